What follows belongs to an exercise in optimizing a design on an open flow for small area; a production flow would make more cautious choices.
Where RTL was checked, it was by simulation tests only, not by an equivalence proof against the original.
Runs are listed by start time; runs that overlapped did not see each other's results, and the first one shown may already differ from the original design.
Not every run is shown, and edits may drop behaviour that the tests do not exercise.
Only the layout flow was run in run 1; the RTL was not checked for function there.

File: flow/constraint.sdc
create_clock -name core_clock -period 5.0 [get_ports {clk}]
set_input_delay 1.0000 -clock core_clock [delete_from_list [all_inputs] [get_ports {clk}]]
set_output_delay 1.0000 -clock core_clock [all_outputs]
set_load 0.01 [all_outputs]
File: flow/run.sh
#!/bin/bash
# synth_recipe.tcl (not shown) runs the flow's synth.tcl, then flattens the netlist and writes it again
# the make line also repeats each setting of config.mk as NAME=value (left out here)
make -C /OpenROAD-flow-scripts/flow DESIGN_CONFIG=/design/flow/config.mk WORK_HOME=/design/flow/orfs CLKGATE_MAP_FILE= SYNTH_SCRIPT=/design/flow/synth_recipe.tcl finish
File: flow/config.mk
export PLATFORM = sky130hd
export DESIGN_NAME = top_module
export DESIGN_NICKNAME = top_module
export VERILOG_FILES = /design/flow/design.v
export SDC_FILE = /design/flow/constraint.sdc
export NUM_CORES = 4
export LEC_CHECK = 0
export CAP_MARGIN = 20
export CORE_MARGIN = 2
export CORE_UTILIZATION = 40
export SLEW_MARGIN = 20
File: flow/design.v
`timescale 1ns / 1ps
module fifo (
    input              clk,         
    input              rstn,        
    input              we,          
    input              re,          
    input              soft_rst,    
    input              lfd_state,   
    input      [7:0]   din,         
    output reg [7:0]   dout,        
    output             full,        
    output             empty        
);
    reg [4:0] wr_pt, rd_pt;         
    reg [6:0] fifo_counter;         
    reg       lfd_state_s;          
    reg [8:0] mem[15:0];
    integer i;
    always @(posedge clk) begin
        if (!rstn || soft_rst) begin
            wr_pt <= 5'd0;
            rd_pt <= 5'd0;
        end
        else begin
            if (re && !empty)
                rd_pt <= rd_pt + 5'd1;
            if (we && !full)
                wr_pt <= wr_pt + 5'd1;
        end
    end
    always @(posedge clk) begin
        if (!rstn)
            lfd_state_s <= 1'b0;
        else
            lfd_state_s <= lfd_state;
    end
    always @(posedge clk) begin
        if (!rstn || soft_rst) begin
            for (i = 0; i < 16; i = i + 1)
                mem[i] <= 9'd0;
        end
        else if (we && !full) begin
            mem[wr_pt[3:0]] <= {lfd_state_s, din};   
        end
    end
    always @(posedge clk) begin
        if (!rstn)
            dout <= 8'd0;
        else if (soft_rst)
            dout <= 8'd0;   
        else if (re && !empty)
            dout <= mem[rd_pt[3:0]][7:0];   
    end
    always @(posedge clk) begin
        if (!rstn || soft_rst) begin
            fifo_counter <= 7'd0;
        end
        else if (re && !empty) begin
            if (mem[rd_pt[3:0]][8] == 1)   
                fifo_counter <= mem[rd_pt[3:0]][7:2] + 7'd1;   
            else if (fifo_counter != 7'd0)
                fifo_counter <= fifo_counter - 7'd1;
        end
    end
    assign full  = ((wr_pt[4] != rd_pt[4]) && (wr_pt[3:0] == rd_pt[3:0])) ? 1'b1 : 1'b0;
    assign empty = (wr_pt == rd_pt) ? 1'b1 : 1'b0;
endmodule
`timescale 1ns / 1ps
module fsm (
    input        clk, rstn, pkt_vd,
    input        fifo_full,
    input        fifo_empty0, fifo_empty1, fifo_empty2,
    input        sft_rst0, sft_rst1, sft_rst2,
    input        parity_done, low_pkt_vd,
    input  [1:0] din,
    output       detect_add, ld_state, laf_state, full_state,
    output       lfd_state, write_enb_reg, rst_in_reg, busy
);
    parameter decode_address     = 3'b000,
              load_first_data    = 3'b001,
              load_data          = 3'b010,
              wait_till_empty    = 3'b011,
              load_parity        = 3'b100,
              check_parity_error = 3'b101,
              fifo_full_state    = 3'b110,
              load_after_full    = 3'b111;
    reg [2:0] pst, nst;  
    always @(posedge clk) begin
        if (!rstn || sft_rst0 || sft_rst1 || sft_rst2)
            pst <= decode_address;
        else
            pst <= nst;
    end
    always @(*) begin
        nst = decode_address;   
        case (pst)
            decode_address: begin
                if ((pkt_vd && din == 2'd0 && fifo_empty0) ||
                    (pkt_vd && din == 2'd1 && fifo_empty1) ||
                    (pkt_vd && din == 2'd2 && fifo_empty2))
                    nst = load_first_data;
                else if ((pkt_vd && din == 2'd0 && !fifo_empty0) ||
                         (pkt_vd && din == 2'd1 && !fifo_empty1) ||
                         (pkt_vd && din == 2'd2 && !fifo_empty2))
                    nst = wait_till_empty;
                else
                    nst = decode_address;
            end
            load_first_data:
                nst = load_data;
            load_data: begin
                if (!fifo_full && !pkt_vd)
                    nst = load_parity;
                else if (fifo_full)
                    nst = fifo_full_state;
                else
                    nst = load_data;
            end
            wait_till_empty: begin
                if (fifo_empty0 || fifo_empty1 || fifo_empty2)
                    nst = load_first_data;
                else
                    nst = wait_till_empty;
            end
            load_parity:
                nst = check_parity_error;
            check_parity_error: begin
                if (fifo_full)
                    nst = fifo_full_state;
                else
                    nst = decode_address;
            end
            fifo_full_state: begin
                if (!fifo_full)
                    nst = load_after_full;
                else
                    nst = fifo_full_state;
            end
            load_after_full: begin
                if (!parity_done && !low_pkt_vd)
                    nst = load_data;
                else if (!parity_done && low_pkt_vd)
                    nst = load_parity;
                else if (parity_done)
                    nst = decode_address;
            end
        endcase
    end
    assign detect_add     = (pst == decode_address);
    assign lfd_state      = (pst == load_first_data);
    assign ld_state       = (pst == load_data);
    assign laf_state      = (pst == load_after_full);
    assign full_state     = (pst == fifo_full_state);
    assign write_enb_reg  = (pst == load_data || pst == load_parity || pst == load_after_full);
    assign rst_in_reg     = (pst == check_parity_error);
    assign busy           = (pst == load_data || pst == decode_address) ? 1'b0 : 1'b1;
endmodule
`timescale 1ns / 1ps
module register (
    input        clk, rstn, pkt_vd, fifo_full, rst_in_reg,
    input        detect_addr, ld_state, laf_state, full_state, lfd_state,
    input  [7:0] din,
    output reg   parity_done, low_pkt_vd, error,
    output reg [7:0] dout
);
    reg [7:0] hold_header_reg;      
    reg [7:0] fifo_full_reg;        
    reg [7:0] pkt_parity_reg;       
    reg [7:0] itrnl_parity_reg;     
    always @(posedge clk) begin
        if (!rstn) begin
            dout <= 8'b0;
            fifo_full_reg <= 8'b0;                         
        end
        else begin
            if (detect_addr && pkt_vd)
                hold_header_reg <= din;                    
            else if (lfd_state)
                dout <= hold_header_reg;                   
            else if (ld_state && !fifo_full)
                dout <= din;                               
            else if (ld_state && fifo_full)
                fifo_full_reg <= din;                      
            else if (laf_state)
                dout <= fifo_full_reg;                     
        end
    end
    always @(posedge clk) begin
        if (!rstn)
            pkt_parity_reg <= 8'b0;
        else if (!pkt_vd && ld_state)
            pkt_parity_reg <= din;  
    end
    always @(posedge clk) begin
        if (!rstn)
            itrnl_parity_reg <= 8'b0;
        else if (detect_addr)
            itrnl_parity_reg <= 8'b0;  
        else if (lfd_state)
            itrnl_parity_reg <= itrnl_parity_reg ^ hold_header_reg;  
        else if (ld_state && pkt_vd && !full_state)
            itrnl_parity_reg <= itrnl_parity_reg ^ din;  
    end
    always @(posedge clk) begin
        if (!rstn)
            error <= 1'b0;
        else if (parity_done) begin
            error <= (itrnl_parity_reg != pkt_parity_reg);  
        end
    end
    always @(posedge clk) begin
        if (!rstn)
            parity_done <= 1'b0;
        else if ((ld_state && !fifo_full && !pkt_vd) || (laf_state && !pkt_vd))
            parity_done <= 1'b1;  
        else
            parity_done <= 1'b0;
    end
    always @(posedge clk) begin
        if (!rstn)
            low_pkt_vd <= 1'b0;
        else if (rst_in_reg)
            low_pkt_vd <= 1'b0;  
        else if (ld_state && !pkt_vd)
            low_pkt_vd <= 1'b1;  
    end
endmodule
`timescale 1ns / 1ps
module synchronizer_block (
    input        clk, rstn,
    input        detect_addr, write_enb_reg,
    input        re0, re1, re2,     
    input        e0, e1, e2,        
    input        f0, f1, f2,        
    input  [1:0] din,               
    output reg   fifo_full,         
    output       vo0, vo1, vo2,     
    output reg   sr0, sr1, sr2,     
    output reg [2:0] we             
);
    reg [1:0] address;              
    reg [4:0] count_0, count_1, count_2;   
    always @(posedge clk) begin
        if (!rstn)
            address <= 2'b00;
        else if (detect_addr)
            address <= din;
    end
    always @(*) begin
        if (write_enb_reg) begin
            case (address)
                2'b00: we = 3'b001;   
                2'b01: we = 3'b010;   
                2'b10: we = 3'b100;   
                default: we = 3'b000;
            endcase
        end else begin
            we = 3'b000;
        end
    end
    always @(*) begin
        case (address)
            2'b00: fifo_full = f0;
            2'b01: fifo_full = f1;
            2'b10: fifo_full = f2;
            default: fifo_full = 1'b0;
        endcase
    end
    assign vo0 = ~e0;
    assign vo1 = ~e1;
    assign vo2 = ~e2;
    always @(posedge clk) begin
        if (!rstn) begin
            sr0     <= 1'b0;
            count_0 <= 5'd0;
        end else if (!vo0 || re0) begin
            sr0     <= 1'b0;
            count_0 <= 5'd0;
        end else if (count_0 <= 5'd29) begin
            sr0     <= 1'b0;
            count_0 <= count_0 + 1;
        end else begin
            sr0     <= 1'b1;
            count_0 <= 5'd0;
        end
    end
    always @(posedge clk) begin
        if (!rstn) begin
            sr1     <= 1'b0;
            count_1 <= 5'd0;
        end else if (!vo1 || re1) begin
            sr1     <= 1'b0;
            count_1 <= 5'd0;
        end else if (count_1 <= 5'd29) begin
            sr1     <= 1'b0;
            count_1 <= count_1 + 1;
        end else begin
            sr1     <= 1'b1;
            count_1 <= 5'd0;
        end
    end
    always @(posedge clk) begin
        if (!rstn) begin
            sr2     <= 1'b0;
            count_2 <= 5'd0;
        end else if (!vo2 || re2) begin
            sr2     <= 1'b0;
            count_2 <= 5'd0;
        end else if (count_2 <= 5'd29) begin
            sr2     <= 1'b0;
            count_2 <= count_2 + 1;
        end else begin
            sr2     <= 1'b1;
            count_2 <= 5'd0;
        end
    end
endmodule
`timescale 1ns / 1ps
module top_module (
    input         clk, rstn,           
    input         pkt_vd,             
    input         re0, re1, re2,      
    input  [7:0]  din,                
    output        vo0, vo1, vo2,      
    output        busy, error,        
    output [7:0]  dout0, dout1, dout2  
);
    wire sr0, sr1, sr2;              
    wire parity_done;                
    wire fifo_full;                  
    wire low_pkt_vd;                 
    wire fe0, fe1, fe2;              
    wire full0, full1, full2;        
    wire detect_addr;                
    wire ld_state, laf_state;        
    wire full_state, write_enb_reg;  
    wire lfd_state, rst_int_reg;     
    wire [2:0] we;                   
    wire [7:0] data_out;             
    fifo f1 (
        .clk(clk), .rstn(rstn),
        .we(we[0]), .re(re0), .soft_rst(sr0),
        .lfd_state(lfd_state),
        .empty(fe0), .full(full0),
        .din(data_out), .dout(dout0)
    );
    fifo f2 (
        .clk(clk), .rstn(rstn),
        .we(we[1]), .re(re1), .soft_rst(sr1),
        .lfd_state(lfd_state),
        .empty(fe1), .full(full1),
        .din(data_out), .dout(dout1)
    );
    fifo f3 (
        .clk(clk), .rstn(rstn),
        .we(we[2]), .re(re2), .soft_rst(sr2),
        .lfd_state(lfd_state),
        .empty(fe2), .full(full2),
        .din(data_out), .dout(dout2)
    );
    fsm fb (
        .clk(clk), .rstn(rstn),
        .pkt_vd(pkt_vd),
        .din(din[1:0]),
        .fifo_full(fifo_full),
        .fifo_empty0(fe0),
        .fifo_empty1(fe1),
        .fifo_empty2(fe2),
        .sft_rst0(sr0),
        .sft_rst1(sr1),
        .sft_rst2(sr2),
        .parity_done(parity_done),
        .low_pkt_vd(low_pkt_vd),
        .detect_add(detect_addr),
        .ld_state(ld_state),
        .laf_state(laf_state),
        .full_state(full_state),
        .lfd_state(lfd_state),
        .write_enb_reg(write_enb_reg),
        .rst_in_reg(rst_int_reg),
        .busy(busy)
    );
    register r1 (
        .clk(clk), .rstn(rstn),
        .pkt_vd(pkt_vd),
        .fifo_full(fifo_full),
        .rst_in_reg(rst_int_reg),
        .detect_addr(detect_addr),
        .ld_state(ld_state),
        .laf_state(laf_state),
        .full_state(full_state),
        .lfd_state(lfd_state),
        .din(din),
        .parity_done(parity_done),
        .low_pkt_vd(low_pkt_vd),
        .error(error),
        .dout(data_out)
    );
    synchronizer_block s1 (
        .clk(clk), .rstn(rstn),
        .detect_addr(detect_addr),
        .write_enb_reg(write_enb_reg),
        .re0(re0), .re1(re1), .re2(re2),
        .e0(fe0), .e1(fe1), .e2(fe2),
        .f0(full0), .f1(full1), .f2(full2),
        .din(din[1:0]),
        .vo0(vo0), .vo1(vo1), .vo2(vo2),
        .sr0(sr0), .sr1(sr1), .sr2(sr2),
        .fifo_full(fifo_full),
        .we(we)
    );
endmodule
==> flow_summary.ini, run 1 <==
[synthesis]
ys_warn_count = 4
syn_inst = 1739
yosys.area.top_type = edfxtp_1
yosysUniqueCellTypes = 70
yosys.area_share.simple = 0.178
synth-xor-area-share = 0.0207
synth_top_family_by_area = simple AND/OR/NAND/NOR gates
syn-mean-instance-area_sq_um = 13.6
synth_compound_area_frac = 0.0395
ys_ff_latch = 504
syn_nets = 1774
async_reset_ff_frac = 0
synthTopCellsByArea = edfxtp_1, mux4_2, and2_1
synth.mux.area_fraction = 0.127
synth_adder_area_share = 0.0111
synth_top_area_frac = 0.498
ys.flop_type = edfxtp_1
syn_area_sq_um = 23600
synth-edff-count = 392
yosysSeqAreaShare = 0.593

[detailed_routing]
drc_errors = 0
drt_iter0_markers = 1176
via_per_inst = 5.36
avgRoutedWirePerCell_um = 21.9
via_count = 13700
wl_um = 55900
ant_nets = 0
drtPass1Iterations = 5

[floorplanning]
coreArea_sq_um = 58700
die_w_um = 247
die-area_sq_um = 61000
rows = 89
start_util = 0.403
die_h_um = 247
ioPinCount = 43

[clocking]
post_cts_buffers = 0
cts_resized = 0
clock_sinks = 504
root_buffer = clkbuf_16
cts_hold_buf = 0
clock_path_buffers = 3
worstSkewPairLatency_ns = 0.60
htree_levels = 2
cts_buffers = 55
cts_tree = built
clk_pin_slew_ns = 0.05

[layout]
antenna_cells = 0
fillers = 5165
post_route_cells_drive_above_1_share = 0.156
largest_registers = f1.mem x128, f2.mem x128, f3.mem x128
seq_area_sq_um = 14000
syn2layout_area_growth_pct = 11.6
multi_input_area_sq_um = 8920
layout_commonest_cell = edfxtp_1
fin_nets = 1774
final_cell_mix = edfxtp_1, and2_1, mux4_2

[worst_setup_path]
slowest_delay_ns = 0.72
cp_top_family = simple AND/OR/NAND/NOR gates
endpoint_kind = primary output
arrival_ns = 2.99
critPathKind = reg2out
cp-start-kind = flop
crit_path_top_delay_cell = dfxtp_1
critPathBufInv = 2
required_ns = 4.00
cp_cell_sequence = xnor2_1, nand4_1, nor2_1, inv_1, clkdlybuf4s50_1
crit_fanout = 10

[timing]
timing.setup.tns_ns = 0
setup_viol = 0
slew_headroom = 0.214
period_needed_ns = 3.99
rsz0062_at_grt = no
hold_violations = 0
drv_slew = 0
fin_crit_sh = 0.798
finClkSkew_ns = 0.0205
max_freq_mhz = 251
tightest_slew_ns = 1.17

[grt]
gr-total-overflow = 0
grt_pass1_wl_um = 85600
first_global_vias = 13800
antenna_found_initial = 0
grt_max_degree = 50
grt_usage = 0.188

[placement]
routabilityCongestion = 0.805
hpwl_um = 36100
io_buffers = 42

[flow_run]
maxCapViolations = 0

[run_status]
outcome = no timing/DRC/antenna violations

[worst_hold_path]
hold_class = reg2reg
==> metal layers <==
| layer | vias to the layer above | GRT usage | share of wire |
|---|---|---|---|
| li1 | 6270 | - | - |
| met3 | 80 | 0.0303 | 0.059 |
| met4 | 0 | 0.0498 | 0.022 |
| met2 | 435 | 0.303 | 0.47 |
| met5 | - | 0 | 0 |
| met1 | 6903 | 0.264 | 0.45 |
==> final cells by class <==
class	count	area share
clock buffers	79	0.0571
clock inverters	20	0.00844
inverters	30	0.00427
multi-input cells	1077	0.338
flip-flops and latches	504	0.532
well taps	773	0.0367
repair buffers	71	0.0240
==> metrics by stage <==
stage	utilization	hold WS (ns)	cells	worst slack (ns)	instance area [sq um]
2_1_floorplan	-	0.434	1739	2.35	23600
3_3_place_gp	0.420	0.442	2455	1.43	24700
3_5_place_dp	0.420	0.455	2455	1.33	24700
4_1_cts	0.450	0.466	2554	1.01	26400
5_1_grt	0.450	0.491	2554	0.871	26400
6_report	0.450	0.463	2554	1.01	26400
==> worst paths after layout <==
kind / cells after the start / startpoint / to / slack, ns
max reg2reg: 5 / f1.rd_pt[2]$_SDFFE_PP0P_ / f1.mem[5][0]$_SDFFCE_PN0P_ / 1.61
min reg2reg: 2 / f1.dout[1]$_SDFFE_PP0P_ / f1.dout[1]$_SDFFE_PP0P_ / 0.46
max: 5 / f1.rd_pt[2]$_SDFFE_PP0P_ / vo0 / 1.01
min: 2 / f1.dout[1]$_SDFFE_PP0P_ / f1.dout[1]$_SDFFE_PP0P_ / 0.46
==> worst register-to-register path, stage by stage (launching register included) <==
cell,delay (ns)
dfxtp_1,0.72
xnor2_1,0.23
nand4_1,0.49
o2111ai_2,0.94
nor3_1,0.30
nand2b_1,0.40
==> kinds of logic after synthesis <==
family                   after synthesis
buffers and inverters                158
AO/OA/AOI/OAI                        133
AND/OR/NAND/NOR                      717
XOR/XNOR                              55
adder cells (fa/ha/maj)               21
multiplexers                         151
flip-flops                           504
==> cells in the mapped netlist, drive strengths merged (4+ instances only) <==
library cell and n:
or3 6, nand3 14, and3 23, edfxtp 392
buf 49, nor2b 8, clkbuf 79, a22oi 7
o21ai 28, o2bb2ai 8, or4 5, a21oi 37
ha 21, mux2i 31, o31ai 6, and2 386
xnor2 28, nand4 4, a21boi 16, xor2 27
nor3b 6, mux4 120, nor3 33, a21o 7
nand2b 50, inv 30, and4 7, nand2 109
nor2 55, dfxtp 112, o211ai 4
Power of run 1 is not shown: the default activity estimate is doubtful for this run.
==> inputs of run 2 (changes only) <==
==> flow/design.v (replaced) <==
module fifo (
    input            clk,
    input            rstn,
    input            we,
    input            re,
    input            soft_rst,
    input      [7:0] din,
    output reg [7:0] dout,
    output           full,
    output           empty
);
    reg [3:0] wr_pt, rd_pt;
    reg       wrap;                  
    reg [7:0] mem [15:0];
    wire same = (wr_pt == rd_pt);
    assign empty = same & ~wrap;
    assign full  = same &  wrap;
    wire do_wr = we & ~full;
    wire do_rd = re & ~empty;
    always @(posedge clk) begin
        if (!rstn || soft_rst) begin
            wr_pt <= 4'd0;
            rd_pt <= 4'd0;
            wrap  <= 1'b0;
        end else begin
            if (do_rd) rd_pt <= rd_pt + 4'd1;
            if (do_wr) wr_pt <= wr_pt + 4'd1;
            wrap <= wrap ^ (do_wr & (&wr_pt)) ^ (do_rd & (&rd_pt));
        end
    end
    always @(posedge clk)
        if (do_wr) mem[wr_pt] <= din;
    always @(posedge clk) begin
        if (!rstn || soft_rst)
            dout <= 8'd0;
        else if (do_rd)
            dout <= mem[rd_pt];
    end
endmodule
module fsm (
    input        clk, rstn, pkt_vd,
    input        fifo_full,
    input        fifo_empty0, fifo_empty1, fifo_empty2,
    input        sft_rst,
    input        parity_done, low_pkt_vd,
    input  [1:0] din,
    output       detect_add, ld_state, laf_state,
    output       lfd_state, write_enb_reg, rst_in_reg, busy
);
    localparam decode_address     = 3'b000,
               load_first_data    = 3'b001,
               load_data          = 3'b010,
               wait_till_empty    = 3'b011,
               load_parity        = 3'b100,
               check_parity_error = 3'b101,
               fifo_full_state    = 3'b110,
               load_after_full    = 3'b111;
    reg [2:0] pst, nst;
    always @(posedge clk) begin
        if (!rstn || sft_rst)
            pst <= decode_address;
        else
            pst <= nst;
    end
    reg sel_empty;
    always @(*) begin
        case (din)
            2'd0: sel_empty = fifo_empty0;
            2'd1: sel_empty = fifo_empty1;
            default: sel_empty = fifo_empty2;
        endcase
    end
    always @(*) begin
        nst = decode_address;
        case (pst)
            decode_address:
                if (pkt_vd && din != 2'd3)
                    nst = sel_empty ? load_first_data : wait_till_empty;
            load_first_data:
                nst = load_data;
            load_data:
                nst = fifo_full ? fifo_full_state : (pkt_vd ? load_data : load_parity);
            wait_till_empty:
                nst = (fifo_empty0 || fifo_empty1 || fifo_empty2) ? load_first_data : wait_till_empty;
            load_parity:
                nst = check_parity_error;
            check_parity_error:
                nst = fifo_full ? fifo_full_state : decode_address;
            fifo_full_state:
                nst = fifo_full ? fifo_full_state : load_after_full;
            load_after_full:
                nst = parity_done ? decode_address : (low_pkt_vd ? load_parity : load_data);
        endcase
    end
    assign detect_add    = (pst == decode_address);
    assign lfd_state     = (pst == load_first_data);
    assign ld_state      = (pst == load_data);
    assign laf_state     = (pst == load_after_full);
    assign write_enb_reg = (pst == load_data || pst == load_parity || pst == load_after_full);
    assign rst_in_reg    = (pst == check_parity_error);
    assign busy          = !(pst == load_data || pst == decode_address);
endmodule
module register (
    input        clk, rstn, pkt_vd, fifo_full, rst_in_reg,
    input        detect_addr, ld_state, laf_state,
    input  [7:0] din,
    output reg   parity_done, low_pkt_vd, error,
    output reg [7:0] dout
);
    reg [7:0] fifo_full_reg;
    reg [7:0] pkt_parity_reg;
    reg [7:0] itrnl_parity_reg;
    always @(posedge clk) begin
        if (detect_addr || (ld_state && !fifo_full))
            dout <= din;
        else if (laf_state)
            dout <= fifo_full_reg;
    end
    always @(posedge clk) begin
        if (!rstn)
            fifo_full_reg <= 8'b0;
        else if (ld_state && fifo_full)
            fifo_full_reg <= din;
    end
    always @(posedge clk) begin
        if (!rstn)
            pkt_parity_reg <= 8'b0;
        else if (!pkt_vd && ld_state)
            pkt_parity_reg <= din;
    end
    always @(posedge clk) begin
        if (detect_addr)
            itrnl_parity_reg <= din;
        else if (ld_state && pkt_vd)
            itrnl_parity_reg <= itrnl_parity_reg ^ din;
    end
    always @(posedge clk) begin
        if (!rstn)
            error <= 1'b0;
        else if (parity_done)
            error <= (itrnl_parity_reg != pkt_parity_reg);
    end
    always @(posedge clk) begin
        if (!rstn)
            parity_done <= 1'b0;
        else
            parity_done <= !pkt_vd && ((ld_state && !fifo_full) || laf_state);
    end
    always @(posedge clk) begin
        if (!rstn)
            low_pkt_vd <= 1'b0;
        else if (rst_in_reg)
            low_pkt_vd <= 1'b0;
        else if (ld_state && !pkt_vd)
            low_pkt_vd <= 1'b1;
    end
endmodule
module synchronizer_block (
    input        clk, rstn,
    input        detect_addr, write_enb_reg,
    input        re0, re1, re2,
    input        e0, e1, e2,
    input        f0, f1, f2,
    input  [1:0] din,
    output reg   fifo_full,
    output       vo0, vo1, vo2,
    output       sr0, sr1, sr2,
    output reg [2:0] we
);
    reg [1:0] address;
    reg [4:0] count_0, count_1, count_2;
    always @(posedge clk) begin
        if (!rstn)
            address <= 2'b00;
        else if (detect_addr)
            address <= din;
    end
    always @(*) begin
        we = 3'b000;
        if (write_enb_reg)
            case (address)
                2'b00: we = 3'b001;
                2'b01: we = 3'b010;
                2'b10: we = 3'b100;
                default: we = 3'b000;
            endcase
    end
    always @(*) begin
        case (address)
            2'b00: fifo_full = f0;
            2'b01: fifo_full = f1;
            2'b10: fifo_full = f2;
            default: fifo_full = 1'b0;
        endcase
    end
    assign vo0 = ~e0;
    assign vo1 = ~e1;
    assign vo2 = ~e2;
    assign sr0 = &count_0;
    assign sr1 = &count_1;
    assign sr2 = &count_2;
    always @(posedge clk) begin
        if (!rstn || e0 || re0) count_0 <= 5'd0;
        else                    count_0 <= (count_0 + 5'd1) | {4'd0, sr0};
    end
    always @(posedge clk) begin
        if (!rstn || e1 || re1) count_1 <= 5'd0;
        else                    count_1 <= (count_1 + 5'd1) | {4'd0, sr1};
    end
    always @(posedge clk) begin
        if (!rstn || e2 || re2) count_2 <= 5'd0;
        else                    count_2 <= (count_2 + 5'd1) | {4'd0, sr2};
    end
endmodule
module top_module (
    input         clk, rstn,
    input         pkt_vd,
    input         re0, re1, re2,
    input  [7:0]  din,
    output        vo0, vo1, vo2,
    output        busy, error,
    output [7:0]  dout0, dout1, dout2
);
    wire sr0, sr1, sr2;
    wire parity_done, fifo_full, low_pkt_vd;
    wire fe0, fe1, fe2;
    wire full0, full1, full2;
    wire detect_addr, ld_state, laf_state, write_enb_reg;
    wire lfd_state, rst_int_reg;
    wire [2:0] we;
    wire [7:0] data_out;
    fifo f1 (.clk(clk), .rstn(rstn), .we(we[0]), .re(re0), .soft_rst(sr0),
             .din(data_out), .dout(dout0), .full(full0), .empty(fe0));
    fifo f2 (.clk(clk), .rstn(rstn), .we(we[1]), .re(re1), .soft_rst(sr1),
             .din(data_out), .dout(dout1), .full(full1), .empty(fe1));
    fifo f3 (.clk(clk), .rstn(rstn), .we(we[2]), .re(re2), .soft_rst(sr2),
             .din(data_out), .dout(dout2), .full(full2), .empty(fe2));
    fsm fb (
        .clk(clk), .rstn(rstn), .pkt_vd(pkt_vd), .din(din[1:0]),
        .fifo_full(fifo_full),
        .fifo_empty0(fe0), .fifo_empty1(fe1), .fifo_empty2(fe2),
        .sft_rst(sr0 | sr1 | sr2),
        .parity_done(parity_done), .low_pkt_vd(low_pkt_vd),
        .detect_add(detect_addr), .ld_state(ld_state), .laf_state(laf_state),
        .lfd_state(lfd_state), .write_enb_reg(write_enb_reg),
        .rst_in_reg(rst_int_reg), .busy(busy)
    );
    register r1 (
        .clk(clk), .rstn(rstn), .pkt_vd(pkt_vd), .fifo_full(fifo_full),
        .rst_in_reg(rst_int_reg),
        .detect_addr(detect_addr), .ld_state(ld_state), .laf_state(laf_state),
        .din(din),
        .parity_done(parity_done), .low_pkt_vd(low_pkt_vd), .error(error),
        .dout(data_out)
    );
    synchronizer_block s1 (
        .clk(clk), .rstn(rstn),
        .detect_addr(detect_addr), .write_enb_reg(write_enb_reg),
        .re0(re0), .re1(re1), .re2(re2),
        .e0(fe0), .e1(fe1), .e2(fe2),
        .f0(full0), .f1(full1), .f2(full2),
        .din(din[1:0]),
        .vo0(vo0), .vo1(vo1), .vo2(vo2),
        .sr0(sr0), .sr1(sr1), .sr2(sr2),
        .fifo_full(fifo_full), .we(we)
    );
endmodule
==> run 2 against run 1 <==
Effect of this change:
- cell area shrank 14%
- sequential cell count shrank 14
- global-route usage shrank 2.6 points
- sequential share of layout area grew 7.5 points
- still clean
- core utilization grew 0.70 points
==> flow_summary.ini, run 2 <==
[synthesis]
synth-edff-count = 400
synth_top_area_frac = 0.599
ys_ff_latch = 490
ys_warn_count = 4
synth_commonest_cells = edfxtp_1, mux4_2, nor2_1, dfxtp_1, nand2_1
async_reset_ff_frac = 0
syn-mean-instance-area_sq_um = 17.1
syn_nets = 1207
yosysUniqueCellTypes = 63
yosys.area.top_type = edfxtp_1
yosysMostFrequentCell = edfxtp_1
syn_area_sq_um = 20100
ys.flop_type = edfxtp_1
syn_inst = 1172
synthTopCellsByArea = edfxtp_1, mux4_2, dfxtp_1
yosysSeqAreaShare = 0.688

[worst_setup_path]
r2r_cells = 4
cp_cell_sequence = xnor2_2, and4_1, nand2_1, clkdlybuf4s50_1
critPathKind = reg2out
regToRegSetupSlack_ns = 1.48
crit_fanout = 11
r2r-end = f1.mem[3][6]$_DFFE_PP_
worstReg2RegStart = fb.pst[1]$_SDFF_PP0_
endpoint_kind = primary output
critPathBufInv = 1
arrival_ns = 2.72
slowest_delay_ns = 0.79
cp_top_family = flip-flops
worst-path-stages = 4
cp-start-kind = flop
crit_path_top_delay_cell = dfxtp_1
required_ns = 4.00

[clocking]
clock_sinks = 490
htree_levels = 2
clk_pin_slew_ns = 0.06
cts_hold_buf = 0
worstSkewPairLatency_ns = 0.59
cts_buffers = 48
root_buffer = clkbuf_16
cts_resized = 0
clock_path_buffers = 3
cts_tree = built
post_cts_buffers = 0

[detailed_routing]
drtPass1Iterations = 5
via_per_inst = 5.27
via_count = 10200
ant_nets = 0
wl_um = 41500
drc_errors = 0
avgRoutedWirePerCell_um = 21.5
drt_iter0_markers = 866

[layout]
antenna_cells = 0
final_cell_area_sq_um = 22800
post_route_cells_drive_above_1_share = 0.198
fin_nets = 1255
fillers = 4305
syn2layout_area_growth_pct = 13.5
layout_commonest_cell = edfxtp_1
largest_registers = f1.mem x128, f2.mem x128, f3.mem x128
final_cell_mix = edfxtp_1, mux4_2, nor2_1

[floorplanning]
die_h_um = 228
die_w_um = 228
ioPinCount = 43
rows = 82
die-area_sq_um = 52000
coreArea_sq_um = 49900
start_util = 0.402

[timing]
hold_violations = 0
rsz0062_at_grt = no
fin_crit_sh = 0.744
drv_slew = 0
max_freq_mhz = 269
slew_headroom = 0.309
timing.setup.tns_ns = 0
setup_viol = 0
finClkSkew_ns = 0.0284
period_needed_ns = 3.72
tightest_slew_ns = 1.03

[placement]
hpwl_um = 26400
routabilityCongestion = 0.773
place_area_sq_um = 21200
io_buffers = 42

[worst_hold_path]
hold_class = reg2reg
hold_end = s1.count_1[0]$_SDFF_PP0_
min-delay-start = s1.count_1[0]$_SDFF_PP0_
hold_path_depth = 1

[grt]
grt_max_degree = 49
grt_pass1_wl_um = 64400
first_global_vias = 10500
grt_usage = 0.162
gr-total-overflow = 0
antenna_found_initial = 1

[flow_run]
maxCapViolations = 0

[run_status]
outcome = no timing/DRC/antenna violations
run 2: changes by cell type after synthesis, sizes merged, moves of 13 or more:
cell    change
and2      -384
clkbuf     -47
nor2       +45
nand2b     -40
nand2      -34
a21oi      -22
dfxtp      -22
and3       -17
o21ai      -17
buf        -16
nor3       -16
nand3      +13
run 2: how the worst max path moves through the flow:
stage	end	slack, ns	startpoint
final	vo2	1.28	f3.rd_pt[3]$_SDFFE_PP0P_
after global routing	vo2	1.09	f3.rd_pt[3]$_SDFFE_PP0P_
after CTS	vo2	1.19	f3.rd_pt[3]$_SDFFE_PP0P_
after detailed placement	f1.mem[0][2]$_DFFE_PP_	1.45	fb.pst[1]$_SDFF_PP0_
after global placement	f1.mem[1][2]$_DFFE_PP_	1.61	fb.pst[1]$_SDFF_PP0_
after floorplan	f3.mem[2][0]$_DFFE_PP_	2.56	f3.rd_pt[0]$_SDFFE_PP0P_
run 2: worst reg2reg max path, stage by stage, from the launching register on:
cell and delay (ns):
dfxtp_1 0.89, xnor2_1 0.19, o21ai_0 0.68, o2111ai_1 0.50, nor3_1 0.90
run 2: stage by stage:
step	instances	setup WS (ns)	hold WS (ns)	util
after floorplan	1172	2.56	0.437	-
after global placement	1842	1.61	0.455	0.425
after detailed placement	1842	1.45	0.461	0.425
after CTS	1932	1.19	0.472	0.456
after global routing	1932	1.09	0.502	0.457
final	1932	1.28	0.469	0.457
run 2: layout make-up:
class / count / area (sq um) / area share
Clock inverter: 22 / 180 / 0.00791
Sequential cell: 490 / 13800 / 0.607
Multi-Input combinational cell: 594 / 5900 / 0.259
Inverter: 23 / 86.3 / 0.00379
Tap cell: 672 / 841 / 0.0369
Timing Repair Buffer: 63 / 578 / 0.0254
Clock buffer: 68 / 1370 / 0.0601
run 2: logic make-up (layout without fill, tap and decap cells):
group | after synthesis | in the layout | share of synthesized area
AOI/OAI and AO/OA | 84 | 84 | 0.0331
xor gates and xnor gates | 54 | 54 | 0.0262
adders and majority gates | 21 | 21 | 0.0131
buffers and inverters | 88 | 176 | 0.0200
DFF | 490 | 490 | 0.688
muxes | 158 | 158 | 0.154
and+or+nand+nor | 277 | 277 | 0.0656
run 2: routing by layer:
metal,track usage,wire length (um),vias up
li1,-,-,4684
met3,0.0230,1940,42
met4,0.0498,817,0
met5,0,0,-
met2,0.265,20200,240
met1,0.226,18600,5209
Power of run 2 is not shown: the default activity estimate is doubtful for this run.
==> inputs of run 3 (changes only) <==
--- a/flow/config.mk
+++ b/flow/config.mk
@@ -8,4 +8,6 @@
 export CAP_MARGIN = 20
 export CORE_MARGIN = 2
-export CORE_UTILIZATION = 40
+export CORE_UTILIZATION = 60
+export CTS_BUF_LIST = sky130_fd_sc_hd__clkbuf_2 sky130_fd_sc_hd__clkbuf_4
+export CTS_CLUSTER_SIZE = 20
 export SLEW_MARGIN = 20
==> run 3 against run 2 <==
Effect of this change:
- still clean on timing, DRC and antenna
- count of clock-buffer cells in the layout rose by 122
- sequential share of layout area increased by 0.69 points
- via count grew 6.1%
- register-to-register slack improved by 0.05 ns
- critical path depth down 1
- first-iteration DRC count grew 22%
- die area decreased by 33%
- cell area down 1.1%
- core utilization increased by 23 points
- worst setup slack got worse by 0.48 ns
- largest cell class unchanged
==> flow_summary.ini, run 3 <==
[detailed_routing]
drc_errors = 0
avgRoutedWirePerCell_um = 22.6
drt_iter0_markers = 1055
via_per_inst = 5.89
drtPass1Iterations = 7
ant_nets = 0
wl_um = 41500
via_count = 10800

[layout]
layout_commonest_cell = edfxtp_1
post_route_cells_drive_above_1_share = 0.267
syn2layout_area_growth_pct = 12.2
largest_registers = f1.mem x128, f2.mem x128, f3.mem x128
fin_nets = 1329
final_cell_mix = edfxtp_1, clkbuf_4, mux4_2

[worst_setup_path]
cp_cell_sequence = nor2_1, clkinv_1, clkdlybuf4s50_1
crit_path_top_delay_cell = nor2_1
cp-start-kind = flop
slowest_delay_ns = 0.68
critPathKind = reg2out
crit_fanout = 18
endpoint_kind = primary output
required_ns = 4.00
arrival_ns = 3.20

[timing]
slew_headroom = 0.264
timing.setup.tns_ns = 0
hold_violations = 0
tightest_slew_ns = 1.10
setup_viol = 0
finClkSkew_ns = 0.0429
period_needed_ns = 4.20
fin_crit_sh = 0.839
drv_slew = 0
finalWorstSetupSlack_ns = 0.805
max_freq_mhz = 238
rsz0062_at_grt = no

[synthesis]
ys_warn_count = 4
synthTopCellsByArea = edfxtp_1, mux4_2, dfxtp_1
ys_ff_latch = 490
yosys.area.top_type = edfxtp_1
synth-edff-count = 400
syn_area_sq_um = 20100
yosysSeqAreaShare = 0.688
yosysMostFrequentCell = edfxtp_1
yosysUniqueCellTypes = 63
syn-mean-instance-area_sq_um = 17.1
ys.flop_type = edfxtp_1
syn_nets = 1207
syn_inst = 1172
synth_top_area_frac = 0.599
async_reset_ff_frac = 0
synth_commonest_cells = edfxtp_1, mux4_2, nor2_1, dfxtp_1, nand2_1

[placement]
hpwl_um = 25300
io_buffers = 42
routabilityCongestion = 0.790
dp_slack_ns = 1.46

[floorplanning]
die-area_sq_um = 34900
die_h_um = 187
coreArea_sq_um = 32700
die_w_um = 187
rows = 66
start_util = 0.614
ioPinCount = 43

[clocking]
clock_sinks = 490
cts_hold_buf = 0
root_buffer = clkbuf_4
cts_resized = 0
clock_path_buffers = 3
cts_tree = built
clk_pin_slew_ns = 0.06
cts_buffers = 119
worstSkewPairLatency_ns = 0.79
post_cts_buffers = 0
htree_levels = 3

[grt]
gr-total-overflow = 0
grt_max_degree = 49
first_global_vias = 10900
antenna_found_initial = 1
grt_pass1_wl_um = 63900
grt_usage = 0.244

[flow_run]
maxCapViolations = 0

[run_status]
outcome = no timing/DRC/antenna violations

[worst_hold_path]
hold_class = reg2reg
-- run 3: cell counts after synthesis --
No cell type changed its count.
-- run 3: final timing paths --
check                                 from                       end  slack, ns  cells past startpoint
setup / recovery      fb.pst[0]$_SDFF_PP0_                      busy       0.80                      3
hold / removal    s1.count_2[0]$_SDFF_PP0_  s1.count_2[0]$_SDFF_PP0_       0.48                      1
setup reg to reg      fb.pst[1]$_SDFF_PP0_    f1.mem[1][0]$_DFFE_PP_       1.53                      5
hold reg to reg   s1.count_2[0]$_SDFF_PP0_  s1.count_2[0]$_SDFF_PP0_       0.48                      1
-- run 3: critical path, delay by kind of cell, from the launching register on --
family / cells / cell delay, ns
buffers and inverters: 2 / 1.30
AND/OR/NAND/NOR: 1 / 0.68
flip-flops: 1 / 0.44
-- run 3: area by class of cell --
class / instances / area (sq um)
Sequential cell: 490 / 13800
Antenna cell: 1 / 2.50
Multi-Input combinational cell: 594 / 5890
Timing Repair Buffer: 66 / 601
Tap cell: 442 / 553
Inverter: 23 / 86.3
Clock inverter: 27 / 131
Fill cell: 2294 / 10200
Clock buffer: 190 / 1430
-- run 3: logic make-up after synthesis --
group / Yosys count / share of synthesized area
buffers and inverters: 88 / 0.0200
adders and majority gates: 21 / 0.0131
DFF: 490 / 0.688
xor gates and xnor gates: 54 / 0.0262
muxes: 158 / 0.154
AOI/OAI and AO/OA: 84 / 0.0331
and+or+nand+nor: 277 / 0.0656
-- run 3: metrics by stage --
| step | utilization | cell area, sq um | cells | hold WS [ns] |
|---|---|---|---|---|
| CTS | 0.687 | 22500 | 1832 | 0.477 |
| global placement | 0.640 | 20900 | 1615 | 0.456 |
| global route | 0.688 | 22500 | 1833 | 0.486 |
| finish | 0.688 | 22500 | 1833 | 0.475 |
| detailed placement | 0.640 | 20900 | 1615 | 0.460 |
| floorplan | - | 20100 | 1172 | 0.437 |
-- run 3: layer usage --
layer / vias up / global-route usage / wire length, um
met5: - / 0 / 0
met3: 56 / 0.0542 / 2800
li1: 4931 / - / -
met1: 5440 / 0.359 / 18100
met2: 365 / 0.374 / 19800
met4: 0 / 0.0675 / 679
Power of run 3 is not shown: the default activity estimate is doubtful for this run.
==> inputs of run 4 (changes only) <==
--- a/flow/config.mk
+++ b/flow/config.mk
@@ -8,6 +8,5 @@
 export CAP_MARGIN = 20
 export CORE_MARGIN = 2
-export CORE_UTILIZATION = 60
-export CTS_BUF_LIST = sky130_fd_sc_hd__clkbuf_2 sky130_fd_sc_hd__clkbuf_4
-export CTS_CLUSTER_SIZE = 20
+export CORE_UTILIZATION = 40
+export CTS_BUF_LIST = sky130_fd_sc_hd__clkbuf_4
 export SLEW_MARGIN = 20
==> run 4 against run 3 <==
Effect of this change:
- critical path type unchanged
- critical path depth is 1 higher
- non-clock buffer count shrank 3
- register-to-register slack got worse by 0.07 ns
- final cell count rose by 13%
- first-iteration DRC count down 16%
- largest cell class unchanged
- count of clock-buffer cells in the layout fell by 2
- area after synthesis unchanged
- hold slack got worse by 0.0019 ns
- critical endpoint is now vo1
- cell area up 1.4%
- via count is 1.5% lower
- still clean
- sequential share of layout area is 0.83 points lower
==> flow_summary.ini, run 4 <==
[run_status]
outcome = no timing/DRC/antenna violations

[synthesis]
yosysUniqueCellTypes = 63
yosysSeqAreaShare = 0.688
async_reset_ff_frac = 0
yosysMostFrequentCell = edfxtp_1
ys_warn_count = 4
syn_inst = 1172
synth-edff-count = 400
yosys.area.top_type = edfxtp_1
synthTopCellsByArea = edfxtp_1, mux4_2, dfxtp_1
ys_ff_latch = 490
syn-mean-instance-area_sq_um = 17.1
syn_area_sq_um = 20100
ys.flop_type = edfxtp_1
synth_top_area_frac = 0.599
synth_commonest_cells = edfxtp_1, mux4_2, nor2_1, dfxtp_1, nand2_1
syn_nets = 1207

[worst_setup_path]
worstReg2RegStart = fb.pst[1]$_SDFF_PP0_
required_ns = 4.00
r2r_cells = 4
cp-start-kind = flop
r2r-end = f1.mem[3][5]$_DFFE_PP_
critPathKind = reg2out
arrival_ns = 2.97
endpoint_kind = primary output
regToRegSetupSlack_ns = 1.46
startpoint = f2.rd_pt[3]$_SDFFE_PP0P_
crit_fanout = 11

[timing]
hold_ws_ns = 0.474
rsz0062_at_grt = no
hold_violations = 0
fin_crit_sh = 0.794
timing.setup.tns_ns = 0
slew_headroom = 0.310
max_freq_mhz = 252
setup_viol = 0
drv_slew = 0
finClkSkew_ns = 0.0658
tightest_slew_ns = 1.03
period_needed_ns = 3.97

[detailed_routing]
drc_errors = 0
drt_iter0_markers = 891
drtPass1Iterations = 5
wl_um = 42000
via_per_inst = 5.15
avgRoutedWirePerCell_um = 20.3
via_count = 10600
ant_nets = 0

[clocking]
cts_buffers = 120
worstSkewPairLatency_ns = 0.85
root_buffer = clkbuf_4
cts_resized = 0
clock_path_buffers = 3
htree_levels = 3
post_cts_buffers = 0
clk_pin_slew_ns = 0.07
cts_hold_buf = 0
cts_tree = built
clock_sinks = 490

[grt]
first_global_vias = 11100
grt_pass1_wl_um = 65800
grt_max_degree = 49
gr-total-overflow = 0
antenna_found_initial = 2
grt_usage = 0.165

[layout]
final_cell_mix = edfxtp_1, clkbuf_4, mux4_2
post_route_cells_drive_above_1_share = 0.269
layout_commonest_cell = edfxtp_1
syn2layout_area_growth_pct = 13.7
fin_nets = 1327
largest_registers = f1.mem x128, f2.mem x128, f3.mem x128

[floorplanning]
rows = 82
die-area_sq_um = 52000
die_h_um = 228
ioPinCount = 43
coreArea_sq_um = 49900
start_util = 0.402
die_w_um = 228

[worst_hold_path]
hold_class = reg2reg
hold_end = s1.count_1[0]$_SDFF_PP0_
hold_path_depth = 1
min-delay-start = s1.count_1[0]$_SDFF_PP0_

[placement]
routabilityCongestion = 0.773
io_buffers = 42
hpwl_um = 26400

[flow_run]
maxCapViolations = 0
==> run 4: cell counts after synthesis <==
No cell type changed its count.
==> run 4: metrics by stage <==
stage | setup slack (ns) | area [sq um] | cells | utilization
finish | 1.03 | 22800 | 2064 | 0.458
global route | 0.803 | 22800 | 2064 | 0.458
CTS | 0.890 | 22800 | 2063 | 0.457
detailed placement | 1.45 | 21200 | 1842 | 0.425
global placement | 1.61 | 21200 | 1842 | 0.425
floorplan | 2.56 | 20100 | 1172 | -
==> run 4: cells by family after synthesis <==
group           count (synthesis)  share of synthesized area
xor+xnor                       54                     0.0262
buf+inv                        88                     0.0200
mux                           158                      0.154
flops                         490                      0.688
compound gates                 84                     0.0331
simple gates                  277                     0.0656
fa+ha+maj                      21                     0.0131
==> run 4: critical path: stages, from the launching register on <==
cell and delay, ns:
dfxtp_1 0.79, xnor2_1 0.23, and4_4 0.28, nand2_1 0.23
clkdlybuf4s50_1 0.59
==> run 4: worst max-delay path by stage <==
stage / to / slack [ns] / depth (start not counted)
floorplan: f3.mem[2][0]$_DFFE_PP_ / 2.56 / 7
global placement: f1.mem[1][2]$_DFFE_PP_ / 1.61 / 5
detailed placement: f1.mem[0][2]$_DFFE_PP_ / 1.45 / 5
CTS: vo2 / 0.89 / 4
global route: vo1 / 0.80 / 4
finish: vo1 / 1.03 / 4
==> run 4: layout make-up <==
class	count	area [sq um]
well taps	672	841
inverters	23	86.3
multi-input cells	594	5900
diodes	1	2.50
fillers	4415	27000
flip-flops and latches	490	13800
clock buffers	188	1410
clock inverters	33	189
repair buffers	63	578
==> run 4: layer usage <==
layer | vias up | global-route usage | routed length, um
met5 | - | 0 | 0
met1 | 5377 | 0.223 | 18500
met2 | 296 | 0.268 | 20700
met4 | 0 | 0.0613 | 725
met3 | 38 | 0.0330 | 2100
li1 | 4920 | - | -
Power of run 4 is not shown: the default activity estimate is doubtful for this run.
==> inputs of run 5 (changes only) <==
==> flow/flow/run.sh (new file) <==
#!/bin/bash
export CTS_ARGS="-sink_clustering_enable -repair_clock_nets -buf_list sky130_fd_sc_hd__clkbuf_8 -dont_use_dummy_load -sink_clustering_size 20 -sink_clustering_max_diameter 40"
bash standard.sh > standard.log 2>&1
==> flow/standard.sh (new file) <==
#!/bin/bash
# synth_recipe.tcl (not shown) runs the flow's synth.tcl, then flattens the netlist and writes it again
# the make line also repeats each setting of config.mk as NAME=value (left out here)
make -C /OpenROAD-flow-scripts/flow DESIGN_CONFIG=/design/flow/config.mk WORK_HOME=/design/flow/orfs CLKGATE_MAP_FILE= SYNTH_SCRIPT=/design/flow/synth_recipe.tcl "${@:-finish}"
--- a/flow/config.mk
+++ b/flow/config.mk
@@ -6,7 +6,7 @@
 export NUM_CORES = 4
 export LEC_CHECK = 0
+export ABC_AREA = 1
 export CAP_MARGIN = 20
 export CORE_MARGIN = 2
-export CORE_UTILIZATION = 40
-export CTS_BUF_LIST = sky130_fd_sc_hd__clkbuf_4
+export CORE_UTILIZATION = 55
 export SLEW_MARGIN = 20
removed: flow/run.sh
==> run 5 against run 4 <==
Effect of this change:
- via count is 23% higher
- area after synthesis is 1.1% lower
- non-clock buffer count is 1 higher
- clock skew is 0.030 ns lower
- global-route usage is 8.5 points higher
- first-iteration DRC count is 41% higher
- final cell count is 7.9% higher
- register-to-register slack better by 0.80 ns
- routed wire length is 11% higher
- critical path depth is 2 higher
==> flow_summary.ini, run 5 <==
[run_status]
outcome = no timing/DRC/antenna violations

[synthesis]
syn_inst = 1733
syn_nets = 1768
ys_warn_count = 4
synth_top_area_frac = 0.605
synth_commonest_cells = edfxtp_1, nor2_1, o21ai_0, nand2_1, dfxtp_1
yosysUniqueCellTypes = 38
ys.flop_type = edfxtp_1
yosysSeqAreaShare = 0.696
yosysMostFrequentCell = edfxtp_1
synth-edff-count = 400
synthTopCellsByArea = edfxtp_1, dfxtp_1, nor2_1
ys_ff_latch = 490
syn_area_sq_um = 19900
yosys.area.top_type = edfxtp_1
syn-mean-instance-area_sq_um = 11.5
async_reset_ff_frac = 0

[detailed_routing]
drc_errors = 0
drt_iter0_markers = 1252
drtPass1Iterations = 5
ant_nets = 0
via_per_inst = 5.85
via_count = 13000
avgRoutedWirePerCell_um = 21.0
wl_um = 46700

[timing]
drv_slew = 0
tightest_slew_ns = 1.11
fin_crit_sh = 0.752
rsz0062_at_grt = no
timing.setup.tns_ns = 0
slew_headroom = 0.261
period_needed_ns = 3.76
max_freq_mhz = 266
finClkSkew_ns = 0.0355
finalWorstSetupSlack_ns = 1.24
hold_violations = 0
setup_viol = 0

[clocking]
cts_resized = 0
clock_sinks = 490
cts_buffers = 55
htree_levels = 2
root_buffer = clkbuf_8
cts_hold_buf = 0
worstSkewPairLatency_ns = 0.65
clock_path_buffers = 3
clk_pin_slew_ns = 0.07
post_cts_buffers = 0
cts_tree = built

[layout]
largest_registers = f1.mem x128, f2.mem x128, f3.mem x128
fillers = 2932
final_cell_mix = edfxtp_1, nor2_1, o21ai_0
fin_util = 0.601
final_cells = 2227
post_route_cells_drive_above_1_share = 0.0651
fin_nets = 1803
syn2layout_area_growth_pct = 7.75
multi_input_area_sq_um = 5280
layout_commonest_cell = edfxtp_1
antenna_cells = 0
seq_area_sq_um = 13800

[placement]
dp_slack_ns = 1.84
routabilityCongestion = 0.883
hpwl_um = 28200
place_inst = 2172
io_buffers = 42

[worst_setup_path]
endpoint_kind = primary output
cp-start-kind = flop
crit_fanout = 21
arrival_ns = 2.76
critPathKind = reg2out
required_ns = 4.00

[grt]
first_global_vias = 12500
grt_usage = 0.250
antenna_found_initial = 0
grt_pass1_wl_um = 72600
gr-total-overflow = 0
grt_max_degree = 68

[floorplanning]
ioPinCount = 43
rows = 69
die-area_sq_um = 37600
start_util = 0.558
die_w_um = 194
coreArea_sq_um = 35600
die_h_um = 194

[flow_run]
maxCapViolations = 0

[worst_hold_path]
hold_class = reg2reg
-- run 5: logic make-up (layout without fill, tap and decap cells) --
logic type,count (synthesis),after routing,synth area share
AO/OA/AOI/OAI,435,435,0.124
XOR/XNOR,17,17,0.00750
adder cells (fa/ha/maj),21,21,0.0132
buffers and inverters,184,217,0.0381
flip-flops,490,490,0.696
AND/OR/NAND/NOR,586,586,0.121
-- run 5: per-stage QoR --
stage                     hold WS, ns  instance area [sq um]
after floorplan                 0.437                  19900
after global placement          0.452                  20600
after detailed placement        0.464                  20600
after CTS                       0.474                  21400
after global routing            0.500                  21400
final                           0.471                  21400
-- run 5: routing by layer --
layer,GRT usage,up-vias,routed length [um]
li1,-,6205,-
met2,0.394,397,21900
met4,0.0645,0,826
met3,0.0412,73,2750
met1,0.366,6355,21200
met5,0,-,0
-- run 5: layout make-up --
type / count / share of cell area
clock buffer: 55 / 0.0354
inverter: 98 / 0.0173
multi-input combinational: 1059 / 0.247
sequential: 490 / 0.646
tap: 461 / 0.0270
timing repair buffer: 64 / 0.0274
-- run 5: path summary, 6_finish.rpt --
kind	from	endpoint	slack (ns)	cells after the start
max	f2.rd_pt[1]$_SDFFE_PP0P_	vo1	1.24	6
min	s1.count_1[0]$_SDFF_PP0_	s1.count_1[0]$_SDFF_PP0_	0.47	1
max reg2reg	f1.rd_pt[0]$_SDFFE_PP0P_	f1.mem[11][6]$_DFFE_PP_	2.26	9
min reg2reg	s1.count_1[0]$_SDFF_PP0_	s1.count_1[0]$_SDFF_PP0_	0.47	1
-- run 5: critical path, stage by stage (launching register included) --
cell and delay, ns:
dfxtp_1 0.83, inv_1 0.15, nand2_1 0.09, nand2_1 0.05, nor2_1 0.21, nand3_2 0.23, clkdlybuf4s50_1 0.55
Power of run 5 is not shown: the default activity estimate is doubtful for this run.
==> inputs of run 6 (changes only) <==
==> flow/flow/run.sh (replaced) <==
#!/bin/bash
export CTS_ARGS="-sink_clustering_enable -repair_clock_nets -buf_list sky130_fd_sc_hd__clkbuf_8 -dont_use_dummy_load -sink_clustering_size 16 -sink_clustering_max_diameter 50"
bash standard.sh > standard.log 2>&1
--- a/flow/config.mk
+++ b/flow/config.mk
@@ -6,7 +6,6 @@
 export NUM_CORES = 4
 export LEC_CHECK = 0
-export ABC_AREA = 1
 export CAP_MARGIN = 20
 export CORE_MARGIN = 2
-export CORE_UTILIZATION = 55
+export CORE_UTILIZATION = 40
 export SLEW_MARGIN = 20
==> run 6 against run 5 <==
Effect of this change:
- via count shrank 23%
- core utilization is 16 points lower
- area after synthesis is 1.1% higher
- first-iteration DRC count shrank 30%
- global-route usage fell by 8.9 points
- clock skew is 0.0088 ns higher
- critical path type unchanged
- largest cell class unchanged
==> flow_summary.ini, run 6 <==
[timing]
max_freq_mhz = 265
fin_crit_sh = 0.754
slew_headroom = 0.291
finalWorstSetupSlack_ns = 1.23
drv_slew = 0
hold_violations = 0
finClkSkew_ns = 0.0443
tightest_slew_ns = 1.06
rsz0062_at_grt = no
period_needed_ns = 3.77
timing.setup.tns_ns = 0
setup_viol = 0

[clocking]
cts_resized = 0
clock_path_buffers = 3
clock_sinks = 490
htree_levels = 2
cts_tree = built
clk_pin_slew_ns = 0.07
worstSkewPairLatency_ns = 0.63
cts_hold_buf = 0
cts_buffers = 43
root_buffer = clkbuf_8
post_cts_buffers = 0

[synthesis]
syn_inst = 1172
yosys.area.top_type = edfxtp_1
synth_commonest_cells = edfxtp_1, mux4_2, nor2_1, dfxtp_1, nand2_1
yosysSeqAreaShare = 0.688
ys.flop_type = edfxtp_1
synth-edff-count = 400
yosysUniqueCellTypes = 63
syn_nets = 1207
synthTopCellsByArea = edfxtp_1, mux4_2, dfxtp_1
async_reset_ff_frac = 0
yosysMostFrequentCell = edfxtp_1
ys_warn_count = 4
ys_ff_latch = 490
syn_area_sq_um = 20100
syn-mean-instance-area_sq_um = 17.1
synth_top_area_frac = 0.599

[detailed_routing]
drt_iter0_markers = 882
drc_errors = 0
via_count = 10100
wl_met1_um = 18700
ant_nets = 0
via_per_inst = 5.35
routed.top_layer = met4
avgRoutedWirePerCell_um = 21.9
wl_met3_um = 1640
drtPass1Iterations = 5
wl_met2_um = 19900
wl_um = 41300

[floorplanning]
ioPinCount = 43
die-area_sq_um = 52000
die_h_um = 228
rows = 82
die_w_um = 228
start_util = 0.402
coreArea_sq_um = 49900

[grt]
antenna_found_initial = 1
gr-total-overflow = 0
first_global_vias = 10300
grt_pass1_wl_um = 63800
grt_max_degree = 49
grt_usage = 0.161

[layout]
largest_registers = f1.mem x128, f2.mem x128, f3.mem x128
final_cell_area_sq_um = 21800
final_cell_mix = edfxtp_1, mux4_2, nor2_1
layout_commonest_cell = edfxtp_1
antenna_cells = 0
fin_nets = 1250
post_route_cells_drive_above_1_share = 0.180
syn2layout_area_growth_pct = 8.70

[placement]
routabilityCongestion = 0.773
dp_slack_ns = 1.45
hpwl_um = 26400
io_buffers = 42
place_area_sq_um = 21200

[flow_run]
maxCapViolations = 0

[run_status]
outcome = no timing/DRC/antenna violations

[worst_setup_path]
endpoint_kind = primary output
critPathKind = reg2out
crit_fanout = 11
cp-start-kind = flop
arrival_ns = 2.77
required_ns = 4.00

[worst_hold_path]
hold_class = reg2reg
run 6: cells by family (layout without fill, tap and decap cells):
family	after synthesis	after routing	synth area share
flops	490	490	0.688
fa+ha+maj	21	21	0.0131
simple gates	277	277	0.0656
mux	158	158	0.154
buf+inv	88	129	0.0200
compound gates	84	84	0.0331
xor+xnor	54	54	0.0262
run 6: worst max-delay path, cell delays in order (launching register included):
cell             delay (ns)
dfxtp_1                0.81
xnor2_2                0.20
and4_1                 0.46
nand2_1                0.19
clkdlybuf4s50_1        0.51
run 6: path summary, 6_finish.rpt:
| check | cells after the start | from | end | slack, ns |
|---|---|---|---|---|
| setup / recovery | 4 | f3.rd_pt[3]$_SDFFE_PP0P_ | vo2 | 1.23 |
| hold / removal | 1 | s1.count_1[0]$_SDFF_PP0_ | s1.count_1[0]$_SDFF_PP0_ | 0.47 |
| setup reg to reg | 4 | fb.pst[1]$_SDFF_PP0_ | f1.mem[3][3]$_DFFE_PP_ | 1.52 |
| hold reg to reg | 1 | s1.count_1[0]$_SDFF_PP0_ | s1.count_1[0]$_SDFF_PP0_ | 0.47 |
run 6: cell type report:
class | count | area, sq um
tap | 672 | 841
inverter | 23 | 86.3
sequential | 490 | 13800
timing repair buffer | 63 | 578
clock buffer | 43 | 592
multi-input combinational | 594 | 5900
fill | 4372 | 28100
run 6: stage by stage:
stage	instances	utilization	hold WS, ns
after floorplan	1172	-	0.437
after global placement	1842	0.425	0.455
after detailed placement	1842	0.425	0.461
after CTS	1885	0.437	0.473
after global routing	1885	0.437	0.511
final	1885	0.437	0.470
run 6: routing by layer:
layer,GRT usage,vias up
met3,0.0220,60
met4,0.0515,0
met1,0.225,5184
met5,0,-
li1,-,4618
met2,0.263,216
Power of run 6 is not shown: the default activity estimate is doubtful for this run.
==> inputs of run 7 (changes only) <==
==> flow/flow/run.sh (replaced) <==
#!/bin/bash
# The standard layout (standard.sh) with three changes:
#  - synthesis maps logic with an area-oriented ABC script (flow/area.abc);
#    the rest of the synthesis script, and so every register, is the standard flow's own;
#  - clock tree: no dummy loads, clkbuf_8 sink clusters;
#  - port buffers use the smallest buffer cell.
set -euo pipefail
HERE=$(pwd)
cat flow/abc_override.tcl synth_recipe.tcl > my_synth.tcl
sed "s#SYNTH_SCRIPT=[^ ]*#SYNTH_SCRIPT=$HERE/my_synth.tcl#" standard.sh > my_standard.sh
export MY_ABC_SCRIPT=$HERE/flow/area.abc
export CTS_ARGS="-sink_clustering_enable -repair_clock_nets -buf_list sky130_fd_sc_hd__clkbuf_8 -dont_use_dummy_load -sink_clustering_size 16 -sink_clustering_max_diameter 50"
export BUFFER_PORTS_ARGS="-buffer_cell sky130_fd_sc_hd__buf_1"
bash my_standard.sh > standard.log 2>&1
==> flow/flow/abc_override.tcl (new file) <==
# Map the combinational logic with an area-oriented ABC script (flow/area.abc)
# instead of ORFS's delay-driven one. Everything else in synthesis is unchanged.
proc abc {args} {
  set i [lsearch -exact $args -script]
  if { $i >= 0 } { set args [lreplace $args $i [expr {$i + 1}] -script $::env(MY_ABC_SCRIPT)] }
  set i [lsearch -exact $args -D]
  if { $i >= 0 } { set args [lreplace $args $i [expr {$i + 1}]] }
  yosys abc {*}$args
}
==> flow/flow/area.abc (new file) <==
strash
dch
map -a
mfs2
strash
dch
map -a
topo
==> run 7 against run 6 <==
Effect of this change:
- largest cell class unchanged
- core utilization up 0.67 points
- non-clock buffer count up 2
- sequential share of layout area increased by 3.2 points
- still clean on timing, DRC and antenna
- final cell count rose by 19%
- area after synthesis decreased by 5.0%
- critical path type unchanged
- routed wire length rose by 7.5%
==> flow_summary.ini, run 7 <==
[run_status]
outcome = no timing/DRC/antenna violations

[clocking]
post_cts_buffers = 0
clock_sinks = 490
cts_hold_buf = 0
root_buffer = clkbuf_8
cts_buffers = 44
htree_levels = 2
cts_tree = built
clk_pin_slew_ns = 0.07
worstSkewPairLatency_ns = 0.62
cts_resized = 0
clock_path_buffers = 3

[grt]
grt_max_degree = 71
antenna_found_initial = 0
grt_usage = 0.180
gr-total-overflow = 0
first_global_vias = 11900
grt_pass1_wl_um = 69600

[layout]
post_route_cells_drive_above_1_share = 0.0445
fin_util = 0.444
syn2layout_area_growth_pct = 8.94
fillers = 4304
largest_registers = f1.mem x128, f2.mem x128, f3.mem x128
seq_area_sq_um = 13800
antenna_cells = 0
final_cell_mix = edfxtp_1, nor2_1, o21ai_0
multi_input_area_sq_um = 4930
fin_nets = 1676
layout_commonest_cell = edfxtp_1

[detailed_routing]
ant_nets = 0
avgRoutedWirePerCell_um = 19.8
drt_iter0_markers = 1045
wl_um = 44400
via_count = 12500
via_per_inst = 5.56
drc_errors = 0
drtPass1Iterations = 5

[floorplanning]
ioPinCount = 43
coreArea_sq_um = 46800
rows = 79
die-area_sq_um = 49400
start_util = 0.408
die_w_um = 222
die_h_um = 222

[synthesis]
syn_nets = 1565
syn_area_sq_um = 19100
ys.flop_type = edfxtp_1
ys_warn_count = 4
syn-mean-instance-area_sq_um = 12.5
async_reset_ff_frac = 0
yosysMostFrequentCell = edfxtp_1
synthTopCellsByArea = edfxtp_1, dfxtp_1, o21ai_0
synth_commonest_cells = edfxtp_1, nor2_1, o21ai_0, dfxtp_1, clkinv_1
synth-edff-count = 400
yosysUniqueCellTypes = 24
ys_ff_latch = 490
synth_top_area_frac = 0.630
yosysSeqAreaShare = 0.725
yosys.area.top_type = edfxtp_1
syn_inst = 1530

[timing]
fin_crit_sh = 0.818
timing.setup.tns_ns = 0
period_needed_ns = 4.09
finalWorstSetupSlack_ns = 0.910
drv_slew = 0
rsz0062_at_grt = no
max_freq_mhz = 245
hold_violations = 0
finClkSkew_ns = 0.0369
slew_headroom = 0.293
setup_viol = 0
tightest_slew_ns = 1.06
hold_ws_ns = 0.468

[worst_hold_path]
hold_class = reg2reg
min-delay-start = s1.count_1[3]$_SDFF_PP0_

[worst_setup_path]
arrival_ns = 3.09
required_ns = 4.00
crit_fanout = 17
critPathKind = reg2out
endpoint_kind = primary output
worstReg2RegStart = f1.rd_pt[1]$_SDFFE_PP0P_
cp-start-kind = flop
startpoint = f2.rd_pt[2]$_SDFFE_PP0P_

[flow_run]
maxCapViolations = 0

[placement]
hpwl_um = 26200
io_buffers = 42
routabilityCongestion = 0.858
dp_slack_ns = 1.56
## run 7: changes by cell type in the layout (fill, tap and decap cells not counted), moves of 24 or more
cell,change
a31oi_1,+24
buf_1,+42
nor2_1,+194
a21oi_1,+38
mux2i_1,-38
o21ai_0,+265
o221ai_1,+28
o22ai_1,+69
clkinv_1,+85
clkdlybuf4s50_1,-42
mux4_2,-120
## run 7: cell families (layout without fill, tap and decap cells)
family,after synthesis,in the layout,share of synthesized area
fa+ha+maj,21,21,0.0138
buf+inv,86,195,0.0169
xor+xnor,16,16,0.00735
simple gates,412,412,0.0846
flops,490,490,0.725
compound gates,505,505,0.152
## run 7: stage by stage
| stage | std cells | cell area, sq um |
|---|---|---|
| finish | 2246 | 20800 |
| global route | 2246 | 20800 |
| CTS | 2246 | 20800 |
| detailed placement | 2202 | 20200 |
| global placement | 2202 | 20200 |
| floorplan | 1530 | 19100 |
## run 7: per-layer routing
layer / track usage / wire length [um]
met1: 0.255 / 19800
met2: 0.284 / 20500
met3: 0.0364 / 3080
met4: 0.0506 / 1030
met5: 0 / 0
## run 7: worst paths after layout
| path | to | slack [ns] | cells after the start |
|---|---|---|---|
| worst max-delay path | vo1 | 0.91 | 8 |
| worst min register to register | s1.count_1[3]$_SDFF_PP0_ | 0.47 | 2 |
| worst max register to register | f1.wrap$_SDFF_PP0_ | 1.60 | 13 |
| worst min-delay path | s1.count_1[3]$_SDFF_PP0_ | 0.47 | 2 |
## run 7: critical path, cell delays in order (launching register included)
cell      delay, ns
dfxtp_1        0.47
clkinv_1       0.50
nand2_1        0.18
nand4_1        0.16
a221oi_1       0.26
o21ai_0        0.20
nor2_1         0.40
clkinv_1       0.17
buf_1          0.16
## run 7: cell type report
class | count | share of cell area
timing repair buffer | 65 | 0.0159
multi-input combinational | 954 | 0.237
sequential | 490 | 0.666
inverter | 86 | 0.0155
clock buffer | 44 | 0.0292
tap | 607 | 0.0366
Power of run 7 is not shown: the default activity estimate is doubtful for this run.
==> inputs of run 8 (changes only) <==
--- a/flow/config.mk
+++ b/flow/config.mk
@@ -8,4 +8,4 @@
 export CAP_MARGIN = 20
 export CORE_MARGIN = 2
-export CORE_UTILIZATION = 40
+export CORE_UTILIZATION = 65
 export SLEW_MARGIN = 20
==> run 8 against run 7 <==
Effect of this change:
- die area shrank 38%
- count of clock-buffer cells in the layout shrank 3
- cell area fell by 1.4%
- maximum frequency rose by 5.9%
- via count rose by 1.2%
- first-iteration DRC count increased by 48%
- register-to-register slack improved by 0.12 ns
- critical path depth unchanged
- hold slack better by 0.00056 ns
- clock skew grew 0.0097 ns
- worst setup slack better by 0.23 ns
==> flow_summary.ini, run 8 <==
[synthesis]
synth-edff-count = 400
ys_warn_count = 4
yosys.area.top_type = edfxtp_1
yosysSeqAreaShare = 0.725
yosysMostFrequentCell = edfxtp_1
ys.flop_type = edfxtp_1
yosysUniqueCellTypes = 24
async_reset_ff_frac = 0
syn_nets = 1565
synth_commonest_cells = edfxtp_1, nor2_1, o21ai_0, dfxtp_1, clkinv_1
ys_ff_latch = 490
syn_inst = 1530
synth_top_area_frac = 0.630
synthTopCellsByArea = edfxtp_1, dfxtp_1, o21ai_0
syn-mean-instance-area_sq_um = 12.5
syn_area_sq_um = 19100

[floorplanning]
ioPinCount = 43
rows = 62
coreArea_sq_um = 28800
die_w_um = 175
start_util = 0.662
die_h_um = 175
die-area_sq_um = 30700

[layout]
layout_commonest_cell = edfxtp_1
final_cell_mix = edfxtp_1, nor2_1, o21ai_0
antenna_cells = 0
post_route_cells_drive_above_1_share = 0.0451
fin_nets = 1677
largest_registers = f1.mem x128, f2.mem x128, f3.mem x128
syn2layout_area_growth_pct = 7.41

[worst_setup_path]
crit_fanout = 16
worstReg2RegStart = f1.rd_pt[0]$_SDFFE_PP0P_
startpoint = f3.rd_pt[2]$_SDFFE_PP0P_
required_ns = 4.00
endpoint_kind = primary output
critPathKind = reg2out
cp-start-kind = flop
arrival_ns = 2.86

[worst_hold_path]
hold_class = reg2reg
min-delay-start = s1.count_0[3]$_SDFF_PP0_

[timing]
rsz0062_at_grt = no
setup_viol = 0
fin_crit_sh = 0.772
max_freq_mhz = 259
timing.setup.tns_ns = 0
finClkSkew_ns = 0.0466
drv_slew = 0
tightest_slew_ns = 1.01
slew_headroom = 0.324
hold_violations = 0
period_needed_ns = 3.86

[detailed_routing]
drtPass1Iterations = 5
routed.top_layer = met4
wl_um = 43100
drc_errors = 0
wl_met3_um = 3610
via_per_inst = 6.25
wl_met2_um = 19800
avgRoutedWirePerCell_um = 21.3
drt_iter0_markers = 1543
via_count = 12600
wl_met1_um = 18700
ant_nets = 0

[clocking]
clock_path_buffers = 3
htree_levels = 2
post_cts_buffers = 0
cts_resized = 0
clock_sinks = 490
worstSkewPairLatency_ns = 0.59
clk_pin_slew_ns = 0.10
cts_tree = built
cts_buffers = 41
cts_hold_buf = 0
root_buffer = clkbuf_8

[grt]
grt_usage = 0.285
grt_pass1_wl_um = 67300
gr-total-overflow = 0
antenna_found_initial = 0
first_global_vias = 12100
grt_max_degree = 62

[run_status]
outcome = no timing/DRC/antenna violations

[placement]
routabilityCongestion = 0.845
hpwl_um = 25900
io_buffers = 42

[flow_run]
maxCapViolations = 0
run 8: cell counts after synthesis:
No cell type changed its count.
run 8: layout make-up:
type                    count  area [sq um]
repair buffers             69           360
multi-input cells         954          4920
clock buffers              41           564
fillers                  2055          8310
well taps                 384           480
inverters                  86           323
flip-flops and latches    490         13800
run 8: final timing paths:
check                                   to  slack (ns)  cells past startpoint
setup / recovery                       vo2        1.14                      8
hold / removal    s1.count_0[3]$_SDFF_PP0_        0.47                      2
setup reg to reg        f1.wrap$_SDFF_PP0_        1.72                     12
hold reg to reg   s1.count_0[3]$_SDFF_PP0_        0.47                      2
run 8: worst max-delay path, cell delays in order (launching register included):
cell	delay [ns]
dfxtp_1	0.47
clkinv_1	0.44
nand2_1	0.16
nand4_1	0.12
a221oi_1	0.24
o21ai_0	0.17
nor2_1	0.30
clkinv_1	0.21
buf_1	0.17
run 8: cell families (layout without fill, tap and decap cells):
| family | after synthesis | in the layout | share of synthesized area |
|---|---|---|---|
| buffers and inverters | 86 | 196 | 0.0169 |
| flip-flops | 490 | 490 | 0.725 |
| adder cells (fa/ha/maj) | 21 | 21 | 0.0138 |
| AO/OA/AOI/OAI | 505 | 505 | 0.152 |
| XOR/XNOR | 16 | 16 | 0.00735 |
| AND/OR/NAND/NOR | 412 | 412 | 0.0846 |
run 8: per-stage QoR:
step                 util  instance area [sq um]  setup WS, ns  hold slack [ns]  cells
finish              0.711                  20500          1.14            0.469   2024
global route        0.711                  20500         0.899            0.491   2024
CTS                 0.711                  20500          1.12            0.473   2024
detailed placement  0.692                  19900          1.61            0.462   1983
global placement    0.692                  19900          1.78            0.457   1983
floorplan               -                  19100          1.72            0.448   1530
run 8: metal layers:
metal  vias up  GRT usage
met4         0     0.0764
met3        73     0.0374
met5         -          0
met1      6072      0.431
met2       550      0.442
li1       5948          -
Power of run 8 is not shown: the default activity estimate is doubtful for this run.
==> inputs of run 9 (changes only) <==
--- a/flow/design.v
+++ b/flow/design.v
@@ -10,30 +10,30 @@
     output           empty
 );
-    reg [3:0] wr_pt, rd_pt;
-    reg       wrap;                  
+    reg [4:0] last;
     reg [7:0] mem [15:0];
-    wire same = (wr_pt == rd_pt);
-    assign empty = same & ~wrap;
-    assign full  = same &  wrap;
+    integer i;
+    assign empty = last[4];
+    assign full  = (last == 5'd15);
     wire do_wr = we & ~full;
     wire do_rd = re & ~empty;
     always @(posedge clk) begin
-        if (!rstn || soft_rst) begin
-            wr_pt <= 4'd0;
-            rd_pt <= 4'd0;
-            wrap  <= 1'b0;
-        end else begin
-            if (do_rd) rd_pt <= rd_pt + 4'd1;
-            if (do_wr) wr_pt <= wr_pt + 4'd1;
-            wrap <= wrap ^ (do_wr & (&wr_pt)) ^ (do_rd & (&rd_pt));
+        if (!rstn || soft_rst)
+            last <= 5'b11111;
+        else if (do_wr && !do_rd)
+            last <= last + 5'd1;
+        else if (do_rd && !do_wr)
+            last <= last - 5'd1;
+    end
+    always @(posedge clk)
+        if (do_wr) begin
+            mem[0] <= din;
+            for (i = 1; i < 16; i = i + 1)
+                mem[i] <= mem[i-1];
         end
-    end
-    always @(posedge clk)
-        if (do_wr) mem[wr_pt] <= din;
     always @(posedge clk) begin
         if (!rstn || soft_rst)
             dout <= 8'd0;
         else if (do_rd)
-            dout <= mem[rd_pt];
+            dout <= mem[last[3:0]];
     end
 endmodule
--- a/flow/config.mk
+++ b/flow/config.mk
@@ -8,4 +8,4 @@
 export CAP_MARGIN = 20
 export CORE_MARGIN = 2
-export CORE_UTILIZATION = 65
+export CORE_UTILIZATION = 40
 export SLEW_MARGIN = 20
==> run 9 against run 8 <==
Effect of this change:
- still clean on timing, DRC and antenna
- sequential cell count decreased by 12
- via count decreased by 17%
- core utilization decreased by 27 points
- critical path depth increased by 9
- die area increased by 51%
- synthesized cell count decreased by 19%
- routed wire length decreased by 13%
- sequential share of layout area increased by 1.9 points
- maximum frequency increased by 5.3%
- final cell count decreased by 4.6%
- clock skew increased by 0.056 ns
- non-clock buffer count decreased by 16
==> flow_summary.ini, run 9 <==
[clocking]
clock_sinks = 478
cts_resized = 0
cts_buffers = 43
post_cts_buffers = 0
htree_levels = 2
cts_tree = built
cts_hold_buf = 0
clock_path_buffers = 3
root_buffer = clkbuf_8
clk_pin_slew_ns = 0.09
worstSkewPairLatency_ns = 0.64

[floorplanning]
start_util = 0.404
coreArea_sq_um = 44100
die-area_sq_um = 46300
die_w_um = 215
rows = 77
die_h_um = 215
ioPinCount = 43

[timing]
drv_slew = 0
hold_violations = 0
finClkSkew_ns = 0.103
timing.setup.tns_ns = 0
tightest_slew_ns = 1.10
max_freq_mhz = 273
fin_crit_sh = 0.734
setup_viol = 0
rsz0062_at_grt = no
period_needed_ns = 3.67
slew_headroom = 0.267

[layout]
multi_input_area_sq_um = 4000
layout_commonest_cell = edfxtp_1
final_cell_mix = edfxtp_1, a22oi_1, nor2_1
largest_registers = f1.mem x128, f2.mem x128, f3.mem x128
seq_area_sq_um = 13600
fillers = 4054
post_route_cells_drive_above_1_share = 0.0605
final_cells = 1931
fin_nets = 1375
syn2layout_area_growth_pct = 9.60
fin_util = 0.443

[detailed_routing]
wl_met1_um = 17500
drc_errors = 0
avgRoutedWirePerCell_um = 19.5
via_per_inst = 5.47
wl_met3_um = 2300
routed.top_layer = met4
ant_nets = 0
drt_iter0_markers = 1283
wl_met2_um = 17000
drtPass1Iterations = 5
wl_um = 37700
via_count = 10600

[synthesis]
yosys.area.top_type = edfxtp_1
yosysUniqueCellTypes = 29
synthTopCellsByArea = edfxtp_1, dfxtp_1, a22oi_1
yosysMostFrequentCell = edfxtp_1
synth_commonest_cells = edfxtp_1, nor2_1, a22oi_1, clkinv_1, nand2_1
syn-mean-instance-area_sq_um = 14.4
syn_inst = 1242
syn_nets = 1277
ys_ff_latch = 478
syn_area_sq_um = 17800
synth_top_area_frac = 0.673
async_reset_ff_frac = 0
yosysSeqAreaShare = 0.761
ys_warn_count = 5
synth-edff-count = 400
ys.flop_type = edfxtp_1

[worst_setup_path]
crit_fanout = 8
cp-start-kind = flop
r2r_cells = 17
endpoint_kind = flop
required_ns = 5.47
arrival_ns = 4.14
critPathKind = reg2reg

[grt]
gr-total-overflow = 0
grt_pass1_wl_um = 59600
first_global_vias = 10400
antenna_found_initial = 1
grt_max_degree = 78
grt_usage = 0.163

[placement]
place_inst = 1887
hpwl_um = 24900
routabilityCongestion = 0.829
io_buffers = 42

[worst_hold_path]
hold_path_depth = 0
hold_class = reg2reg

[flow_run]
maxCapViolations = 0

[run_status]
outcome = no timing/DRC/antenna violations
run 9: changes by cell type in the layout (fill, tap and decap cells not counted), moves of 15 or more:
cell / previous run / this run
nand3_1: 22 / 37
o211ai_1: 18 / 3
o21ai_0: 272 / 57
a221oi_1: 4 / 24
o22ai_1: 70 / 2
buf_4: 27 / 11
nand2_1: 72 / 94
a22oi_1: 24 / 124
nor2_1: 295 / 121
o221ai_1: 29 / 1
run 9: path summary, 6_finish.rpt:
path                                start                 endpoint  slack [ns]
hold reg to reg    f2.mem[8][3]$_DFFE_PP_   f2.mem[9][3]$_DFFE_PP_        0.40
hold / removal     f2.mem[8][3]$_DFFE_PP_   f2.mem[9][3]$_DFFE_PP_        0.40
setup / recovery  f3.last[0]$_SDFFE_PP1P_  f3.last[4]$_SDFFE_PP1P_        1.33
setup reg to reg  f3.last[0]$_SDFFE_PP1P_  f3.last[4]$_SDFFE_PP1P_        1.33
run 9: metal layers:
metal | track usage | up-vias
met1 | 0.235 | 5193
li1 | - | 4968
met2 | 0.248 | 325
met3 | 0.0317 | 69
met4 | 0.0582 | 0
met5 | 0 | -
run 9: logic make-up after synthesis:
kind of cell             count (synthesis)  share of synthesized area
adder cells (fa/ha/maj)                 21                     0.0160
XOR/XNOR                                14                    0.00687
AND/OR/NAND/NOR                        285                     0.0658
AO/OA/AOI/OAI                          340                      0.129
buffers and inverters                  104                     0.0219
flip-flops                             478                      0.761
run 9: final cells by class:
type                       count  area share
sequential                   478       0.694
clock buffer                  43      0.0303
tap                          592      0.0379
timing repair buffer          53      0.0123
multi-input combinational    660       0.204
inverter                     104      0.0209
antenna                        1    0.000128
run 9: critical path, cell delays in order, from the launching register on:
cell and delay [ns]:
dfxtp_1 0.41, clkinv_1 0.15, nor2_1 0.31, clkinv_1 0.19
nor2_1 0.62, clkinv_1 0.15, nor2_1 0.25, nor4_4 0.06
ha_1 0.27, fa_1 0.47, nor2_4 0.12, o21ai_2 0.07
nand2_1 0.06, nand2_1 0.04, nand2_1 0.05, a31oi_1 0.05
a21oi_1 0.15, o21ai_1 0.07
run 9: stage by stage:
stage / hold WS [ns] / setup slack, ns / area, sq um
finish: 0.401 / 1.33 / 19600
global placement: 0.428 / 1.51 / 19000
global route: 0.403 / 0.977 / 19600
CTS: 0.402 / 1.33 / 19600
floorplan: 0.422 / -1.87 / 18000
detailed placement: 0.432 / 1.40 / 19000
Power of run 9 is not shown: the default activity estimate is doubtful for this run.
==> inputs of run 10 (changes only) <==
==> flow/flow/area.abc (replaced) <==
strash
&get -n
&st
&dch
&nf -a -R 1000
&put
mfs2 -a
strash
&get -n
&st
&dch
&nf -a -R 1000
&put
==> run 10 against run 9 <==
Effect of this change:
- count of clock-buffer cells in the layout unchanged
- core utilization increased by 0.61 points
- non-clock buffer count increased by 14
- register-to-register slack improved by 0.41 ns
- area after synthesis decreased by 1.5%
- highest routed layer unchanged
==> flow_summary.ini, run 10 <==
[clocking]
htree_levels = 2
cts_buffers = 43
post_cts_buffers = 0
cts_tree = built
clock_path_buffers = 3
cts_resized = 0
worstSkewPairLatency_ns = 0.61
cts_hold_buf = 0
root_buffer = clkbuf_8
clock_sinks = 478
clk_pin_slew_ns = 0.10

[floorplanning]
coreArea_sq_um = 43300
die_h_um = 214
die_w_um = 214
die-area_sq_um = 45600
ioPinCount = 43
start_util = 0.406
rows = 76

[detailed_routing]
via_per_inst = 5.65
drc_errors = 0
drtPass1Iterations = 6
drt_iter0_markers = 1132
avgRoutedWirePerCell_um = 20.8
ant_nets = 0
via_count = 10200
wl_um = 37600

[worst_hold_path]
hold_path_depth = 0
hold_class = reg2reg

[grt]
antenna_found_initial = 0
grt_pass1_wl_um = 58300
grt_max_degree = 92
first_global_vias = 9986
gr-total-overflow = 0
grt_usage = 0.167

[timing]
timing.setup.tns_ns = 0
slew_headroom = 0.276
finalWorstSetupSlack_ns = 1.74
finClkSkew_ns = 0.0534
period_needed_ns = 3.26
max_freq_mhz = 307
tightest_slew_ns = 1.08
drv_slew = 0
setup_viol = 0
rsz0062_at_grt = no
fin_crit_sh = 0.652
hold_violations = 0

[placement]
dp_slack_ns = 1.24
routabilityCongestion = 0.799
hpwl_um = 24300
io_buffers = 42

[synthesis]
yosys.area.top_type = edfxtp_1
syn-mean-instance-area_sq_um = 15.8
yosys.area_share.simple = 0.0695
synth.mux.area_fraction = 0.00569
yosysSeqAreaShare = 0.772
synth-xor-area-share = 0.0149
synth-edff-count = 400
synth_top_area_frac = 0.683
syn_area_sq_um = 17600
yosysMostFrequentCell = edfxtp_1
ys_warn_count = 5
ys.flop_type = edfxtp_1
yosysUniqueCellTypes = 36
synth_compound_area_frac = 0.117
synth_adder_area_share = 0.0162
ys_ff_latch = 478
async_reset_ff_frac = 0
synth_top_family_by_area = compound AO/OA/AOI/OAI gates
synthTopCellsByArea = edfxtp_1, dfxtp_1, a222oi_1
synth_commonest_cells = edfxtp_1, nor2_1, dfxtp_1, o21ai_0, nand2_1
syn_inst = 1116
syn_nets = 1151

[worst_setup_path]
regToRegSetupSlack_ns = 1.74
cp-start-kind = flop
critPathKind = reg2reg
arrival_ns = 3.82
required_ns = 5.56
r2r_cells = 12
crit_fanout = 48
endpoint_kind = flop

[layout]
post_route_cells_drive_above_1_share = 0.0840
syn2layout_area_growth_pct = 10.6
fin_nets = 1263
largest_registers = f1.mem x128, f2.mem x128, f3.mem x128
fin_util = 0.449
layout_commonest_cell = edfxtp_1
antenna_cells = 0
final_cell_mix = edfxtp_1, nor2_1, dfxtp_1

[run_status]
outcome = no timing/DRC/antenna violations

[flow_run]
maxCapViolations = 0
## run 10: changes by cell type after synthesis, moves of 16 or more
| cell | change |
|---|---|
| nor3_1 | +16 |
| a222oi_1 | +57 |
| a21oi_1 | -16 |
| xnor2_1 | +16 |
| nand2_1 | -31 |
| clkinv_1 | -84 |
| a22oi_1 | -72 |
| nor2_1 | -35 |
## run 10: critical path, cell delays in order, from the launching register on
cell and delay [ns]:
dfxtp_1 0.58, nand2_1 0.23, nor3_1 0.54, nor3_4 0.04, buf_4 0.33, ha_1 0.33
clkinv_2 0.09, ha_1 0.26, a21o_1 0.20, a21oi_2 0.14, xnor2_1 0.08, or3_1 0.31
nand3_1 0.08
## run 10: area by class of cell
type | instances | area [sq um]
Clock buffer | 43 | 592
Sequential cell | 478 | 13600
Tap cell | 585 | 732
Inverter | 20 | 80.1
Timing Repair Buffer | 67 | 347
Fill cell | 3825 | 23800
Multi-Input combinational cell | 618 | 4100
## run 10: worst paths after layout
kind	from	end
worst max-delay path	f2.last[0]$_SDFFE_PP1P_	f2.last[4]$_SDFFE_PP1P_
worst min-delay path	f1.mem[2][7]$_DFFE_PP_	f1.mem[3][7]$_DFFE_PP_
worst max register to register	f2.last[0]$_SDFFE_PP1P_	f2.last[4]$_SDFFE_PP1P_
worst min register to register	f1.mem[2][7]$_DFFE_PP_	f1.mem[3][7]$_DFFE_PP_
## run 10: cell families after synthesis
kind of cell,after synthesis
and+or+nand+nor,267
DFF,478
buffers and inverters,20
adders and majority gates,21
xor gates and xnor gates,30
muxes,9
AOI/OAI and AO/OA,291
## run 10: stage by stage
stage                     cells  hold slack, ns  area, sq um
after floorplan            1116           0.421        17800
after global routing       1811           0.419        19400
after global placement     1767           0.428        18800
final                      1811           0.418        19400
after CTS                  1811           0.419        19400
after detailed placement   1768           0.432        18800
## run 10: per-layer routing
layer / global-route usage / routed length [um] / share of wire / up-vias
met3: 0.0330 / 2360 / 0.063 / 76
met1: 0.240 / 17100 / 0.45 / 5071
met4: 0.0697 / 1290 / 0.034 / 0
met2: 0.250 / 16900 / 0.45 / 351
li1: - / - / - / 4740
met5: 0 / 0 / 0 / -
Power of run 10 is not shown: the default activity estimate is doubtful for this run.
==> inputs of run 11 (changes only) <==
--- a/flow/flow/run.sh
+++ b/flow/flow/run.sh
@@ -10,5 +10,5 @@
 sed "s#SYNTH_SCRIPT=[^ ]*#SYNTH_SCRIPT=$HERE/my_synth.tcl#" standard.sh > my_standard.sh
 export MY_ABC_SCRIPT=$HERE/flow/area.abc
-export CTS_ARGS="-sink_clustering_enable -repair_clock_nets -buf_list sky130_fd_sc_hd__clkbuf_8 -dont_use_dummy_load -sink_clustering_size 16 -sink_clustering_max_diameter 50"
+export CTS_ARGS="-sink_clustering_enable -repair_clock_nets -buf_list sky130_fd_sc_hd__clkbuf_16 -dont_use_dummy_load -sink_clustering_size 30 -sink_clustering_max_diameter 70"
 export BUFFER_PORTS_ARGS="-buffer_cell sky130_fd_sc_hd__buf_1"
 bash my_standard.sh > standard.log 2>&1
==> run 11 against run 10 <==
Effect of this change:
- final cell count is 0.77% lower
- register-to-register slack better by 0.03 ns
- die area is the same
- still clean on timing, DRC and antenna
- via count is essentially flat
- global-route usage down 0.34 points
- critical path depth unchanged
- cell area is 0.69% higher
- routed wire length is 1.1% lower
- synthesized cell count unchanged
- maximum frequency increased by 1.1%
- worst setup slack gained 0.034 ns
- sequential cell count did not move
- critical endpoint unchanged
==> flow_summary.ini, run 11 <==
[clocking]
worstSkewPairLatency_ns = 0.59
clk_pin_slew_ns = 0.10
clock_sinks = 478
cts_tree = built
cts_resized = 0
cts_hold_buf = 0
post_cts_buffers = 0
htree_levels = 1
cts_buffers = 29
clock_path_buffers = 3
root_buffer = clkbuf_16

[layout]
layout_commonest_cell = edfxtp_1
post_route_cells_drive_above_1_share = 0.0734
antenna_cells = 0
largest_registers = f1.mem x128, f2.mem x128, f3.mem x128
syn2layout_area_growth_pct = 11.3
final_cells = 1797
final_cell_mix = edfxtp_1, nor2_1, dfxtp_1
fin_nets = 1249

[grt]
first_global_vias = 9884
grt_max_degree = 92
gr-total-overflow = 0
antenna_found_initial = 0
grt_usage = 0.164
grt_pass1_wl_um = 58100

[synthesis]
synth_commonest_cells = edfxtp_1, nor2_1, dfxtp_1, o21ai_0, nand2_1
ys_ff_latch = 478
yosysMostFrequentCell = edfxtp_1
syn_area_sq_um = 17600
syn_nets = 1151
yosysUniqueCellTypes = 36
ys_warn_count = 5
syn_inst = 1116
yosys.area.top_type = edfxtp_1
syn-mean-instance-area_sq_um = 15.8
yosysSeqAreaShare = 0.772
ys.flop_type = edfxtp_1
synth-edff-count = 400
synth_top_area_frac = 0.683
async_reset_ff_frac = 0
synthTopCellsByArea = edfxtp_1, dfxtp_1, a222oi_1

[floorplanning]
ioPinCount = 43
start_util = 0.406
coreArea_sq_um = 43300
die-area_sq_um = 45600
die_h_um = 214
rows = 76
die_w_um = 214

[timing]
finClkSkew_ns = 0.0566
period_needed_ns = 3.22
max_freq_mhz = 310
hold_violations = 0
drv_slew = 0
hold_ws_ns = 0.414
fin_crit_sh = 0.645
timing.setup.tns_ns = 0
setup_viol = 0
slew_headroom = 0.299
rsz0062_at_grt = no
tightest_slew_ns = 1.05

[placement]
hpwl_um = 24300
place_inst = 1768
io_buffers = 42
routabilityCongestion = 0.799

[detailed_routing]
drtPass1Iterations = 7
wl_um = 37200
drc_errors = 0
via_count = 10200
ant_nets = 0
avgRoutedWirePerCell_um = 20.7
via_per_inst = 5.70
drt_iter0_markers = 1055

[flow_run]
maxCapViolations = 0

[worst_setup_path]
required_ns = 5.51
critPathKind = reg2reg
arrival_ns = 3.73
endpoint_kind = flop
crit_fanout = 48
cp-start-kind = flop

[worst_hold_path]
hold_class = reg2reg

[run_status]
outcome = no timing/DRC/antenna violations
run 11: cell counts after synthesis:
No cell type changed its count.
run 11: path summary, 6_finish.rpt:
| kind | from | endpoint | slack (ns) | cells after the start |
|---|---|---|---|---|
| worst min-delay path | f3.mem[6][7]$_DFFE_PP_ | f3.mem[7][7]$_DFFE_PP_ | 0.41 | 0 |
| worst max register to register | f2.last[0]$_SDFFE_PP1P_ | f2.last[4]$_SDFFE_PP1P_ | 1.78 | 12 |
| worst max-delay path | f2.last[0]$_SDFFE_PP1P_ | f2.last[4]$_SDFFE_PP1P_ | 1.78 | 12 |
| worst min register to register | f3.mem[6][7]$_DFFE_PP_ | f3.mem[7][7]$_DFFE_PP_ | 0.41 | 0 |
run 11: layout make-up:
| type | count | area, sq um |
|---|---|---|
| clock buffer | 29 | 726 |
| fill | 3798 | 23700 |
| inverter | 20 | 80.1 |
| multi-input combinational | 618 | 4100 |
| sequential | 478 | 13600 |
| tap | 585 | 732 |
| timing repair buffer | 67 | 347 |
run 11: through the flow:
step / instance area, sq um / utilization / setup slack (ns)
6_report: 19600 / 0.452 / 1.78
3_3_place_gp: 18800 / 0.435 / 1.28
5_1_grt: 19600 / 0.452 / 1.51
2_1_floorplan: 17800 / - / -0.596
3_5_place_dp: 18800 / 0.435 / 1.24
4_1_cts: 19600 / 0.452 / 1.76
run 11: kinds of logic (layout without fill, tap and decap cells):
kind of cell	Yosys count	count (layout)	share of synthesized area
muxes	9	9	0.00569
buffers and inverters	20	116	0.00427
adders and majority gates	21	21	0.0162
and+or+nand+nor	267	267	0.0695
AOI/OAI and AO/OA	291	291	0.117
xor gates and xnor gates	30	30	0.0149
DFF	478	478	0.772
run 11: layer usage:
metal | global-route usage | up-vias | share of wire
li1 | - | 4717 | -
met1 | 0.241 | 5093 | 0.45
met2 | 0.253 | 367 | 0.45
met3 | 0.0264 | 57 | 0.068
met4 | 0.0462 | 0 | 0.027
met5 | 0 | - | 0
run 11: worst max-delay path: stages, from the launching register on:
cell and delay, ns:
dfxtp_1 0.57, nand2_1 0.23, nor3_1 0.54, nor3_4 0.04
buf_4 0.32, ha_1 0.33, clkinv_2 0.09, ha_1 0.26
a21o_1 0.20, a21oi_2 0.14, xnor2_1 0.08, or3_1 0.31
nand3_1 0.08
Power of run 11 is not shown: the default activity estimate is doubtful for this run.
==> inputs of run 12 (changes only) <==
--- a/flow/design.v
+++ b/flow/design.v
@@ -197,18 +197,18 @@
     assign vo1 = ~e1;
     assign vo2 = ~e2;
-    assign sr0 = &count_0;
-    assign sr1 = &count_1;
-    assign sr2 = &count_2;
+    assign sr0 = (count_0 == 5'b10000);
+    assign sr1 = (count_1 == 5'b10000);
+    assign sr2 = (count_2 == 5'b10000);
     always @(posedge clk) begin
         if (!rstn || e0 || re0) count_0 <= 5'd0;
-        else                    count_0 <= (count_0 + 5'd1) | {4'd0, sr0};
+        else count_0 <= {count_0[3:0], count_0[4] ^ count_0[1] ^ ~|count_0};
     end
     always @(posedge clk) begin
         if (!rstn || e1 || re1) count_1 <= 5'd0;
-        else                    count_1 <= (count_1 + 5'd1) | {4'd0, sr1};
+        else count_1 <= {count_1[3:0], count_1[4] ^ count_1[1] ^ ~|count_1};
     end
     always @(posedge clk) begin
         if (!rstn || e2 || re2) count_2 <= 5'd0;
-        else                    count_2 <= (count_2 + 5'd1) | {4'd0, sr2};
+        else count_2 <= {count_2[3:0], count_2[4] ^ count_2[1] ^ ~|count_2};
     end
 endmodule
--- a/flow/flow/run.sh
+++ b/flow/flow/run.sh
@@ -10,5 +10,5 @@
 sed "s#SYNTH_SCRIPT=[^ ]*#SYNTH_SCRIPT=$HERE/my_synth.tcl#" standard.sh > my_standard.sh
 export MY_ABC_SCRIPT=$HERE/flow/area.abc
-export CTS_ARGS="-sink_clustering_enable -repair_clock_nets -buf_list sky130_fd_sc_hd__clkbuf_16 -dont_use_dummy_load -sink_clustering_size 30 -sink_clustering_max_diameter 70"
+export CTS_ARGS="-sink_clustering_enable -repair_clock_nets -buf_list sky130_fd_sc_hd__clkbuf_4 -dont_use_dummy_load -sink_clustering_size 10 -sink_clustering_max_diameter 40"
 export BUFFER_PORTS_ARGS="-buffer_cell sky130_fd_sc_hd__buf_1"
 bash my_standard.sh > standard.log 2>&1
--- a/flow/config.mk
+++ b/flow/config.mk
@@ -6,6 +6,6 @@
 export NUM_CORES = 4
 export LEC_CHECK = 0
-export CAP_MARGIN = 20
+export CAP_MARGIN = 0
 export CORE_MARGIN = 2
 export CORE_UTILIZATION = 40
-export SLEW_MARGIN = 20
+export SLEW_MARGIN = 0
==> run 12 against run 11 <==
Effect of this change:
- still clean
- sequential cell count unchanged
- count of clock-buffer cells in the layout increased by 39
- clock skew increased by 0.0049 ns
- hold slack got worse by 0.0015 ns
- synthesized cell count decreased by 2.2%
- first-iteration DRC count increased by 23%
- cell area decreased by 1.5%
- area after synthesis decreased by 0.57%
- final cell count increased by 1.0%
- critical path type unchanged
- largest cell class unchanged
==> flow_summary.ini, run 12 <==
[run_status]
outcome = no timing/DRC/antenna violations

[flow_run]
maxCapViolations = 0

[clocking]
worstSkewPairLatency_ns = 0.74
post_cts_buffers = 0
cts_tree = built
clk_pin_slew_ns = 0.09
cts_hold_buf = 0
clock_path_buffers = 3
cts_buffers = 68
htree_levels = 3
cts_resized = 0
root_buffer = clkbuf_4
clock_sinks = 478

[placement]
hpwl_um = 24500
io_buffers = 42
routabilityCongestion = 0.806

[worst_setup_path]
slowest_delay_ns = 0.76
crit_fanout = 64
cp-start-kind = flop
arrival_ns = 3.40
crit_path_top_delay_cell = buf_4
required_ns = 5.32
critPathBufInv = 2
endpoint_kind = flop
cp_cell_sequence = nand2_1, o31ai_1, nor3_4, buf_4, buf_4
cp_top_family = buffers and inverters
critPathKind = reg2reg
crit_top_cell = buf_4

[timing]
period_needed_ns = 3.08
setup_viol = 0
finClkSkew_ns = 0.0616
hold_violations = 0
fin_crit_sh = 0.617
max_freq_mhz = 324
hold_ws_ns = 0.413
rsz0062_at_grt = no
slew_headroom = 0.200
drv_slew = 0
tightest_slew_ns = 1.19

[grt]
first_global_vias = 10200
gr-total-overflow = 0
grt_usage = 0.178
grt_pass1_wl_um = 60900
grt_max_degree = 87
antenna_found_initial = 2

[floorplanning]
start_util = 0.406
die-area_sq_um = 45400
rows = 76
die_w_um = 213
die_h_um = 213
ioPinCount = 43
coreArea_sq_um = 43100

[layout]
fillers = 3807
seq_area_sq_um = 13600
largest_registers = f1.mem x128, f2.mem x128, f3.mem x128
multi_input_area_sq_um = 4020
post_route_cells_drive_above_1_share = 0.107
layout_commonest_cell = edfxtp_1
fin_nets = 1259
syn2layout_area_growth_pct = 10.3
final_cell_mix = edfxtp_1, nor2_1, dfxtp_1

[worst_hold_path]
hold_class = reg2reg

[synthesis]
synth_top_area_frac = 0.687
syn_inst = 1091
synthTopCellsByArea = edfxtp_1, dfxtp_1, a222oi_1
ys.flop_type = edfxtp_1
ys_warn_count = 5
syn_nets = 1120
yosysSeqAreaShare = 0.776
async_reset_ff_frac = 0
synth-edff-count = 400
yosys.area.top_type = edfxtp_1
syn-mean-instance-area_sq_um = 16.0
ys_ff_latch = 478
yosysMostFrequentCell = edfxtp_1
synth_commonest_cells = edfxtp_1, nor2_1, dfxtp_1, nand2_1, a222oi_1
syn_area_sq_um = 17500
yosysUniqueCellTypes = 38

[detailed_routing]
drt_iter0_markers = 1297
drc_errors = 0
drtPass1Iterations = 6
via_count = 10400
via_per_inst = 5.73
ant_nets = 0
avgRoutedWirePerCell_um = 21.8
wl_um = 39500
[run 12: cell type report]
type                            count  area share
Multi-Input combinational cell    599       0.209
Tap cell                          585      0.0380
Sequential cell                   478       0.705
Antenna cell                        2    0.000260
Clock buffer                       68      0.0265
Timing Repair Buffer               69      0.0187
Inverter                           14     0.00299
[run 12: path summary, 6_finish.rpt]
check	end	cells past startpoint	slack, ns	start
max	f3.mem[14][3]$_DFFE_PP_	5	1.92	f3.last[0]$_SDFFE_PP1P_
min	f1.mem[9][2]$_DFFE_PP_	0	0.41	f1.mem[8][2]$_DFFE_PP_
max reg2reg	f3.mem[14][3]$_DFFE_PP_	5	1.92	f3.last[0]$_SDFFE_PP1P_
min reg2reg	f1.mem[9][2]$_DFFE_PP_	0	0.41	f1.mem[8][2]$_DFFE_PP_
[run 12: per-stage QoR]
step	worst slack, ns	cell area (sq um)	cells	util	TNS, ns
floorplan	-0.636	17600	1091	-	-4.16
global placement	1.38	18800	1745	0.436	0
detailed placement	1.29	18800	1745	0.436	0
CTS	1.91	19300	1813	0.447	0
global route	1.63	19300	1814	0.447	0
finish	1.92	19300	1815	0.448	0
[run 12: layer usage]
metal / up-vias / part of all wire / track usage
met5: - / 0 / 0
met4: 0 / 0.030 / 0.0719
met3: 84 / 0.081 / 0.0387
met2: 446 / 0.45 / 0.265
met1: 5136 / 0.44 / 0.254
li1: 4729 / - / -
[run 12: cells by family after synthesis]
| group | count (synthesis) | synth area share |
|---|---|---|
| DFF | 478 | 0.776 |
| and+or+nand+nor | 270 | 0.0716 |
| AOI/OAI and AO/OA | 266 | 0.111 |
| xor gates and xnor gates | 34 | 0.0170 |
| adders and majority gates | 15 | 0.0120 |
| buffers and inverters | 14 | 0.00301 |
| muxes | 14 | 0.00866 |
Power of run 12 is not shown: the default activity estimate is doubtful for this run.
==> inputs of run 13 (changes only) <==
--- a/flow/flow/run.sh
+++ b/flow/flow/run.sh
@@ -10,5 +10,5 @@
 sed "s#SYNTH_SCRIPT=[^ ]*#SYNTH_SCRIPT=$HERE/my_synth.tcl#" standard.sh > my_standard.sh
 export MY_ABC_SCRIPT=$HERE/flow/area.abc
-export CTS_ARGS="-sink_clustering_enable -repair_clock_nets -buf_list sky130_fd_sc_hd__clkbuf_4 -dont_use_dummy_load -sink_clustering_size 10 -sink_clustering_max_diameter 40"
+export CTS_ARGS="-sink_clustering_enable -repair_clock_nets -buf_list sky130_fd_sc_hd__clkbuf_8 -dont_use_dummy_load -sink_clustering_size 16 -sink_clustering_max_diameter 50"
 export BUFFER_PORTS_ARGS="-buffer_cell sky130_fd_sc_hd__buf_1"
 bash my_standard.sh > standard.log 2>&1
==> run 13 against run 12 <==
Effect of this change:
- still clean on timing, DRC and antenna
- final cell count shrank 1.5%
- largest cell class unchanged
- clock skew is 0.020 ns lower
- die area unchanged
- via count decreased by 1.8%
- sequential share of layout area fell by 0.28 points
- critical endpoint is now f3.last[4]$_SDFFE_PP1P_
- worst setup slack lost 0.018 ns
- maximum frequency decreased by 0.57%
- global-route usage fell by 0.29 points
- area after synthesis unchanged
==> flow_summary.ini, run 13 <==
[synthesis]
yosysSeqAreaShare = 0.776
synth_commonest_cells = edfxtp_1, nor2_1, dfxtp_1, nand2_1, a222oi_1
syn_nets = 1120
ys_warn_count = 5
ys_ff_latch = 478
yosysMostFrequentCell = edfxtp_1
ys.flop_type = edfxtp_1
yosys.area.top_type = edfxtp_1
syn-mean-instance-area_sq_um = 16.0
async_reset_ff_frac = 0
syn_area_sq_um = 17500
yosysUniqueCellTypes = 38
synth_top_area_frac = 0.687
synthTopCellsByArea = edfxtp_1, dfxtp_1, a222oi_1
synth-edff-count = 400
syn_inst = 1091

[layout]
seq_area_sq_um = 13600
fin_util = 0.449
multi_input_area_sq_um = 4020
post_route_cells_drive_above_1_share = 0.0889
fin_nets = 1234
antenna_cells = 0
layout_commonest_cell = edfxtp_1
syn2layout_area_growth_pct = 10.7
fillers = 3791
largest_registers = f1.mem x128, f2.mem x128, f3.mem x128
final_cell_mix = edfxtp_1, nor2_1, dfxtp_1

[floorplanning]
start_util = 0.406
die_h_um = 213
rows = 76
die-area_sq_um = 45400
ioPinCount = 43
die_w_um = 213
coreArea_sq_um = 43100

[timing]
period_needed_ns = 3.10
drv_slew = 0
tightest_slew_ns = 1.20
slew_headroom = 0.191
setup_viol = 0
rsz0062_at_grt = no
fin_crit_sh = 0.620
hold_violations = 0
max_freq_mhz = 323
finClkSkew_ns = 0.0413

[clocking]
cts_resized = 0
cts_buffers = 43
clock_sinks = 478
cts_hold_buf = 0
post_cts_buffers = 0
clock_path_buffers = 3
cts_tree = built
root_buffer = clkbuf_8
worstSkewPairLatency_ns = 0.62
clk_pin_slew_ns = 0.09
htree_levels = 2

[worst_setup_path]
required_ns = 5.47
arrival_ns = 3.58
crit_fanout = 14
slowest_delay_ns = 0.65
r2r_cells = 5
cp-start-kind = input pin
critPathKind = in2reg
endpoint_kind = flop
crit_path_top_delay_cell = nor2b_1
cp_cell_sequence = buf_1, nor2b_1, clkinv_1, ha_1, clkinv_2, ha_1, a21o_1, a21oi_2, xnor2_1, nor2_1, xnor2_1, nand2_1

[detailed_routing]
wl_um = 39000
via_per_inst = 5.71
ant_nets = 0
drt_iter0_markers = 1144
drtPass1Iterations = 8
via_count = 10200
avgRoutedWirePerCell_um = 21.8
drc_errors = 0

[grt]
gr-total-overflow = 0
first_global_vias = 9981
antenna_found_initial = 1
grt_usage = 0.175
grt_max_degree = 87
grt_pass1_wl_um = 60100

[placement]
routabilityCongestion = 0.806
io_buffers = 42
hpwl_um = 24500

[worst_hold_path]
hold_class = reg2reg
hold_path_depth = 0

[run_status]
outcome = no timing/DRC/antenna violations

[flow_run]
maxCapViolations = 0
==> run 13: metal layers <==
| layer | GRT usage | vias up | wire length (um) |
|---|---|---|---|
| met1 | 0.251 | 5102 | 17300 |
| met3 | 0.0346 | 64 | 2920 |
| met5 | 0 | - | 16 |
| li1 | - | 4644 | - |
| met4 | 0.0649 | 2 | 1120 |
| met2 | 0.264 | 396 | 17700 |
==> run 13: worst max-delay path, delay by kind of cell <==
family          cells  cell delay, ns
compound gates      2            0.35
fa+ha+maj           2            0.60
buf+inv             3            0.58
simple gates        3            0.78
xor+xnor            2            0.27
==> run 13: final timing paths <==
path / start / to / slack [ns]
worst max-delay path: re2 / f3.last[4]$_SDFFE_PP1P_ / 1.90
worst min-delay path: f3.mem[12][6]$_DFFE_PP_ / f3.mem[13][6]$_DFFE_PP_ / 0.43
worst max register to register: fb.pst[1]$_SDFF_PP0_ / f3.mem[5][6]$_DFFE_PP_ / 1.91
worst min register to register: f3.mem[12][6]$_DFFE_PP_ / f3.mem[13][6]$_DFFE_PP_ / 0.43
==> run 13: cell type report <==
type / instances / area share
inverters: 14 / 0.00297
multi-input cells: 599 / 0.208
well taps: 585 / 0.0378
clock buffers: 43 / 0.0306
flip-flops and latches: 478 / 0.702
repair buffers: 69 / 0.0186
==> run 13: stage by stage <==
step           TNS (ns)  instance area (sq um)  instances  hold slack [ns]  setup slack [ns]
2_1_floorplan     -4.16                  17600       1091            0.425            -0.636
4_1_cts               0                  19400       1788            0.430              1.90
3_5_place_dp          0                  18800       1745            0.433              1.29
3_3_place_gp          0                  18800       1745            0.428              1.38
5_1_grt               0                  19400       1788            0.436              1.61
6_report              0                  19400       1788            0.426              1.90
==> run 13: logic make-up (layout without fill, tap and decap cells) <==
logic type	count (synthesis)	in the layout	synth area share
AOI/OAI and AO/OA	266	266	0.111
xor gates and xnor gates	34	34	0.0170
adders and majority gates	15	15	0.0120
buffers and inverters	14	126	0.00301
DFF	478	478	0.776
muxes	14	14	0.00866
and+or+nand+nor	270	270	0.0716
Power of run 13 is not shown: the default activity estimate is doubtful for this run.
==> inputs of run 14 (changes only) <==
--- a/flow/flow/run.sh
+++ b/flow/flow/run.sh
@@ -10,5 +10,5 @@
 sed "s#SYNTH_SCRIPT=[^ ]*#SYNTH_SCRIPT=$HERE/my_synth.tcl#" standard.sh > my_standard.sh
 export MY_ABC_SCRIPT=$HERE/flow/area.abc
-export CTS_ARGS="-sink_clustering_enable -repair_clock_nets -buf_list sky130_fd_sc_hd__clkbuf_8 -dont_use_dummy_load -sink_clustering_size 16 -sink_clustering_max_diameter 50"
+export CTS_ARGS="-sink_clustering_enable -repair_clock_nets -buf_list sky130_fd_sc_hd__clkbuf_4 -dont_use_dummy_load -sink_clustering_size 10 -sink_clustering_max_diameter 40"
 export BUFFER_PORTS_ARGS="-buffer_cell sky130_fd_sc_hd__buf_1"
 bash my_standard.sh > standard.log 2>&1
==> flow/flow/area.abc (replaced) <==
strash
&get -n
&st
&dch
&nf -a -R 1000 -Q 100 -C 32
&put
mfs2 -a
strash
&get -n
&st
&dch
&nf -a -R 1000 -Q 100 -C 32
&put
--- a/flow/config.mk
+++ b/flow/config.mk
@@ -6,6 +6,6 @@
 export NUM_CORES = 4
 export LEC_CHECK = 0
-export CAP_MARGIN = 0
+export CAP_MARGIN = 20
 export CORE_MARGIN = 2
 export CORE_UTILIZATION = 40
-export SLEW_MARGIN = 0
+export SLEW_MARGIN = 20
==> run 14 against run 13 <==
Effect of this change:
- register-to-register slack got worse by 0.29 ns
- clock skew rose by 0.085 ns
- critical path type is now reg2reg
- count of clock-buffer cells in the layout rose by 15
- cell area fell by 1.2%
- synthesized cell count fell by 4.3%
- routed wire length rose by 0.30%
- area after synthesis fell by 0.49%
- sequential share of layout area rose by 0.85 points
- sequential cell count did not move
- maximum frequency fell by 8.2%
==> flow_summary.ini, run 14 <==
[run_status]
outcome = no timing/DRC/antenna violations

[placement]
routabilityCongestion = 0.798
hpwl_um = 24400
io_buffers = 42

[detailed_routing]
ant_nets = 0
avgRoutedWirePerCell_um = 22.3
via_per_inst = 5.80
wl_um = 39200
drc_errors = 0
via_count = 10200
drtPass1Iterations = 7
drt_iter0_markers = 1165

[grt]
antenna_found_initial = 2
first_global_vias = 9937
grt_usage = 0.176
grt_pass1_wl_um = 60400
gr-total-overflow = 0
grt_max_degree = 91

[synthesis]
ys.flop_type = edfxtp_1
syn_area_sq_um = 17400
synth_commonest_cells = edfxtp_1, a222oi_1, dfxtp_1, nor2_1, nand2_1
syn_nets = 1073
yosysUniqueCellTypes = 41
synth_adder_area_share = 0.0121
ys_ff_latch = 478
synth.mux.area_fraction = 0.00870
synth-edff-count = 400
syn_inst = 1044
yosysMostFrequentCell = edfxtp_1
yosys.area_share.simple = 0.0660
synth_compound_area_frac = 0.112
syn-mean-instance-area_sq_um = 16.7
synth-xor-area-share = 0.0166
synth_top_family_by_area = compound AO/OA/AOI/OAI gates
synth_top_area_frac = 0.690
async_reset_ff_frac = 0
ys_warn_count = 5
synthTopCellsByArea = edfxtp_1, dfxtp_1, a222oi_1
yosys.area.top_type = edfxtp_1
yosysSeqAreaShare = 0.780

[timing]
period_needed_ns = 3.38
timing.setup.tns_ns = 0
drv_slew = 0
finClkSkew_ns = 0.126
tightest_slew_ns = 1.03
slew_headroom = 0.308
rsz0062_at_grt = no
hold_violations = 0
max_freq_mhz = 296
setup_viol = 0
fin_crit_sh = 0.676

[floorplanning]
start_util = 0.405
ioPinCount = 43
coreArea_sq_um = 43000
die_w_um = 213
rows = 76
die_h_um = 213
die-area_sq_um = 45200

[worst_setup_path]
cp_cell_sequence = nand2_2, nor2_2, a2111oi_4, buf_4, ha_1, fa_1, clkinv_1, a21o_1, a21oi_2, a21oi_1, o21ai_1, xnor2_1, nand2_1
worstReg2RegStart = f2.last[1]$_SDFFE_PP1P_
endpoint_kind = flop
startpoint = f2.last[1]$_SDFFE_PP1P_
arrival_ns = 4.07
critPathKind = reg2reg
cp-start-kind = flop
required_ns = 5.70
crit_path_top_delay_cell = dfxtp_1
slowest_delay_ns = 0.60
crit_fanout = 40

[clocking]
cts_tree = built
worstSkewPairLatency_ns = 0.83
root_buffer = clkbuf_4
clock_path_buffers = 3
cts_hold_buf = 0
clk_pin_slew_ns = 0.11
clock_sinks = 478
cts_buffers = 58
cts_resized = 0
htree_levels = 2
post_cts_buffers = 0

[flow_run]
maxCapViolations = 0

[layout]
layout_commonest_cell = edfxtp_1
largest_registers = f1.mem x128, f2.mem x128, f3.mem x128
final_cell_mix = edfxtp_1, a222oi_1, dfxtp_1
syn2layout_area_growth_pct = 9.89
post_route_cells_drive_above_1_share = 0.105
fin_nets = 1198

[worst_hold_path]
hold_class = reg2reg
min-delay-start = f1.mem[5][2]$_DFFE_PP_
## run 14: changes by cell type after synthesis, sizes merged, moves of 7 or more
cell / before / now
nor2: 91 / 72
a21oi: 43 / 22
o221a: 0 / 9
a22oi: 46 / 34
a31oi: 5 / 12
o21ai: 48 / 40
nand2: 67 / 58
a22o: 12 / 1
a222oi: 62 / 85
o22ai: 15 / 5
nand4: 26 / 17
and4: 0 / 8
## run 14: layout make-up
class                           instances  area [sq um]
Fill cell                            3841         23900
Sequential cell                       478         13600
Multi-Input combinational cell        548          3960
Tap cell                              585           732
Clock buffer                           58           435
Timing Repair Buffer                   65           332
Inverter                               18          72.6
Antenna cell                            2          5.00
## run 14: worst paths after layout
kind	to	slack [ns]	cells past startpoint
worst max-delay path	f2.last[4]$_SDFFE_PP1P_	1.62	13
worst min-delay path	f1.mem[6][2]$_DFFE_PP_	0.37	0
worst max register to register	f2.last[4]$_SDFFE_PP1P_	1.62	13
worst min register to register	f1.mem[6][2]$_DFFE_PP_	0.37	0
## run 14: logic make-up (layout without fill, tap and decap cells)
kind of cell	after synthesis	after routing
AO/OA/AOI/OAI	247	247
other	0	2
flip-flops	478	478
multiplexers	14	14
buffers and inverters	18	141
XOR/XNOR	33	33
AND/OR/NAND/NOR	239	239
adder cells (fa/ha/maj)	15	15
## run 14: metal layers
metal,vias up,wire (um),GRT usage
li1,4603,-,-
met1,5107,17600,0.253
met2,402,17700,0.266
met3,58,3080,0.0431
met4,0,739,0.0516
met5,-,0,0
## run 14: critical path: cells and delay by family (launching register included)
kind | cells | cell delay [ns]
AOI/OAI and AO/OA | 5 | 0.56
xor gates and xnor gates | 1 | 0.15
adders and majority gates | 2 | 0.77
buffers and inverters | 2 | 0.39
DFF | 1 | 0.60
and+or+nand+nor | 3 | 0.79
## run 14: per-stage QoR
stage,setup WS [ns],hold WS (ns),instance area (sq um),utilization,cells
floorplan,-1.92,0.421,17600,-,1044
global placement,1.18,0.428,18700,0.434,1693
detailed placement,1.13,0.429,18700,0.434,1693
CTS,1.62,0.376,19100,0.444,1751
global route,1.34,0.408,19100,0.445,1754
finish,1.62,0.366,19100,0.445,1754
Power of run 14 is not shown: the default activity estimate is doubtful for this run.
==> inputs of run 15 (changes only) <==
--- a/flow/config.mk
+++ b/flow/config.mk
@@ -8,4 +8,4 @@
 export CAP_MARGIN = 20
 export CORE_MARGIN = 2
-export CORE_UTILIZATION = 40
+export CORE_UTILIZATION = 60
 export SLEW_MARGIN = 20
==> run 15 against run 14 <==
Effect of this change:
- still clean on timing, DRC and antenna
- sequential share of layout area grew 0.77 points
- cell area shrank 1.1%
- non-clock buffer count grew 9
- die area shrank 33%
- register-to-register slack is essentially flat
- synthesized cell count is the same
- final cell count shrank 11%
- largest cell class unchanged
==> flow_summary.ini, run 15 <==
[run_status]
outcome = no timing/DRC/antenna violations

[synthesis]
syn-mean-instance-area_sq_um = 16.7
ys.flop_type = edfxtp_1
synthTopCellsByArea = edfxtp_1, dfxtp_1, a222oi_1
yosysMostFrequentCell = edfxtp_1
ys_ff_latch = 478
yosys.area.top_type = edfxtp_1
synth_commonest_cells = edfxtp_1, a222oi_1, dfxtp_1, nor2_1, nand2_1
async_reset_ff_frac = 0
yosysSeqAreaShare = 0.780
ys_warn_count = 5
syn_area_sq_um = 17400
synth-edff-count = 400
yosysUniqueCellTypes = 41
syn_inst = 1044
syn_nets = 1073
synth_top_area_frac = 0.690

[timing]
rsz0062_at_grt = no
hold_ws_ns = 0.428
drv_slew = 0
finClkSkew_ns = 0.0347
slew_headroom = 0.204
setup_viol = 0
hold_violations = 0
max_freq_mhz = 297
period_needed_ns = 3.36
tightest_slew_ns = 1.19
fin_crit_sh = 0.673

[placement]
io_buffers = 42
hpwl_um = 23800
routabilityCongestion = 0.793

[clocking]
post_cts_buffers = 0
htree_levels = 2
clk_pin_slew_ns = 0.10
cts_tree = built
root_buffer = clkbuf_4
cts_resized = 0
worstSkewPairLatency_ns = 0.73
clock_sinks = 478
cts_hold_buf = 0
clock_path_buffers = 3
cts_buffers = 58

[floorplanning]
ioPinCount = 43
coreArea_sq_um = 28600
start_util = 0.608
die_w_um = 174
die-area_sq_um = 30400
die_h_um = 174
rows = 62

[worst_setup_path]
critPathKind = reg2reg
required_ns = 5.56
endpoint_kind = flop
slowest_delay_ns = 0.60
crit_path_top_delay_cell = dfxtp_1
regToRegSetupSlack_ns = 1.64
arrival_ns = 3.92
cp-start-kind = flop
cp_cell_sequence = nand2_2, nor2_2, a2111oi_4, buf_4, ha_1, clkinv_2, ha_1, a21o_1, a21oi_2, xnor2_1, nor2_1, xnor2_1, nand2_1
crit_fanout = 42

[layout]
fin_util = 0.661
syn2layout_area_growth_pct = 8.71
fillers = 2059
largest_registers = f1.mem x128, f2.mem x128, f3.mem x128
layout_commonest_cell = edfxtp_1
fin_nets = 1207
final_cell_mix = edfxtp_1, a222oi_1, dfxtp_1
post_route_cells_drive_above_1_share = 0.108

[grt]
grt_usage = 0.256
gr-total-overflow = 0
first_global_vias = 9988
antenna_found_initial = 1
grt_max_degree = 89
grt_pass1_wl_um = 58900

[detailed_routing]
via_count = 10300
drtPass1Iterations = 9
drc_errors = 0
ant_nets = 0
via_per_inst = 6.57
wl_um = 38700
avgRoutedWirePerCell_um = 24.8
drt_iter0_markers = 1612

[worst_hold_path]
hold_class = reg2reg

[flow_run]
maxCapViolations = 0
-- run 15: cell counts after synthesis --
No cell type changed its count.
-- run 15: layout make-up --
| cell class | instances | area, sq um | area share |
|---|---|---|---|
| flip-flops and latches | 478 | 13600 | 0.718 |
| multi-input cells | 548 | 3940 | 0.208 |
| well taps | 384 | 480 | 0.0254 |
| clock buffers | 58 | 435 | 0.0230 |
| repair buffers | 74 | 398 | 0.0210 |
| inverters | 18 | 72.6 | 0.00384 |
| diodes | 2 | 5.00 | 0.000265 |
-- run 15: per-stage QoR --
step,cells,TNS (ns),setup slack (ns),instance area [sq um]
global placement,1502,0,1.51,18500
global route,1562,0,1.39,18900
detailed placement,1502,0,1.47,18500
CTS,1560,0,1.65,18900
floorplan,1044,-176.36,-1.92,17600
finish,1562,0,1.64,18900
-- run 15: critical path, delay by kind of cell, from the launching register on --
| kind | cells | cell delay, ns |
|---|---|---|
| XOR/XNOR | 2 | 0.29 |
| AND/OR/NAND/NOR | 4 | 0.86 |
| AO/OA/AOI/OAI | 3 | 0.48 |
| adder cells (fa/ha/maj) | 2 | 0.58 |
| buffers and inverters | 2 | 0.41 |
| flip-flops | 1 | 0.60 |
-- run 15: path summary, 6_finish.rpt --
kind / startpoint / end / depth (start not counted)
max: f1.last[0]$_SDFFE_PP1P_ / f1.last[4]$_SDFFE_PP1P_ / 13
min reg2reg: f2.mem[6][3]$_DFFE_PP_ / f2.mem[7][3]$_DFFE_PP_ / 0
max reg2reg: f1.last[0]$_SDFFE_PP1P_ / f1.last[4]$_SDFFE_PP1P_ / 13
min: f2.mem[6][3]$_DFFE_PP_ / f2.mem[7][3]$_DFFE_PP_ / 0
-- run 15: logic make-up after synthesis --
family	count (synthesis)	share of synthesized area
fa+ha+maj	15	0.0121
xor+xnor	33	0.0166
simple gates	239	0.0660
compound gates	247	0.112
flops	478	0.780
buf+inv	18	0.00388
mux	14	0.00870
-- run 15: layer usage --
layer	vias up	GRT usage	part of all wire	wire, um
li1	4604	-	-	-
met1	5034	0.374	0.43	16500
met2	541	0.392	0.45	17600
met3	89	0.0507	0.092	3570
met4	0	0.0826	0.028	1090
met5	-	0	0	0
Power of run 15 is not shown: the default activity estimate is doubtful for this run.
==> inputs of run 16 (changes only) <==
--- a/flow/flow/run.sh
+++ b/flow/flow/run.sh
@@ -4,5 +4,7 @@
 #    the rest of the synthesis script, and so every register, is the standard flow's own;
 #  - clock tree: no dummy loads, clkbuf_8 sink clusters;
-#  - port buffers use the smallest buffer cell.
+#  - port buffers use the smallest buffer cell;
+#  - no pre-placement timing repair at floorplan (REMOVE_ABC_BUFFERS=1): it
+#    upsizes cells against unplaced, unbuffered wire loads.
 set -euo pipefail
 HERE=$(pwd)
@@ -11,4 +13,5 @@
 export MY_ABC_SCRIPT=$HERE/flow/area.abc
 export CTS_ARGS="-sink_clustering_enable -repair_clock_nets -buf_list sky130_fd_sc_hd__clkbuf_4 -dont_use_dummy_load -sink_clustering_size 10 -sink_clustering_max_diameter 40"
+export REMOVE_ABC_BUFFERS=1
 export BUFFER_PORTS_ARGS="-buffer_cell sky130_fd_sc_hd__buf_1"
 bash my_standard.sh > standard.log 2>&1
==> run 16 against run 15 <==
Effect of this change:
- still clean on timing, DRC and antenna
- critical path depth fell by 7
- count of clock-buffer cells in the layout did not move
- via count rose by 0.90%
- maximum frequency fell by 1.0%
- sequential share of layout area rose by 0.24 points
- area after synthesis did not move
- final cell count rose by 0.45%
- routed wire length rose by 0.20%
- critical path type unchanged
- highest routed layer unchanged
==> flow_summary.ini, run 16 <==
[grt]
grt_usage = 0.257
gr-total-overflow = 0
grt_pass1_wl_um = 59100
grt_use_met2 = 0.393
grtUsageMet3 = 0.0466
grt_max_degree = 77
first_global_vias = 10100
busiest_layer = met2
antenna_found_initial = 1
met1_usage = 0.384

[timing]
hold_violations = 0
setup_viol = 0
drv_slew = 0
max_freq_mhz = 294
slew_headroom = 0.243
hold_ws_ns = 0.410
period_needed_ns = 3.40
fin_crit_sh = 0.680
tightest_slew_ns = 1.13
finalWorstSetupSlack_ns = 1.60
finClkSkew_ns = 0.0625
rsz0062_at_grt = no

[synthesis]
synth_top_area_frac = 0.690
yosys.area.top_type = edfxtp_1
synth-edff-count = 400
syn_area_sq_um = 17400
synthTopCellsByArea = edfxtp_1, dfxtp_1, a222oi_1
async_reset_ff_frac = 0
yosysSeqAreaShare = 0.780
synth_commonest_cells = edfxtp_1, a222oi_1, dfxtp_1, nor2_1, nand2_1
syn-mean-instance-area_sq_um = 16.7
yosysMostFrequentCell = edfxtp_1
yosysUniqueCellTypes = 41
ys.flop_type = edfxtp_1
syn_inst = 1044
ys_ff_latch = 478
ys_warn_count = 5

[detailed_routing]
drc_errors = 0
drt_iter0_markers = 1605
via_per_inst = 6.60
avgRoutedWirePerCell_um = 24.7
ant_nets = 0
drtPass1Iterations = 8
via_count = 10400
wl_um = 38800

[placement]
io_buffers = 42
dp_slack_ns = 1.51
routabilityCongestion = 0.795
hpwl_um = 23800

[floorplanning]
start_util = 0.608
die_h_um = 174
coreArea_sq_um = 28600
rows = 62
ioPinCount = 43
die_w_um = 174
die-area_sq_um = 30400

[worst_setup_path]
arrival_ns = 3.74
endpoint_kind = flop
crit_top_cell = buf_4
crit_path_top_delay_cell = buf_4
critPathKind = reg2reg
crit_fanout = 76
slowest_delay_ns = 0.84
required_ns = 5.34
cp-start-kind = flop
cp_cell_sequence = nand3_1, nand2_1, a21oi_1, nor4b_2, buf_4, buf_4

[layout]
post_route_cells_drive_above_1_share = 0.0904
largest_registers = f1.mem x128, f2.mem x128, f3.mem x128
final_cell_mix = edfxtp_1, a222oi_1, dfxtp_1
syn2layout_area_growth_pct = 8.26
layout_commonest_cell = edfxtp_1
fin_nets = 1215

[clocking]
clk_pin_slew_ns = 0.11
post_cts_buffers = 0
cts_resized = 0
worstSkewPairLatency_ns = 0.74
cts_buffers = 58
cts_hold_buf = 0
clock_path_buffers = 3
clock_sinks = 478
root_buffer = clkbuf_4
cts_tree = built
htree_levels = 2

[run_status]
outcome = no timing/DRC/antenna violations

[worst_hold_path]
hold_class = reg2reg

[flow_run]
maxCapViolations = 0
==> run 16: changes by cell type in the layout (fill, tap and decap cells not counted), moves of 3 or more <==
cell,change
nand2_2,-5
buf_4,+8
nor2_1,+4
dfxtp_1,+5
ha_4,-3
a21oi_2,-5
ha_1,+3
clkinv_2,-4
nor2_2,-3
clkinv_1,+4
dfxtp_2,-3
a21oi_1,+6
nand2_1,+5
==> run 16: cell families after synthesis <==
group	after synthesis	share of synthesized area
adder cells (fa/ha/maj)	15	0.0121
AND/OR/NAND/NOR	239	0.0660
AO/OA/AOI/OAI	247	0.112
flip-flops	478	0.780
multiplexers	14	0.00870
buffers and inverters	18	0.00388
XOR/XNOR	33	0.0166
==> run 16: path summary, 6_finish.rpt <==
check / startpoint / to / slack [ns] / depth (start not counted)
setup / recovery: fb.pst[1]$_SDFF_PP0_ / f3.mem[10][2]$_DFFE_PP_ / 1.60 / 6
hold / removal: f1.mem[11][4]$_DFFE_PP_ / f1.mem[12][4]$_DFFE_PP_ / 0.41 / 0
hold reg to reg: f1.mem[11][4]$_DFFE_PP_ / f1.mem[12][4]$_DFFE_PP_ / 0.41 / 0
setup reg to reg: fb.pst[1]$_SDFF_PP0_ / f3.mem[10][2]$_DFFE_PP_ / 1.60 / 6
==> run 16: cell type report <==
type / instances / area [sq um]
fill: 2054 / 9790
clock buffer: 58 / 435
inverter: 18 / 67.6
tap: 384 / 480
timing repair buffer: 82 / 458
antenna: 1 / 2.50
multi-input combinational: 548 / 3810
sequential: 478 / 13600
==> run 16: critical path, delay by kind of cell (launching register included) <==
kind / cells / cell delay (ns)
buffers and inverters: 2 / 1.46
and+or+nand+nor: 3 / 0.84
DFF: 1 / 0.56
AOI/OAI and AO/OA: 1 / 0.10
==> run 16: metal layers <==
layer | routed length (um) | part of all wire
met1 | 16400 | 0.42
met2 | 18000 | 0.46
met3 | 3490 | 0.090
met4 | 872 | 0.022
met5 | 0 | 0
==> run 16: through the flow <==
step           utilization  instance area [sq um]  TNS (ns)  instances
6_report             0.658                  18800         0       1569
5_1_grt              0.658                  18800         0       1569
4_1_cts              0.657                  18800         0       1568
3_5_place_dp         0.642                  18400         0       1510
3_3_place_gp         0.642                  18400         0       1510
2_1_floorplan            -                  17400  -5871.76       1044
Power of run 16 is not shown: the default activity estimate is doubtful for this run.
==> inputs of run 17 (changes only) <==
--- a/flow/config.mk
+++ b/flow/config.mk
@@ -9,3 +9,4 @@
 export CORE_MARGIN = 2
 export CORE_UTILIZATION = 60
+export PLACE_DENSITY = 0.8
 export SLEW_MARGIN = 20
==> run 17 against run 16 <==
Effect of this change:
- still clean
- register-to-register slack worse by 0.20 ns
- sequential share of layout area up 0.32 points
- count of clock-buffer cells in the layout unchanged
- worst setup slack worse by 0.20 ns
- critical endpoint is now f2.last[4]$_SDFFE_PP1P_
- highest routed layer unchanged
==> flow_summary.ini, run 17 <==
[timing]
drv_slew = 0
setup_viol = 0
tightest_slew_ns = 1.09
slew_headroom = 0.266
hold_ws_ns = 0.410
max_freq_mhz = 278
finClkSkew_ns = 0.0879
period_needed_ns = 3.60
finalWorstSetupSlack_ns = 1.40
fin_crit_sh = 0.720
hold_violations = 0
rsz0062_at_grt = no
timing.setup.tns_ns = 0

[clocking]
clock_sinks = 478
clock_path_buffers = 3
post_cts_buffers = 0
htree_levels = 2
cts_buffers = 58
clk_pin_slew_ns = 0.12
cts_hold_buf = 0
cts_resized = 0
root_buffer = clkbuf_4
worstSkewPairLatency_ns = 0.73
cts_tree = built

[detailed_routing]
via_per_inst = 6.74
ant_nets = 0
wl_um = 38200
drtPass1Iterations = 8
via_count = 10500
drc_errors = 0
avgRoutedWirePerCell_um = 24.5
drt_iter0_markers = 1662

[worst_hold_path]
min-delay-start = f3.mem[6][6]$_DFFE_PP_
hold_class = reg2reg

[synthesis]
ys_warn_count = 5
yosysSeqAreaShare = 0.780
yosys.area.top_type = edfxtp_1
syn_inst = 1044
synthTopCellsByArea = edfxtp_1, dfxtp_1, a222oi_1
ys.flop_type = edfxtp_1
syn_area_sq_um = 17400
syn-mean-instance-area_sq_um = 16.7
synth-edff-count = 400
async_reset_ff_frac = 0
synth_commonest_cells = edfxtp_1, a222oi_1, dfxtp_1, nor2_1, nand2_1
synth_top_area_frac = 0.690
ys_ff_latch = 478
yosysUniqueCellTypes = 41
yosysMostFrequentCell = edfxtp_1

[layout]
syn2layout_area_growth_pct = 7.78
fillers = 1980
largest_registers = f1.mem x128, f2.mem x128, f3.mem x128
fin_nets = 1208
layout_commonest_cell = edfxtp_1
final_cell_mix = edfxtp_1, a222oi_1, dfxtp_1
post_route_cells_drive_above_1_share = 0.0816

[grt]
first_global_vias = 10600
antenna_found_initial = 1
grt_usage = 0.253
grt_pass1_wl_um = 59200
grt_max_degree = 85
gr-total-overflow = 0

[placement]
dp_slack_ns = 1.18
hpwl_um = 24200
io_buffers = 42
routabilityCongestion = 0.846

[worst_setup_path]
startpoint = fb.pst[1]$_SDFF_PP0_
cp-start-kind = flop
worstReg2RegStart = fb.pst[1]$_SDFF_PP0_
regToRegSetupSlack_ns = 1.40
critPathKind = reg2reg
endpoint_kind = flop
arrival_ns = 4.14
required_ns = 5.54
crit_fanout = 46

[flow_run]
maxCapViolations = 0

[floorplanning]
rows = 62
die_h_um = 174
die-area_sq_um = 30400
start_util = 0.608
ioPinCount = 43
coreArea_sq_um = 28600
die_w_um = 174

[run_status]
outcome = no timing/DRC/antenna violations
[run 17: cell count changes in the layout (fill, tap and decap cells not counted)]
cell and change:
nor4_1 +1, nor4_4 -1, nor3_2 -3, buf_4 -7, nor3_1 +3
[run 17: final timing paths]
check,endpoint,cells after the start
worst max-delay path,f2.last[4]$_SDFFE_PP1P_,14
worst max register to register,f2.last[4]$_SDFFE_PP1P_,14
worst min-delay path,f3.mem[7][6]$_DFFE_PP_,0
worst min register to register,f3.mem[7][6]$_DFFE_PP_,0
[run 17: per-stage QoR]
step	util	area, sq um	cells
after floorplan	-	17400	1044
after global placement	0.640	18300	1503
after detailed placement	0.640	18300	1503
after CTS	0.655	18700	1561
after global routing	0.655	18700	1562
final	0.655	18700	1562
[run 17: area by class of cell]
class                      count  area, sq um  share of cell area
sequential                   478        13600               0.724
tap                          384          480              0.0256
inverter                      18         67.6             0.00360
antenna                        1         2.50            0.000133
clock buffer                  58          435              0.0232
multi-input combinational    548         3780               0.202
timing repair buffer          75          405              0.0216
[run 17: worst max-delay path, stage by stage, from the launching register on]
cell and delay [ns]:
dfxtp_1 0.57, nand3_1 0.23, nand2_1 0.13, a21oi_1 0.10, a2111oi_2 0.24, buf_4 0.54
ha_1 0.35, clkinv_1 0.15, ha_1 0.35, a21o_1 0.20, a21oi_1 0.16, a21oi_1 0.08
o21ai_0 0.11, xnor2_1 0.15, nand2_1 0.06
[run 17: cell families after synthesis]
| family | after synthesis | share of synthesized area |
|---|---|---|
| and+or+nand+nor | 239 | 0.0660 |
| AOI/OAI and AO/OA | 247 | 0.112 |
| adders and majority gates | 15 | 0.0121 |
| buffers and inverters | 18 | 0.00388 |
| muxes | 14 | 0.00870 |
| DFF | 478 | 0.780 |
| xor gates and xnor gates | 33 | 0.0166 |
[run 17: layer usage]
metal  global-route usage  up-vias  part of all wire
met2                0.380      638              0.46
met3               0.0569      116              0.11
li1                     -     4610                 -
met5                    0        -                 0
met1                0.366     5171              0.40
met4               0.0980        0             0.034
Power of run 17 is not shown: the default activity estimate is doubtful for this run.
==> inputs of run 18 (changes only) <==
--- a/flow/config.mk
+++ b/flow/config.mk
@@ -8,5 +8,5 @@
 export CAP_MARGIN = 20
 export CORE_MARGIN = 2
-export CORE_UTILIZATION = 60
-export PLACE_DENSITY = 0.8
+export CORE_UTILIZATION = 75
+export PLACE_DENSITY = 0.9
 export SLEW_MARGIN = 20
==> run 18 against run 17 <==
Effect of this change:
- hold slack better by 0.010 ns
- die area is 20% lower
- worst setup slack worse by 0.29 ns
- final cell count is 6.7% lower
- first-iteration DRC count is 35% higher
- sequential cell count stayed put
- sequential share of layout area is 0.52 points higher
- clock skew is 0.0013 ns higher
- maximum frequency is 7.5% lower
- count of clock-buffer cells in the layout is 3 lower
- register-to-register slack worse by 0.29 ns
- critical endpoint is now f1.last[4]$_SDFFE_PP1P_
- highest routed layer unchanged
==> flow_summary.ini, run 18 <==
[run_status]
outcome = no timing/DRC/antenna violations

[floorplanning]
coreArea_sq_um = 22700
start_util = 0.766
die-area_sq_um = 24400
die_w_um = 156
ioPinCount = 43
die_h_um = 156
rows = 55

[worst_hold_path]
hold_class = reg2reg
min-delay-start = f3.mem[14][0]$_DFFE_PP_

[clocking]
clk_pin_slew_ns = 0.10
clock_path_buffers = 3
cts_resized = 0
cts_buffers = 55
cts_hold_buf = 0
clock_sinks = 478
post_cts_buffers = 0
root_buffer = clkbuf_4
htree_levels = 2
worstSkewPairLatency_ns = 0.75
cts_tree = built

[layout]
syn2layout_area_growth_pct = 7.01
layout_commonest_cell = edfxtp_1
post_route_cells_drive_above_1_share = 0.0776
fin_util = 0.820
fin_nets = 1203
largest_registers = f1.mem x128, f2.mem x128, f3.mem x128
final_cell_mix = edfxtp_1, a222oi_1, dfxtp_1
final_cells = 1458

[timing]
fin_crit_sh = 0.778
period_needed_ns = 3.89
setup_viol = 0
drv_slew = 0
timing.setup.tns_ns = 0
rsz0062_at_grt = no
max_freq_mhz = 257
slew_headroom = 0.233
hold_violations = 0
finClkSkew_ns = 0.0893
tightest_slew_ns = 1.15

[worst_setup_path]
required_ns = 5.58
slowest_delay_ns = 0.92
worstReg2RegStart = f1.last[2]$_SDFFE_PP1P_
cp_cell_sequence = nand2_1, nor2_1, a2111oi_2, buf_4, ha_1, clkinv_1, ha_1, a21o_1, a21oi_1, xnor2_1, nor2_1, xnor2_1, nand2_1
crit_path_top_delay_cell = nor2_1
crit_fanout = 39
critPathKind = reg2reg
cp_top_family = simple AND/OR/NAND/NOR gates
arrival_ns = 4.47
startpoint = f1.last[2]$_SDFFE_PP1P_
endpoint_kind = flop
cp-start-kind = flop
critPathBufInv = 2

[synthesis]
synthTopCellsByArea = edfxtp_1, dfxtp_1, a222oi_1
yosysSeqAreaShare = 0.780
syn-mean-instance-area_sq_um = 16.7
yosysUniqueCellTypes = 41
ys_ff_latch = 478
ys.flop_type = edfxtp_1
syn_inst = 1044
synth_commonest_cells = edfxtp_1, a222oi_1, dfxtp_1, nor2_1, nand2_1
syn_area_sq_um = 17400
async_reset_ff_frac = 0
synth_top_area_frac = 0.690
yosysMostFrequentCell = edfxtp_1
yosys.area.top_type = edfxtp_1
synth-edff-count = 400
ys_warn_count = 5

[grt]
grt_pass1_wl_um = 60000
gr-total-overflow = 0
grt_usage = 0.327
first_global_vias = 10600
grt_max_degree = 97
antenna_found_initial = 1

[detailed_routing]
via_count = 11000
drtPass1Iterations = 10
wl_um = 39600
drt_iter0_markers = 2249
via_per_inst = 7.52
avgRoutedWirePerCell_um = 27.1
ant_nets = 0
drc_errors = 0

[placement]
place_inst = 1400
routabilityCongestion = 0.882
io_buffers = 42
hpwl_um = 24600

[flow_run]
maxCapViolations = 0
-- run 18: routing by layer --
metal / vias up / part of all wire / GRT usage
li1: 4594 / - / -
met3: 164 / 0.13 / 0.0795
met5: - / 0 / 0.00828
met1: 5237 / 0.36 / 0.461
met2: 971 / 0.47 / 0.508
met4: 0 / 0.042 / 0.121
-- run 18: per-stage QoR --
step / hold slack, ns / instance area (sq um) / setup WS (ns)
floorplan: 0.421 / 17400 / -19.62
global placement: 0.422 / 18100 / 1.53
detailed placement: 0.434 / 18100 / 1.27
CTS: 0.429 / 18600 / 1.26
global route: 0.446 / 18600 / 0.915
finish: 0.420 / 18600 / 1.11
-- run 18: logic make-up after synthesis --
group                    count (synthesis)  share of synthesized area
adder cells (fa/ha/maj)                 15                     0.0121
buffers and inverters                   18                    0.00388
AND/OR/NAND/NOR                        239                     0.0660
flip-flops                             478                      0.780
AO/OA/AOI/OAI                          247                      0.112
multiplexers                            14                    0.00870
XOR/XNOR                                33                     0.0166
-- run 18: worst paths after layout --
kind	slack, ns	to	cells past startpoint
setup / recovery	1.11	f1.last[4]$_SDFFE_PP1P_	13
hold / removal	0.42	f3.mem[15][0]$_DFFE_PP_	0
setup reg to reg	1.11	f1.last[4]$_SDFFE_PP1P_	13
hold reg to reg	0.42	f3.mem[15][0]$_DFFE_PP_	0
-- run 18: area by class of cell --
class	count	area (sq um)
Fill cell	1112	4090
Tap cell	285	357
Clock buffer	55	413
Inverter	18	67.6
Sequential cell	478	13600
Timing Repair Buffer	73	409
Multi-Input combinational cell	548	3790
Antenna cell	1	2.50
Power of run 18 is not shown: the default activity estimate is doubtful for this run.
==> inputs of run 19 (changes only) <==
--- a/flow/flow/run.sh
+++ b/flow/flow/run.sh
@@ -14,4 +14,5 @@
 export CTS_ARGS="-sink_clustering_enable -repair_clock_nets -buf_list sky130_fd_sc_hd__clkbuf_4 -dont_use_dummy_load -sink_clustering_size 10 -sink_clustering_max_diameter 40"
 export REMOVE_ABC_BUFFERS=1
+export DONT_USE_CELLS="sky130_fd_sc_hd__buf_4 sky130_fd_sc_hd__buf_6 sky130_fd_sc_hd__buf_8 sky130_fd_sc_hd__buf_12 sky130_fd_sc_hd__buf_16"
 export BUFFER_PORTS_ARGS="-buffer_cell sky130_fd_sc_hd__buf_1"
 bash my_standard.sh > standard.log 2>&1
--- a/flow/config.mk
+++ b/flow/config.mk
@@ -8,5 +8,5 @@
 export CAP_MARGIN = 20
 export CORE_MARGIN = 2
-export CORE_UTILIZATION = 75
-export PLACE_DENSITY = 0.9
+export CORE_UTILIZATION = 60
+export PLACE_DENSITY = 0.8
 export SLEW_MARGIN = 20
==> run 19 against run 18 <==
Effect of this change:
- still clean on timing, DRC and antenna
- synthesized cell count did not move
- die area rose by 24%
- sequential cell count did not move
- sequential share of layout area fell by 0.52 points
- clock skew fell by 0.0013 ns
- final cell count rose by 7.1%
- hold slack got worse by 0.010 ns
==> flow_summary.ini, run 19 <==
[worst_setup_path]
arrival_ns = 4.14
crit_fanout = 46
cp_top_family = compound AO/OA/AOI/OAI gates
cp_cell_sequence = nand3_1, nand2_1, a21oi_1, a2111oi_2, buf_4, ha_1, clkinv_1, ha_1, a21o_1, a21oi_1, a21oi_1, o21ai_0, xnor2_1, nand2_1
endpoint_kind = flop
critPathBufInv = 2
critPathKind = reg2reg
crit_top_cell = a21oi_1
slowest_delay_ns = 0.57
cp-start-kind = flop
required_ns = 5.54
crit_path_top_delay_cell = dfxtp_1
regToRegSetupSlack_ns = 1.40

[synthesis]
ys_ff_latch = 478
syn_inst = 1044
synth_commonest_cells = edfxtp_1, a222oi_1, dfxtp_1, nor2_1, nand2_1
yosys.area.top_type = edfxtp_1
synth-edff-count = 400
syn-mean-instance-area_sq_um = 16.7
yosysMostFrequentCell = edfxtp_1
yosysSeqAreaShare = 0.780
yosysUniqueCellTypes = 41
ys_warn_count = 5
synthTopCellsByArea = edfxtp_1, dfxtp_1, a222oi_1
syn_area_sq_um = 17400
ys.flop_type = edfxtp_1
async_reset_ff_frac = 0
synth_top_area_frac = 0.690

[clocking]
clk_pin_slew_ns = 0.12
root_buffer = clkbuf_4
cts_resized = 0
post_cts_buffers = 0
cts_hold_buf = 0
clock_sinks = 478
cts_buffers = 58
cts_tree = built
worstSkewPairLatency_ns = 0.73
htree_levels = 2
clock_path_buffers = 3

[floorplanning]
coreArea_sq_um = 28600
die_w_um = 174
die_h_um = 174
die-area_sq_um = 30400
start_util = 0.608
rows = 62
ioPinCount = 43

[detailed_routing]
wl_um = 38200
drtPass1Iterations = 8
drt_iter0_markers = 1662
via_per_inst = 6.74
ant_nets = 0
via_count = 10500
avgRoutedWirePerCell_um = 24.5
drc_errors = 0

[placement]
routabilityCongestion = 0.846
hpwl_um = 24200
io_buffers = 42
dp_slack_ns = 1.18
place_area_sq_um = 18300

[grt]
gr-total-overflow = 0
grt_pass1_wl_um = 59200
first_global_vias = 10600
antenna_found_initial = 1
grt_usage = 0.253
grt_max_degree = 85

[layout]
final_cell_mix = edfxtp_1, a222oi_1, dfxtp_1
seq_area_sq_um = 13600
layout_commonest_cell = edfxtp_1
multi_input_area_sq_um = 3780
post_route_cells_drive_above_1_share = 0.0816
fin_nets = 1208
final_cell_area_sq_um = 18700
largest_registers = f1.mem x128, f2.mem x128, f3.mem x128
fillers = 1980
syn2layout_area_growth_pct = 7.78

[timing]
slew_headroom = 0.266
setup_viol = 0
fin_crit_sh = 0.720
tightest_slew_ns = 1.09
finalWorstSetupSlack_ns = 1.40
rsz0062_at_grt = no
drv_slew = 0
hold_violations = 0
period_needed_ns = 3.60
finClkSkew_ns = 0.0879
timing.setup.tns_ns = 0
max_freq_mhz = 278

[worst_hold_path]
hold_class = reg2reg

[flow_run]
maxCapViolations = 0

[run_status]
outcome = no timing/DRC/antenna violations
## run 19: layer usage
layer | track usage | up-vias | wire length [um]
met5 | 0 | - | 0
met4 | 0.0980 | 0 | 1310
met3 | 0.0569 | 116 | 4140
met2 | 0.380 | 638 | 17600
met1 | 0.366 | 5171 | 15200
li1 | - | 4610 | -
## run 19: final cells by class
type                    count  area share
flip-flops and latches    478       0.724
multi-input cells         548       0.202
clock buffers              58      0.0232
well taps                 384      0.0256
inverters                  18     0.00360
repair buffers             75      0.0216
diodes                      1    0.000133
## run 19: metrics by stage
step / std cells / util / hold slack, ns
2_1_floorplan: 1044 / - / 0.421
3_3_place_gp: 1503 / 0.640 / 0.427
3_5_place_dp: 1503 / 0.640 / 0.433
4_1_cts: 1561 / 0.655 / 0.407
5_1_grt: 1562 / 0.655 / 0.426
6_report: 1562 / 0.655 / 0.410
## run 19: final timing paths
| kind | start | endpoint | cells after the start |
|---|---|---|---|
| max reg2reg | fb.pst[1]$_SDFF_PP0_ | f2.last[4]$_SDFFE_PP1P_ | 14 |
| max | fb.pst[1]$_SDFF_PP0_ | f2.last[4]$_SDFFE_PP1P_ | 14 |
| min reg2reg | f3.mem[6][6]$_DFFE_PP_ | f3.mem[7][6]$_DFFE_PP_ | 0 |
| min | f3.mem[6][6]$_DFFE_PP_ | f3.mem[7][6]$_DFFE_PP_ | 0 |
## run 19: cell families after synthesis
kind of cell / synth area share
flip-flops: 0.780
AO/OA/AOI/OAI: 0.112
AND/OR/NAND/NOR: 0.0660
XOR/XNOR: 0.0166
buffers and inverters: 0.00388
adder cells (fa/ha/maj): 0.0121
multiplexers: 0.00870
Power of run 19 is not shown: the default activity estimate is doubtful for this run.
==> inputs of run 20 (changes only) <==
==> flow/flow/run.sh (replaced) <==
#!/bin/bash
# The standard layout (standard.sh), with these changes:
#  - synthesis maps the logic with an area-oriented ABC script (flow/area.abc)
#    and without ORFS's half/full-adder extraction; the rest of the synthesis
#    script is the standard flow's own, so the registers are the standard synthesis's;
#  - no pre-placement timing repair at floorplan (REMOVE_ABC_BUFFERS=1): it
#    upsizes cells against unplaced, unbuffered wire loads;
#  - clock tree: clkbuf_4 sink clusters of up to 10 flops, no dummy loads;
#  - port buffers use the smallest buffer cell (buf_1).
# Each tool's full output goes to ORFS's logs; make's output to standard.log.
set -euo pipefail
HERE=$(pwd)
cat flow/abc_override.tcl synth_recipe.tcl > my_synth.tcl
sed "s#SYNTH_SCRIPT=[^ ]*#SYNTH_SCRIPT=$HERE/my_synth.tcl#" standard.sh > my_standard.sh
export MY_ABC_SCRIPT=$HERE/flow/area.abc
export ADDER_MAP_FILE=
export REMOVE_ABC_BUFFERS=1
export CTS_ARGS="-sink_clustering_enable -repair_clock_nets -buf_list sky130_fd_sc_hd__clkbuf_4 -dont_use_dummy_load -sink_clustering_size 10 -sink_clustering_max_diameter 40"
export BUFFER_PORTS_ARGS="-buffer_cell sky130_fd_sc_hd__buf_1"
bash my_standard.sh > standard.log 2>&1
--- a/flow/flow/area.abc
+++ b/flow/flow/area.abc
@@ -12,2 +12,9 @@
 &nf -a -R 1000 -Q 100 -C 32
 &put
+mfs2 -a
+strash
+&get -n
+&st
+&dch
+&nf -a -R 1000 -Q 100 -C 32
+&put
==> run 20 against run 19 <==
Effect of this change:
- still clean on timing, DRC and antenna
- register-to-register slack better by 0.12 ns
- routed wire length is 2.3% lower
- non-clock buffer count is 8 lower
- area after synthesis is 1.1% lower
- core utilization is 0.46 points lower
==> flow_summary.ini, run 20 <==
[clocking]
cts_resized = 0
clock_path_buffers = 3
clk_pin_slew_ns = 0.11
clock_sinks = 478
post_cts_buffers = 0
cts_hold_buf = 0
htree_levels = 2
cts_tree = built
cts_buffers = 56
root_buffer = clkbuf_4
worstSkewPairLatency_ns = 0.73

[grt]
gr-total-overflow = 0
grt_usage = 0.247
first_global_vias = 10200
grt_pass1_wl_um = 57700
antenna_found_initial = 1
grt_max_degree = 130

[synthesis]
yosys.area_share.simple = 0.0731
syn_area_sq_um = 17200
synth_commonest_cells = edfxtp_1, nor2_1, a222oi_1, dfxtp_1, nand2_1
ys_warn_count = 5
synth-edff-count = 400
async_reset_ff_frac = 0
ys.flop_type = edfxtp_1
syn-mean-instance-area_sq_um = 16.5
synth_adder_area_share = 0
yosysMostFrequentCell = edfxtp_1
synth-xor-area-share = 0.0178
syn_inst = 1046
synthTopCellsByArea = edfxtp_1, dfxtp_1, a222oi_1
yosysUniqueCellTypes = 35
yosysSeqAreaShare = 0.789
synth_top_area_frac = 0.698
yosys.area.top_type = edfxtp_1
synth_compound_area_frac = 0.114
ys_ff_latch = 478
synth_top_family_by_area = compound AO/OA/AOI/OAI gates
synth.mux.area_fraction = 0.00523

[layout]
layout_commonest_cell = edfxtp_1
fin_nets = 1185
syn2layout_area_growth_pct = 7.57
post_route_cells_drive_above_1_share = 0.0753
final_cell_mix = edfxtp_1, nor2_1, a222oi_1
largest_registers = f1.mem x128, f2.mem x128, f3.mem x128

[timing]
tightest_slew_ns = 1.12
period_needed_ns = 3.48
drv_slew = 0
rsz0062_at_grt = no
finClkSkew_ns = 0.0872
hold_violations = 0
hold_ws_ns = 0.401
max_freq_mhz = 288
fin_crit_sh = 0.695
setup_viol = 0
slew_headroom = 0.250
timing.setup.tns_ns = 0

[detailed_routing]
routed.top_layer = met4
wl_met2_um = 17500
avgRoutedWirePerCell_um = 24.0
drtPass1Iterations = 8
drc_errors = 0
wl_met3_um = 3900
via_count = 10500
wl_met1_um = 15000
via_per_inst = 6.76
ant_nets = 0
wl_um = 37300
drt_iter0_markers = 1673

[floorplanning]
die_w_um = 173
start_util = 0.605
ioPinCount = 43
coreArea_sq_um = 28500
rows = 62
die-area_sq_um = 30100
die_h_um = 173

[worst_setup_path]
crit_fanout = 11
critPathCapture = r1.dout[4]$_DFFE_PP_
arrival_ns = 3.90
slowest_delay_ns = 0.68
critPathBufInv = 0
endpoint_kind = flop
r2r-end = r1.dout[4]$_DFFE_PP_
startpoint = f2.last[0]$_SDFFE_PP1P_
cp_top_family = compound AO/OA/AOI/OAI gates
cp-start-kind = flop
crit_top_cell = nand2_1
r2r_cells = 6
cp_cell_sequence = nand2_1, nor2_1, nand2_1, o32ai_1, a21oi_1, mux2_1
worstReg2RegStart = f2.last[0]$_SDFFE_PP1P_
required_ns = 5.42
worst-path-stages = 6
regToRegSetupSlack_ns = 1.52
crit_path_top_delay_cell = nor2_1
critPathKind = reg2reg

[placement]
hpwl_um = 23400
io_buffers = 42
routabilityCongestion = 0.883

[run_status]
outcome = no timing/DRC/antenna violations

[flow_run]
maxCapViolations = 0

[worst_hold_path]
hold_class = reg2reg
[run 20: cell count changes after synthesis, sizes merged, moves of 8 or more]
cell,change
o221a,-8
ha,-12
nor2,+16
o21ai,+13
clkinv,-12
[run 20: metal layers]
metal  up-vias  GRT usage
li1       4584          -
met4         0     0.0855
met5         -          0
met2       697      0.386
met1      5139      0.352
met3        90     0.0502
[run 20: layout make-up]
cell class | instances | area (sq um)
flip-flops and latches | 478 | 13600
fillers | 1995 | 9950
multi-input cells | 562 | 3660
well taps | 384 | 480
clock buffers | 56 | 420
repair buffers | 67 | 362
inverters | 6 | 22.5
diodes | 1 | 2.50
[run 20: worst min path at each step]
| stage | from | to | slack [ns] | cells after the start |
|---|---|---|---|---|
| 3_3_place_gp | f3.mem[14][7]$_DFFE_PP_ | f3.mem[15][7]$_DFFE_PP_ | 0.43 | 0 |
| 2_1_floorplan | f2.mem[0][0]$_DFFE_PP_ | f2.mem[1][0]$_DFFE_PP_ | 0.42 | 0 |
| 4_1_cts | f2.mem[0][1]$_DFFE_PP_ | f2.mem[1][1]$_DFFE_PP_ | 0.43 | 0 |
| 3_5_place_dp | f3.mem[0][0]$_DFFE_PP_ | f3.mem[1][0]$_DFFE_PP_ | 0.43 | 0 |
| 6_report | f2.mem[0][1]$_DFFE_PP_ | f2.mem[1][1]$_DFFE_PP_ | 0.40 | 0 |
| 5_1_grt | f2.mem[0][1]$_DFFE_PP_ | f2.mem[1][1]$_DFFE_PP_ | 0.41 | 0 |
[run 20: through the flow]
stage | utilization | cells | cell area [sq um] | setup WS (ns)
2_1_floorplan | - | 1046 | 17200 | -6.78
3_3_place_gp | 0.635 | 1497 | 18100 | 1.92
3_5_place_dp | 0.635 | 1497 | 18100 | 1.73
4_1_cts | 0.650 | 1553 | 18500 | 1.67
5_1_grt | 0.650 | 1554 | 18500 | 1.28
6_report | 0.650 | 1554 | 18500 | 1.52
[run 20: worst register-to-register path, stage by stage (launching register included)]
cell     delay (ns)
dfxtp_1        0.57
nand2_1        0.27
nor2_1         0.68
nand2_1        0.12
o32ai_1        0.66
a21oi_1        0.45
mux2_1         0.43
[run 20: cells by family after synthesis]
family,Yosys count
AO/OA/AOI/OAI,259
XOR/XNOR,35
buffers and inverters,6
flip-flops,478
multiplexers,8
AND/OR/NAND/NOR,260
Power of run 20 is not shown: the default activity estimate is doubtful for this run.
==> inputs of run 21 (changes only) <==
--- a/flow/flow/run.sh
+++ b/flow/flow/run.sh
@@ -16,5 +16,5 @@
 export ADDER_MAP_FILE=
 export REMOVE_ABC_BUFFERS=1
-export CTS_ARGS="-sink_clustering_enable -repair_clock_nets -buf_list sky130_fd_sc_hd__clkbuf_4 -dont_use_dummy_load -sink_clustering_size 10 -sink_clustering_max_diameter 40"
+export CTS_ARGS="-sink_clustering_enable -repair_clock_nets -buf_list sky130_fd_sc_hd__clkbuf_4 -dont_use_dummy_load -sink_clustering_size 12 -sink_clustering_max_diameter 35"
 export BUFFER_PORTS_ARGS="-buffer_cell sky130_fd_sc_hd__buf_1"
 bash my_standard.sh > standard.log 2>&1
==> run 21 against run 20 <==
Effect of this change:
- critical path type unchanged
- final cell count is 0.13% higher
- sequential share of layout area shrank 0.059 points
- sequential cell count unchanged
- routed wire length barely moved
==> flow_summary.ini, run 21 <==
[run_status]
outcome = no timing/DRC/antenna violations

[clocking]
cts_buffers = 58
worstSkewPairLatency_ns = 0.73
clock_sinks = 478
root_buffer = clkbuf_4
cts_hold_buf = 0
clk_pin_slew_ns = 0.11
clock_path_buffers = 3
htree_levels = 2
cts_resized = 0
cts_tree = built
post_cts_buffers = 0

[detailed_routing]
avgRoutedWirePerCell_um = 24.0
drc_errors = 0
drt_iter0_markers = 1711
wl_um = 37400
via_count = 10500
via_per_inst = 6.74
ant_nets = 0
drtPass1Iterations = 8

[synthesis]
synth-edff-count = 400
synth_commonest_cells = edfxtp_1, nor2_1, a222oi_1, dfxtp_1, nand2_1
syn-mean-instance-area_sq_um = 16.5
ys_warn_count = 5
yosysUniqueCellTypes = 35
async_reset_ff_frac = 0
ys_ff_latch = 478
synthTopCellsByArea = edfxtp_1, dfxtp_1, a222oi_1
yosys.area.top_type = edfxtp_1
yosysSeqAreaShare = 0.789
syn_area_sq_um = 17200
syn_inst = 1046
yosysMostFrequentCell = edfxtp_1
synth_top_area_frac = 0.698
ys.flop_type = edfxtp_1

[layout]
fin_nets = 1187
layout_commonest_cell = edfxtp_1
post_route_cells_drive_above_1_share = 0.0769
fillers = 2010
final_cell_mix = edfxtp_1, nor2_1, a222oi_1
largest_registers = f1.mem x128, f2.mem x128, f3.mem x128
final_cell_area_sq_um = 18500
syn2layout_area_growth_pct = 7.66
fin_util = 0.651

[floorplanning]
ioPinCount = 43
die_w_um = 173
start_util = 0.605
die-area_sq_um = 30100
die_h_um = 173
coreArea_sq_um = 28500
rows = 62

[grt]
grt_usage = 0.247
first_global_vias = 10200
gr-total-overflow = 0
grt_pass1_wl_um = 57300
antenna_found_initial = 1
grt_max_degree = 130

[placement]
place_area_sq_um = 18100
routabilityCongestion = 0.883
io_buffers = 42
dp_slack_ns = 1.73
hpwl_um = 23400

[timing]
hold_ws_ns = 0.404
period_needed_ns = 3.41
max_freq_mhz = 293
fin_crit_sh = 0.683
rsz0062_at_grt = no
finClkSkew_ns = 0.0810
hold_violations = 0
finalWorstSetupSlack_ns = 1.59
setup_viol = 0
slew_headroom = 0.268
drv_slew = 0
tightest_slew_ns = 1.09

[worst_setup_path]
required_ns = 5.46
endpoint_kind = flop
cp-start-kind = flop
crit_top_cell = nand2_1
slowest_delay_ns = 0.67
critPathKind = reg2reg
crit_path_top_delay_cell = nor2_1
crit_fanout = 11
arrival_ns = 3.87
cp_cell_sequence = nand2_1, nor2_1, nand2_1, o32ai_1, a21oi_1, mux2_1

[flow_run]
maxCapViolations = 0

[worst_hold_path]
hold_class = reg2reg
run 21: cell counts after synthesis:
No cell type changed its count.
run 21: area by class of cell:
type,count,area (sq um),area share
inverter,6,22.5,0.00122
timing repair buffer,67,362,0.0195
sequential,478,13600,0.732
antenna,1,2.50,0.000135
multi-input combinational,562,3660,0.197
clock buffer,58,435,0.0235
tap,384,480,0.0259
run 21: final timing paths:
| kind | from | endpoint | slack, ns | cells after the start |
|---|---|---|---|---|
| worst max-delay path | f2.last[0]$_SDFFE_PP1P_ | r1.dout[0]$_DFFE_PP_ | 1.59 | 6 |
| worst min register to register | f3.mem[10][1]$_DFFE_PP_ | f3.mem[11][1]$_DFFE_PP_ | 0.40 | 0 |
| worst max register to register | f2.last[0]$_SDFFE_PP1P_ | r1.dout[0]$_DFFE_PP_ | 1.59 | 6 |
| worst min-delay path | f3.mem[10][1]$_DFFE_PP_ | f3.mem[11][1]$_DFFE_PP_ | 0.40 | 0 |
run 21: kinds of logic after synthesis:
| kind of cell | after synthesis | share of synthesized area |
|---|---|---|
| AOI/OAI and AO/OA | 259 | 0.114 |
| xor gates and xnor gates | 35 | 0.0178 |
| buffers and inverters | 6 | 0.00131 |
| DFF | 478 | 0.789 |
| muxes | 8 | 0.00523 |
| and+or+nand+nor | 260 | 0.0731 |
run 21: critical path: cells and delay by family, from the launching register on:
family	cells	cell delay (ns)
compound gates	2	1.10
simple gates	3	1.05
flops	1	0.57
mux	1	0.43
run 21: layer usage:
metal  track usage  vias up  wire [um]
met5             0        -          0
met1         0.351     5134      15100
met3        0.0535       96       3880
li1              -     4591          -
met2         0.380      672      17300
met4        0.0925        0       1060
run 21: per-stage QoR:
step,std cells,setup TNS (ns)
3_3_place_gp,1497,0
6_report,1556,0
2_1_floorplan,1046,-2181.64
4_1_cts,1555,0
5_1_grt,1556,0
3_5_place_dp,1497,0
Power of run 21 is not shown: the default activity estimate is doubtful for this run.
==> inputs of run 22 (changes only) <==
--- a/flow/flow/run.sh
+++ b/flow/flow/run.sh
@@ -16,5 +16,5 @@
 export ADDER_MAP_FILE=
 export REMOVE_ABC_BUFFERS=1
-export CTS_ARGS="-sink_clustering_enable -repair_clock_nets -buf_list sky130_fd_sc_hd__clkbuf_4 -dont_use_dummy_load -sink_clustering_size 12 -sink_clustering_max_diameter 35"
+export CTS_ARGS="-sink_clustering_enable -repair_clock_nets -buf_list sky130_fd_sc_hd__clkbuf_4 -dont_use_dummy_load -sink_clustering_size 10 -sink_clustering_max_diameter 40"
 export BUFFER_PORTS_ARGS="-buffer_cell sky130_fd_sc_hd__buf_1"
 bash my_standard.sh > standard.log 2>&1
--- a/flow/config.mk
+++ b/flow/config.mk
@@ -9,4 +9,6 @@
 export CORE_MARGIN = 2
 export CORE_UTILIZATION = 60
+export GPL_ROUTABILITY_DRIVEN = 0
+export GPL_TIMING_DRIVEN = 0
 export PLACE_DENSITY = 0.8
 export SLEW_MARGIN = 20
==> run 22 against run 21 <==
Effect of this change:
- non-clock buffer count increased by 17
- die area is the same
- area after synthesis is the same
- global-route usage is 0.77 points higher
- critical endpoint is now r1.dout[2]$_DFFE_PP_
- largest cell class unchanged
==> flow_summary.ini, run 22 <==
[detailed_routing]
wl_um = 38500
ant_nets = 0
via_per_inst = 6.78
via_count = 10700
avgRoutedWirePerCell_um = 24.5
drtPass1Iterations = 6
drc_errors = 0
drt_iter0_markers = 1775

[worst_setup_path]
endpoint_kind = flop
worstReg2RegStart = f1.last[0]$_SDFFE_PP1P_
crit_fanout = 11
regToRegSetupSlack_ns = 1.38
critPathKind = reg2reg
slowest_delay_ns = 0.86
cp-start-kind = flop
crit_top_cell = nand2_1
arrival_ns = 4.08
r2r_cells = 7
required_ns = 5.46
r2r-end = r1.dout[2]$_DFFE_PP_
cp_cell_sequence = nand2_1, nor2_1, a21o_1, nand2_1, o32ai_1, a21oi_1, mux2_1
crit_path_top_delay_cell = nor2_1

[grt]
grt_pass1_wl_um = 59000
first_global_vias = 10600
grt_usage = 0.254
antenna_found_initial = 1
grt_max_degree = 19
gr-total-overflow = 0

[timing]
finClkSkew_ns = 0.0594
slew_headroom = 0.249
hold_violations = 0
fin_crit_sh = 0.724
setup_viol = 0
timing.setup.tns_ns = 0
tightest_slew_ns = 1.12
drv_slew = 0
period_needed_ns = 3.62
rsz0062_at_grt = no
max_freq_mhz = 276

[clocking]
cts_resized = 0
clk_pin_slew_ns = 0.10
post_cts_buffers = 0
cts_hold_buf = 0
htree_levels = 2
worstSkewPairLatency_ns = 0.75
cts_buffers = 57
clock_sinks = 478
clock_path_buffers = 3
cts_tree = built
root_buffer = clkbuf_4

[synthesis]
ys_ff_latch = 478
synth-edff-count = 400
syn_area_sq_um = 17200
yosysSeqAreaShare = 0.789
synth.mux.area_fraction = 0.00523
ys_warn_count = 5
yosys.area_share.simple = 0.0731
synth_top_family_by_area = compound AO/OA/AOI/OAI gates
syn-mean-instance-area_sq_um = 16.5
yosysMostFrequentCell = edfxtp_1
synth-xor-area-share = 0.0178
synth_compound_area_frac = 0.114
yosysUniqueCellTypes = 35
syn_inst = 1046
synthTopCellsByArea = edfxtp_1, dfxtp_1, a222oi_1
synth_commonest_cells = edfxtp_1, nor2_1, a222oi_1, dfxtp_1, nand2_1
ys.flop_type = edfxtp_1
synth_adder_area_share = 0
yosys.area.top_type = edfxtp_1
async_reset_ff_frac = 0
synth_top_area_frac = 0.698

[placement]
place_inst = 1514
io_buffers = 42
hpwl_um = 25100

[floorplanning]
coreArea_sq_um = 28500
die_w_um = 173
rows = 62
ioPinCount = 43
die-area_sq_um = 30100
die_h_um = 173
start_util = 0.605

[run_status]
outcome = no timing/DRC/antenna violations

[layout]
final_cell_mix = edfxtp_1, nor2_1, a222oi_1
layout_commonest_cell = edfxtp_1
syn2layout_area_growth_pct = 9.01
seq_area_sq_um = 13600
largest_registers = f1.mem x128, f2.mem x128, f3.mem x128
post_route_cells_drive_above_1_share = 0.104
fillers = 1936
multi_input_area_sq_um = 3750
final_cells = 1573
fin_nets = 1203

[worst_hold_path]
hold_path_depth = 0
min-delay-start = f1.mem[7][3]$_DFFE_PP_
hold_class = reg2reg
hold_end = f1.mem[8][3]$_DFFE_PP_

[flow_run]
maxCapViolations = 0
[run 22: cell counts after synthesis]
Identical to the previous run, type by type.
[run 22: worst max path at each step]
stage,start,to,slack [ns],depth (start not counted)
finish,f1.last[0]$_SDFFE_PP1P_,r1.dout[2]$_DFFE_PP_,1.38,7
global route,f1.last[0]$_SDFFE_PP1P_,r1.dout[2]$_DFFE_PP_,1.10,8
CTS,f1.last[0]$_SDFFE_PP1P_,r1.dout[0]$_DFFE_PP_,1.43,8
detailed placement,f1.last[0]$_SDFFE_PP1P_,r1.dout[3]$_DFFE_PP_,1.49,7
global placement,fb.pst[1]$_SDFF_PP0_,f3.last[4]$_SDFFE_PP1P_,-10.11,11
floorplan,fb.pst[1]$_SDFF_PP0_,f3.last[4]$_SDFFE_PP1P_,-6.78,11
[run 22: final cells by class]
cell class / count / share of cell area
Inverter: 6 / 0.00120
Multi-Input combinational cell: 562 / 0.200
Clock buffer: 57 / 0.0228
Tap cell: 384 / 0.0256
Timing Repair Buffer: 84 / 0.0271
Sequential cell: 478 / 0.723
Antenna cell: 2 / 0.000267
[run 22: worst max-delay path: cells and delay by family (launching register included)]
kind	cells	cell delay, ns
compound gates	3	1.12
flops	1	0.60
simple gates	3	1.22
mux	1	0.42
[run 22: stage by stage]
stage	hold WS, ns	instance area (sq um)	utilization	worst slack [ns]
2_1_floorplan	0.417	17200	-	-6.78
3_3_place_gp	0.420	17900	0.627	-10.11
3_5_place_dp	0.434	18300	0.644	1.49
4_1_cts	0.422	18700	0.659	1.43
5_1_grt	0.423	18800	0.659	1.10
6_report	0.426	18800	0.659	1.38
[run 22: routing by layer]
| layer | share of wire | global-route usage | wire length [um] | vias up |
|---|---|---|---|---|
| met5 | 0 | 0 | 0 | - |
| met4 | 0.032 | 0.102 | 1240 | 0 |
| met3 | 0.11 | 0.0520 | 4080 | 100 |
| met2 | 0.46 | 0.397 | 17900 | 689 |
| met1 | 0.40 | 0.357 | 15300 | 5255 |
| li1 | - | - | - | 4626 |
[run 22: kinds of logic after synthesis]
logic type | count (synthesis)
flip-flops | 478
AND/OR/NAND/NOR | 260
AO/OA/AOI/OAI | 259
XOR/XNOR | 35
multiplexers | 8
buffers and inverters | 6
Power of run 22 is not shown: the default activity estimate is doubtful for this run.
==> inputs of run 23 (changes only) <==
--- a/flow/config.mk
+++ b/flow/config.mk
@@ -8,7 +8,5 @@
 export CAP_MARGIN = 20
 export CORE_MARGIN = 2
-export CORE_UTILIZATION = 60
-export GPL_ROUTABILITY_DRIVEN = 0
-export GPL_TIMING_DRIVEN = 0
-export PLACE_DENSITY = 0.8
+export CORE_UTILIZATION = 70
+export PLACE_DENSITY = 0.9
 export SLEW_MARGIN = 20
==> run 23 against run 22 <==
Effect of this change:
- sequential cell count is the same
- critical endpoint is now r1.dout[4]$_DFFE_PP_
- first-iteration DRC count grew 22%
- cell area shrank 1.5%
- hold slack lost 0.022 ns
- worst setup slack gained 0.15 ns
==> flow_summary.ini, run 23 <==
[run_status]
outcome = no timing/DRC/antenna violations

[grt]
antenna_found_initial = 2
grt_pass1_wl_um = 59000
grt_usage = 0.301
gr-total-overflow = 0
grt_max_degree = 130
first_global_vias = 10500

[floorplanning]
ioPinCount = 43
die_h_um = 161
die-area_sq_um = 25900
start_util = 0.710
coreArea_sq_um = 24200
die_w_um = 161
rows = 57

[clocking]
cts_tree = built
clock_path_buffers = 3
root_buffer = clkbuf_4
clk_pin_slew_ns = 0.10
clock_sinks = 478
worstSkewPairLatency_ns = 0.77
cts_hold_buf = 0
cts_resized = 0
htree_levels = 2
cts_buffers = 57
post_cts_buffers = 0

[layout]
syn2layout_area_growth_pct = 7.36
largest_registers = f1.mem x128, f2.mem x128, f3.mem x128
fin_nets = 1190
post_route_cells_drive_above_1_share = 0.0801
layout_commonest_cell = edfxtp_1
fin_util = 0.762
final_cell_mix = edfxtp_1, nor2_1, a222oi_1

[synthesis]
yosysUniqueCellTypes = 35
synth_commonest_cells = edfxtp_1, nor2_1, a222oi_1, dfxtp_1, nand2_1
syn_inst = 1046
ys_warn_count = 5
synthTopCellsByArea = edfxtp_1, dfxtp_1, a222oi_1
synth-edff-count = 400
async_reset_ff_frac = 0
ys_ff_latch = 478
synth_top_area_frac = 0.698
ys.flop_type = edfxtp_1
syn_area_sq_um = 17200
yosys.area.top_type = edfxtp_1
yosysMostFrequentCell = edfxtp_1
syn-mean-instance-area_sq_um = 16.5
yosysSeqAreaShare = 0.789

[detailed_routing]
drtPass1Iterations = 8
drt_iter0_markers = 2169
wl_um = 38700
avgRoutedWirePerCell_um = 25.8
via_count = 10900
ant_nets = 0
drc_errors = 0
via_per_inst = 7.24

[timing]
setup_viol = 0
max_freq_mhz = 288
timing.setup.tns_ns = 0
slew_headroom = 0.178
finalWorstSetupSlack_ns = 1.53
period_needed_ns = 3.47
rsz0062_at_grt = no
finClkSkew_ns = 0.110
tightest_slew_ns = 1.23
hold_violations = 0
fin_crit_sh = 0.694
drv_slew = 0

[worst_hold_path]
hold_path_depth = 0
min-delay-start = f2.mem[1][1]$_DFFE_PP_
hold_end = f2.mem[2][1]$_DFFE_PP_
hold_class = reg2reg

[worst_setup_path]
crit_top_cell = nand2_1
r2r-end = r1.dout[4]$_DFFE_PP_
cp_cell_sequence = nand2_1, nor2_1, nand2_1, o32ai_1, a21oi_1, mux2_1
endpoint_kind = flop
cp-start-kind = flop
slowest_delay_ns = 0.75
r2r_cells = 6
worstReg2RegStart = f2.last[0]$_SDFFE_PP1P_
crit_path_top_delay_cell = nor2_1
crit_fanout = 11
critPathKind = reg2reg
regToRegSetupSlack_ns = 1.53
required_ns = 5.44
arrival_ns = 3.91

[placement]
hpwl_um = 24100
dp_slack_ns = 1.75
routabilityCongestion = 0.910
io_buffers = 42

[flow_run]
maxCapViolations = 0
==> run 23: logic make-up after synthesis <==
family | count (synthesis) | share of synthesized area
DFF | 478 | 0.789
and+or+nand+nor | 260 | 0.0731
xor gates and xnor gates | 35 | 0.0178
muxes | 8 | 0.00523
AOI/OAI and AO/OA | 259 | 0.114
buffers and inverters | 6 | 0.00131
==> run 23: stage by stage <==
step	instance area (sq um)	std cells	hold WS (ns)
2_1_floorplan	17200	1046	0.417
3_3_place_gp	18000	1441	0.428
3_5_place_dp	18000	1441	0.433
4_1_cts	18500	1498	0.407
5_1_grt	18500	1499	0.425
6_report	18500	1499	0.403
==> run 23: worst max-delay path by stage <==
stage | from | to | cells past startpoint
3_5_place_dp | f2.last[0]$_SDFFE_PP1P_ | r1.dout[5]$_DFFE_PP_ | 6
5_1_grt | f2.last[0]$_SDFFE_PP1P_ | r1.dout[0]$_DFFE_PP_ | 7
6_report | f2.last[0]$_SDFFE_PP1P_ | r1.dout[4]$_DFFE_PP_ | 6
3_3_place_gp | re1 | f2.last[2]$_SDFFE_PP1P_ | 7
4_1_cts | f2.last[0]$_SDFFE_PP1P_ | r1.dout[4]$_DFFE_PP_ | 6
2_1_floorplan | fb.pst[1]$_SDFF_PP0_ | f3.last[4]$_SDFFE_PP1P_ | 11
==> run 23: layout make-up <==
| cell class | count | area, sq um |
|---|---|---|
| Antenna cell | 1 | 2.50 |
| Tap cell | 324 | 405 |
| Clock buffer | 57 | 428 |
| Fill cell | 1399 | 5770 |
| Inverter | 6 | 22.5 |
| Timing Repair Buffer | 71 | 388 |
| Sequential cell | 478 | 13600 |
| Multi-Input combinational cell | 562 | 3660 |
==> run 23: routing by layer <==
metal	global-route usage	vias to the layer above	routed length, um
li1	-	4601	-
met1	0.427	5157	14500
met2	0.449	931	17400
met3	0.0783	162	5120
met4	0.136	2	1720
met5	0	-	14
==> run 23: worst max-delay path: cells and delay by family (launching register included) <==
kind            cells  cell delay (ns)
mux                 1             0.43
flops               1             0.56
compound gates      2             1.04
simple gates        3             1.12
Power of run 23 is not shown: the default activity estimate is doubtful for this run.
==> inputs of run 24 (changes only) <==
--- a/flow/flow/run.sh
+++ b/flow/flow/run.sh
@@ -16,5 +16,5 @@
 export ADDER_MAP_FILE=
 export REMOVE_ABC_BUFFERS=1
-export CTS_ARGS="-sink_clustering_enable -repair_clock_nets -buf_list sky130_fd_sc_hd__clkbuf_4 -dont_use_dummy_load -sink_clustering_size 10 -sink_clustering_max_diameter 40"
+export CTS_ARGS="-sink_clustering_enable -repair_clock_nets -buf_list sky130_fd_sc_hd__clkbuf_8 -dont_use_dummy_load -sink_clustering_size 20 -sink_clustering_max_diameter 30"
 export BUFFER_PORTS_ARGS="-buffer_cell sky130_fd_sc_hd__buf_1"
 bash my_standard.sh > standard.log 2>&1
--- a/flow/config.mk
+++ b/flow/config.mk
@@ -8,5 +8,5 @@
 export CAP_MARGIN = 20
 export CORE_MARGIN = 2
-export CORE_UTILIZATION = 70
-export PLACE_DENSITY = 0.9
+export CORE_UTILIZATION = 60
+export PLACE_DENSITY = 0.8
 export SLEW_MARGIN = 20
==> run 24 against run 23 <==
Effect of this change:
- critical path depth stayed put
- register-to-register slack better by 0.04 ns
- sequential cell count unchanged
==> flow_summary.ini, run 24 <==
[clocking]
clock_path_buffers = 3
cts_buffers = 78
root_buffer = clkbuf_8
clock_sinks = 478
htree_levels = 3
cts_hold_buf = 0
post_cts_buffers = 0
cts_tree = built
worstSkewPairLatency_ns = 0.62
cts_resized = 0
clk_pin_slew_ns = 0.08

[synthesis]
ys_warn_count = 5
yosysSeqAreaShare = 0.789
yosysMostFrequentCell = edfxtp_1
async_reset_ff_frac = 0
yosys.area.top_type = edfxtp_1
syn_inst = 1046
synthTopCellsByArea = edfxtp_1, dfxtp_1, a222oi_1
synth-edff-count = 400
ys_ff_latch = 478
syn_area_sq_um = 17200
ys.flop_type = edfxtp_1
synth_top_area_frac = 0.698
syn-mean-instance-area_sq_um = 16.5
yosysUniqueCellTypes = 35
synth_commonest_cells = edfxtp_1, nor2_1, a222oi_1, dfxtp_1, nand2_1

[floorplanning]
start_util = 0.605
coreArea_sq_um = 28500
rows = 62
ioPinCount = 43
die-area_sq_um = 30100
die_w_um = 173
die_h_um = 173

[grt]
grt_pass1_wl_um = 58100
antenna_found_initial = 0
grt_max_degree = 130
first_global_vias = 10400
gr-total-overflow = 0
grt_usage = 0.250

[layout]
syn2layout_area_growth_pct = 11.4
final_cell_area_sq_um = 19200
final_cells = 1575
fin_nets = 1207
antenna_cells = 0
layout_commonest_cell = edfxtp_1
largest_registers = f1.mem x128, f2.mem x128, f3.mem x128
final_cell_mix = edfxtp_1, nor2_1, a222oi_1
post_route_cells_drive_above_1_share = 0.0924

[detailed_routing]
drt_iter0_markers = 1892
via_count = 10600
ant_nets = 0
drtPass1Iterations = 7
avgRoutedWirePerCell_um = 24.0
via_per_inst = 6.73
wl_um = 37700
drc_errors = 0

[worst_setup_path]
critPathKind = reg2reg
cp-start-kind = flop
arrival_ns = 3.72
endpoint_kind = flop
cp_top_family = compound AO/OA/AOI/OAI gates
regToRegSetupSlack_ns = 1.57
crit_top_cell = nand2_1
required_ns = 5.29
crit_fanout = 11
cp_cell_sequence = nand2_1, nor2_1, nand2_1, o32ai_1, a21oi_1, mux2_1
crit_path_top_delay_cell = nor2_1
slowest_delay_ns = 0.67
critPathBufInv = 0

[timing]
slew_headroom = 0.270
finalWorstSetupSlack_ns = 1.57
drv_slew = 0
tightest_slew_ns = 1.09
finClkSkew_ns = 0.0870
fin_crit_sh = 0.686
rsz0062_at_grt = no
setup_viol = 0
timing.setup.tns_ns = 0
hold_violations = 0
period_needed_ns = 3.43
max_freq_mhz = 292

[placement]
place_inst = 1497
hpwl_um = 23400
routabilityCongestion = 0.883
place_area_sq_um = 18100
io_buffers = 42
dp_slack_ns = 1.73

[run_status]
outcome = no timing/DRC/antenna violations

[flow_run]
maxCapViolations = 0

[worst_hold_path]
hold_class = reg2reg
[run 24: cell count changes in the layout (fill, tap and decap cells not counted), sizes merged]
cell / delta
buf: -4
clkbuf: +21
diode: -1
[run 24: final timing paths]
kind / start / end / depth (start not counted)
worst min register to register: f1.mem[4][0]$_DFFE_PP_ / f1.mem[5][0]$_DFFE_PP_ / 0
worst max register to register: f2.last[0]$_SDFFE_PP1P_ / r1.dout[4]$_DFFE_PP_ / 6
worst min-delay path: f1.mem[4][0]$_DFFE_PP_ / f1.mem[5][0]$_DFFE_PP_ / 0
worst max-delay path: f2.last[0]$_SDFFE_PP1P_ / r1.dout[4]$_DFFE_PP_ / 6
[run 24: logic make-up (layout without fill, tap and decap cells)]
group / Yosys count / after routing / share of synthesized area
flip-flops: 478 / 478 / 0.789
AND/OR/NAND/NOR: 260 / 260 / 0.0731
AO/OA/AOI/OAI: 259 / 259 / 0.114
XOR/XNOR: 35 / 35 / 0.0178
multiplexers: 8 / 8 / 0.00523
buffers and inverters: 6 / 151 / 0.00131
[run 24: layout make-up]
class	count	area [sq um]
Timing Repair Buffer	67	362
Multi-Input combinational cell	562	3660
Fill cell	1904	9300
Sequential cell	478	13600
Tap cell	384	480
Inverter	6	22.5
Clock buffer	78	1070
[run 24: routing by layer]
metal | global-route usage | vias up | wire [um]
met5 | 0 | - | 0
met4 | 0.0989 | 0 | 1130
met3 | 0.0546 | 101 | 3930
met2 | 0.385 | 679 | 17400
met1 | 0.354 | 5205 | 15300
li1 | - | 4608 | -
[run 24: per-stage QoR]
stage	hold WS, ns	utilization
after CTS	0.393	0.673
after floorplan	0.417	-
after detailed placement	0.428	0.635
final	0.393	0.673
after global routing	0.415	0.673
after global placement	0.427	0.635
Power of run 24 is not shown: the default activity estimate is doubtful for this run.

==> static timing again, ports no longer ideal <==
In the flow no input, the clock included, has a driving cell. The finished layouts below were timed again as built, in two steps.
Step 1 sets driving cells, clkbuf_16 on the clock port and buf_2 on the other inputs (assumed; they add their load-dependent delay and slew).
Step 2 times the ports against the registers' clock, not the clock port: input delays grow and output delays shrink by t, the midpoint of the rising clock arrivals with the driver on.
a / b / c = ideal / step 1 / step 2; a / b = the first two.
| run | shift t [ns] | setup slack, ns | latest minus earliest clock arrival (ns) | worst register clock-pin slew, ns | worst data-port slew with drivers (ns) |
|---|---|---|---|---|---|
| run 1 | 0.645 | 1.008 / 0.951 / 1.322 | 0.022 / 0.022 | 0.06 / 0.06 | 0.04 |
| run 2 | 0.630 | 1.280 / 1.227 / 1.476 | 0.028 / 0.028 | 0.07 / 0.07 | 0.03 |
| run 3 | 0.811 | 0.805 / 0.760 / 1.535 | 0.044 / 0.044 | 0.07 / 0.07 | 0.04 |
| run 4 | 0.861 | 1.029 / 0.982 / 1.460 | 0.071 / 0.071 | 0.08 / 0.08 | 0.03 |
| run 5 | 0.677 | 1.241 / 1.192 / 1.838 | 0.036 / 0.036 | 0.10 / 0.10 | 0.04 |
| run 6 | 0.653 | 1.229 / 1.179 / 1.524 | 0.044 / 0.045 | 0.10 / 0.10 | 0.03 |
| run 7 | 0.653 | 0.910 / 0.859 / 1.479 | 0.045 / 0.045 | 0.10 / 0.10 | 0.04 |
| run 8 | 0.617 | 1.138 / 1.093 / 1.710 | 0.050 / 0.050 | 0.10 / 0.10 | 0.03 |
| run 9 | 0.640 | 1.331 / 1.331 / 1.331 | 0.103 / 0.103 | 0.10 / 0.10 | 0.03 |
| run 10 | 0.637 | 1.742 / 1.742 / 1.210 | 0.066 / 0.067 | 0.10 / 0.10 | 0.05 |
| run 11 | 0.610 | 1.776 / 1.776 / 1.262 | 0.063 / 0.064 | 0.11 / 0.11 | 0.05 |
| run 12 | 0.764 | 1.917 / 1.917 / 1.276 | 0.073 / 0.073 | 0.11 / 0.11 | 0.07 |
| run 13 | 0.645 | 1.900 / 1.911 / 1.280 | 0.057 / 0.057 | 0.10 / 0.10 | 0.07 |
| run 14 | 0.818 | 1.622 / 1.622 / 1.001 | 0.127 / 0.127 | 0.11 / 0.11 | 0.08 |
| run 15 | 0.750 | 1.637 / 1.637 / 1.470 | 0.046 / 0.047 | 0.12 / 0.12 | 0.04 |
| run 16 | 0.747 | 1.602 / 1.602 / 1.483 | 0.076 / 0.076 | 0.11 / 0.11 | 0.03 |
| run 17 | 0.739 | 1.401 / 1.401 / 1.045 | 0.102 / 0.103 | 0.12 / 0.12 | 0.05 |
| run 18 | 0.751 | 1.110 / 1.110 / 1.110 | 0.096 / 0.096 | 0.11 / 0.11 | 0.03 |
| run 19 | 0.739 | 1.401 / 1.401 / 1.045 | 0.102 / 0.103 | 0.12 / 0.12 | 0.05 |
| run 20 | 0.726 | 1.524 / 1.524 / 1.524 | 0.092 / 0.092 | 0.11 / 0.11 | 0.04 |
| run 21 | 0.733 | 1.586 / 1.586 / 1.586 | 0.088 / 0.088 | 0.12 / 0.12 | 0.04 |
| run 22 | 0.752 | 1.380 / 1.380 / 1.380 | 0.082 / 0.081 | 0.11 / 0.11 | 0.05 |
| run 23 | 0.754 | 1.530 / 1.530 / 1.530 | 0.134 / 0.134 | 0.12 / 0.12 | 0.08 |
| run 24 | 0.605 | 1.570 / 1.570 / 1.570 | 0.104 / 0.104 | 0.08 / 0.08 | 0.04 |
After both steps every run listed still meets setup and hold. For run 12, which loses most, drivers alone change the setup slack by 0.000 ns; drivers and shift together by -0.641 ns.
